This is an optimization exercise on Yosys and OpenROAD, whose aim is small area, not a production implementation.
RTL that was checked went through simulation tests only; none was proved equivalent to the original.
Runs are listed by start time; runs that overlapped did not see each other's results, and the first one shown may already differ from the original design.
Some runs may be left out. An edit can pass the tests and still lose a function that they never use.
No functional check of the RTL was part of runs 1, 2, 5, 7, 8, 12 and 13.
Power figures rest on the tool's default switching activity, not on a simulated workload.

<file path="flow/config.mk">
export PLATFORM = sky130hd
export DESIGN_NAME = VectorExec
export DESIGN_NICKNAME = VectorExec
export VERILOG_FILES = /design/flow/design.v
export SDC_FILE = /design/flow/constraint.sdc
export NUM_CORES = 8
export LEC_CHECK = 0
export CAP_MARGIN = 20
export CORE_MARGIN = 2
export CORE_UTILIZATION = 30
export PLACE_DENSITY = 0.45
export SLEW_MARGIN = 20
</file>
<file path="flow/constraint.sdc">
create_clock -name core_clock -period 45.0 [get_ports {clk}]
set_input_delay 9.0000 -clock core_clock [delete_from_list [all_inputs] [get_ports {clk}]]
set_output_delay 9.0000 -clock core_clock [all_outputs]
set_load 0.01 [all_outputs]
</file>
<file path="flow/design.v">
module extendZero(input[7:0] in, output[20:0] out);
	assign out[7:0] = in[7:0];
	assign out[20:8] = '0;
endmodule
module MUX_ALU (inp0, inp1, select, out);
	input logic [20:0] inp0, inp1;
	input logic select;
	output logic [20:0] out;
	assign out = select ? inp1 : inp0;
endmodule
module ALU_Control (exec, opALU, aluSrc, operALUe, operALUve, operSum);
	input logic [3:0] exec;
	output logic [2:0] opALU;
	output logic aluSrc;
	output logic operALUe;
	output logic operALUve;
	output logic operSum;
	logic func;
	logic [2:0] opcode;
	assign func = exec[3];
	assign opcode = exec[2:0];
	always @(*) begin
		opALU = opcode;
		aluSrc = 1'b0;
		operALUe = 1'b0;
		operALUve = 1'b0;
		operSum = 1'b0;
		case(func)
			1'b0: begin
				case(opcode)
					3'b000: begin												 
						aluSrc = 1'b1;
						operALUe = 1'b1;
					end
					3'b001: begin												 
						operALUve = 1'b1;
					end
					3'b010: begin												 
						aluSrc = 1'b1;
						operALUe = 1'b1;
					end
					3'b011: begin												 
						aluSrc = 1'b1;
						operALUe = 1'b1;
					end
					3'b100: begin												 
						operALUve = 1'b1;
					end
					3'b101: begin												 
						operSum = 1'b1;
					end
					3'b110: begin												 
						operALUve = 1'b1;
					end
					3'b111: begin												 
						operALUe = 1'b1;
					end
				endcase
			end
			1'b1: begin															 
				opALU = 3'b111;
			end
		endcase
	end
endmodule
module ALU (op1, op2, funct, result);
	input logic [20: 0] op1;
	input logic [20: 0] op2;
	input logic [2: 0] funct;
	output logic [20: 0] result;
	always @(*) begin
		case(funct)
			3'b000:  
				result = op2;
			3'b010:  
				result = op1 + op2;
			3'b011:  
				result = op1 - op2;
			3'b111:  
				result = op1 * op2;
			default:
				result = '0;
		endcase
	end 
endmodule
module ALU_VE (op1, op2, funct, result);
	input logic [191: 0] op1;
	input logic [20: 0] op2;
	input logic [2: 0] funct;
	output logic [191:0] result;
	integer i;
	always @(*) begin
		result = '0;
		case(funct)
			3'b001: begin											 
				for (i = 0; i < 24; i = i + 1)
					result[8*i +: 8] = op2;
			end
			3'b100: begin											 
				for (i = 0; i < 24; i = i + 1)
					result[8*i +: 8] = op1[8*i +: 8] * op2;
			end
			3'b110: begin											 
				for (i = 0; i < 24; i = i + 1)
					result[8*i +: 8] = (op2 == 21'd0) ? 8'hFF : op1[8*i +: 8] / op2;
			end
			default: ;
		endcase
	end
endmodule
module ADDER_VV (op1, op2, result);
	input logic [191: 0] op1;
	input logic [191: 0] op2;
	output logic [191:0] result;
	integer i;
	always @(*) begin
		for (i = 0; i < 24; i = i + 1)
			result[8*i +: 8] = op1[8*i +: 8] + op2[8*i +: 8];
	end
endmodule
module MUX_MEM (inp0, inp1, opcode, out);
	input logic [191:0] inp0, inp1;
	input logic [2:0] opcode;
	output logic [191:0] out;
	always @(*) begin
		case(opcode)
			3'b101: begin
				out = inp0;
			end
			default: begin
				out = inp1;
			end
		endcase
	end
endmodule
module ID_EX(clk, rst, exc, r1e, r2e, r1v, r2v, imm,
						exc_out, r1e_out, r2e_out, r1v_out, r2v_out, imm_out);
	input logic clk;
	input logic rst;
	input logic [3:0] exc;
	input logic [20:0] r1e;
	input logic [20:0] r2e;
	input logic [191:0] r1v;
	input logic [191:0] r2v;
	input logic [20:0] imm;
	output logic [3:0] exc_out;
	output logic [20:0] r1e_out;
	output logic [20:0] r2e_out;
	output logic [191:0] r1v_out;
	output logic [191:0] r2v_out;
	output logic [20:0] imm_out;
	always @(posedge clk) begin
		if (rst)
			exc_out <= 4'b1000;					 
		else
			exc_out <= exc;
		r1e_out <= r1e;
		r2e_out <= r2e;
		r1v_out <= r1v;
		r2v_out <= r2v;
		imm_out <= imm;
	end
endmodule
module EX_MEM (clk, rst, weE, weV, resALUe, resV, resALUe_out, resV_out);
	input logic clk;
	input logic rst;
	input logic weE;
	input logic weV;
	input logic [20:0] resALUe;
	input logic [191:0] resV;
	output logic [20:0] resALUe_out;
	output logic [191:0] resV_out;
	always @(posedge clk) begin
		if (rst) begin
			resALUe_out <= '0;
			resV_out <= '0;
		end else begin
			if (weE)
				resALUe_out <= resALUe;
			if (weV)
				resV_out <= resV;
		end
	end
endmodule
module EXEC_Stage (exc, r1e, r2e, r1v, r2v, imm, resALUe, resV, weE, weV);
	input logic [3:0] exc; 
	input logic [20:0] r1e;
	input logic [20:0] r2e;
	input logic [191:0] r1v;
	input logic [191:0] r2v;
	input logic [20:0] imm;
	output logic [20:0] resALUe;
	output logic [191:0] resV;
	output logic weE;
	output logic weV;
	logic [20:0] muxAlu;
	logic [2:0] operAlu;
	logic aluSrc;
	logic [191:0] resALUve;
	logic [191:0] resSum;
	logic flagALUe;
	logic flagALUve;
	logic flagSum;
	ALU_Control controlALU (exc, operAlu, aluSrc, flagALUe, flagALUve, flagSum);
	MUX_ALU exMux (r2e, imm, aluSrc, muxAlu);
	ALU aluE(r1e, muxAlu, operAlu, resALUe);
	ALU_VE aluve(r2v, muxAlu, operAlu, resALUve);
	ADDER_VV addVV(r1v, r2v, resSum);
	MUX_MEM muxXmem(resSum, resALUve, operAlu, resV);
	assign weE = flagALUe;
	assign weV = flagALUve | flagSum;
endmodule
module VectorExec(clk, rst, op, imm, r1e, r2e, r1v, r2v, res_e, res_v);
	input logic clk;
	input logic rst;
	input logic [3:0] op;
	input logic [7:0] imm;
	input logic [20:0] r1e;
	input logic [20:0] r2e;
	input logic [191:0] r1v;
	input logic [191:0] r2v;
	output logic [20:0] res_e;
	output logic [191:0] res_v;
	logic [20:0] imm21;
	logic [3:0] exc_out;
	logic [20:0] r1e_out;
	logic [20:0] r2e_out;
	logic [191:0] r1v_out;
	logic [191:0] r2v_out;
	logic [20:0] imm_out;
	logic [20:0] resALUe;
	logic [191:0] resV;
	logic weE, weV;
	extendZero zeroExt (imm, imm21);
	ID_EX pipeIdex(clk, rst, op, r1e, r2e, r1v, r2v, imm21,
			exc_out, r1e_out, r2e_out, r1v_out, r2v_out, imm_out);
	EXEC_Stage execS(exc_out, r1e_out, r2e_out, r1v_out, r2v_out, imm_out, resALUe, resV, weE, weV);
	EX_MEM pipeExecMem(clk, rst, weE, weV, resALUe, resV, res_e, res_v);
endmodule
</file>
<file path="flow/run.sh">
#!/bin/bash
# synth_recipe.tcl (not shown) runs the flow's synth.tcl, then flattens the netlist and writes it again
# the make line also repeats each setting of config.mk as NAME=value (left out here)
make -C /OpenROAD-flow-scripts/flow DESIGN_CONFIG=/design/flow/config.mk WORK_HOME=/design/flow/orfs CLKGATE_MAP_FILE= SYNTH_SCRIPT=/design/flow/synth_recipe.tcl finish
</file>
==> summary.txt, run 1 <==
Run status
  • Result of the run: no timing/DRC/antenna violations

Floorplan
  • Initial core utilization: 0.301
  • Cell row count: approximately 380
  • IO Pins: 653
  • Area of the die: between 1000000 and 1500000 um2
  • Vertical die dimension: about 1000 um
  • Die width: 1040 um
  • Area of the core region: 1060000 um2

STA
  • Number of pins exceeding their max-slew limit in the final report: 0
  • Aggregate negative setup slack: 0 ns
  • Tmin final: 42.93 ns
  • Post-route clock period utilization: 0.954
  • Final-report setup violation count: 0
  • Relative slew slack: 0.135
  • Hold Fails Final Rpt: 0
  • Transition time of the tightest slew-check pin: 1.28 ns
  • Highest achievable clock rate: 23.3 MHz
  • Final worst hold slack: 0.490 ns
  • Worst Skew: between 0.1 and 0.15 ns

Clocking
  • Master cell of the clock root buffer: sky130_fd_sc_hd__clkbuf_16
  • Hold bufs inserted after CTS: 0
  • Number of buffers inserted during clock tree synthesis: 105
  • Clock transition at the registers of the reported paths: 0.07 ns
  • Later-pin clock latency in the skew report: 1.01 ns
  • Count of H-tree levels built during CTS: 3
  • Buffer depth of the longest clock path: 4
  • Number of sinks handled by clock tree synthesis: 655
  • CTS tree: yes

Synthesis
  • Main synth FF type: sky130_fd_sc_hd__dfxtp_1
  • Fraction of the yosys area taken by sequential cells: 0.0411
  • Post-synthesis instance total: between 40000 and 50000
  • Number of synthesized register bits: approximately 660
  • Netlist area before placement: around 320000 um2
  • Ys async rst share: 0
  • Count of different cell masters after synthesis: 117
  • Post-synth EDFFs: 0
  • Mean Syn Cell Area: 7.25 um2
  • Yosys warning total: 7

Routing
  • Number of remaining DRC errors: 0
  • Overall routed net length: 1620000 um
  • Via density: 5.81
  • First drt pass iteration count: 6
  • Average wire per standard cell: 26.8 um
  • Via Count: 351000
  • Antenna-violating nets left: 0
  • Initial drt markers: about 29000

Power and ir drop
  • Worst vdd rail ir drop: just over 0.08 mV
  • Clock network fraction of design power: 0.147
  • Reported leakage power: 179 nW
  • Total internal power: roughly 3.0 mW
  • Net switching power: 3.23 mW
  • Fraction of power spent switching nets: 0.521
  • Sequential share of power: 0.108
  • Power per standard cell area: about 17 nW/um2
  • Share of power burned in combinational logic: 0.745

Setup path
  • Master of the slowest instance on the critical path: sky130_fd_sc_hd__or4_4
  • CP dominant cell by count: sky130_fd_sc_hd__ha_1
  • Critical path data arrival time: 43.66 ns
  • Worst stage delay on the critical path: slightly below 0.7 ns
  • Type of origin of the critical path: flip-flop
  • Crit path required time: 45.73 ns
  • Type of the worst setup path: reg -> reg
  • Type of destination of the critical path: flip-flop
  • Maximum fanout encountered on the critical timing path: 14

Placed design
  • Number of instances in the placed design: about 60000
  • Final HPWL from detailed placement: 1300000 um
  • Buffers on Ports: 652
  • Area of placed instances: 357000 um2
  • Placer congestion estimate: 0.963

Layout
  • Fin util: 0.348
  • Non-filler instance count after layout: 60500
  • Combined area of the multi-input logic cells: around 300000 um2
  • Fraction of layout instances using a drive strength above 1: 0.118
  • Final Instance Area: 369000 um2
  • P&R area growth vs syn: 15.6%
  • Filler cell count in the final layout: 113000
  • Final nets: 53200
  • Sequential cell area in the final layout: 13100 um2

Global routing
  • Aggregate global routing overflow: 0
  • Largest net degree at the start of global routing: 78
  • First-pass GRT wire length: around 2300000 um
  • Antenna violations before repair: between 200 and 300
  • Vias in the first global route: 334000
  • Total GRT Usage: 0.286

Job
  • Count of max-cap constraint violations: 0

Min path
  • Hold Path Class: reg -> reg
-- cell families after synthesis --
| family | after synthesis | share of synthesized area |
|---|---|---|
| compound gates | 13600 | 0.285 |
| xor+xnor | 3425 | 0.0940 |
| fa+ha+maj | 6752 | 0.276 |
| buf+inv | 3523 | 0.0419 |
| flops | 655 | 0.0411 |
| mux | 1233 | 0.0423 |
| other cells | 1 | 0.0000118 |
| simple gates | 14800 | 0.220 |
-- stage by stage --
step	power, mW	setup WS [ns]
finish	6.19	2.07
CTS	6.11	0.000757
detailed placement	5.14	-2.25
global placement	5.11	-2.71
floorplan	3.78	-0.331
global route	6.68	-0.225
-- path summary, 6_finish.rpt --
kind | slack (ns) | endpoint | start | cells past startpoint
worst min register to register | 0.49 | pipeExecMem.resALUe_out[0] | pipeExecMem.resALUe_out[0] | 2
worst min-delay path | 0.49 | pipeExecMem.resALUe_out[0] | pipeExecMem.resALUe_out[0] | 2
worst max register to register | 2.07 | pipeExecMem.resV_out[48] | pipeIdex.exc_out[3] | 180
worst max-delay path | 2.07 | pipeExecMem.resV_out[48] | pipeIdex.exc_out[3] | 180
-- power by group through the flow --
stage / clock (mW) / sequential (mW) / combinational (mW)
global route: 0.943 / 0.668 / 5.07
detailed placement: 0 / 0.677 / 4.46
floorplan: 0 / 0.652 / 3.12
CTS: 0.935 / 0.665 / 4.51
global placement: 0 / 0.678 / 4.43
finish: 0.909 / 0.667 / 4.61
-- layout by cell type (no fill, tap or decap), drive strengths merged, types with 335 or more instances in the layout --
| master | count |
|---|---|
| nand4 | 428 |
| a21o | 1574 |
| or2 | 448 |
| o21a | 1517 |
| dfxtp | 655 |
| xor2 | 1312 |
| nor3 | 1610 |
| a211oi | 543 |
| fa | 468 |
| o211ai | 482 |
| clkdlybuf4s50 | 650 |
| a31oi | 610 |
| buf | 2335 |
| and2 | 604 |
| o21ai | 2442 |
| ha | 6284 |
| inv | 2152 |
| nand3 | 904 |
| nand2 | 3673 |
| nor2 | 4486 |
| o31ai | 376 |
| a21oi | 3238 |
| xnor2 | 2113 |
| mux2 | 914 |
| nand2b | 435 |
| or3 | 618 |
| and3 | 335 |
| nor2b | 602 |
-- sequential cells by signal, indices dropped and copies added (netlist names), named ones only --
| register | cells |
|---|---|
| pipeExecMem.resALUe_out | 21 |
| pipeExecMem.resV_out | 192 |
| pipeIdex.exc_out | 4 |
| pipeIdex.imm_out | 8 |
| pipeIdex.r1e_out | 21 |
| pipeIdex.r1v_out | 192 |
| pipeIdex.r2e_out | 21 |
| pipeIdex.r2v_out | 192 |
-- cells in the mapped netlist (all sizes together), types with 115 or more instances --
| cell | count | area [um2] |
|---|---|---|
| xor2 | 1312 | 11500 |
| nor3 | 1610 | 8080 |
| nor4 | 204 | 1310 |
| nand2b | 435 | 2720 |
| ha | 6284 | 78600 |
| o2111ai | 121 | 1060 |
| dfxtp | 655 | 13100 |
| a211o | 159 | 1390 |
| o211ai | 482 | 3620 |
| a31oi | 610 | 3820 |
| and2 | 604 | 3780 |
| o311ai | 115 | 1010 |
| xnor2 | 2113 | 18500 |
| o221ai | 122 | 1070 |
| nor2b | 602 | 3770 |
| nand3 | 904 | 4520 |
| buf | 204 | 910 |
| o21bai | 218 | 1640 |
| or2 | 448 | 2800 |
| o21ai | 2442 | 12200 |
| inv | 2135 | 8010 |
| o21a | 1517 | 11400 |
| mux2i | 319 | 3190 |
| nor2 | 4485 | 16800 |
| nand2 | 3673 | 13800 |
| a311oi | 129 | 1130 |
| and3 | 335 | 2100 |
| mux2 | 914 | 10300 |
| clkbuf | 1163 | 4370 |
| a31o | 144 | 1260 |
| a211oi | 543 | 4090 |
| a21oi | 3235 | 16200 |
| o31ai | 376 | 2850 |
| nand4 | 428 | 2680 |
| a221oi | 259 | 2320 |
| a21boi | 200 | 1500 |
| a2111oi | 117 | 1030 |
| or3 | 618 | 3870 |
| o22ai | 121 | 763 |
| a21o | 1574 | 11800 |
| fa | 468 | 9370 |
-- per-layer routing --
layer / part of all wire / vias to the layer above / track usage / routed length [um]
li1: - / 167000 / - / -
met1: 0.46 / 171000 / 0.397 / 747000
met4: 0.038 / 30 / 0.0949 / 62000
met2: 0.44 / 11000 / 0.456 / 708000
met3: 0.065 / 1712 / 0.0347 / 105000
met5: 0.00014 / - / 0 / 221
-- worst max-delay path, delay by kind of cell, from the launching register on --
kind	cells	cell delay (ns)
simple gates	42	10.07
flops	1	0.36
fa+ha+maj	20	5.91
buf+inv	16	2.45
mux	6	2.03
compound gates	96	21.82
-- cell type report --
| cell class | count | share of cell area |
|---|---|---|
| Tap cell | 14100 | 0.0477 |
| Inverter | 2156 | 0.0223 |
| Sequential cell | 655 | 0.0356 |
| Clock buffer | 129 | 0.00764 |
| Multi-Input combinational cell | 40100 | 0.816 |
| Antenna cell | 278 | 0.00189 |
| Timing Repair Buffer | 2989 | 0.0674 |
| Clock inverter | 55 | 0.00185 |
-- timing repair --
action                     CTS  global route
gates resized for setup    194          1327
pin swaps                    9           175
setup endpoints to repair   26            48
cloned                       0             8
setup buffers               17           200
==> run 2: changes to the inputs <==
==> flow/design.v (replaced) <==
module VE_BPP (x1, x2, one, two, pp);
	input  logic x1, x2, one, two;
	output logic pp;
	assign pp = (one & x1) | (two & x2);
endmodule
module VE_Scalar (a, b, imm, sMul, sAdd, sSub, sMov, y);
	input  logic [20:0] a;     
	input  logic [20:0] b;     
	input  logic [7:0] imm;
	input  logic sMul, sAdd, sSub, sMov;
	output logic [20:0] y;
	logic [22:0] bb;
	assign bb = {2'b00, b[20:1] & {20{sMul}}, (b[0] & sMul) | sAdd | sSub};
	logic one0, two0, neg0;
	logic [20:0] xa0;
	assign one0 = bb[0] ^ 1'b0;
	assign two0 = (bb[1] & ~bb[0] & ~1'b0) | (~bb[1] & bb[0] & 1'b0);
	assign neg0 = bb[1] & ~(bb[0] & 1'b0);
	assign xa0 = a[20:0] ^ {21{neg0}};
	logic p0_0; VE_BPP up0_0 (xa0[0], neg0, one0, two0, p0_0);
	logic p0_1; VE_BPP up0_1 (xa0[1], xa0[0], one0, two0, p0_1);
	logic p0_2; VE_BPP up0_2 (xa0[2], xa0[1], one0, two0, p0_2);
	logic p0_3; VE_BPP up0_3 (xa0[3], xa0[2], one0, two0, p0_3);
	logic p0_4; VE_BPP up0_4 (xa0[4], xa0[3], one0, two0, p0_4);
	logic p0_5; VE_BPP up0_5 (xa0[5], xa0[4], one0, two0, p0_5);
	logic p0_6; VE_BPP up0_6 (xa0[6], xa0[5], one0, two0, p0_6);
	logic p0_7; VE_BPP up0_7 (xa0[7], xa0[6], one0, two0, p0_7);
	logic p0_8; VE_BPP up0_8 (xa0[8], xa0[7], one0, two0, p0_8);
	logic p0_9; VE_BPP up0_9 (xa0[9], xa0[8], one0, two0, p0_9);
	logic p0_10; VE_BPP up0_10 (xa0[10], xa0[9], one0, two0, p0_10);
	logic p0_11; VE_BPP up0_11 (xa0[11], xa0[10], one0, two0, p0_11);
	logic p0_12; VE_BPP up0_12 (xa0[12], xa0[11], one0, two0, p0_12);
	logic p0_13; VE_BPP up0_13 (xa0[13], xa0[12], one0, two0, p0_13);
	logic p0_14; VE_BPP up0_14 (xa0[14], xa0[13], one0, two0, p0_14);
	logic p0_15; VE_BPP up0_15 (xa0[15], xa0[14], one0, two0, p0_15);
	logic p0_16; VE_BPP up0_16 (xa0[16], xa0[15], one0, two0, p0_16);
	logic p0_17; VE_BPP up0_17 (xa0[17], xa0[16], one0, two0, p0_17);
	logic p0_18; VE_BPP up0_18 (xa0[18], xa0[17], one0, two0, p0_18);
	logic p0_19; VE_BPP up0_19 (xa0[19], xa0[18], one0, two0, p0_19);
	logic p0_20; VE_BPP up0_20 (xa0[20], xa0[19], one0, two0, p0_20);
	logic one1, two1, neg1;
	logic [18:0] xa1;
	assign one1 = bb[2] ^ bb[1];
	assign two1 = (bb[3] & ~bb[2] & ~bb[1]) | (~bb[3] & bb[2] & bb[1]);
	assign neg1 = bb[3] & ~(bb[2] & bb[1]);
	assign xa1 = a[18:0] ^ {19{neg1}};
	logic p1_0; VE_BPP up1_0 (xa1[0], neg1, one1, two1, p1_0);
	logic p1_1; VE_BPP up1_1 (xa1[1], xa1[0], one1, two1, p1_1);
	logic p1_2; VE_BPP up1_2 (xa1[2], xa1[1], one1, two1, p1_2);
	logic p1_3; VE_BPP up1_3 (xa1[3], xa1[2], one1, two1, p1_3);
	logic p1_4; VE_BPP up1_4 (xa1[4], xa1[3], one1, two1, p1_4);
	logic p1_5; VE_BPP up1_5 (xa1[5], xa1[4], one1, two1, p1_5);
	logic p1_6; VE_BPP up1_6 (xa1[6], xa1[5], one1, two1, p1_6);
	logic p1_7; VE_BPP up1_7 (xa1[7], xa1[6], one1, two1, p1_7);
	logic p1_8; VE_BPP up1_8 (xa1[8], xa1[7], one1, two1, p1_8);
	logic p1_9; VE_BPP up1_9 (xa1[9], xa1[8], one1, two1, p1_9);
	logic p1_10; VE_BPP up1_10 (xa1[10], xa1[9], one1, two1, p1_10);
	logic p1_11; VE_BPP up1_11 (xa1[11], xa1[10], one1, two1, p1_11);
	logic p1_12; VE_BPP up1_12 (xa1[12], xa1[11], one1, two1, p1_12);
	logic p1_13; VE_BPP up1_13 (xa1[13], xa1[12], one1, two1, p1_13);
	logic p1_14; VE_BPP up1_14 (xa1[14], xa1[13], one1, two1, p1_14);
	logic p1_15; VE_BPP up1_15 (xa1[15], xa1[14], one1, two1, p1_15);
	logic p1_16; VE_BPP up1_16 (xa1[16], xa1[15], one1, two1, p1_16);
	logic p1_17; VE_BPP up1_17 (xa1[17], xa1[16], one1, two1, p1_17);
	logic p1_18; VE_BPP up1_18 (xa1[18], xa1[17], one1, two1, p1_18);
	logic one2, two2, neg2;
	logic [16:0] xa2;
	assign one2 = bb[4] ^ bb[3];
	assign two2 = (bb[5] & ~bb[4] & ~bb[3]) | (~bb[5] & bb[4] & bb[3]);
	assign neg2 = bb[5] & ~(bb[4] & bb[3]);
	assign xa2 = a[16:0] ^ {17{neg2}};
	logic p2_0; VE_BPP up2_0 (xa2[0], neg2, one2, two2, p2_0);
	logic p2_1; VE_BPP up2_1 (xa2[1], xa2[0], one2, two2, p2_1);
	logic p2_2; VE_BPP up2_2 (xa2[2], xa2[1], one2, two2, p2_2);
	logic p2_3; VE_BPP up2_3 (xa2[3], xa2[2], one2, two2, p2_3);
	logic p2_4; VE_BPP up2_4 (xa2[4], xa2[3], one2, two2, p2_4);
	logic p2_5; VE_BPP up2_5 (xa2[5], xa2[4], one2, two2, p2_5);
	logic p2_6; VE_BPP up2_6 (xa2[6], xa2[5], one2, two2, p2_6);
	logic p2_7; VE_BPP up2_7 (xa2[7], xa2[6], one2, two2, p2_7);
	logic p2_8; VE_BPP up2_8 (xa2[8], xa2[7], one2, two2, p2_8);
	logic p2_9; VE_BPP up2_9 (xa2[9], xa2[8], one2, two2, p2_9);
	logic p2_10; VE_BPP up2_10 (xa2[10], xa2[9], one2, two2, p2_10);
	logic p2_11; VE_BPP up2_11 (xa2[11], xa2[10], one2, two2, p2_11);
	logic p2_12; VE_BPP up2_12 (xa2[12], xa2[11], one2, two2, p2_12);
	logic p2_13; VE_BPP up2_13 (xa2[13], xa2[12], one2, two2, p2_13);
	logic p2_14; VE_BPP up2_14 (xa2[14], xa2[13], one2, two2, p2_14);
	logic p2_15; VE_BPP up2_15 (xa2[15], xa2[14], one2, two2, p2_15);
	logic p2_16; VE_BPP up2_16 (xa2[16], xa2[15], one2, two2, p2_16);
	logic one3, two3, neg3;
	logic [14:0] xa3;
	assign one3 = bb[6] ^ bb[5];
	assign two3 = (bb[7] & ~bb[6] & ~bb[5]) | (~bb[7] & bb[6] & bb[5]);
	assign neg3 = bb[7] & ~(bb[6] & bb[5]);
	assign xa3 = a[14:0] ^ {15{neg3}};
	logic p3_0; VE_BPP up3_0 (xa3[0], neg3, one3, two3, p3_0);
	logic p3_1; VE_BPP up3_1 (xa3[1], xa3[0], one3, two3, p3_1);
	logic p3_2; VE_BPP up3_2 (xa3[2], xa3[1], one3, two3, p3_2);
	logic p3_3; VE_BPP up3_3 (xa3[3], xa3[2], one3, two3, p3_3);
	logic p3_4; VE_BPP up3_4 (xa3[4], xa3[3], one3, two3, p3_4);
	logic p3_5; VE_BPP up3_5 (xa3[5], xa3[4], one3, two3, p3_5);
	logic p3_6; VE_BPP up3_6 (xa3[6], xa3[5], one3, two3, p3_6);
	logic p3_7; VE_BPP up3_7 (xa3[7], xa3[6], one3, two3, p3_7);
	logic p3_8; VE_BPP up3_8 (xa3[8], xa3[7], one3, two3, p3_8);
	logic p3_9; VE_BPP up3_9 (xa3[9], xa3[8], one3, two3, p3_9);
	logic p3_10; VE_BPP up3_10 (xa3[10], xa3[9], one3, two3, p3_10);
	logic p3_11; VE_BPP up3_11 (xa3[11], xa3[10], one3, two3, p3_11);
	logic p3_12; VE_BPP up3_12 (xa3[12], xa3[11], one3, two3, p3_12);
	logic p3_13; VE_BPP up3_13 (xa3[13], xa3[12], one3, two3, p3_13);
	logic p3_14; VE_BPP up3_14 (xa3[14], xa3[13], one3, two3, p3_14);
	logic one4, two4, neg4;
	logic [12:0] xa4;
	assign one4 = bb[8] ^ bb[7];
	assign two4 = (bb[9] & ~bb[8] & ~bb[7]) | (~bb[9] & bb[8] & bb[7]);
	assign neg4 = bb[9] & ~(bb[8] & bb[7]);
	assign xa4 = a[12:0] ^ {13{neg4}};
	logic p4_0; VE_BPP up4_0 (xa4[0], neg4, one4, two4, p4_0);
	logic p4_1; VE_BPP up4_1 (xa4[1], xa4[0], one4, two4, p4_1);
	logic p4_2; VE_BPP up4_2 (xa4[2], xa4[1], one4, two4, p4_2);
	logic p4_3; VE_BPP up4_3 (xa4[3], xa4[2], one4, two4, p4_3);
	logic p4_4; VE_BPP up4_4 (xa4[4], xa4[3], one4, two4, p4_4);
	logic p4_5; VE_BPP up4_5 (xa4[5], xa4[4], one4, two4, p4_5);
	logic p4_6; VE_BPP up4_6 (xa4[6], xa4[5], one4, two4, p4_6);
	logic p4_7; VE_BPP up4_7 (xa4[7], xa4[6], one4, two4, p4_7);
	logic p4_8; VE_BPP up4_8 (xa4[8], xa4[7], one4, two4, p4_8);
	logic p4_9; VE_BPP up4_9 (xa4[9], xa4[8], one4, two4, p4_9);
	logic p4_10; VE_BPP up4_10 (xa4[10], xa4[9], one4, two4, p4_10);
	logic p4_11; VE_BPP up4_11 (xa4[11], xa4[10], one4, two4, p4_11);
	logic p4_12; VE_BPP up4_12 (xa4[12], xa4[11], one4, two4, p4_12);
	logic one5, two5, neg5;
	logic [10:0] xa5;
	assign one5 = bb[10] ^ bb[9];
	assign two5 = (bb[11] & ~bb[10] & ~bb[9]) | (~bb[11] & bb[10] & bb[9]);
	assign neg5 = bb[11] & ~(bb[10] & bb[9]);
	assign xa5 = a[10:0] ^ {11{neg5}};
	logic p5_0; VE_BPP up5_0 (xa5[0], neg5, one5, two5, p5_0);
	logic p5_1; VE_BPP up5_1 (xa5[1], xa5[0], one5, two5, p5_1);
	logic p5_2; VE_BPP up5_2 (xa5[2], xa5[1], one5, two5, p5_2);
	logic p5_3; VE_BPP up5_3 (xa5[3], xa5[2], one5, two5, p5_3);
	logic p5_4; VE_BPP up5_4 (xa5[4], xa5[3], one5, two5, p5_4);
	logic p5_5; VE_BPP up5_5 (xa5[5], xa5[4], one5, two5, p5_5);
	logic p5_6; VE_BPP up5_6 (xa5[6], xa5[5], one5, two5, p5_6);
	logic p5_7; VE_BPP up5_7 (xa5[7], xa5[6], one5, two5, p5_7);
	logic p5_8; VE_BPP up5_8 (xa5[8], xa5[7], one5, two5, p5_8);
	logic p5_9; VE_BPP up5_9 (xa5[9], xa5[8], one5, two5, p5_9);
	logic p5_10; VE_BPP up5_10 (xa5[10], xa5[9], one5, two5, p5_10);
	logic one6, two6, neg6;
	logic [8:0] xa6;
	assign one6 = bb[12] ^ bb[11];
	assign two6 = (bb[13] & ~bb[12] & ~bb[11]) | (~bb[13] & bb[12] & bb[11]);
	assign neg6 = bb[13] & ~(bb[12] & bb[11]);
	assign xa6 = a[8:0] ^ {9{neg6}};
	logic p6_0; VE_BPP up6_0 (xa6[0], neg6, one6, two6, p6_0);
	logic p6_1; VE_BPP up6_1 (xa6[1], xa6[0], one6, two6, p6_1);
	logic p6_2; VE_BPP up6_2 (xa6[2], xa6[1], one6, two6, p6_2);
	logic p6_3; VE_BPP up6_3 (xa6[3], xa6[2], one6, two6, p6_3);
	logic p6_4; VE_BPP up6_4 (xa6[4], xa6[3], one6, two6, p6_4);
	logic p6_5; VE_BPP up6_5 (xa6[5], xa6[4], one6, two6, p6_5);
	logic p6_6; VE_BPP up6_6 (xa6[6], xa6[5], one6, two6, p6_6);
	logic p6_7; VE_BPP up6_7 (xa6[7], xa6[6], one6, two6, p6_7);
	logic p6_8; VE_BPP up6_8 (xa6[8], xa6[7], one6, two6, p6_8);
	logic one7, two7, neg7;
	logic [6:0] xa7;
	assign one7 = bb[14] ^ bb[13];
	assign two7 = (bb[15] & ~bb[14] & ~bb[13]) | (~bb[15] & bb[14] & bb[13]);
	assign neg7 = bb[15] & ~(bb[14] & bb[13]);
	assign xa7 = a[6:0] ^ {7{neg7}};
	logic p7_0; VE_BPP up7_0 (xa7[0], neg7, one7, two7, p7_0);
	logic p7_1; VE_BPP up7_1 (xa7[1], xa7[0], one7, two7, p7_1);
	logic p7_2; VE_BPP up7_2 (xa7[2], xa7[1], one7, two7, p7_2);
	logic p7_3; VE_BPP up7_3 (xa7[3], xa7[2], one7, two7, p7_3);
	logic p7_4; VE_BPP up7_4 (xa7[4], xa7[3], one7, two7, p7_4);
	logic p7_5; VE_BPP up7_5 (xa7[5], xa7[4], one7, two7, p7_5);
	logic p7_6; VE_BPP up7_6 (xa7[6], xa7[5], one7, two7, p7_6);
	logic one8, two8, neg8;
	logic [4:0] xa8;
	assign one8 = bb[16] ^ bb[15];
	assign two8 = (bb[17] & ~bb[16] & ~bb[15]) | (~bb[17] & bb[16] & bb[15]);
	assign neg8 = bb[17] & ~(bb[16] & bb[15]);
	assign xa8 = a[4:0] ^ {5{neg8}};
	logic p8_0; VE_BPP up8_0 (xa8[0], neg8, one8, two8, p8_0);
	logic p8_1; VE_BPP up8_1 (xa8[1], xa8[0], one8, two8, p8_1);
	logic p8_2; VE_BPP up8_2 (xa8[2], xa8[1], one8, two8, p8_2);
	logic p8_3; VE_BPP up8_3 (xa8[3], xa8[2], one8, two8, p8_3);
	logic p8_4; VE_BPP up8_4 (xa8[4], xa8[3], one8, two8, p8_4);
	logic one9, two9, neg9;
	logic [2:0] xa9;
	assign one9 = bb[18] ^ bb[17];
	assign two9 = (bb[19] & ~bb[18] & ~bb[17]) | (~bb[19] & bb[18] & bb[17]);
	assign neg9 = bb[19] & ~(bb[18] & bb[17]);
	assign xa9 = a[2:0] ^ {3{neg9}};
	logic p9_0; VE_BPP up9_0 (xa9[0], neg9, one9, two9, p9_0);
	logic p9_1; VE_BPP up9_1 (xa9[1], xa9[0], one9, two9, p9_1);
	logic p9_2; VE_BPP up9_2 (xa9[2], xa9[1], one9, two9, p9_2);
	logic one10, two10, neg10;
	logic [0:0] xa10;
	assign one10 = bb[20] ^ bb[19];
	assign two10 = (bb[21] & ~bb[20] & ~bb[19]) | (~bb[21] & bb[20] & bb[19]);
	assign neg10 = bb[21] & ~(bb[20] & bb[19]);
	assign xa10 = a[0:0] ^ {1{neg10}};
	logic p10_0; VE_BPP up10_0 (xa10[0], neg10, one10, two10, p10_0);
	logic n0; assign n0 = (imm[0] & (sAdd | sMov)) | (~imm[0] & sSub);
	logic n1; assign n1 = (imm[1] & (sAdd | sMov)) | (~imm[1] & sSub);
	logic n2; assign n2 = (imm[2] & (sAdd | sMov)) | (~imm[2] & sSub);
	logic n3; assign n3 = (imm[3] & (sAdd | sMov)) | (~imm[3] & sSub);
	logic n4; assign n4 = (imm[4] & (sAdd | sMov)) | (~imm[4] & sSub);
	logic n5; assign n5 = (imm[5] & (sAdd | sMov)) | (~imm[5] & sSub);
	logic n6; assign n6 = (imm[6] & (sAdd | sMov)) | (~imm[6] & sSub);
	logic n7; assign n7 = (imm[7] & (sAdd | sMov)) | (~imm[7] & sSub);
	logic s8, c8; VE_FA us8 (p0_0, neg0, n0, s8, c8);
	logic s9, c10; assign s9 = sSub ^ s8; assign c10 = sSub & s8;
	assign y[0] = s9;
	logic s11, c11; VE_FA us11 (p0_1, n1, c8, s11, c11);
	logic s12, c13; assign s12 = c10 ^ s11; assign c13 = c10 & s11;
	assign y[1] = s12;
	logic s14, c14; VE_FA us14 (p0_2, p1_0, neg1, s14, c14);
	logic s15, c15; VE_FA us15 (n2, c11, c13, s15, c15);
	logic s16, c17; assign s16 = s14 ^ s15; assign c17 = s14 & s15;
	assign y[2] = s16;
	logic s18, c18; VE_FA us18 (p0_3, p1_1, n3, s18, c18);
	logic s19, c19; VE_FA us19 (c14, c15, c17, s19, c19);
	logic s20, c21; assign s20 = s18 ^ s19; assign c21 = s18 & s19;
	assign y[3] = s20;
	logic s22, c22; VE_FA us22 (p0_4, p1_2, p2_0, s22, c22);
	logic s23, c23; VE_FA us23 (neg2, n4, c18, s23, c23);
	logic s24, c24; VE_FA us24 (c19, c21, s22, s24, c24);
	logic s25, c26; assign s25 = s23 ^ s24; assign c26 = s23 & s24;
	assign y[4] = s25;
	logic s27, c27; VE_FA us27 (p0_5, p1_3, p2_1, s27, c27);
	logic s28, c28; VE_FA us28 (n5, c22, c23, s28, c28);
	logic s29, c29; VE_FA us29 (c24, c26, s27, s29, c29);
	logic s30, c31; assign s30 = s28 ^ s29; assign c31 = s28 & s29;
	assign y[5] = s30;
	logic s32, c32; VE_FA us32 (p0_6, p1_4, p2_2, s32, c32);
	logic s33, c33; VE_FA us33 (p3_0, neg3, n6, s33, c33);
	logic s34, c34; VE_FA us34 (c27, c28, c29, s34, c34);
	logic s35, c35; VE_FA us35 (c31, s32, s33, s35, c35);
	logic s36, c37; assign s36 = s34 ^ s35; assign c37 = s34 & s35;
	assign y[6] = s36;
	logic s38, c38; VE_FA us38 (p0_7, p1_5, p2_3, s38, c38);
	logic s39, c39; VE_FA us39 (p3_1, n7, c32, s39, c39);
	logic s40, c40; VE_FA us40 (c33, c34, c35, s40, c40);
	logic s41, c41; VE_FA us41 (c37, s38, s39, s41, c41);
	logic s42, c43; assign s42 = s40 ^ s41; assign c43 = s40 & s41;
	assign y[7] = s42;
	logic s44, c44; VE_FA us44 (p0_8, p1_6, p2_4, s44, c44);
	logic s45, c45; VE_FA us45 (p3_2, p4_0, neg4, s45, c45);
	logic s46, c46; VE_FA us46 (sSub, c38, c39, s46, c46);
	logic s47, c47; VE_FA us47 (c40, c41, c43, s47, c47);
	logic s48, c48; VE_FA us48 (s44, s45, s46, s48, c48);
	logic s49, c50; assign s49 = s47 ^ s48; assign c50 = s47 & s48;
	assign y[8] = s49;
	logic s51, c51; VE_FA us51 (p0_9, p1_7, p2_5, s51, c51);
	logic s52, c52; VE_FA us52 (p3_3, p4_1, sSub, s52, c52);
	logic s53, c53; VE_FA us53 (c44, c45, c46, s53, c53);
	logic s54, c54; VE_FA us54 (c47, c48, c50, s54, c54);
	logic s55, c55; VE_FA us55 (s51, s52, s53, s55, c55);
	logic s56, c57; assign s56 = s54 ^ s55; assign c57 = s54 & s55;
	assign y[9] = s56;
	logic s58, c58; VE_FA us58 (p0_10, p1_8, p2_6, s58, c58);
	logic s59, c59; VE_FA us59 (p3_4, p4_2, p5_0, s59, c59);
	logic s60, c60; VE_FA us60 (neg5, sSub, c51, s60, c60);
	logic s61, c61; VE_FA us61 (c52, c53, c54, s61, c61);
	logic s62, c62; VE_FA us62 (c55, c57, s58, s62, c62);
	logic s63, c63; VE_FA us63 (s59, s60, s61, s63, c63);
	logic s64, c65; assign s64 = s62 ^ s63; assign c65 = s62 & s63;
	assign y[10] = s64;
	logic s66, c66; VE_FA us66 (p0_11, p1_9, p2_7, s66, c66);
	logic s67, c67; VE_FA us67 (p3_5, p4_3, p5_1, s67, c67);
	logic s68, c68; VE_FA us68 (sSub, c58, c59, s68, c68);
	logic s69, c69; VE_FA us69 (c60, c61, c62, s69, c69);
	logic s70, c70; VE_FA us70 (c63, c65, s66, s70, c70);
	logic s71, c71; VE_FA us71 (s67, s68, s69, s71, c71);
	logic s72, c73; assign s72 = s70 ^ s71; assign c73 = s70 & s71;
	assign y[11] = s72;
	logic s74, c74; VE_FA us74 (p0_12, p1_10, p2_8, s74, c74);
	logic s75, c75; VE_FA us75 (p3_6, p4_4, p5_2, s75, c75);
	logic s76, c76; VE_FA us76 (p6_0, neg6, sSub, s76, c76);
	logic s77, c77; VE_FA us77 (c66, c67, c68, s77, c77);
	logic s78, c78; VE_FA us78 (c69, c70, c71, s78, c78);
	logic s79, c79; VE_FA us79 (c73, s74, s75, s79, c79);
	logic s80, c80; VE_FA us80 (s76, s77, s78, s80, c80);
	logic s81, c82; assign s81 = s79 ^ s80; assign c82 = s79 & s80;
	assign y[12] = s81;
	logic s83, c83; VE_FA us83 (p0_13, p1_11, p2_9, s83, c83);
	logic s84, c84; VE_FA us84 (p3_7, p4_5, p5_3, s84, c84);
	logic s85, c85; VE_FA us85 (p6_1, sSub, c74, s85, c85);
	logic s86, c86; VE_FA us86 (c75, c76, c77, s86, c86);
	logic s87, c87; VE_FA us87 (c78, c79, c80, s87, c87);
	logic s88, c88; VE_FA us88 (c82, s83, s84, s88, c88);
	logic s89, c89; VE_FA us89 (s85, s86, s87, s89, c89);
	logic s90, c91; assign s90 = s88 ^ s89; assign c91 = s88 & s89;
	assign y[13] = s90;
	logic s92, c92; VE_FA us92 (p0_14, p1_12, p2_10, s92, c92);
	logic s93, c93; VE_FA us93 (p3_8, p4_6, p5_4, s93, c93);
	logic s94, c94; VE_FA us94 (p6_2, p7_0, neg7, s94, c94);
	logic s95, c95; VE_FA us95 (sSub, c83, c84, s95, c95);
	logic s96, c96; VE_FA us96 (c85, c86, c87, s96, c96);
	logic s97, c97; VE_FA us97 (c88, c89, c91, s97, c97);
	logic s98, c98; VE_FA us98 (s92, s93, s94, s98, c98);
	logic s99, c99; VE_FA us99 (s95, s96, s97, s99, c99);
	logic s100, c101; assign s100 = s98 ^ s99; assign c101 = s98 & s99;
	assign y[14] = s100;
	logic s102, c102; VE_FA us102 (p0_15, p1_13, p2_11, s102, c102);
	logic s103, c103; VE_FA us103 (p3_9, p4_7, p5_5, s103, c103);
	logic s104, c104; VE_FA us104 (p6_3, p7_1, sSub, s104, c104);
	logic s105, c105; VE_FA us105 (c92, c93, c94, s105, c105);
	logic s106, c106; VE_FA us106 (c95, c96, c97, s106, c106);
	logic s107, c107; VE_FA us107 (c98, c99, c101, s107, c107);
	logic s108, c108; VE_FA us108 (s102, s103, s104, s108, c108);
	logic s109, c109; VE_FA us109 (s105, s106, s107, s109, c109);
	logic s110, c111; assign s110 = s108 ^ s109; assign c111 = s108 & s109;
	assign y[15] = s110;
	logic s112, c112; VE_FA us112 (p0_16, p1_14, p2_12, s112, c112);
	logic s113, c113; VE_FA us113 (p3_10, p4_8, p5_6, s113, c113);
	logic s114, c114; VE_FA us114 (p6_4, p7_2, p8_0, s114, c114);
	logic s115, c115; VE_FA us115 (neg8, sSub, c102, s115, c115);
	logic s116, c116; VE_FA us116 (c103, c104, c105, s116, c116);
	logic s117, c117; VE_FA us117 (c106, c107, c108, s117, c117);
	logic s118, c118; VE_FA us118 (c109, c111, s112, s118, c118);
	logic s119, c119; VE_FA us119 (s113, s114, s115, s119, c119);
	logic s120, c120; VE_FA us120 (s116, s117, s118, s120, c120);
	logic s121, c122; assign s121 = s119 ^ s120; assign c122 = s119 & s120;
	assign y[16] = s121;
	logic s123, c123; VE_FA us123 (p0_17, p1_15, p2_13, s123, c123);
	logic s124, c124; VE_FA us124 (p3_11, p4_9, p5_7, s124, c124);
	logic s125, c125; VE_FA us125 (p6_5, p7_3, p8_1, s125, c125);
	logic s126, c126; VE_FA us126 (sSub, c112, c113, s126, c126);
	logic s127, c127; VE_FA us127 (c114, c115, c116, s127, c127);
	logic s128, c128; VE_FA us128 (c117, c118, c119, s128, c128);
	logic s129, c129; VE_FA us129 (c120, c122, s123, s129, c129);
	logic s130, c130; VE_FA us130 (s124, s125, s126, s130, c130);
	logic s131, c131; VE_FA us131 (s127, s128, s129, s131, c131);
	logic s132, c133; assign s132 = s130 ^ s131; assign c133 = s130 & s131;
	assign y[17] = s132;
	logic s134, c134; VE_FA us134 (p0_18, p1_16, p2_14, s134, c134);
	logic s135, c135; VE_FA us135 (p3_12, p4_10, p5_8, s135, c135);
	logic s136, c136; VE_FA us136 (p6_6, p7_4, p8_2, s136, c136);
	logic s137, c137; VE_FA us137 (p9_0, neg9, sSub, s137, c137);
	logic s138, c138; VE_FA us138 (c123, c124, c125, s138, c138);
	logic s139, c139; VE_FA us139 (c126, c127, c128, s139, c139);
	logic s140, c140; VE_FA us140 (c129, c130, c131, s140, c140);
	logic s141, c141; VE_FA us141 (c133, s134, s135, s141, c141);
	logic s142, c142; VE_FA us142 (s136, s137, s138, s142, c142);
	logic s143, c143; VE_FA us143 (s139, s140, s141, s143, c143);
	logic s144, c145; assign s144 = s142 ^ s143; assign c145 = s142 & s143;
	assign y[18] = s144;
	logic s146, c146; VE_FA us146 (p0_19, p1_17, p2_15, s146, c146);
	logic s147, c147; VE_FA us147 (p3_13, p4_11, p5_9, s147, c147);
	logic s148, c148; VE_FA us148 (p6_7, p7_5, p8_3, s148, c148);
	logic s149, c149; VE_FA us149 (p9_1, sSub, c134, s149, c149);
	logic s150, c150; VE_FA us150 (c135, c136, c137, s150, c150);
	logic s151, c151; VE_FA us151 (c138, c139, c140, s151, c151);
	logic s152, c152; VE_FA us152 (c141, c142, c143, s152, c152);
	logic s153, c153; VE_FA us153 (c145, s146, s147, s153, c153);
	logic s154, c154; VE_FA us154 (s148, s149, s150, s154, c154);
	logic s155, c155; VE_FA us155 (s151, s152, s153, s155, c155);
	logic s156, c157; assign s156 = s154 ^ s155; assign c157 = s154 & s155;
	assign y[19] = s156;
	logic s158, c158; VE_FA us158 (p0_20, p1_18, p2_16, s158, c158);
	logic s159, c159; VE_FA us159 (p3_14, p4_12, p5_10, s159, c159);
	logic s160, c160; VE_FA us160 (p6_8, p7_6, p8_4, s160, c160);
	logic s161, c161; VE_FA us161 (p9_2, p10_0, sSub, s161, c161);
	logic s162, c162; VE_FA us162 (c146, c147, c148, s162, c162);
	logic s163, c163; VE_FA us163 (c149, c150, c151, s163, c163);
	logic s164, c164; VE_FA us164 (c152, c153, c154, s164, c164);
	logic s165, c165; VE_FA us165 (c155, c157, s158, s165, c165);
	logic s166, c166; VE_FA us166 (s159, s160, s161, s166, c166);
	logic s167, c167; VE_FA us167 (s162, s163, s164, s167, c167);
	logic s168, c168; VE_FA us168 (s165, s166, s167, s168, c168);
	assign y[20] = s168;
endmodule
module VE_FA (a, b, c, s, co);
	input  logic a, b, c;
	output logic s, co;
	assign s = a ^ b ^ c;
	assign co = (a & b) | (a & c) | (b & c);
endmodule
module VE_MXI (a, b, s, y);
	input  logic a, b, s;
	output logic y;
	assign y = ~(s ? b : a);
endmodule
module VE_Lane (a, b, D, Dn, Mm, D0, hzd, mDiv, mMul, mAdd, y);
	input  logic [7:0] a;       
	input  logic [7:0] b;       
	input  logic [7:0] D;       
	input  logic [7:0] Dn;      
	input  logic [7:0] Mm;      
	input  logic [7:0] D0;      
	input  logic [7:0] hzd;     
	input  logic mDiv, mMul, mAdd;
	output logic [7:0] y;
	logic [7:0] q;
	logic [7:0] t0n;
	logic [7:0] x, y0n;
	logic [7:0] r [8:1];
	assign x = (a & {8{mDiv}}) | (b & {8{mAdd}});
	assign y0n = ~((a & {8{mAdd}}) | (Mm & {8{a[0]}}) | D0);
	genvar i, j;
	for (i = 7; i >= 0; i = i - 1) begin : row
		localparam int W = 8 - i;
		localparam bit NEG = (i % 2) == 0;
		logic [W-1:0] s, yy, t;
		logic [W:0] c;
		logic xi;
		assign xi = NEG ? ~x[i] : x[i];
		if (i == 7) begin : s7
			assign s = xi;
		end else begin : sn
			assign s = {r[i+1][W-2:0], xi};
		end
		assign c[0] = NEG ? ~mDiv : mDiv;
		for (j = 0; j < W; j = j + 1) begin : bitc
			if (i == 0) assign yy[j] = y0n[j];
			else if (NEG) assign yy[j] = Dn[j];
			else assign yy[j] = D[j];
			VE_FA fa (s[j], yy[j], c[j], t[j], c[j+1]);
		end
		assign q[i] = (NEG ? ~c[W] : c[W]) & hzd[i];
		if (i > 0) begin : rn
			logic sel;
			assign sel = (a[i] & mMul) | q[i];
			for (j = 0; j < W; j = j + 1) begin : mx
				VE_MXI m (s[j], t[j], sel, r[i][j]);
			end
			if (W < 8) assign r[i][7:W] = '0;
		end else begin : r0
			assign t0n = t;
		end
	end
	assign y = q | ~(t0n | {8{mDiv}});
endmodule
module VE_HOLD (p, q, ld, hd, d);
	input  logic p, q, ld, hd;
	output logic d;
	assign d = (p & ld) | (q & hd);
endmodule
module VectorExec(clk, rst, op, imm, r1e, r2e, r1v, r2v, res_e, res_v);
	input logic clk;
	input logic rst;
	input logic [3:0] op;
	input logic [7:0] imm;
	input logic [20:0] r1e;
	input logic [20:0] r2e;
	input logic [191:0] r1v;
	input logic [191:0] r2v;
	output logic [20:0] res_e;
	output logic [191:0] res_v;
	logic en, isS, isV, mBc, mMul, mAdd, mDiv, sMov, sAdd, sSub, sMul;
	assign en   = ~op[3];
	assign sMov = en & (op[2:0] == 3'b000);
	assign mBc  = en & (op[2:0] == 3'b001);
	assign sAdd = en & (op[2:0] == 3'b010);
	assign sSub = en & (op[2:0] == 3'b011);
	assign mMul = en & (op[2:0] == 3'b100);
	assign mAdd = en & (op[2:0] == 3'b101);
	assign mDiv = en & (op[2:0] == 3'b110);
	assign sMul = en & (op[2:0] == 3'b111);
	assign isS = sMov | sAdd | sSub | sMul;
	assign isV = mBc | mMul | mAdd | mDiv;
	logic [7:0] D, Mm, D0, hzd;
	genvar k;
	for (k = 0; k < 8; k = k + 1) begin : shc
		assign Mm[k] = mMul & r2e[k];
		assign D0[k] = (mDiv & ~r2e[k]) | (mBc & r2e[k]);
		assign D[k] = Mm[k] | D0[k];
		assign hzd[k] = mDiv & (r2e[20:8-k] == '0);
	end
	logic [191:0] vres;
	genvar l;
	for (l = 0; l < 24; l = l + 1) begin : lane
		VE_Lane u (.a(r2v[8*l +: 8]), .b(r1v[8*l +: 8]), .D(D), .Dn(~D), .Mm(Mm), .D0(D0), .hzd(hzd),
			.mDiv(mDiv), .mMul(mMul), .mAdd(mAdd), .y(vres[8*l +: 8]));
	end
	logic [20:0] sres;
	VE_Scalar scal (.a(r1e), .b(r2e), .imm(imm), .sMul(sMul), .sAdd(sAdd), .sSub(sSub),
		.sMov(sMov), .y(sres));
	logic [191:0] P;
	logic tE, tV;
	logic [20:0] Re;
	logic [191:0] Rv;
	logic ldE, hdE, ldV, hdV;
	assign ldE = ~rst & tE;
	assign hdE = ~rst & ~tE;
	assign ldV = ~rst & tV;
	assign hdV = ~rst & ~tV;
	logic [20:0] ReD;
	logic [191:0] RvD;
	genvar h;
	for (h = 0; h < 21; h = h + 1) begin : hE
		VE_HOLD u (P[h], Re[h], ldE, hdE, ReD[h]);
	end
	for (h = 0; h < 192; h = h + 1) begin : hV
		VE_HOLD u (P[h], Rv[h], ldV, hdV, RvD[h]);
	end
	always @(posedge clk) begin
		P <= {vres[191:21], (sres & {21{isS}}) | (vres[20:0] & {21{~isS}})};
		tE <= ~rst & isS;
		tV <= ~rst & isV;
		Re <= ReD;
		Rv <= RvD;
	end
	assign res_e = Re;
	assign res_v = Rv;
endmodule
--- a/flow/config.mk
+++ b/flow/config.mk
@@ -8,5 +8,7 @@
 export CAP_MARGIN = 20
 export CORE_MARGIN = 2
-export CORE_UTILIZATION = 30
-export PLACE_DENSITY = 0.45
+export CORE_UTILIZATION = 55
+export PLACE_DENSITY = 0.65
 export SLEW_MARGIN = 20
+export SYNTH_HIERARCHICAL = 1
+export SYNTH_MINIMUM_KEEP_SIZE = 0
==> summary.txt, run 2 <==
STA
  • Number of pins exceeding their max-slew limit in the final report: 0 (unchanged)
  • Post-route clock period utilization: 0.645 (was 0.954)
  • Unrepaired setup endpoints after global routing: no
  • Relative slew slack: 0.307 (was 0.135)
  • Aggregate negative setup slack: 0 ns (unchanged)
  • Hold Fails Final Rpt: 0 (unchanged)
  • Highest achievable clock rate: 34.4 MHz (was 23.3 MHz)
  • Transition time of the tightest slew-check pin: 1.04 ns (was 1.28 ns)
  • Tmin final: 29.05 ns (was 42.93 ns)
  • Final-report setup violation count: 0 (unchanged)
  • Final worst-path setup slack: 15.95 ns (was 2.07 ns)
  • Worst Skew: 0.0181 ns (was 0.141 ns)

Placed design
  • Placer congestion estimate: 0.952 (was 0.963)
  • Pre-CTS setup slack: 15.30 ns (was -2.25 ns)
  • Buffers on Ports: 652 (unchanged)
  • Number of instances in the placed design: 5796 (was 59800)
  • Final HPWL from detailed placement: 128000 um (was 1300000 um)

Clocking
  • Count of H-tree levels built during CTS: 2 (was 3)
  • Buffer depth of the longest clock path: 3 (was 4)
  • CTS tree: yes (unchanged)
  • Master cell of the clock root buffer: sky130_fd_sc_hd__clkbuf_16 (unchanged)
  • Later-pin clock latency in the skew report: 0.67 ns (was 1.01 ns)
  • # resized after CTS: 0 (was 194)
  • Hold bufs inserted after CTS: 0 (unchanged)
  • Number of sinks handled by clock tree synthesis: 407 (was 655)
  • Number of buffers inserted during clock tree synthesis: 50 (was 105)
  • Clock transition at the registers of the reported paths: 0.06 ns (was 0.07 ns)
  • Buffers inserted by post-CTS timing repair: 0 (was 17)

Setup path
  • Bufs and invs on worst path: 2 (was 16)
  • Crit path required time: 45.56 ns (was 45.73 ns)
  • Type of the worst setup path: in -> reg (was reg -> reg)
  • Terminus of the critical flop-to-flop path: Rv[44] (was pipeExecMem.resV_out[48])
  • Worst path top cell family by delay: adder cells (was compound AO/OA/AOI/OAI gates)
  • CP dominant cell by count: sky130_fd_sc_hd__fa_1 (was sky130_fd_sc_hd__ha_1)
  • Worst stage delay on the critical path: 1.10 ns (was 0.68 ns)
  • Type of destination of the critical path: flip-flop (unchanged)
  • Type of origin of the critical path: input port (was flip-flop)
  • Reg2Reg Setup Slack: 42.66 ns (was 2.07 ns)
  • Worst Reg-to-Reg Cells: 4 (was 180)
  • Maximum fanout encountered on the critical timing path: 24 (was 14)
  • Reg-to-reg critical path startpoint: tV (was pipeIdex.exc_out[3])
  • Master of the slowest instance on the critical path: sky130_fd_sc_hd__clkdlybuf4s50_1 (was sky130_fd_sc_hd__or4_4)
  • Critical path data arrival time: 29.61 ns (was 43.66 ns)

Layout
  • Final nets: 6130 (was 53200)
  • P&R area growth vs syn: 18.9% (was 15.6%)
  • Fraction of layout instances using a drive strength above 1: 0.0637 (was 0.118)
  • Most common library cell in the layout ignoring fill and taps: sky130_fd_sc_hd__fa_1 (was sky130_fd_sc_hd__ha_1)
  • Filler cell count in the final layout: 7110 (was 113000)
  • Largest registers ranked by flip-flop count: P (192), Rv (192), Re (21) (was pipeExecMem.resV_out (192), pipeIdex.r1v_out (192), pipeIdex.r2v_out (192))
  • Commonest cells after routing, fill and taps aside: 985 x sky130_fd_sc_hd__fa_1, 672 x sky130_fd_sc_hd__mux2i_1, 652 x sky130_fd_sc_hd__clkdlybuf4s50_1 (was 6283 x sky130_fd_sc_hd__ha_1, 4417 x sky130_fd_sc_hd__nor2_1, 3629 x sky130_fd_sc_hd__nand2_1)
  • Sequential cell area in the final layout: 8150 um2 (was 13100 um2)
  • Combined area of the multi-input logic cells: 38900 um2 (was 301000 um2)
  • Non-filler instance count after layout: 5909 (was 60500)

Power and ir drop
  • Power per standard cell area: 19.7 nW/um2 (was 16.8 nW/um2)
  • Sequential share of power: 0.351 (was 0.108)
  • Reported leakage power: 20.2 nW (was 179 nW)
  • Fraction of power spent switching nets: 0.330 (was 0.521)
  • Share of power burned in combinational logic: 0.266 (was 0.745)
  • Total internal power: 0.763 mW (was 2.96 mW)
  • Worst vdd rail ir drop: 0.0303 mV (was 0.0819 mV)
  • Net switching power: 0.376 mW (was 3.23 mW)
  • Clock network fraction of design power: 0.383 (was 0.147)

Run status
  • Result of the run: no timing/DRC/antenna violations (unchanged)

Floorplan
  • Cell row count: 109 (was 378)
  • Die width: 301 um (was 1040 um)
  • IO Pins: 653 (unchanged)
  • Vertical die dimension: 301 um (was 1040 um)
  • Area of the core region: 88000 um2 (was 1060000 um2)
  • Area of the die: 90700 um2 (was 1070000 um2)
  • Initial core utilization: 0.552 (was 0.301)

Routing
  • Antenna-violating nets left: 0 (unchanged)
  • Overall routed net length: 180000 um (was 1620000 um)
  • Initial drt markers: 3632 (was 28600)
  • Average wire per standard cell: 30.5 um (was 26.8 um)
  • Via Count: 38200 (was 351000)
  • Number of remaining DRC errors: 0 (unchanged)
  • First drt pass iteration count: 5 (was 6)
  • Via density: 6.47 (was 5.81)

Min path
  • Number of stages on the worst hold path: 1 (was 2)
  • Hold Path Class: reg -> reg (unchanged)
  • Endpoint of the worst hold path: Rv[108] (was pipeExecMem.resALUe_out[0])
  • Hold Startpoint: P[108] (was pipeExecMem.resALUe_out[0])

Synthesis
  • Netlist area before placement: 48600 um2 (was 319000 um2)
  • Post-synthesis instance total: 4068 (was 44000)
  • Yosys warning total: 10 (was 7)
  • Mean Syn Cell Area: 11.9 um2 (was 7.25 um2)

Global routing
  • Met3 Track Usage GR: 0.112 (was 0.0347)
  • First-pass GRT wire length: 267000 um (was 2310000 um)
  • Met2 global-route usage: 0.617 (was 0.456)
  • Vias in the first global route: 39800 (was 334000)
  • Aggregate global routing overflow: 0 (unchanged)
  • Global routing's busiest layer: met2 (unchanged)
  • Global-route track usage on met1: 0.527 (was 0.397)
  • Antenna violations before repair: 30 (was 272)
  • Total GRT Usage: 0.403 (was 0.286)
  • Largest net degree at the start of global routing: 132 (was 78)

Job
  • Count of max-cap constraint violations: 0 (unchanged)
## run 2: worst max-delay path by stage
stage / start / to / slack, ns / depth (start not counted)
after floorplan: op[0] / P[15] / 11.77 / 56
after global placement: op[3] / P[20] / 15.56 / 54
after detailed placement: op[3] / P[20] / 15.30 / 54
after CTS: op[3] / P[20] / 15.98 / 54
after global routing: op[3] / P[20] / 15.25 / 55
final: op[3] / P[20] / 15.95 / 54
## run 2: final cells by class
| cell class | instances | share of cell area |
|---|---|---|
| Inverter | 55 | 0.00357 |
| Multi-Input combinational cell | 3424 | 0.673 |
| Sequential cell | 407 | 0.141 |
| Tap cell | 1165 | 0.0252 |
| Timing Repair Buffer | 745 | 0.126 |
| Clock inverter | 31 | 0.00609 |
| Antenna cell | 20 | 0.000866 |
| Clock buffer | 62 | 0.0242 |
## run 2: layer usage
layer | vias up | share of wire
li1 | 16000 | -
met1 | 19600 | 0.38
met2 | 2134 | 0.45
met3 | 551 | 0.11
met4 | 20 | 0.059
met5 | - | 0.00064
## run 2: worst register-to-register path, stage by stage (launching register included)
cell and delay [ns]:
sky130_fd_sc_hd__dfxtp_1 0.38, sky130_fd_sc_hd__nor2b_4 0.17, sky130_fd_sc_hd__buf_4 0.71, sky130_fd_sc_hd__buf_4 0.71, sky130_fd_sc_hd__a22o_1 0.30
## run 2: through the flow
| stage | utilization | power [mW] | hold slack [ns] | instance area [um2] |
|---|---|---|---|---|
| 6_report | 0.657 | 1.14 | 0.451 | 57800 |
| 5_1_grt | 0.656 | 1.19 | 0.460 | 57700 |
| 4_1_cts | 0.656 | 1.14 | 0.453 | 57700 |
| 3_5_place_dp | 0.636 | 0.707 | 0.439 | 56000 |
| 3_3_place_gp | 0.636 | 0.701 | 0.434 | 56000 |
| 2_1_floorplan | - | 0.582 | 0.433 | 48600 |
## run 2: power by group through the flow
stage / clock, mW / sequential, mW / combinational, mW
2_1_floorplan: 0 / 0.404 / 0.179
3_3_place_gp: 0 / 0.407 / 0.293
3_5_place_dp: 0 / 0.407 / 0.299
4_1_cts: 0.442 / 0.400 / 0.301
5_1_grt: 0.453 / 0.402 / 0.332
6_report: 0.437 / 0.400 / 0.303
==> run 3: changes to the inputs <==
--- a/flow/design.v
+++ b/flow/design.v
@@ -381,28 +381,35 @@
 	assign y = ~(s ? b : a);
 endmodule
-module VE_Lane (a, b, D, Dn, Mm, D0, hzd, mDiv, mMul, mAdd, y);
+module VE_OUT (q, t, en, bc, y);
+	input  logic q, t, en, bc;
+	output logic y;
+	assign y = q | (t & en) | bc;
+endmodule
+module VE_Lane (a, b, D, Dn, Mm1, D0, hzd, mDiv, mMul, mAdd, bc, y);
 	input  logic [7:0] a;       
 	input  logic [7:0] b;       
 	input  logic [7:0] D;       
 	input  logic [7:0] Dn;      
-	input  logic [7:0] Mm;      
+	input  logic [7:0] Mm1;     
 	input  logic [7:0] D0;      
 	input  logic [7:0] hzd;     
 	input  logic mDiv, mMul, mAdd;
+	input  logic [7:0] bc;      
 	output logic [7:0] y;
 	logic [7:0] q;
-	logic [7:0] t0n;
-	logic [7:0] x, y0n;
+	logic [7:0] t0;
+	logic [7:0] y0;
+	logic ten;
 	logic [7:0] r [8:1];
-	assign x = (a & {8{mDiv}}) | (b & {8{mAdd}});
-	assign y0n = ~((a & {8{mAdd}}) | (Mm & {8{a[0]}}) | D0);
+	assign y0 = (b & {8{mAdd}}) | (Mm1 & {8{a[0]}}) | D0;
+	assign ten = mMul | mAdd;
 	genvar i, j;
 	for (i = 7; i >= 0; i = i - 1) begin : row
 		localparam int W = 8 - i;
-		localparam bit NEG = (i % 2) == 0;
+		localparam bit NEG = (i % 2) == 1;
 		logic [W-1:0] s, yy, t;
 		logic [W:0] c;
 		logic xi;
-		assign xi = NEG ? ~x[i] : x[i];
+		assign xi = NEG ? ~a[i] : a[i];
 		if (i == 7) begin : s7
 			assign s = xi;
@@ -412,5 +419,5 @@
 		assign c[0] = NEG ? ~mDiv : mDiv;
 		for (j = 0; j < W; j = j + 1) begin : bitc
-			if (i == 0) assign yy[j] = y0n[j];
+			if (i == 0) assign yy[j] = y0[j];
 			else if (NEG) assign yy[j] = Dn[j];
 			else assign yy[j] = D[j];
@@ -426,8 +433,10 @@
 			if (W < 8) assign r[i][7:W] = '0;
 		end else begin : r0
-			assign t0n = t;
+			assign t0 = t;
 		end
 	end
-	assign y = q | ~(t0n | {8{mDiv}});
+	for (j = 0; j < 8; j = j + 1) begin : yo
+		VE_OUT o (q[j], t0[j], ten, bc[j], y[j]);
+	end
 endmodule
 module VE_HOLD (p, q, ld, hd, d);
@@ -459,10 +468,12 @@
 	assign isS = sMov | sAdd | sSub | sMul;
 	assign isV = mBc | mMul | mAdd | mDiv;
-	logic [7:0] D, Mm, D0, hzd;
+	logic [7:0] D, Mm1, D0, hzd, bc, m1;
+	assign m1 = r2e[7:0] - 8'd1;
+	assign Mm1 = m1 & {8{mMul}};
+	assign D0 = ~r2e[7:0] & {8{mDiv}};
+	assign D = Mm1 | D0;
+	assign bc = r2e[7:0] & {8{mBc}};
 	genvar k;
 	for (k = 0; k < 8; k = k + 1) begin : shc
-		assign Mm[k] = mMul & r2e[k];
-		assign D0[k] = (mDiv & ~r2e[k]) | (mBc & r2e[k]);
-		assign D[k] = Mm[k] | D0[k];
 		assign hzd[k] = mDiv & (r2e[20:8-k] == '0);
 	end
@@ -470,5 +481,5 @@
 	genvar l;
 	for (l = 0; l < 24; l = l + 1) begin : lane
-		VE_Lane u (.a(r2v[8*l +: 8]), .b(r1v[8*l +: 8]), .D(D), .Dn(~D), .Mm(Mm), .D0(D0), .hzd(hzd),
+		VE_Lane u (.a(r2v[8*l +: 8]), .b(r1v[8*l +: 8]), .D(D), .Dn(~D), .Mm1(Mm1), .D0(D0), .hzd(hzd), .bc(bc),
 			.mDiv(mDiv), .mMul(mMul), .mAdd(mAdd), .y(vres[8*l +: 8]));
 	end
==> flow/flow/run.sh (new file) <==
#!/bin/bash
# Own layout flow: the standard flow (standard.sh) step by step, with
# the port buffers made from the smallest buffer cell instead of the one
# buffer_ports picks by default.  Each step's full output goes to its own
# log file in the work folder.
set -euo pipefail
export BUFFER_PORTS_ARGS="-buffer_cell sky130_fd_sc_hd__buf_1"
bash standard.sh synth > synth.log 2>&1
bash standard.sh floorplan > floorplan.log 2>&1
bash standard.sh place > place.log 2>&1
bash standard.sh cts > cts.log 2>&1
bash standard.sh route > route.log 2>&1
bash standard.sh finish > finish.log 2>&1
==> flow/standard.sh (new file) <==
#!/bin/bash
# synth_recipe.tcl (not shown) runs the flow's synth.tcl, then flattens the netlist and writes it again
# the make line also repeats each setting of config.mk as NAME=value (left out here)
make -C /OpenROAD-flow-scripts/flow DESIGN_CONFIG=/design/flow/config.mk WORK_HOME=/design/flow/orfs CLKGATE_MAP_FILE= SYNTH_SCRIPT=/design/flow/synth_recipe.tcl "${@:-finish}"
removed: flow/run.sh
==> summary.txt, run 3 <==
Layout
  • Fraction of layout instances using a drive strength above 1: 0.0632 (was 0.0637)
  • Most common library cell in the layout ignoring fill and taps: sky130_fd_sc_hd__fa_1 (unchanged)
  • Largest registers ranked by flip-flop count: P (192), Rv (192), Re (21) (unchanged)
  • Final nets: 5890 (was 6130)
  • Commonest cells after routing, fill and taps aside: 985 x sky130_fd_sc_hd__fa_1, 672 x sky130_fd_sc_hd__mux2i_1, 652 x sky130_fd_sc_hd__buf_1 (was 985 x sky130_fd_sc_hd__fa_1, 672 x sky130_fd_sc_hd__mux2i_1, 652 x sky130_fd_sc_hd__clkdlybuf4s50_1)
  • P&R area growth vs syn: 11.8% (was 18.9%)

STA
  • Worst Skew: 0.0312 ns (was 0.0181 ns)
  • Aggregate negative setup slack: 0 ns (unchanged)
  • Final-report setup violation count: 0 (unchanged)
  • Post-route clock period utilization: 0.633 (was 0.645)
  • Transition time of the tightest slew-check pin: 1.13 ns (was 1.04 ns)
  • Tmin final: 28.49 ns (was 29.05 ns)
  • Unrepaired setup endpoints after global routing: no (unchanged)
  • Highest achievable clock rate: 35.1 MHz (was 34.4 MHz)
  • Final worst-path setup slack: 16.51 ns (was 15.95 ns)
  • Hold Fails Final Rpt: 0 (unchanged)
  • Number of pins exceeding their max-slew limit in the final report: 0 (unchanged)
  • Relative slew slack: 0.249 (was 0.307)

Power and ir drop
  • Overall power: 1.14 mW (about the same)
  • Reported leakage power: 22.3 nW (was 20.2 nW)
  • Worst vdd rail ir drop: 0.0415 mV (was 0.0303 mV)
  • Power per standard cell area: 21.1 nW/um2 (was 19.7 nW/um2)

Synthesis
  • Mean Syn Cell Area: 12.7 um2 (was 11.9 um2)
  • Netlist area before placement: 48000 um2 (was 48600 um2)
  • Post-synthesis instance total: 3786 (was 4068)
  • Yosys warning total: 10 (unchanged)

Clocking
  • Number of buffers inserted during clock tree synthesis: 50 (unchanged)
  • # resized after CTS: 0 (unchanged)
  • Number of sinks handled by clock tree synthesis: 407 (unchanged)
  • Later-pin clock latency in the skew report: 0.67 ns (about the same)
  • Clock transition at the registers of the reported paths: 0.06 ns (about the same)
  • Hold bufs inserted after CTS: 0 (unchanged)
  • Buffer depth of the longest clock path: 3 (unchanged)
  • Master cell of the clock root buffer: sky130_fd_sc_hd__clkbuf_16 (unchanged)
  • CTS tree: yes (unchanged)
  • Buffers inserted by post-CTS timing repair: 0 (unchanged)
  • Count of H-tree levels built during CTS: 2 (unchanged)

Routing
  • Antenna-violating nets left: 0 (unchanged)
  • Via density: 6.52 (was 6.47)
  • Initial drt markers: 3675 (was 3632)
  • Average wire per standard cell: 31.7 um (was 30.5 um)
  • Number of remaining DRC errors: 0 (unchanged)
  • Via Count: 37000 (was 38200)
  • Overall routed net length: 179000 um (was 180000 um)
  • First drt pass iteration count: 6 (was 5)

Placed design
  • Placer congestion estimate: 0.969 (was 0.952)
  • Pre-CTS setup slack: 15.80 ns (was 15.30 ns)
  • Buffers on Ports: 652 (unchanged)
  • Final HPWL from detailed placement: 125000 um (was 128000 um)

Min path
  • Endpoint of the worst hold path: Rv[189] (was Rv[108])
  • Number of stages on the worst hold path: 1 (unchanged)
  • Hold Path Class: reg -> reg (unchanged)
  • Hold Startpoint: P[189] (was P[108])

Floorplan
  • Cell row count: 108 (was 109)
  • Area of the die: 89700 um2 (was 90700 um2)
  • IO Pins: 653 (unchanged)
  • Initial core utilization: 0.554 (was 0.552)
  • Area of the core region: 86600 um2 (was 88000 um2)
  • Die width: 299 um (was 301 um)
  • Vertical die dimension: 299 um (was 301 um)

Run status
  • Result of the run: no timing/DRC/antenna violations (unchanged)

Setup path
  • Worst stage delay on the critical path: 0.56 ns (was 1.10 ns)
  • Terminus of the critical flop-to-flop path: Rv[14] (was Rv[44])
  • Master of the slowest instance on the critical path: sky130_fd_sc_hd__fa_1 (was sky130_fd_sc_hd__clkdlybuf4s50_1)
  • Crit path required time: 45.53 ns (was 45.56 ns)
  • Type of destination of the critical path: flip-flop (unchanged)
  • Reg2Reg Setup Slack: 43.20 ns (was 42.66 ns)
  • Critical path data arrival time: 29.02 ns (was 29.61 ns)
  • Maximum fanout encountered on the critical timing path: 30 (was 24)
  • Worst Reg-to-Reg Cells: 3 (was 4)
  • Type of origin of the critical path: input port (unchanged)
  • Type of the worst setup path: in -> reg (unchanged)
  • CP dominant cell by count: sky130_fd_sc_hd__fa_1 (unchanged)
  • Reg-to-reg critical path startpoint: tV (unchanged)

Job
  • Count of max-cap constraint violations: 0 (unchanged)

Global routing
  • Antenna violations before repair: 34 (was 30)
  • Vias in the first global route: 38500 (was 39800)
  • Largest net degree at the start of global routing: 193 (was 132)
  • First-pass GRT wire length: 262000 um (was 267000 um)
  • Aggregate global routing overflow: 0 (unchanged)
  • Total GRT Usage: 0.405 (was 0.403)
[run 3: cell count changes in the layout (fill, tap and decap cells not counted), moves of 168 or more]
| cell | delta |
|---|---|
| sky130_fd_sc_hd__a211o_1 | +192 |
| sky130_fd_sc_hd__buf_1 | +652 |
| sky130_fd_sc_hd__a21o_1 | +168 |
| sky130_fd_sc_hd__a221o_1 | +192 |
| sky130_fd_sc_hd__clkdlybuf4s50_1 | -652 |
| sky130_fd_sc_hd__nand2_1 | -427 |
[run 3: metrics by stage]
step                      instance area, um2  cells  hold WS (ns)  utilization
final                                  53700   5668         0.425        0.620
after CTS                              53600   5636         0.419        0.619
after detailed placement               51900   5545         0.440        0.599
after floorplan                        48000   3786         0.433            -
after global routing                   53600   5654         0.460        0.619
after global placement                 51900   5545         0.435        0.599
[run 3: final cells by class]
class	instances	area, um2
clock inverters	26	317
diodes	32	80.1
inverters	133	522
clock buffers	65	1380
well taps	1155	1450
flip-flops and latches	407	8150
multi-input cells	3109	38600
fillers	7148	33000
repair buffers	741	3170
[run 3: worst max-delay path, delay by kind of cell]
family | cells | cell delay [ns]
simple gates | 3 | 0.78
compound gates | 1 | 0.26
buf+inv | 2 | 0.78
fa+ha+maj | 47 | 17.61
mux | 1 | 0.27
xor+xnor | 1 | 0.28
[run 3: routing by layer]
metal / wire [um] / track usage / share of wire / up-vias
met5: 98 / 0 / 0.00055 / -
met2: 79200 / 0.599 / 0.44 / 2176
met1: 69000 / 0.538 / 0.38 / 19000
met3: 21600 / 0.141 / 0.12 / 510
met4: 9580 / 0.186 / 0.053 / 16
li1: - / - / - / 15200
[run 3: worst max-delay path by stage]
stage	end	startpoint	slack, ns
final	P[20]	op[1]	16.51
after detailed placement	P[20]	op[1]	15.80
after global routing	P[20]	op[1]	15.68
after floorplan	P[15]	op[3]	6.05
after global placement	P[20]	op[1]	16.03
after CTS	P[20]	op[1]	16.51
[run 3: power by group]
part	total [mW]	switching (mW)	leakage (nW)	internal [mW]
Combinational	0.326	0.200	18.2	0.125
Sequential	0.383	0.00794	3.31	0.375
Clock	0.426	0.184	0.824	0.242
==> run 4: changes to the inputs <==
==> flow/run.sh (new file) <==
#!/bin/bash
# synth_recipe.tcl (not shown) runs the flow's synth.tcl, then flattens the netlist and writes it again
# the make line also repeats each setting of config.mk as NAME=value (left out here)
make -C /OpenROAD-flow-scripts/flow DESIGN_CONFIG=/design/flow/config.mk WORK_HOME=/design/flow/orfs CLKGATE_MAP_FILE= SYNTH_SCRIPT=/design/flow/synth_recipe.tcl finish
removed: flow/flow/run.sh
removed: flow/standard.sh
==> summary.txt, run 4 <==
Clocking
  • Buffer depth of the longest clock path: 3 (unchanged)
  • # resized after CTS: 0 (unchanged)
  • Count of H-tree levels built during CTS: 2 (unchanged)
  • CTS tree: yes (unchanged)
  • Buffers inserted by post-CTS timing repair: 0 (unchanged)
  • Hold bufs inserted after CTS: 0 (unchanged)
  • Number of buffers inserted during clock tree synthesis: 49 (was 50)
  • Later-pin clock latency in the skew report: 0.68 ns (was 0.67 ns)
  • Clock transition at the registers of the reported paths: 0.07 ns (was 0.06 ns)
  • Master cell of the clock root buffer: sky130_fd_sc_hd__clkbuf_16 (unchanged)
  • Number of sinks handled by clock tree synthesis: 407 (unchanged)

Power and ir drop
  • Clock network fraction of design power: 0.375 (about the same)
  • Net switching power: 0.398 mW (was 0.392 mW)
  • Power per standard cell area: 20.5 nW/um2 (was 21.1 nW/um2)
  • Sequential share of power: 0.323 (was 0.338)
  • Overall power: 1.19 mW (was 1.14 mW)
  • Share of power burned in combinational logic: 0.301 (was 0.287)
  • Fraction of power spent switching nets: 0.336 (was 0.346)
  • Total internal power: 0.788 mW (was 0.743 mW)
  • Reported leakage power: 24.0 nW (was 22.3 nW)
  • Worst vdd rail ir drop: 0.0352 mV (was 0.0415 mV)

Routing
  • Overall routed net length: 184000 um (was 179000 um)
  • Via Count: 37100 (was 37000)
  • Initial drt markers: 3525 (was 3675)
  • Antenna-violating nets left: 0 (unchanged)
  • Via density: 6.54 (was 6.52)
  • Number of remaining DRC errors: 0 (unchanged)
  • Average wire per standard cell: 32.5 um (was 31.7 um)
  • First drt pass iteration count: 5 (was 6)

Setup path
  • Critical path data arrival time: 29.32 ns (was 29.02 ns)
  • Type of the worst setup path: in -> reg (unchanged)
  • Terminus of the critical flop-to-flop path: Rv[55] (was Rv[14])
  • Worst Reg-to-Reg Cells: 4 (was 3)
  • Type of origin of the critical path: input port (unchanged)
  • Reg-to-reg critical path startpoint: tV (unchanged)
  • Worst stage delay on the critical path: 0.79 ns (was 0.56 ns)
  • Master of the slowest instance on the critical path: sky130_fd_sc_hd__clkdlybuf4s50_1 (was sky130_fd_sc_hd__fa_1)
  • Crit path required time: 45.56 ns (was 45.53 ns)
  • Type of destination of the critical path: flip-flop (unchanged)
  • Maximum fanout encountered on the critical timing path: 30 (unchanged)
  • CP dominant cell by count: sky130_fd_sc_hd__fa_1 (unchanged)
  • Reg2Reg Setup Slack: 41.94 ns (was 43.20 ns)

Floorplan
  • Area of the die: 89700 um2 (unchanged)
  • Vertical die dimension: 299 um (unchanged)
  • Initial core utilization: 0.554 (unchanged)
  • Area of the core region: 86600 um2 (unchanged)
  • Cell row count: 108 (unchanged)
  • Die width: 299 um (unchanged)
  • IO Pins: 653 (unchanged)

Global routing
  • Total GRT Usage: 0.414 (was 0.405)
  • Vias in the first global route: 39200 (was 38500)
  • Met2 global-route usage: 0.628 (was 0.599)
  • First-pass GRT wire length: 268000 um (was 262000 um)
  • Global routing's busiest layer: met2 (unchanged)
  • Largest net degree at the start of global routing: 146 (was 193)
  • Global-route track usage on met1: 0.544 (was 0.538)
  • Met3 Track Usage GR: 0.124 (was 0.141)
  • Antenna violations before repair: 46 (was 34)
  • Aggregate global routing overflow: 0 (unchanged)

Layout
  • Fin util: 0.667 (was 0.620)
  • Commonest cells after routing, fill and taps aside: 985 x sky130_fd_sc_hd__fa_1, 672 x sky130_fd_sc_hd__mux2i_1, 652 x sky130_fd_sc_hd__clkdlybuf4s50_1 (was 985 x sky130_fd_sc_hd__fa_1, 672 x sky130_fd_sc_hd__mux2i_1, 652 x sky130_fd_sc_hd__buf_1)
  • Filler cell count in the final layout: 6788 (was 7148)
  • Non-filler instance count after layout: 5671 (was 5668)
  • Most common library cell in the layout ignoring fill and taps: sky130_fd_sc_hd__fa_1 (unchanged)
  • Fraction of layout instances using a drive strength above 1: 0.0626 (was 0.0632)
  • Final nets: 5884 (was 5890)
  • P&R area growth vs syn: 20.3% (was 11.8%)
  • Largest registers ranked by flip-flop count: P (192), Rv (192), Re (21) (unchanged)
  • Final Instance Area: 57800 um2 (was 53700 um2)

STA
  • Unrepaired setup endpoints after global routing: no (unchanged)
  • Highest achievable clock rate: 34.8 MHz (was 35.1 MHz)
  • Aggregate negative setup slack: 0 ns (unchanged)
  • Relative slew slack: 0.249 (about the same)
  • Tmin final: 28.76 ns (was 28.49 ns)
  • Post-route clock period utilization: 0.639 (was 0.633)
  • Hold Fails Final Rpt: 0 (unchanged)
  • Transition time of the tightest slew-check pin: 1.12 ns (was 1.13 ns)
  • Final worst-path setup slack: 16.24 ns (was 16.51 ns)
  • Final worst hold slack: 0.418 ns (was 0.425 ns)
  • Final-report setup violation count: 0 (unchanged)
  • Number of pins exceeding their max-slew limit in the final report: 0 (unchanged)
  • Worst Skew: 0.0394 ns (was 0.0312 ns)

Placed design
  • Number of instances in the placed design: 5540 (was 5545)
  • Placer congestion estimate: 0.960 (was 0.969)
  • Buffers on Ports: 652 (unchanged)
  • Final HPWL from detailed placement: 129000 um (was 125000 um)
  • Area of placed instances: 55900 um2 (was 51900 um2)
  • Pre-CTS setup slack: 15.58 ns (was 15.80 ns)

Synthesis
  • Yosys warning total: 10 (unchanged)
  • Netlist area before placement: 48000 um2 (unchanged)
  • Mean Syn Cell Area: 12.7 um2 (unchanged)
  • Post-synthesis instance total: 3786 (unchanged)

Job
  • Count of max-cap constraint violations: 0 (unchanged)

Run status
  • Result of the run: no timing/DRC/antenna violations (unchanged)

Min path
  • Hold Path Class: reg -> reg (unchanged)
  • Endpoint of the worst hold path: Rv[189] (unchanged)
  • Hold Startpoint: P[189] (unchanged)
  • Number of stages on the worst hold path: 1 (unchanged)
==> run 4: worst max-delay path by stage <==
stage | slack, ns | start | endpoint | depth (start not counted)
finish | 16.24 | op[1] | P[20] | 55
CTS | 16.27 | op[1] | P[20] | 55
global placement | 15.76 | op[1] | P[20] | 55
floorplan | 6.05 | op[3] | P[15] | 56
detailed placement | 15.58 | op[1] | P[20] | 55
global route | 15.50 | op[1] | P[20] | 55
==> run 4: area by class of cell <==
cell class | instances | area (um2) | share of cell area
inverters | 133 | 522 | 0.00903
well taps | 1155 | 1450 | 0.0250
flip-flops and latches | 407 | 8150 | 0.141
repair buffers | 736 | 7210 | 0.125
clock inverters | 27 | 384 | 0.00665
multi-input cells | 3109 | 38600 | 0.668
clock buffers | 63 | 1370 | 0.0237
diodes | 41 | 103 | 0.00178
==> run 4: critical path: cells and delay by family <==
kind,cells,cell delay (ns)
compound gates,1,0.26
xor+xnor,1,0.28
fa+ha+maj,47,17.65
buf+inv,2,1.10
mux,1,0.27
simple gates,3,0.75
==> run 4: layer usage <==
layer	vias up	wire (um)
met5	-	178
met4	24	10300
met3	500	21200
met2	2249	82800
met1	19100	69700
li1	15200	-
==> run 4: power by group through the flow <==
stage / combinational, mW / clock (mW) / sequential (mW)
floorplan: 0.224 / 0 / 0.389
global placement: 0.339 / 0 / 0.391
detailed placement: 0.351 / 0 / 0.391
CTS: 0.353 / 0.448 / 0.383
global route: 0.396 / 0.461 / 0.384
finish: 0.357 / 0.445 / 0.383
==> run 5: changes to the inputs <==
==> flow/design.v (replaced) <==
module VE_Scalar (p, a, bb, imm, sAdd, sSub, sMov, y);
	input  logic [119:0] p;    
	input  logic [20:0] a;     
	input  logic [20:0] bb;    
	input  logic [7:0] imm;
	input  logic sAdd, sSub, sMov;
	output logic [20:0] y;
	logic h0; assign h0 = a[0] & bb[20];
	logic h1; assign h1 = a[4] & bb[16];
	logic h2; assign h2 = a[8] & bb[12];
	logic h3; assign h3 = a[12] & bb[8];
	logic h4; assign h4 = a[16] & bb[4];
	logic h5; assign h5 = a[20] & bb[0];
	logic cb0; assign cb0 = (imm[0] & (sAdd | sMov)) | (~imm[0] & sSub);
	logic cb1; assign cb1 = (imm[1] & (sAdd | sMov)) | (~imm[1] & sSub);
	logic cb2; assign cb2 = (imm[2] & (sAdd | sMov)) | (~imm[2] & sSub);
	logic cb3; assign cb3 = (imm[3] & (sAdd | sMov)) | (~imm[3] & sSub);
	logic cb4; assign cb4 = (imm[4] & (sAdd | sMov)) | (~imm[4] & sSub);
	logic cb5; assign cb5 = (imm[5] & (sAdd | sMov)) | (~imm[5] & sSub);
	logic cb6; assign cb6 = (imm[6] & (sAdd | sMov)) | (~imm[6] & sSub);
	logic cb7; assign cb7 = (imm[7] & (sAdd | sMov)) | (~imm[7] & sSub);
	logic s0, c0; VE_FA us0 (sSub, cb0, p[0], s0, c0);
	assign y[0] = s0;
	logic s1, c1; VE_FA us1 (cb1, p[1], c0, s1, c1);
	assign y[1] = s1;
	logic s2, c2; VE_FA us2 (cb2, p[2], c1, s2, c2);
	assign y[2] = s2;
	logic s3, c3; VE_FA us3 (cb3, p[3], c2, s3, c3);
	assign y[3] = s3;
	logic s4, c4; VE_FA us4 (cb4, p[40], p[4], s4, c4);
	logic s5, c5; VE_FA us5 (p[8], s4, c3, s5, c5);
	assign y[4] = s5;
	logic s6, c6; VE_FA us6 (cb5, p[41], p[5], s6, c6);
	logic s7, c7; VE_FA us7 (p[9], c4, s6, s7, c7);
	logic s8, c9; assign s8 = c5 ^ s7; assign c9 = c5 & s7;
	assign y[5] = s8;
	logic s10, c10; VE_FA us10 (cb6, p[10], p[42], s10, c10);
	logic s11, c11; VE_FA us11 (p[6], c6, s10, s11, c11);
	logic s12, c12; VE_FA us12 (c7, s11, c9, s12, c12);
	assign y[6] = s12;
	logic s13, c13; VE_FA us13 (cb7, p[11], p[43], s13, c13);
	logic s14, c14; VE_FA us14 (p[7], c10, s13, s14, c14);
	logic s15, c15; VE_FA us15 (c11, s14, c12, s15, c15);
	assign y[7] = s15;
	logic s16, c16; VE_FA us16 (sSub, p[12], p[16], s16, c16);
	logic s17, c17; VE_FA us17 (p[44], p[48], p[72], s17, c17);
	logic s18, c18; VE_FA us18 (c13, s16, s17, s18, c18);
	logic s19, c19; VE_FA us19 (c14, s18, c15, s19, c19);
	assign y[8] = s19;
	logic s20, c20; VE_FA us20 (sSub, p[13], p[17], s20, c20);
	logic s21, c21; VE_FA us21 (p[45], p[49], p[73], s21, c21);
	logic s22, c22; VE_FA us22 (c16, c17, s20, s22, c22);
	logic s23, c23; VE_FA us23 (s21, c18, s22, s23, c23);
	logic s24, c25; assign s24 = c19 ^ s23; assign c25 = c19 & s23;
	assign y[9] = s24;
	logic s26, c26; VE_FA us26 (sSub, p[14], p[18], s26, c26);
	logic s27, c27; VE_FA us27 (p[46], p[50], p[74], s27, c27);
	logic s28, c28; VE_FA us28 (c20, c21, s26, s28, c28);
	logic s29, c29; VE_FA us29 (s27, c22, s28, s29, c29);
	logic s30, c30; VE_FA us30 (c23, s29, c25, s30, c30);
	assign y[10] = s30;
	logic s31, c31; VE_FA us31 (sSub, p[15], p[19], s31, c31);
	logic s32, c32; VE_FA us32 (p[47], p[51], p[75], s32, c32);
	logic s33, c33; VE_FA us33 (c26, c27, s31, s33, c33);
	logic s34, c34; VE_FA us34 (s32, c28, s33, s34, c34);
	logic s35, c35; VE_FA us35 (c29, s34, c30, s35, c35);
	assign y[11] = s35;
	logic s36, c36; VE_FA us36 (sSub, p[20], p[24], s36, c36);
	logic s37, c37; VE_FA us37 (p[52], p[56], p[76], s37, c37);
	logic s38, c38; VE_FA us38 (p[80], p[96], c31, s38, c38);
	logic s39, c39; VE_FA us39 (c32, s36, s37, s39, c39);
	logic s40, c40; VE_FA us40 (c33, s38, s39, s40, c40);
	logic s41, c41; VE_FA us41 (c34, s40, c35, s41, c41);
	assign y[12] = s41;
	logic s42, c42; VE_FA us42 (sSub, p[21], p[25], s42, c42);
	logic s43, c43; VE_FA us43 (p[53], p[57], p[77], s43, c43);
	logic s44, c44; VE_FA us44 (p[81], p[97], c36, s44, c44);
	logic s45, c45; VE_FA us45 (c37, s42, s43, s45, c45);
	logic s46, c46; VE_FA us46 (c38, c39, s44, s46, c46);
	logic s47, c47; VE_FA us47 (s45, c40, s46, s47, c47);
	logic s48, c49; assign s48 = c41 ^ s47; assign c49 = c41 & s47;
	assign y[13] = s48;
	logic s50, c50; VE_FA us50 (sSub, p[22], p[26], s50, c50);
	logic s51, c51; VE_FA us51 (p[54], p[58], p[78], s51, c51);
	logic s52, c52; VE_FA us52 (p[82], p[98], c42, s52, c52);
	logic s53, c53; VE_FA us53 (c43, s50, s51, s53, c53);
	logic s54, c54; VE_FA us54 (c44, c45, s52, s54, c54);
	logic s55, c55; VE_FA us55 (s53, c46, s54, s55, c55);
	logic s56, c56; VE_FA us56 (c47, s55, c49, s56, c56);
	assign y[14] = s56;
	logic s57, c57; VE_FA us57 (sSub, p[23], p[27], s57, c57);
	logic s58, c58; VE_FA us58 (p[55], p[59], p[79], s58, c58);
	logic s59, c59; VE_FA us59 (p[83], p[99], c50, s59, c59);
	logic s60, c60; VE_FA us60 (c51, s57, s58, s60, c60);
	logic s61, c61; VE_FA us61 (c52, c53, s59, s61, c61);
	logic s62, c62; VE_FA us62 (s60, c54, s61, s62, c62);
	logic s63, c63; VE_FA us63 (c55, s62, c56, s63, c63);
	assign y[15] = s63;
	logic s64, c64; VE_FA us64 (sSub, p[100], p[104], s64, c64);
	logic s65, c65; VE_FA us65 (p[112], p[28], p[32], s65, c65);
	logic s66, c66; VE_FA us66 (p[60], p[64], p[84], s66, c66);
	logic s67, c67; VE_FA us67 (p[88], c57, c58, s67, c67);
	logic s68, c68; VE_FA us68 (s64, s65, s66, s68, c68);
	logic s69, c69; VE_FA us69 (c59, c60, s67, s69, c69);
	logic s70, c70; VE_FA us70 (s68, c61, s69, s70, c70);
	logic s71, c71; VE_FA us71 (c62, s70, c63, s71, c71);
	assign y[16] = s71;
	logic s72, c72; VE_FA us72 (sSub, p[101], p[105], s72, c72);
	logic s73, c73; VE_FA us73 (p[113], p[29], p[33], s73, c73);
	logic s74, c74; VE_FA us74 (p[61], p[65], p[85], s74, c74);
	logic s75, c75; VE_FA us75 (p[89], c64, c65, s75, c75);
	logic s76, c76; VE_FA us76 (c66, s72, s73, s76, c76);
	logic s77, c77; VE_FA us77 (s74, c67, c68, s77, c77);
	logic s78, c78; VE_FA us78 (s75, s76, c69, s78, c78);
	logic s79, c79; VE_FA us79 (s77, c70, s78, s79, c79);
	logic s80, c81; assign s80 = c71 ^ s79; assign c81 = c71 & s79;
	assign y[17] = s80;
	logic s82, c82; VE_FA us82 (sSub, p[102], p[106], s82, c82);
	logic s83, c83; VE_FA us83 (p[114], p[30], p[34], s83, c83);
	logic s84, c84; VE_FA us84 (p[62], p[66], p[86], s84, c84);
	logic s85, c85; VE_FA us85 (p[90], c72, c73, s85, c85);
	logic s86, c86; VE_FA us86 (c74, s82, s83, s86, c86);
	logic s87, c87; VE_FA us87 (s84, c75, c76, s87, c87);
	logic s88, c88; VE_FA us88 (s85, s86, c77, s88, c88);
	logic s89, c89; VE_FA us89 (s87, c78, s88, s89, c89);
	logic s90, c90; VE_FA us90 (c79, s89, c81, s90, c90);
	assign y[18] = s90;
	logic s91, c91; VE_FA us91 (sSub, p[103], p[107], s91, c91);
	logic s92, c92; VE_FA us92 (p[115], p[31], p[35], s92, c92);
	logic s93, c93; VE_FA us93 (p[63], p[67], p[87], s93, c93);
	logic s94, c94; VE_FA us94 (p[91], c82, c83, s94, c94);
	logic s95, c95; VE_FA us95 (c84, s91, s92, s95, c95);
	logic s96, c96; VE_FA us96 (s93, c85, c86, s96, c96);
	logic s97, c97; VE_FA us97 (s94, s95, c87, s97, c97);
	logic s98, c98; VE_FA us98 (s96, c88, s97, s98, c98);
	logic s99, c99; VE_FA us99 (c89, s98, c90, s99, c99);
	assign y[19] = s99;
	logic s100, c100; VE_FA us100 (sSub, h0, h1, s100, c100);
	logic s101, c101; VE_FA us101 (h2, h3, h4, s101, c101);
	logic s102, c102; VE_FA us102 (h5, s100, s101, s102, c102);
	logic s103, c103; VE_FA us103 (s102, p[108], p[116], s103, c103);
	logic s104, c104; VE_FA us104 (p[36], p[68], p[92], s104, c104);
	logic s105, c105; VE_FA us105 (c91, c92, c93, s105, c105);
	logic s106, c106; VE_FA us106 (s103, s104, c94, s106, c106);
	logic s107, c107; VE_FA us107 (c95, s105, c96, s107, c107);
	logic s108, c108; VE_FA us108 (s106, c97, s107, s108, c108);
	logic s109, c109; VE_FA us109 (c98, s108, c99, s109, c109);
	assign y[20] = s109;
endmodule
module VE_FA (a, b, c, s, co);
	input  logic a, b, c;
	output logic s, co;
	assign s = a ^ b ^ c;
	assign co = (a & b) | (a & c) | (b & c);
endmodule
module VE_MXI (a, b, s, y);
	input  logic a, b, s;
	output logic y;
	assign y = ~(s ? b : a);
endmodule
module VE_OUT (q, t, en, bc, y);
	input  logic q, t, en, bc;
	output logic y;
	assign y = q | (t & en) | bc;
endmodule
module VE_Lane (a, b, D, Dn, Mm1, D0, hzd, mDiv, mMul, mAdd, bc, y);
	input  logic [7:0] a;       
	input  logic [7:0] b;       
	input  logic [7:0] D;       
	input  logic [7:0] Dn;      
	input  logic [7:0] Mm1;     
	input  logic [7:0] D0;      
	input  logic [7:0] hzd;     
	input  logic mDiv, mMul, mAdd;
	input  logic [7:0] bc;      
	output logic [7:0] y;
	logic [7:0] q;
	logic [7:0] t0;
	logic [7:0] y0;
	logic ten;
	logic [7:0] r [8:1];
	assign y0 = (b & {8{mAdd}}) | (Mm1 & {8{a[0]}}) | D0;
	assign ten = mMul | mAdd;
	genvar i, j;
	for (i = 7; i >= 0; i = i - 1) begin : row
		localparam int W = 8 - i;
		localparam bit NEG = (i % 2) == 1;
		logic [W-1:0] s, yy, t;
		logic [W:0] c;
		logic xi;
		assign xi = NEG ? ~a[i] : a[i];
		if (i == 7) begin : s7
			assign s = xi;
		end else begin : sn
			assign s = {r[i+1][W-2:0], xi};
		end
		assign c[0] = NEG ? ~mDiv : mDiv;
		for (j = 0; j < W; j = j + 1) begin : bitc
			if (i == 0) assign yy[j] = y0[j];
			else if (NEG) assign yy[j] = Dn[j];
			else assign yy[j] = D[j];
			VE_FA fa (s[j], yy[j], c[j], t[j], c[j+1]);
		end
		assign q[i] = (NEG ? ~c[W] : c[W]) & hzd[i];
		if (i > 0) begin : rn
			logic sel;
			assign sel = (a[i] & mMul) | q[i];
			for (j = 0; j < W; j = j + 1) begin : mx
				VE_MXI m (s[j], t[j], sel, r[i][j]);
			end
			if (W < 8) assign r[i][7:W] = '0;
		end else begin : r0
			assign t0 = t;
		end
	end
	for (j = 0; j < 8; j = j + 1) begin : yo
		VE_OUT o (q[j], t0[j], ten, bc[j], y[j]);
	end
endmodule
module VE_HOLD (p, q, ld, hd, d);
	input  logic p, q, ld, hd;
	output logic d;
	assign d = (p & ld) | (q & hd);
endmodule
module VectorExec(clk, rst, op, imm, r1e, r2e, r1v, r2v, res_e, res_v);
	input logic clk;
	input logic rst;
	input logic [3:0] op;
	input logic [7:0] imm;
	input logic [20:0] r1e;
	input logic [20:0] r2e;
	input logic [191:0] r1v;
	input logic [191:0] r2v;
	output logic [20:0] res_e;
	output logic [191:0] res_v;
	logic en, isS, isV, mBc, mMul, mAdd, mDiv, sMov, sAdd, sSub, sMul;
	assign en   = ~op[3];
	assign sMov = en & (op[2:0] == 3'b000);
	assign mBc  = en & (op[2:0] == 3'b001);
	assign sAdd = en & (op[2:0] == 3'b010);
	assign sSub = en & (op[2:0] == 3'b011);
	assign mMul = en & (op[2:0] == 3'b100);
	assign mAdd = en & (op[2:0] == 3'b101);
	assign mDiv = en & (op[2:0] == 3'b110);
	assign sMul = en & (op[2:0] == 3'b111);
	assign isS = sMov | sAdd | sSub | sMul;
	assign isV = mBc | mMul | mAdd | mDiv;
	logic [7:0] D, Mm1, D0, hzd, bc, m1;
	assign m1 = r2e[7:0] - 8'd1;
	assign Mm1 = m1 & {8{mMul}};
	assign D0 = ~r2e[7:0] & {8{mDiv}};
	assign D = Mm1 | D0;
	assign bc = r2e[7:0] & {8{mBc}};
	genvar k;
	for (k = 0; k < 8; k = k + 1) begin : shc
		assign hzd[k] = mDiv & (r2e[20:8-k] == '0);
	end
	logic [20:0] bb;
	assign bb = {r2e[20:1] & {20{sMul}}, (r2e[0] & sMul) | sAdd | sSub};
	logic [7:0] Mm1g [0:4];
	genvar g;
	for (g = 0; g < 5; g = g + 1) begin : grp
		logic [3:0] bj;
		assign bj = bb[4*g +: 4];
		assign Mm1g[g] = isS ? {{4{bj == 4'd0}}, bj - 4'd1} : Mm1;
	end
	logic [191:0] vres;
	logic [119:0] prod;
	genvar l;
	for (l = 0; l < 24; l = l + 1) begin : lane
		if (l < 15) begin : sc
			localparam int J = (l < 5) ? 0 : (l < 9) ? 1 : (l < 12) ? 2 : (l < 14) ? 3 : 4;
			localparam int I = l - ((l < 5) ? 0 : (l < 9) ? 5 : (l < 12) ? 9 : (l < 14) ? 12 : 14);
			logic [7:0] la, lD;
			assign la = isS ? {4'd0, r1e[4*I +: 4]} : r2v[8*l +: 8];
			assign lD = Mm1g[J] | D0;
			VE_Lane u (.a(la), .b(r1v[8*l +: 8]), .D(lD), .Dn(~lD), .Mm1(Mm1g[J]), .D0(D0),
				.hzd(hzd), .bc(bc), .mDiv(mDiv), .mMul(mMul | isS), .mAdd(mAdd),
				.y(vres[8*l +: 8]));
			assign prod[8*l +: 8] = vres[8*l +: 8];
		end else begin : vc
			VE_Lane u (.a(r2v[8*l +: 8]), .b(r1v[8*l +: 8]), .D(D), .Dn(~D), .Mm1(Mm1), .D0(D0),
				.hzd(hzd), .bc(bc), .mDiv(mDiv), .mMul(mMul), .mAdd(mAdd),
				.y(vres[8*l +: 8]));
		end
	end
	logic [20:0] sres;
	VE_Scalar scal (.p(prod), .a(r1e), .bb(bb), .imm(imm), .sAdd(sAdd), .sSub(sSub),
		.sMov(sMov), .y(sres));
	logic [191:0] P;
	logic tE, tV;
	logic [20:0] Re;
	logic [191:0] Rv;
	logic ldE, hdE, ldV, hdV;
	assign ldE = ~rst & tE;
	assign hdE = ~rst & ~tE;
	assign ldV = ~rst & tV;
	assign hdV = ~rst & ~tV;
	logic [20:0] ReD;
	logic [191:0] RvD;
	genvar h;
	for (h = 0; h < 21; h = h + 1) begin : hE
		VE_HOLD u (P[h], Re[h], ldE, hdE, ReD[h]);
	end
	for (h = 0; h < 192; h = h + 1) begin : hV
		VE_HOLD u (P[h], Rv[h], ldV, hdV, RvD[h]);
	end
	always @(posedge clk) begin
		P <= {vres[191:21], (sres & {21{isS}}) | (vres[20:0] & {21{~isS}})};
		tE <= ~rst & isS;
		tV <= ~rst & isV;
		Re <= ReD;
		Rv <= RvD;
	end
	assign res_e = Re;
	assign res_v = Rv;
endmodule
==> flow/flow/run.sh (new file) <==
#!/bin/bash
# Own layout flow: the standard flow (standard.sh) step by step, with
# the port buffers made from the smallest buffer cell instead of the one
# buffer_ports picks by default.  Each step's full output goes to its own
# log file in the work folder.
set -euo pipefail
export BUFFER_PORTS_ARGS="-buffer_cell sky130_fd_sc_hd__buf_1"
bash standard.sh synth > synth.log 2>&1
bash standard.sh floorplan > floorplan.log 2>&1
bash standard.sh place > place.log 2>&1
bash standard.sh cts > cts.log 2>&1
bash standard.sh route > route.log 2>&1
bash standard.sh finish > finish.log 2>&1
==> flow/standard.sh (new file) <==
#!/bin/bash
# synth_recipe.tcl (not shown) runs the flow's synth.tcl, then flattens the netlist and writes it again
# the make line also repeats each setting of config.mk as NAME=value (left out here)
make -C /OpenROAD-flow-scripts/flow DESIGN_CONFIG=/design/flow/config.mk WORK_HOME=/design/flow/orfs CLKGATE_MAP_FILE= SYNTH_SCRIPT=/design/flow/synth_recipe.tcl "${@:-finish}"
removed: flow/run.sh
==> summary.txt, run 5 <==
Min path
  • Hold Path Class: reg -> reg (unchanged)
  • Hold Startpoint: P[189] (unchanged)
  • Endpoint of the worst hold path: Rv[189] (unchanged)
  • Number of stages on the worst hold path: 1 (unchanged)

Floorplan
  • IO Pins: 653 (unchanged)
  • Initial core utilization: 0.557 (was 0.554)
  • Area of the die: 87300 um2 (was 89700 um2)
  • Die width: 295 um (was 299 um)
  • Area of the core region: 84000 um2 (was 86600 um2)
  • Vertical die dimension: 295 um (was 299 um)
  • Cell row count: 106 (was 108)

STA
  • Hold Fails Final Rpt: 0 (unchanged)
  • Relative slew slack: 0.221 (was 0.249)
  • Highest achievable clock rate: 29.2 MHz (was 34.8 MHz)
  • Transition time of the tightest slew-check pin: 1.17 ns (was 1.12 ns)
  • Unrepaired setup endpoints after global routing: no (unchanged)
  • Aggregate negative setup slack: 0 ns (unchanged)
  • Number of pins exceeding their max-slew limit in the final report: 0 (unchanged)
  • Post-route clock period utilization: 0.760 (was 0.639)
  • Worst Skew: 0.0172 ns (was 0.0394 ns)
  • Final worst hold slack: 0.449 ns (was 0.418 ns)
  • Final-report setup violation count: 0 (unchanged)
  • Tmin final: 34.21 ns (was 28.76 ns)

Clocking
  • Number of buffers inserted during clock tree synthesis: 48 (was 49)
  • Clock transition at the registers of the reported paths: 0.07 ns (about the same)
  • Master cell of the clock root buffer: sky130_fd_sc_hd__clkbuf_16 (unchanged)
  • Buffers inserted by post-CTS timing repair: 0 (unchanged)
  • # resized after CTS: 0 (unchanged)
  • Count of H-tree levels built during CTS: 2 (unchanged)
  • Later-pin clock latency in the skew report: 0.66 ns (was 0.68 ns)
  • Number of sinks handled by clock tree synthesis: 407 (unchanged)
  • CTS tree: yes (unchanged)
  • Hold bufs inserted after CTS: 0 (unchanged)
  • Buffer depth of the longest clock path: 3 (unchanged)

Routing
  • Overall routed net length: 198000 um (was 184000 um)
  • Via Count: 38000 (was 37100)
  • Average wire per standard cell: 34.6 um (was 32.5 um)
  • Antenna-violating nets left: 0 (unchanged)
  • Initial drt markers: 3993 (was 3525)
  • Via density: 6.63 (was 6.54)
  • Number of remaining DRC errors: 0 (unchanged)
  • First drt pass iteration count: 6 (was 5)

Setup path
  • Reg2Reg Setup Slack: 42.64 ns (was 41.94 ns)
  • Type of destination of the critical path: flip-flop (unchanged)
  • Master of the slowest instance on the critical path: sky130_fd_sc_hd__or4b_4 (was sky130_fd_sc_hd__clkdlybuf4s50_1)
  • CP dominant cell by count: sky130_fd_sc_hd__fa_1 (unchanged)
  • Worst stage delay on the critical path: 0.61 ns (was 0.79 ns)
  • Type of origin of the critical path: input port (unchanged)
  • Terminus of the critical flop-to-flop path: Rv[174] (was Rv[55])
  • Crit path required time: 45.60 ns (was 45.56 ns)
  • Worst Reg-to-Reg Cells: 4 (unchanged)
  • Critical path data arrival time: 34.81 ns (was 29.32 ns)
  • Type of the worst setup path: in -> reg (unchanged)
  • Maximum fanout encountered on the critical timing path: 32 (was 30)
  • Reg-to-reg critical path startpoint: tV (unchanged)
  • Worst path top cell family by delay: adder cells (unchanged)
  • Bufs and invs on worst path: 3 (was 2)

Layout
  • Filler cell count in the final layout: 7008 (was 6788)
  • Most common library cell in the layout ignoring fill and taps: sky130_fd_sc_hd__fa_1 (unchanged)
  • Fin util: 0.625 (was 0.667)
  • P&R area growth vs syn: 12.3% (was 20.3%)
  • Final nets: 5940 (was 5884)
  • Final Instance Area: 52500 um2 (was 57800 um2)
  • Largest registers ranked by flip-flop count: P (192), Rv (192), Re (21) (unchanged)
  • Commonest cells after routing, fill and taps aside: 966 x sky130_fd_sc_hd__fa_1, 672 x sky130_fd_sc_hd__mux2i_1, 652 x sky130_fd_sc_hd__buf_1 (was 985 x sky130_fd_sc_hd__fa_1, 672 x sky130_fd_sc_hd__mux2i_1, 652 x sky130_fd_sc_hd__clkdlybuf4s50_1)
  • Fraction of layout instances using a drive strength above 1: 0.0638 (was 0.0626)

Global routing
  • Total GRT Usage: 0.461 (was 0.414)
  • First-pass GRT wire length: 280000 um (was 268000 um)
  • Aggregate global routing overflow: 0 (unchanged)
  • Largest net degree at the start of global routing: 193 (was 146)
  • Vias in the first global route: 38800 (was 39200)
  • Antenna violations before repair: 30 (was 46)

Placed design
  • Final HPWL from detailed placement: 150000 um (was 129000 um)
  • Buffers on Ports: 652 (unchanged)
  • Area of placed instances: 50700 um2 (was 55900 um2)
  • Placer congestion estimate: 1.05 (was 0.960)

Synthesis
  • Yosys warning total: 12 (was 10)
  • Mean Syn Cell Area: 12.2 um2 (was 12.7 um2)
  • Netlist area before placement: 46700 um2 (was 48000 um2)
  • Post-synthesis instance total: 3839 (was 3786)

Power and ir drop
  • Overall power: 1.67 mW (was 1.19 mW)
  • Reported leakage power: 22.4 nW (was 24.0 nW)
  • Worst vdd rail ir drop: 0.0322 mV (was 0.0352 mV)
  • Power per standard cell area: 31.7 nW/um2 (was 20.5 nW/um2)

Job
  • Count of max-cap constraint violations: 0 (unchanged)

Run status
  • Result of the run: no timing/DRC/antenna violations (unchanged)
## run 5: changes by cell type in the layout (fill, tap and decap cells not counted), moves of 26 or more
cell,delta
sky130_fd_sc_hd__xor2_1,-26
sky130_fd_sc_hd__and2_1,+75
sky130_fd_sc_hd__clkdlybuf4s50_1,-652
sky130_fd_sc_hd__a21o_1,+37
sky130_fd_sc_hd__a22o_1,-121
sky130_fd_sc_hd__nand2_1,+169
sky130_fd_sc_hd__buf_4,+40
sky130_fd_sc_hd__xnor2_1,-95
sky130_fd_sc_hd__buf_1,+652
## run 5: report_power, final
part | internal [mW] | switching, mW | leakage (nW)
combinational | 0.323 | 0.504 | 18.3
clock | 0.239 | 0.181 | 0.823
sequential | 0.397 | 0.0223 | 3.32
total | 0.959 | 0.706 | 22.4
## run 5: metrics by stage
step / std cells / setup WS [ns]
2_1_floorplan: 3839 / 9.17
3_3_place_gp: 5608 / 10.65
3_5_place_dp: 5608 / 10.30
4_1_cts: 5698 / 10.91
5_1_grt: 5710 / 9.78
6_report: 5728 / 10.79
## run 5: cell type report
cell class | count | area (um2) | area share
Sequential cell | 407 | 8150 | 0.155
Tap cell | 1134 | 1420 | 0.0270
Inverter | 150 | 578 | 0.0110
Clock buffer | 64 | 1400 | 0.0268
Timing Repair Buffer | 774 | 3390 | 0.0646
Antenna cell | 30 | 75.1 | 0.00143
Multi-Input combinational cell | 3143 | 37200 | 0.709
Clock inverter | 26 | 264 | 0.00503
## run 5: worst max-delay path by stage
| stage | start | end | slack [ns] | cells after the start |
|---|---|---|---|---|
| 6_report | op[2] | P[20] | 10.79 | 82 |
| 5_1_grt | op[2] | P[20] | 9.78 | 82 |
| 4_1_cts | op[2] | P[20] | 10.91 | 82 |
| 3_5_place_dp | op[2] | P[20] | 10.30 | 82 |
| 3_3_place_gp | op[2] | P[20] | 10.65 | 82 |
| 2_1_floorplan | op[0] | P[20] | 9.17 | 80 |
## run 5: routing by layer
layer / track usage / wire length [um] / up-vias
li1: - / - / 15300
met3: 0.183 / 27000 / 643
met4: 0.271 / 13800 / 20
met5: 0 / 148 / -
met1: 0.586 / 72500 / 19400
met2: 0.665 / 84900 / 2613
==> run 6: changes to the inputs <==
--- a/flow/design.v
+++ b/flow/design.v
@@ -164,5 +164,5 @@
 	assign y = q | (t & en) | bc;
 endmodule
-module VE_Lane (a, b, D, Dn, Mm1, D0, hzd, mDiv, mMul, mAdd, bc, y);
+module VE_Lane (a, b, D, Dn, Mm1, D0, hzd, k7, h7, mDiv, mMul, mAdd, bc, y);
 	input  logic [7:0] a;       
 	input  logic [7:0] b;       
@@ -172,4 +172,6 @@
 	input  logic [7:0] D0;      
 	input  logic [7:0] hzd;     
+	input  logic k7;            
+	input  logic h7;            
 	input  logic mDiv, mMul, mAdd;
 	input  logic [7:0] bc;      
@@ -182,6 +184,8 @@
 	assign y0 = (b & {8{mAdd}}) | (Mm1 & {8{a[0]}}) | D0;
 	assign ten = mMul | mAdd;
+	assign q[7] = (a[7] & hzd[7]) | h7;
+	assign r[7] = {7'd0, a[7] & ~k7};
 	genvar i, j;
-	for (i = 7; i >= 0; i = i - 1) begin : row
+	for (i = 6; i >= 0; i = i - 1) begin : row
 		localparam int W = 8 - i;
 		localparam bit NEG = (i % 2) == 1;
@@ -190,9 +194,5 @@
 		logic xi;
 		assign xi = NEG ? ~a[i] : a[i];
-		if (i == 7) begin : s7
-			assign s = xi;
-		end else begin : sn
-			assign s = {r[i+1][W-2:0], xi};
-		end
+		assign s = {r[i+1][W-2:0], xi};
 		assign c[0] = NEG ? ~mDiv : mDiv;
 		for (j = 0; j < W; j = j + 1) begin : bitc
@@ -252,4 +252,6 @@
 	assign D = Mm1 | D0;
 	assign bc = r2e[7:0] & {8{mBc}};
+	logic h7;
+	assign h7 = hzd[7] & ~r2e[0];
 	genvar k;
 	for (k = 0; k < 8; k = k + 1) begin : shc
@@ -276,10 +278,12 @@
 			assign lD = Mm1g[J] | D0;
 			VE_Lane u (.a(la), .b(r1v[8*l +: 8]), .D(lD), .Dn(~lD), .Mm1(Mm1g[J]), .D0(D0),
-				.hzd(hzd), .bc(bc), .mDiv(mDiv), .mMul(mMul | isS), .mAdd(mAdd),
+				.hzd(hzd), .k7((hzd[7] & r2e[0]) | Mm1g[J][0]), .h7(h7), .bc(bc),
+				.mDiv(mDiv), .mMul(mMul | isS), .mAdd(mAdd),
 				.y(vres[8*l +: 8]));
 			assign prod[8*l +: 8] = vres[8*l +: 8];
 		end else begin : vc
 			VE_Lane u (.a(r2v[8*l +: 8]), .b(r1v[8*l +: 8]), .D(D), .Dn(~D), .Mm1(Mm1), .D0(D0),
-				.hzd(hzd), .bc(bc), .mDiv(mDiv), .mMul(mMul), .mAdd(mAdd),
+				.hzd(hzd), .k7((hzd[7] & r2e[0]) | Mm1[0]), .h7(h7), .bc(bc),
+				.mDiv(mDiv), .mMul(mMul), .mAdd(mAdd),
 				.y(vres[8*l +: 8]));
 		end
--- a/flow/config.mk
+++ b/flow/config.mk
@@ -8,6 +8,9 @@
 export CAP_MARGIN = 20
 export CORE_MARGIN = 2
-export CORE_UTILIZATION = 55
-export PLACE_DENSITY = 0.65
+export CORE_UTILIZATION = 50
+export CTS_BUF_LIST = sky130_fd_sc_hd__clkbuf_8
+export CTS_CLUSTER_DIAMETER = 60
+export CTS_CLUSTER_SIZE = 16
+export PLACE_DENSITY = 0.6
 export SLEW_MARGIN = 20
 export SYNTH_HIERARCHICAL = 1
==> summary.txt, run 6 <==
Run status
  • Result of the run: no timing/DRC/antenna violations (unchanged)

STA
  • Unrepaired setup endpoints after global routing: no (unchanged)
  • Hold Fails Final Rpt: 0 (unchanged)
  • Worst Skew: 0.0367 ns (was 0.0172 ns)
  • Highest achievable clock rate: 29.4 MHz (was 29.2 MHz)
  • Transition time of the tightest slew-check pin: 1.04 ns (was 1.17 ns)
  • Post-route clock period utilization: 0.756 (was 0.760)
  • Tmin final: 34.02 ns (was 34.21 ns)
  • Aggregate negative setup slack: 0 ns (unchanged)
  • Final worst hold slack: 0.436 ns (was 0.449 ns)
  • Relative slew slack: 0.304 (was 0.221)
  • Final-report setup violation count: 0 (unchanged)
  • Number of pins exceeding their max-slew limit in the final report: 0 (unchanged)

Routing
  • Via Count: 37400 (was 38000)
  • Initial drt markers: 4269 (was 3993)
  • Average wire per standard cell: 35.0 um (was 34.6 um)
  • Overall routed net length: 202000 um (was 198000 um)
  • Antenna-violating nets left: 0 (unchanged)
  • First drt pass iteration count: 6 (unchanged)
  • Number of remaining DRC errors: 0 (unchanged)
  • Via density: 6.50 (was 6.63)

Floorplan
  • IO Pins: 653 (unchanged)
  • Area of the core region: 91200 um2 (was 84000 um2)
  • Die width: 307 um (was 295 um)
  • Cell row count: 111 (was 106)
  • Vertical die dimension: 307 um (was 295 um)
  • Area of the die: 94200 um2 (was 87300 um2)
  • Initial core utilization: 0.503 (was 0.557)

Clocking
  • Buffers inserted by post-CTS timing repair: 0 (unchanged)
  • Master cell of the clock root buffer: sky130_fd_sc_hd__clkbuf_8 (was sky130_fd_sc_hd__clkbuf_16)
  • Later-pin clock latency in the skew report: 0.78 ns (was 0.66 ns)
  • Hold bufs inserted after CTS: 0 (unchanged)
  • Number of sinks handled by clock tree synthesis: 407 (unchanged)
  • Count of H-tree levels built during CTS: 2 (unchanged)
  • # resized after CTS: 0 (unchanged)
  • Buffer depth of the longest clock path: 3 (unchanged)
  • Clock transition at the registers of the reported paths: 0.09 ns (was 0.07 ns)
  • CTS tree: yes (unchanged)
  • Number of buffers inserted during clock tree synthesis: 49 (was 48)

Global routing
  • Total GRT Usage: 0.430 (was 0.461)
  • Vias in the first global route: 38000 (was 38800)
  • Largest net degree at the start of global routing: 113 (was 193)
  • First-pass GRT wire length: 283000 um (was 280000 um)
  • Antenna violations before repair: 32 (was 30)
  • Aggregate global routing overflow: 0 (unchanged)

Min path
  • Number of stages on the worst hold path: 1 (unchanged)
  • Hold Path Class: reg -> reg (unchanged)

Layout
  • Largest registers ranked by flip-flop count: P (192), Rv (192), Re (21) (unchanged)
  • P&R area growth vs syn: 11.6% (was 12.3%)
  • Final nets: 5900 (was 5940)
  • Fin util: 0.561 (was 0.625)
  • Non-filler instance count after layout: 5755 (was 5728)
  • Commonest cells after routing, fill and taps aside: 942 x sky130_fd_sc_hd__fa_1, 652 x sky130_fd_sc_hd__buf_1, 648 x sky130_fd_sc_hd__mux2i_1 (was 966 x sky130_fd_sc_hd__fa_1, 672 x sky130_fd_sc_hd__mux2i_1, 652 x sky130_fd_sc_hd__buf_1)
  • Most common library cell in the layout ignoring fill and taps: sky130_fd_sc_hd__fa_1 (unchanged)
  • Filler cell count in the final layout: 8144 (was 7008)
  • Fraction of layout instances using a drive strength above 1: 0.0649 (was 0.0638)

Synthesis
  • Mean Syn Cell Area: 12.1 um2 (was 12.2 um2)
  • Yosys warning total: 12 (unchanged)
  • Netlist area before placement: 45900 um2 (was 46700 um2)
  • Post-synthesis instance total: 3800 (was 3839)

Setup path
  • Critical path data arrival time: 34.73 ns (was 34.81 ns)
  • Worst Reg-to-Reg Cells: 4 (unchanged)
  • Bufs and invs on worst path: 5 (was 3)
  • Master of the slowest instance on the critical path: sky130_fd_sc_hd__inv_2 (was sky130_fd_sc_hd__or4b_4)
  • Worst path top cell family by delay: adder cells (unchanged)
  • CP dominant cell by count: sky130_fd_sc_hd__fa_1 (unchanged)
  • Type of origin of the critical path: input port (unchanged)
  • Worst stage delay on the critical path: 0.59 ns (was 0.61 ns)
  • Type of the worst setup path: in -> reg (unchanged)
  • Number of cells on the critical path: 80 (was 82)
  • Crit path required time: 45.71 ns (was 45.60 ns)
  • Maximum fanout encountered on the critical timing path: 28 (was 32)
  • Type of destination of the critical path: flip-flop (unchanged)

Placed design
  • Number of instances in the placed design: 5643 (was 5608)
  • Buffers on Ports: 652 (unchanged)
  • Placer congestion estimate: 1.01 (was 1.05)
  • Final HPWL from detailed placement: 152000 um (was 150000 um)

Power and ir drop
  • Reported leakage power: 22.0 nW (was 22.4 nW)
  • Worst vdd rail ir drop: 0.0473 mV (was 0.0322 mV)
  • Power per standard cell area: 30.3 nW/um2 (was 31.7 nW/um2)

Job
  • Count of max-cap constraint violations: 0 (unchanged)
## run 6: where the power goes
group	switching (mW)	internal [mW]	total, mW
combinational	0.511	0.318	0.830
clock	0.180	0.129	0.309
sequential	0.0179	0.396	0.414
## run 6: layer usage
metal	share of wire	GRT usage	vias up
met5	0.00050	0	-
met4	0.060	0.226	14
met3	0.12	0.140	564
met2	0.43	0.615	2481
met1	0.39	0.583	19200
li1	-	-	15100
## run 6: layout make-up
cell class / count / area, um2 / area share
diodes: 25 / 62.6 / 0.00122
clock buffers: 50 / 688 / 0.0134
clock inverters: 37 / 435 / 0.00850
inverters: 129 / 490 / 0.00958
multi-input cells: 3149 / 36500 / 0.714
flip-flops and latches: 407 / 8150 / 0.159
well taps: 1186 / 1480 / 0.0290
repair buffers: 772 / 3360 / 0.0656
## run 6: path summary, 6_finish.rpt
path	startpoint	endpoint	slack [ns]
worst min register to register	P[43]	Rv[43]	0.44
worst max register to register	tV	Rv[175]	42.55
worst max-delay path	op[1]	P[20]	10.98
worst min-delay path	P[43]	Rv[43]	0.44
## run 6: per-stage QoR
stage | setup slack (ns) | power (mW) | instance area, um2
after floorplan | 9.36 | 1.02 | 45900
after global placement | 10.68 | 1.22 | 50000
after detailed placement | 10.48 | 1.23 | 50000
after CTS | 11.22 | 1.54 | 51100
after global routing | 9.96 | 1.66 | 51200
final | 10.98 | 1.55 | 51200
==> run 7: changes to the inputs <==
==> flow/design.v (replaced) <==
module VE_Scalar (p, a, bb, imm, sAdd, sSub, sMov, y);
	input  logic [87:0] p;    
	input  logic [20:0] a;     
	input  logic [20:0] bb;    
	input  logic [7:0] imm;
	input  logic sAdd, sSub, sMov;
	output logic [20:0] y;
	logic h12_0; assign h12_0 = a[12] & bb[0];
	logic h12_1; assign h12_1 = a[12] & bb[1];
	logic h12_2; assign h12_2 = a[12] & bb[2];
	logic h12_3; assign h12_3 = a[12] & bb[3];
	logic h8_0; assign h8_0 = a[8] & bb[4];
	logic h8_1; assign h8_1 = a[8] & bb[5];
	logic h8_2; assign h8_2 = a[8] & bb[6];
	logic h8_3; assign h8_3 = a[8] & bb[7];
	logic h4_0; assign h4_0 = a[4] & bb[8];
	logic h4_1; assign h4_1 = a[4] & bb[9];
	logic h4_2; assign h4_2 = a[4] & bb[10];
	logic h4_3; assign h4_3 = a[4] & bb[11];
	logic h0_0; assign h0_0 = a[0] & bb[12];
	logic h0_1; assign h0_1 = a[0] & bb[13];
	logic h0_2; assign h0_2 = a[0] & bb[14];
	logic h0_3; assign h0_3 = a[0] & bb[15];
	logic h20; assign h20 = a[0] & bb[20];
	logic cb0; assign cb0 = (imm[0] & (sAdd | sMov)) | (~imm[0] & sSub);
	logic cb1; assign cb1 = (imm[1] & (sAdd | sMov)) | (~imm[1] & sSub);
	logic cb2; assign cb2 = (imm[2] & (sAdd | sMov)) | (~imm[2] & sSub);
	logic cb3; assign cb3 = (imm[3] & (sAdd | sMov)) | (~imm[3] & sSub);
	logic cb4; assign cb4 = (imm[4] & (sAdd | sMov)) | (~imm[4] & sSub);
	logic cb5; assign cb5 = (imm[5] & (sAdd | sMov)) | (~imm[5] & sSub);
	logic cb6; assign cb6 = (imm[6] & (sAdd | sMov)) | (~imm[6] & sSub);
	logic cb7; assign cb7 = (imm[7] & (sAdd | sMov)) | (~imm[7] & sSub);
	logic s0, c0; VE_FA us0 (sSub, cb0, p[0], s0, c0);
	assign y[0] = s0;
	logic s1, c1; VE_FA us1 (cb1, p[1], c0, s1, c1);
	assign y[1] = s1;
	logic s2, c2; VE_FA us2 (cb2, p[2], c1, s2, c2);
	assign y[2] = s2;
	logic s3, c3; VE_FA us3 (cb3, p[3], c2, s3, c3);
	assign y[3] = s3;
	logic s4, c4; VE_FA us4 (cb4, p[32], p[4], s4, c4);
	logic s5, c5; VE_FA us5 (p[8], s4, c3, s5, c5);
	assign y[4] = s5;
	logic s6, c6; VE_FA us6 (cb5, p[33], p[5], s6, c6);
	logic s7, c7; VE_FA us7 (p[9], c4, s6, s7, c7);
	logic s8, c9; assign s8 = c5 ^ s7; assign c9 = c5 & s7;
	assign y[5] = s8;
	logic s10, c10; VE_FA us10 (cb6, p[10], p[34], s10, c10);
	logic s11, c11; VE_FA us11 (p[6], c6, s10, s11, c11);
	logic s12, c12; VE_FA us12 (c7, s11, c9, s12, c12);
	assign y[6] = s12;
	logic s13, c13; VE_FA us13 (cb7, p[11], p[35], s13, c13);
	logic s14, c14; VE_FA us14 (p[7], c10, s13, s14, c14);
	logic s15, c15; VE_FA us15 (c11, s14, c12, s15, c15);
	assign y[7] = s15;
	logic s16, c16; VE_FA us16 (sSub, p[12], p[16], s16, c16);
	logic s17, c17; VE_FA us17 (p[36], p[40], p[56], s17, c17);
	logic s18, c18; VE_FA us18 (c13, s16, s17, s18, c18);
	logic s19, c19; VE_FA us19 (c14, s18, c15, s19, c19);
	assign y[8] = s19;
	logic s20, c20; VE_FA us20 (sSub, p[13], p[17], s20, c20);
	logic s21, c21; VE_FA us21 (p[37], p[41], p[57], s21, c21);
	logic s22, c22; VE_FA us22 (c16, c17, s20, s22, c22);
	logic s23, c23; VE_FA us23 (s21, c18, s22, s23, c23);
	logic s24, c25; assign s24 = c19 ^ s23; assign c25 = c19 & s23;
	assign y[9] = s24;
	logic s26, c26; VE_FA us26 (sSub, p[14], p[18], s26, c26);
	logic s27, c27; VE_FA us27 (p[38], p[42], p[58], s27, c27);
	logic s28, c28; VE_FA us28 (c20, c21, s26, s28, c28);
	logic s29, c29; VE_FA us29 (s27, c22, s28, s29, c29);
	logic s30, c30; VE_FA us30 (c23, s29, c25, s30, c30);
	assign y[10] = s30;
	logic s31, c31; VE_FA us31 (sSub, p[15], p[19], s31, c31);
	logic s32, c32; VE_FA us32 (p[39], p[43], p[59], s32, c32);
	logic s33, c33; VE_FA us33 (c26, c27, s31, s33, c33);
	logic s34, c34; VE_FA us34 (s32, c28, s33, s34, c34);
	logic s35, c35; VE_FA us35 (c29, s34, c30, s35, c35);
	assign y[11] = s35;
	logic s36, c36; VE_FA us36 (sSub, h0_0, h12_0, s36, c36);
	logic s37, c37; VE_FA us37 (h4_0, h8_0, s36, s37, c37);
	logic s38, c38; VE_FA us38 (s37, p[20], p[44], s38, c38);
	logic s39, c39; VE_FA us39 (p[60], c31, c32, s39, c39);
	logic s40, c40; VE_FA us40 (s38, c33, s39, s40, c40);
	logic s41, c41; VE_FA us41 (c34, s40, c35, s41, c41);
	assign y[12] = s41;
	logic s42, c42; VE_FA us42 (sSub, h0_1, h12_1, s42, c42);
	logic s43, c43; VE_FA us43 (h4_1, h8_1, c36, s43, c43);
	logic s44, c44; VE_FA us44 (s42, c37, s43, s44, c44);
	logic s45, c45; VE_FA us45 (s44, p[21], p[24], s45, c45);
	logic s46, c46; VE_FA us46 (p[45], p[48], p[61], s46, c46);
	logic s47, c47; VE_FA us47 (p[64], p[72], c38, s47, c47);
	logic s48, c48; VE_FA us48 (s45, s46, c39, s48, c48);
	logic s49, c49; VE_FA us49 (s47, c40, s48, s49, c49);
	logic s50, c51; assign s50 = c41 ^ s49; assign c51 = c41 & s49;
	assign y[13] = s50;
	logic s52, c52; VE_FA us52 (sSub, h0_2, h12_2, s52, c52);
	logic s53, c53; VE_FA us53 (h4_2, h8_2, c42, s53, c53);
	logic s54, c54; VE_FA us54 (s52, c43, s53, s54, c54);
	logic s55, c55; VE_FA us55 (c44, s54, p[22], s55, c55);
	logic s56, c56; VE_FA us56 (p[25], p[46], p[49], s56, c56);
	logic s57, c57; VE_FA us57 (p[62], p[65], p[73], s57, c57);
	logic s58, c58; VE_FA us58 (c45, c46, s55, s58, c58);
	logic s59, c59; VE_FA us59 (s56, s57, c47, s59, c59);
	logic s60, c60; VE_FA us60 (s58, c48, s59, s60, c60);
	logic s61, c61; VE_FA us61 (c49, s60, c51, s61, c61);
	assign y[14] = s61;
	logic s62, c62; VE_FA us62 (sSub, h0_3, h12_3, s62, c62);
	logic s63, c63; VE_FA us63 (h4_3, h8_3, c52, s63, c63);
	logic s64, c64; VE_FA us64 (s62, c53, s63, s64, c64);
	logic s65, c65; VE_FA us65 (c54, s64, p[23], s65, c65);
	logic s66, c66; VE_FA us66 (p[26], p[47], p[50], s66, c66);
	logic s67, c67; VE_FA us67 (p[63], p[66], p[74], s67, c67);
	logic s68, c68; VE_FA us68 (c55, c56, c57, s68, c68);
	logic s69, c69; VE_FA us69 (s65, s66, s67, s69, c69);
	logic s70, c70; VE_FA us70 (c58, s68, s69, s70, c70);
	logic s71, c71; VE_FA us71 (c59, s70, c60, s71, c71);
	logic s72, c73; assign s72 = c61 ^ s71; assign c73 = c61 & s71;
	assign y[15] = s72;
	logic s74, c74; VE_FA us74 (sSub, c62, c63, s74, c74);
	logic s75, c75; VE_FA us75 (c64, s74, p[27], s75, c75);
	logic s76, c76; VE_FA us76 (p[51], p[67], p[75], s76, c76);
	logic s77, c77; VE_FA us77 (p[80], c65, c66, s77, c77);
	logic s78, c78; VE_FA us78 (c67, s75, s76, s78, c78);
	logic s79, c79; VE_FA us79 (c68, c69, s77, s79, c79);
	logic s80, c80; VE_FA us80 (s78, c70, s79, s80, c80);
	logic s81, c81; VE_FA us81 (s80, c71, c73, s81, c81);
	assign y[16] = s81;
	logic s82, c82; VE_FA us82 (sSub, c74, p[28], s82, c82);
	logic s83, c83; VE_FA us83 (p[52], p[68], p[76], s83, c83);
	logic s84, c84; VE_FA us84 (p[81], c75, c76, s84, c84);
	logic s85, c85; VE_FA us85 (s82, s83, c77, s85, c85);
	logic s86, c86; VE_FA us86 (c78, s84, c79, s86, c86);
	logic s87, c87; VE_FA us87 (s85, c80, s86, s87, c87);
	logic s88, c89; assign s88 = c81 ^ s87; assign c89 = c81 & s87;
	assign y[17] = s88;
	logic s90, c90; VE_FA us90 (sSub, p[29], p[53], s90, c90);
	logic s91, c91; VE_FA us91 (p[69], p[77], p[82], s91, c91);
	logic s92, c92; VE_FA us92 (c82, c83, s90, s92, c92);
	logic s93, c93; VE_FA us93 (s91, c84, s92, s93, c93);
	logic s94, c94; VE_FA us94 (c85, s93, c86, s94, c94);
	logic s95, c95; VE_FA us95 (c87, s94, c89, s95, c95);
	assign y[18] = s95;
	logic s96, c96; VE_FA us96 (sSub, p[30], p[54], s96, c96);
	logic s97, c97; VE_FA us97 (p[70], p[78], p[83], s97, c97);
	logic s98, c98; VE_FA us98 (c90, c91, s96, s98, c98);
	logic s99, c99; VE_FA us99 (s97, c92, s98, s99, c99);
	logic s100, c100; VE_FA us100 (c93, s99, c94, s100, c100);
	logic s101, c102; assign s101 = c95 ^ s100; assign c102 = c95 & s100;
	assign y[19] = s101;
	logic s103, c103; VE_FA us103 (sSub, h20, p[31], s103, c103);
	logic s104, c104; VE_FA us104 (p[55], p[71], p[79], s104, c104);
	logic s105, c105; VE_FA us105 (p[84], c96, c97, s105, c105);
	logic s106, c106; VE_FA us106 (s103, s104, c98, s106, c106);
	logic s107, c107; VE_FA us107 (s105, c99, s106, s107, c107);
	logic s108, c108; VE_FA us108 (s107, c100, c102, s108, c108);
	assign y[20] = s108;
endmodule
module VE_FA (a, b, c, s, co);
	input  logic a, b, c;
	output logic s, co;
	assign s = a ^ b ^ c;
	assign co = (a & b) | (a & c) | (b & c);
endmodule
module VE_MXI (a, b, s, y);
	input  logic a, b, s;
	output logic y;
	assign y = ~(s ? b : a);
endmodule
module VE_OUT (q, t, en, bc, y);
	input  logic q, t, en, bc;
	output logic y;
	assign y = q | (t & en) | bc;
endmodule
module VE_Lane (a, b, D, Dn, Mm1, D0, hzd, k7, h7, mDiv, mMul, mAdd, bc, y);
	input  logic [7:0] a;       
	input  logic [7:0] b;       
	input  logic [7:0] D;       
	input  logic [7:0] Dn;      
	input  logic [7:0] Mm1;     
	input  logic [7:0] D0;      
	input  logic [7:0] hzd;     
	input  logic k7;            
	input  logic h7;            
	input  logic mDiv, mMul, mAdd;
	input  logic [7:0] bc;      
	output logic [7:0] y;
	logic [7:0] q;
	logic [7:0] t0;
	logic [7:0] y0;
	logic ten;
	logic [7:0] r [8:1];
	assign y0 = (b & {8{mAdd}}) | (Mm1 & {8{a[0]}}) | D0;
	assign ten = mMul | mAdd;
	assign q[7] = (a[7] & hzd[7]) | h7;
	assign r[7] = {7'd0, a[7] & ~k7};
	genvar i, j;
	for (i = 6; i >= 0; i = i - 1) begin : row
		localparam int W = 8 - i;
		localparam bit NEG = (i % 2) == 1;
		logic [W-1:0] s, yy, t;
		logic [W:0] c;
		logic xi;
		assign xi = NEG ? ~a[i] : a[i];
		assign s = {r[i+1][W-2:0], xi};
		assign c[0] = NEG ? ~mDiv : mDiv;
		for (j = 0; j < W; j = j + 1) begin : bitc
			if (i == 0) assign yy[j] = y0[j];
			else if (NEG) assign yy[j] = Dn[j];
			else assign yy[j] = D[j];
			VE_FA fa (s[j], yy[j], c[j], t[j], c[j+1]);
		end
		assign q[i] = (NEG ? ~c[W] : c[W]) & hzd[i];
		if (i > 0) begin : rn
			logic sel;
			assign sel = (a[i] & mMul) | q[i];
			for (j = 0; j < W; j = j + 1) begin : mx
				VE_MXI m (s[j], t[j], sel, r[i][j]);
			end
			if (W < 8) assign r[i][7:W] = '0;
		end else begin : r0
			assign t0 = t;
		end
	end
	for (j = 0; j < 8; j = j + 1) begin : yo
		VE_OUT o (q[j], t0[j], ten, bc[j], y[j]);
	end
endmodule
module VE_HOLD (p, q, ld, hd, d);
	input  logic p, q, ld, hd;
	output logic d;
	assign d = (p & ld) | (q & hd);
endmodule
module VectorExec(clk, rst, op, imm, r1e, r2e, r1v, r2v, res_e, res_v);
	input logic clk;
	input logic rst;
	input logic [3:0] op;
	input logic [7:0] imm;
	input logic [20:0] r1e;
	input logic [20:0] r2e;
	input logic [191:0] r1v;
	input logic [191:0] r2v;
	output logic [20:0] res_e;
	output logic [191:0] res_v;
	logic en, isS, isV, mBc, mMul, mAdd, mDiv, sMov, sAdd, sSub, sMul;
	assign en   = ~op[3];
	assign sMov = en & (op[2:0] == 3'b000);
	assign mBc  = en & (op[2:0] == 3'b001);
	assign sAdd = en & (op[2:0] == 3'b010);
	assign sSub = en & (op[2:0] == 3'b011);
	assign mMul = en & (op[2:0] == 3'b100);
	assign mAdd = en & (op[2:0] == 3'b101);
	assign mDiv = en & (op[2:0] == 3'b110);
	assign sMul = en & (op[2:0] == 3'b111);
	assign isS = sMov | sAdd | sSub | sMul;
	assign isV = mBc | mMul | mAdd | mDiv;
	logic [7:0] D, Mm1, D0, hzd, bc, m1;
	assign m1 = r2e[7:0] - 8'd1;
	assign Mm1 = m1 & {8{mMul}};
	assign D0 = ~r2e[7:0] & {8{mDiv}};
	assign D = Mm1 | D0;
	assign bc = r2e[7:0] & {8{mBc}};
	logic h7;
	assign h7 = hzd[7] & ~r2e[0];
	genvar k;
	for (k = 0; k < 8; k = k + 1) begin : shc
		assign hzd[k] = mDiv & (r2e[20:8-k] == '0);
	end
	logic [20:0] bb;
	assign bb = {r2e[20:1] & {20{sMul}}, (r2e[0] & sMul) | sAdd | sSub};
	logic [7:0] Mm1g [0:4];
	genvar g;
	for (g = 0; g < 5; g = g + 1) begin : grp
		logic [3:0] bj;
		assign bj = bb[4*g +: 4];
		assign Mm1g[g] = isS ? {{4{bj == 4'd0}}, bj - 4'd1} : Mm1;
	end
	logic [191:0] vres;
	logic [87:0] prod;
	genvar l;
	for (l = 0; l < 24; l = l + 1) begin : lane
		if (l < 11) begin : sc
			localparam int J = (l < 4) ? 0 : (l < 7) ? 1 : (l < 9) ? 2 : (l < 10) ? 3 : 4;
			localparam int AO = (l == 1 || l == 5) ? 4 : (l == 2) ? 8 : (l == 3) ? 13 :
				(l == 6) ? 9 : (l == 8) ? 5 : (l == 9) ? 1 : 0;
			localparam int AW = (l == 3 || l == 6 || l == 8 || l == 9 || l == 10) ? 8 : 4;
			logic [7:0] la, lD;
			if (AW == 4) begin : a4
				assign la = isS ? {4'd0, r1e[AO +: 4]} : r2v[8*l +: 8];
			end else begin : a8
				assign la = isS ? r1e[AO +: 8] : r2v[8*l +: 8];
			end
			assign lD = Mm1g[J] | D0;
			VE_Lane u (.a(la), .b(r1v[8*l +: 8]), .D(lD), .Dn(~lD), .Mm1(Mm1g[J]), .D0(D0),
				.hzd(hzd), .k7((hzd[7] & r2e[0]) | Mm1g[J][0]), .h7(h7), .bc(bc),
				.mDiv(mDiv), .mMul(mMul | isS), .mAdd(mAdd),
				.y(vres[8*l +: 8]));
			assign prod[8*l +: 8] = vres[8*l +: 8];
		end else begin : vc
			VE_Lane u (.a(r2v[8*l +: 8]), .b(r1v[8*l +: 8]), .D(D), .Dn(~D), .Mm1(Mm1), .D0(D0),
				.hzd(hzd), .k7((hzd[7] & r2e[0]) | Mm1[0]), .h7(h7), .bc(bc),
				.mDiv(mDiv), .mMul(mMul), .mAdd(mAdd),
				.y(vres[8*l +: 8]));
		end
	end
	logic [20:0] sres;
	VE_Scalar scal (.p(prod), .a(r1e), .bb(bb), .imm(imm), .sAdd(sAdd), .sSub(sSub),
		.sMov(sMov), .y(sres));
	logic [191:0] P;
	logic tE, tV;
	logic [20:0] Re;
	logic [191:0] Rv;
	logic ldE, hdE, ldV, hdV;
	assign ldE = ~rst & tE;
	assign hdE = ~rst & ~tE;
	assign ldV = ~rst & tV;
	assign hdV = ~rst & ~tV;
	logic [20:0] ReD;
	logic [191:0] RvD;
	genvar h;
	for (h = 0; h < 21; h = h + 1) begin : hE
		VE_HOLD u (P[h], Re[h], ldE, hdE, ReD[h]);
	end
	for (h = 0; h < 192; h = h + 1) begin : hV
		VE_HOLD u (P[h], Rv[h], ldV, hdV, RvD[h]);
	end
	always @(posedge clk) begin
		P <= {vres[191:21], (sres & {21{isS}}) | (vres[20:0] & {21{~isS}})};
		tE <= ~rst & isS;
		tV <= ~rst & isV;
		Re <= ReD;
		Rv <= RvD;
	end
	assign res_e = Re;
	assign res_v = Rv;
endmodule
--- a/flow/config.mk
+++ b/flow/config.mk
@@ -6,5 +6,5 @@
 export NUM_CORES = 8
 export LEC_CHECK = 0
-export CAP_MARGIN = 20
+export CAP_MARGIN = 0
 export CORE_MARGIN = 2
 export CORE_UTILIZATION = 50
@@ -13,5 +13,5 @@
 export CTS_CLUSTER_SIZE = 16
 export PLACE_DENSITY = 0.6
-export SLEW_MARGIN = 20
+export SLEW_MARGIN = 0
 export SYNTH_HIERARCHICAL = 1
 export SYNTH_MINIMUM_KEEP_SIZE = 0
==> summary.txt, run 7 <==
Power and ir drop
  • Net switching power: 0.633 mW (was 0.709 mW)
  • Power per standard cell area: 28.0 nW/um2 (was 30.3 nW/um2)
  • Total internal power: 0.785 mW (was 0.844 mW)
  • Share of power burned in combinational logic: 0.503 (was 0.534)
  • Fraction of power spent switching nets: 0.446 (was 0.457)
  • Reported leakage power: 21.9 nW (was 22.0 nW)
  • Worst vdd rail ir drop: 0.0235 mV (was 0.0473 mV)
  • Sequential share of power: 0.287 (was 0.267)
  • Clock network fraction of design power: 0.210 (was 0.199)

Synthesis
  • Netlist area before placement: 45600 um2 (was 45900 um2)
  • Post-synthesis instance total: 3773 (was 3800)
  • Mean Syn Cell Area: 12.1 um2 (about the same)
  • Yosys warning total: 12 (unchanged)

Routing
  • Initial drt markers: 4240 (was 4269)
  • Number of remaining DRC errors: 0 (unchanged)
  • Via Count: 36700 (was 37400)
  • Via density: 6.46 (was 6.50)
  • Average wire per standard cell: 33.7 um (was 35.0 um)
  • Overall routed net length: 191000 um (was 202000 um)
  • Antenna-violating nets left: 0 (unchanged)
  • First drt pass iteration count: 6 (unchanged)

Setup path
  • Type of destination of the critical path: flip-flop (unchanged)
  • Bufs and invs on worst path: 3 (was 5)
  • Number of cells on the critical path: 78 (was 80)
  • Type of origin of the critical path: input port (unchanged)
  • CP dominant cell by count: sky130_fd_sc_hd__fa_1 (unchanged)
  • Worst stage delay on the critical path: 0.64 ns (was 0.59 ns)
  • Maximum fanout encountered on the critical timing path: 16 (was 28)
  • Terminus of the critical flop-to-flop path: Rv[64] (was Rv[175])
  • Crit path capture: P[20] (unchanged)
  • Critical path data arrival time: 34.39 ns (was 34.73 ns)
  • Worst path top cell family by delay: adder cells (unchanged)
  • Worst Reg-to-Reg Cells: 4 (unchanged)
  • Reg-to-reg critical path startpoint: tV (unchanged)
  • Reg2Reg Setup Slack: 42.31 ns (was 42.55 ns)
  • Master of the slowest instance on the critical path: sky130_fd_sc_hd__buf_1 (was sky130_fd_sc_hd__inv_2)
  • Crit path required time: 45.69 ns (was 45.71 ns)
  • Crit. Startpoint: op[1] (unchanged)
  • Type of the worst setup path: in -> reg (unchanged)

Floorplan
  • Vertical die dimension: 306 um (was 307 um)
  • Die width: 306 um (was 307 um)
  • Area of the die: 93700 um2 (was 94200 um2)
  • Initial core utilization: 0.506 (was 0.503)
  • IO Pins: 653 (unchanged)
  • Cell row count: 110 (was 111)
  • Area of the core region: 90100 um2 (was 91200 um2)

Clocking
  • CTS tree: yes (unchanged)
  • Master cell of the clock root buffer: sky130_fd_sc_hd__clkbuf_8 (unchanged)
  • Count of H-tree levels built during CTS: 2 (unchanged)
  • Hold bufs inserted after CTS: 0 (unchanged)
  • Later-pin clock latency in the skew report: 0.80 ns (was 0.78 ns)
  • Number of buffers inserted during clock tree synthesis: 46 (was 49)
  • Buffer depth of the longest clock path: 3 (unchanged)
  • Buffers inserted by post-CTS timing repair: 0 (unchanged)
  • # resized after CTS: 0 (unchanged)
  • Clock transition at the registers of the reported paths: 0.10 ns (was 0.09 ns)
  • Number of sinks handled by clock tree synthesis: 407 (unchanged)

Layout
  • Final nets: 5849 (was 5900)
  • P&R area growth vs syn: 11.1% (was 11.6%)
  • Commonest cells after routing, fill and taps aside: 937 x sky130_fd_sc_hd__fa_1, 652 x sky130_fd_sc_hd__buf_1, 648 x sky130_fd_sc_hd__mux2i_1 (was 942 x sky130_fd_sc_hd__fa_1, 652 x sky130_fd_sc_hd__buf_1, 648 x sky130_fd_sc_hd__mux2i_1)
  • Fraction of layout instances using a drive strength above 1: 0.0568 (was 0.0649)
  • Sequential cell area in the final layout: 8150 um2 (unchanged)
  • Combined area of the multi-input logic cells: 36300 um2 (was 36500 um2)
  • Filler cell count in the final layout: 8046 (was 8144)
  • Most common library cell in the layout ignoring fill and taps: sky130_fd_sc_hd__fa_1 (unchanged)
  • Largest registers ranked by flip-flop count: P (192), Rv (192), Re (21) (unchanged)

Placed design
  • Pre-CTS setup slack: 10.68 ns (was 10.48 ns)
  • Buffers on Ports: 652 (unchanged)
  • Final HPWL from detailed placement: 144000 um (was 152000 um)
  • Placer congestion estimate: 1.02 (was 1.01)

Global routing
  • First-pass GRT wire length: 273000 um (was 283000 um)
  • Antenna violations before repair: 23 (was 32)
  • Aggregate global routing overflow: 0 (unchanged)
  • Total GRT Usage: 0.411 (was 0.430)
  • Vias in the first global route: 38000 (about the same)
  • Largest net degree at the start of global routing: 69 (was 113)

Run status
  • Result of the run: no timing/DRC/antenna violations (unchanged)

STA
  • Unrepaired setup endpoints after global routing: no (unchanged)
  • Aggregate negative setup slack: 0 ns (unchanged)
  • Number of pins exceeding their max-slew limit in the final report: 0 (unchanged)
  • Relative slew slack: 0.168 (was 0.304)
  • Worst Skew: 0.0737 ns (was 0.0367 ns)
  • Post-route clock period utilization: 0.749 (was 0.756)
  • Final worst-path setup slack: 11.30 ns (was 10.98 ns)
  • Hold Fails Final Rpt: 0 (unchanged)
  • Transition time of the tightest slew-check pin: 1.25 ns (was 1.04 ns)
  • Highest achievable clock rate: 29.7 MHz (was 29.4 MHz)
  • Final-report setup violation count: 0 (unchanged)
  • Tmin final: 33.70 ns (was 34.02 ns)

Min path
  • Hold Path Class: reg -> reg (unchanged)

Job
  • Count of max-cap constraint violations: 0 (unchanged)
[run 7: power groups by stage]
| stage | logic [mW] | clock network, mW | registers, mW |
|---|---|---|---|
| 2_1_floorplan | 0.508 | 0 | 0.411 |
| 3_3_place_gp | 0.680 | 0 | 0.416 |
| 3_5_place_dp | 0.690 | 0 | 0.415 |
| 4_1_cts | 0.693 | 0.305 | 0.407 |
| 5_1_grt | 0.781 | 0.316 | 0.410 |
| 6_report | 0.713 | 0.298 | 0.407 |
[run 7: area by class of cell]
class                           instances  share of cell area
Sequential cell                       407               0.161
Timing Repair Buffer                  752              0.0633
Tap cell                             1176              0.0290
Antenna cell                           15            0.000740
Clock buffer                           47              0.0128
Multi-Input combinational cell       3120               0.715
Inverter                              133              0.0101
Clock inverter                         31             0.00807
[run 7: per-layer routing]
metal	vias to the layer above	part of all wire	GRT usage
li1	15000	-	-
met1	18800	0.38	0.547
met2	2354	0.43	0.604
met3	512	0.13	0.138
met4	20	0.056	0.194
met5	-	0.00076	0
[run 7: through the flow]
step	area (um2)	utilization	cells	power, mW	hold slack (ns)
6_report	50700	0.562	5681	1.42	0.449
5_1_grt	50700	0.562	5672	1.51	0.459
4_1_cts	50700	0.562	5666	1.40	0.422
3_5_place_dp	49600	0.550	5588	1.11	0.439
3_3_place_gp	49600	0.550	5588	1.10	0.435
2_1_floorplan	45600	-	3773	0.919	0.433
[run 7: worst min-delay path by stage]
stage	depth (start not counted)	endpoint	slack [ns]	start
6_report	1	Rv[53]	0.45	P[53]
5_1_grt	1	Rv[35]	0.46	P[35]
4_1_cts	1	Rv[42]	0.42	P[42]
3_5_place_dp	1	Rv[163]	0.44	P[163]
3_3_place_gp	1	Rv[173]	0.44	P[173]
2_1_floorplan	1	Rv[100]	0.43	P[100]
==> run 8: changes to the inputs <==
--- a/flow/design.v
+++ b/flow/design.v
@@ -167,4 +167,14 @@
 	assign y = ~(s ? b : a);
 endmodule
+module VE_LXP (a, e, sel, y);
+	input  logic a, e, sel;
+	output logic y;
+	assign y = ~(a ^ (sel & e));
+endmodule
+module VE_LXN (a, e, sel, y);
+	input  logic a, e, sel;
+	output logic y;
+	assign y = a ^ (sel & e);
+endmodule
 module VE_OUT (q, t, en, bc, y);
 	input  logic q, t, en, bc;
@@ -172,12 +182,24 @@
 	assign y = q | (t & en) | bc;
 endmodule
-module VE_Lane (a, b, D, Dn, Mm1, D0, hzd, k7, h7, mDiv, mMul, mAdd, bc, y);
+module VE_OUT2 (c, h, t, en, bc, y);
+	input  logic c, h, t, en, bc;
+	output logic y;
+	assign y = (c & h) | (t & en) | bc;
+endmodule
+module VE_SEL (a, m, c, h, y);
+	input  logic a, m, c, h;
+	output logic y;
+	assign y = (a & m) | (c & h);
+endmodule
+module VE_Lane (a, b, D, Dn, E, G1, G0, Mm1, D0, hzd, hzdn, k7, h7, mDiv, mMul, mAdd, bc, y);
 	input  logic [7:0] a;       
 	input  logic [7:0] b;       
 	input  logic [7:0] D;       
 	input  logic [7:0] Dn;      
+	input  logic E, G1, G0;     
 	input  logic [7:0] Mm1;     
 	input  logic [7:0] D0;      
 	input  logic [7:0] hzd;     
+	input  logic [7:0] hzdn;    
 	input  logic k7;            
 	input  logic h7;            
@@ -208,12 +230,30 @@
 			else if (NEG) assign yy[j] = Dn[j];
 			else assign yy[j] = D[j];
-			VE_FA fa (s[j], yy[j], c[j], t[j], c[j+1]);
+			if (j == 0 && i > 0) begin : lo
+				if (NEG) assign c[1] = ~((a[i] & G1) | G0);
+				else assign c[1] = (a[i] & G1) | G0;
+			end else begin : fb
+				VE_FA fa (s[j], yy[j], c[j], t[j], c[j+1]);
+			end
 		end
-		assign q[i] = (NEG ? ~c[W] : c[W]) & hzd[i];
-		if (i > 0) begin : rn
-			logic sel;
+		logic sel;
+		if (NEG) begin : qn
+			assign q[i] = ~(c[W] | hzdn[i]);
 			assign sel = (a[i] & mMul) | q[i];
+		end else begin : qp
+			assign q[i] = c[W] & hzd[i];
+			if (i > 0) begin : sp
+				VE_SEL us (a[i], mMul, c[W], hzd[i], sel);
+			end
+		end
+		if (i > 0) begin : rn
 			for (j = 0; j < W; j = j + 1) begin : mx
-				VE_MXI m (s[j], t[j], sel, r[i][j]);
+				if (j == 0 && NEG) begin : ln
+					VE_LXN m (a[i], E, sel, r[i][j]);
+				end else if (j == 0) begin : lp
+					VE_LXP m (a[i], E, sel, r[i][j]);
+				end else begin : mm
+					VE_MXI m (s[j], t[j], sel, r[i][j]);
+				end
 			end
 			if (W < 8) assign r[i][7:W] = '0;
@@ -223,5 +263,9 @@
 	end
 	for (j = 0; j < 8; j = j + 1) begin : yo
-		VE_OUT o (q[j], t0[j], ten, bc[j], y[j]);
+		if (j % 2 == 1 || j == 7) begin : on
+			VE_OUT o (q[j], t0[j], ten, bc[j], y[j]);
+		end else begin : op
+			VE_OUT2 o (row[j].c[8-j], hzd[j], t0[j], ten, bc[j], y[j]);
+		end
 	end
 endmodule
@@ -291,12 +335,14 @@
 			end
 			assign lD = Mm1g[J] | D0;
-			VE_Lane u (.a(la), .b(r1v[8*l +: 8]), .D(lD), .Dn(~lD), .Mm1(Mm1g[J]), .D0(D0),
-				.hzd(hzd), .k7((hzd[7] & r2e[0]) | Mm1g[J][0]), .h7(h7), .bc(bc),
+			VE_Lane u (.a(la), .b(r1v[8*l +: 8]), .D(lD), .Dn(~lD),
+				.E(lD[0] ^ mDiv), .G1(lD[0] | mDiv), .G0(lD[0] & mDiv), .Mm1(Mm1g[J]), .D0(D0),
+				.hzd(hzd), .hzdn(~hzd), .k7((hzd[7] & r2e[0]) | Mm1g[J][0]), .h7(h7), .bc(bc),
 				.mDiv(mDiv), .mMul(mMul | isS), .mAdd(mAdd),
 				.y(vres[8*l +: 8]));
 			assign prod[8*l +: 8] = vres[8*l +: 8];
 		end else begin : vc
-			VE_Lane u (.a(r2v[8*l +: 8]), .b(r1v[8*l +: 8]), .D(D), .Dn(~D), .Mm1(Mm1), .D0(D0),
-				.hzd(hzd), .k7((hzd[7] & r2e[0]) | Mm1[0]), .h7(h7), .bc(bc),
+			VE_Lane u (.a(r2v[8*l +: 8]), .b(r1v[8*l +: 8]), .D(D), .Dn(~D),
+				.E(D[0] ^ mDiv), .G1(D[0] | mDiv), .G0(D[0] & mDiv), .Mm1(Mm1), .D0(D0),
+				.hzd(hzd), .hzdn(~hzd), .k7((hzd[7] & r2e[0]) | Mm1[0]), .h7(h7), .bc(bc),
 				.mDiv(mDiv), .mMul(mMul), .mAdd(mAdd),
 				.y(vres[8*l +: 8]));
--- a/flow/config.mk
+++ b/flow/config.mk
@@ -6,5 +6,5 @@
 export NUM_CORES = 8
 export LEC_CHECK = 0
-export CAP_MARGIN = 0
+export CAP_MARGIN = 20
 export CORE_MARGIN = 2
 export CORE_UTILIZATION = 50
@@ -13,5 +13,5 @@
 export CTS_CLUSTER_SIZE = 16
 export PLACE_DENSITY = 0.6
-export SLEW_MARGIN = 0
+export SLEW_MARGIN = 20
 export SYNTH_HIERARCHICAL = 1
 export SYNTH_MINIMUM_KEEP_SIZE = 0
==> summary.txt, run 8 <==
Floorplan
  • Vertical die dimension: 299 um (was 306 um)
  • Area of the die: 89300 um2 (was 93700 um2)
  • Die width: 299 um (was 306 um)
  • Initial core utilization: 0.503 (was 0.506)
  • Area of the core region: 86500 um2 (was 90100 um2)
  • IO Pins: 653 (unchanged)
  • Cell row count: 108 (was 110)

Setup path
  • Worst path top cell family by delay: adder cells (unchanged)
  • Bufs and invs on worst path: 3 (unchanged)
  • Critical path data arrival time: 35.09 ns (was 34.39 ns)
  • Type of origin of the critical path: input port (unchanged)
  • CP dominant cell by count: sky130_fd_sc_hd__fa_1 (unchanged)
  • Crit path required time: 45.68 ns (was 45.69 ns)
  • Master of the slowest instance on the critical path: sky130_fd_sc_hd__buf_1 (unchanged)
  • Maximum fanout encountered on the critical timing path: 24 (was 16)
  • Type of destination of the critical path: flip-flop (unchanged)
  • Worst stage delay on the critical path: 0.78 ns (was 0.64 ns)
  • Type of the worst setup path: in -> reg (unchanged)

STA
  • Highest achievable clock rate: 29.1 MHz (was 29.7 MHz)
  • Unrepaired setup endpoints after global routing: no (unchanged)
  • Number of pins exceeding their max-slew limit in the final report: 0 (unchanged)
  • Transition time of the tightest slew-check pin: 1.25 ns (about the same)
  • Final-report setup violation count: 0 (unchanged)
  • Worst Skew: 0.0406 ns (was 0.0737 ns)
  • Post-route clock period utilization: 0.765 (was 0.749)
  • Aggregate negative setup slack: 0 ns (unchanged)
  • Relative slew slack: 0.163 (was 0.168)
  • Final worst hold slack: 0.432 ns (was 0.449 ns)
  • Hold Fails Final Rpt: 0 (unchanged)
  • Tmin final: 34.41 ns (was 33.70 ns)

Routing
  • Overall routed net length: 192000 um (was 191000 um)
  • Average wire per standard cell: 34.0 um (was 33.7 um)
  • Antenna-violating nets left: 0 (unchanged)
  • Number of remaining DRC errors: 0 (unchanged)
  • Via density: 6.67 (was 6.46)
  • Via Count: 37600 (was 36700)
  • Initial drt markers: 4750 (was 4240)
  • First drt pass iteration count: 6 (unchanged)

Power and ir drop
  • Power per standard cell area: 28.8 nW/um2 (was 28.0 nW/um2)
  • Sequential share of power: 0.291 (was 0.287)
  • Reported leakage power: 19.4 nW (was 21.9 nW)
  • Worst vdd rail ir drop: 0.0256 mV (was 0.0235 mV)
  • Clock network fraction of design power: 0.211 (was 0.210)
  • Net switching power: 0.620 mW (was 0.633 mW)
  • Total internal power: 0.774 mW (was 0.785 mW)
  • Share of power burned in combinational logic: 0.498 (was 0.503)
  • Fraction of power spent switching nets: 0.445 (was 0.446)

Global routing
  • First-pass GRT wire length: 273000 um (about the same)
  • Largest net degree at the start of global routing: 105 (was 69)
  • Antenna violations before repair: 26 (was 23)
  • Aggregate global routing overflow: 0 (unchanged)
  • Total GRT Usage: 0.428 (was 0.411)
  • Vias in the first global route: 38000 (about the same)

Layout
  • Most common library cell in the layout ignoring fill and taps: sky130_fd_sc_hd__fa_1 (unchanged)
  • Commonest cells after routing, fill and taps aside: 793 x sky130_fd_sc_hd__fa_1, 652 x sky130_fd_sc_hd__buf_1, 504 x sky130_fd_sc_hd__mux2i_1 (was 937 x sky130_fd_sc_hd__fa_1, 652 x sky130_fd_sc_hd__buf_1, 648 x sky130_fd_sc_hd__mux2i_1)
  • Non-filler instance count after layout: 5647 (was 5681)
  • Filler cell count in the final layout: 7825 (was 8046)
  • Fraction of layout instances using a drive strength above 1: 0.0604 (was 0.0568)
  • Final nets: 5698 (was 5849)
  • Largest registers ranked by flip-flop count: P (192), Rv (192), Re (21) (unchanged)
  • P&R area growth vs syn: 11.6% (was 11.1%)

Clocking
  • Buffer depth of the longest clock path: 3 (unchanged)
  • CTS tree: yes (unchanged)
  • # resized after CTS: 0 (unchanged)
  • Clock transition at the registers of the reported paths: 0.10 ns (about the same)
  • Master cell of the clock root buffer: sky130_fd_sc_hd__clkbuf_8 (unchanged)
  • Number of buffers inserted during clock tree synthesis: 47 (was 46)
  • Count of H-tree levels built during CTS: 2 (unchanged)
  • Hold bufs inserted after CTS: 0 (unchanged)
  • Number of sinks handled by clock tree synthesis: 407 (unchanged)
  • Buffers inserted by post-CTS timing repair: 0 (unchanged)
  • Later-pin clock latency in the skew report: 0.76 ns (was 0.80 ns)

Synthesis
  • Netlist area before placement: 43500 um2 (was 45600 um2)
  • Mean Syn Cell Area: 11.6 um2 (was 12.1 um2)
  • Yosys warning total: 12 (unchanged)
  • Post-synthesis instance total: 3755 (was 3773)

Run status
  • Result of the run: no timing/DRC/antenna violations (unchanged)

Job
  • Count of max-cap constraint violations: 0 (unchanged)

Placed design
  • Final HPWL from detailed placement: 142000 um (was 144000 um)
  • Placer congestion estimate: 0.978 (was 1.02)
  • Buffers on Ports: 652 (unchanged)
  • Number of instances in the placed design: 5546 (was 5588)

Min path
  • Hold Path Class: reg -> reg (unchanged)
## run 8: area by class of cell
| cell class | count | area [um2] | area share |
|---|---|---|---|
| Inverter | 42 | 164 | 0.00338 |
| Sequential cell | 407 | 8150 | 0.168 |
| Clock inverter | 29 | 354 | 0.00730 |
| Clock buffer | 49 | 674 | 0.0139 |
| Antenna cell | 22 | 55.1 | 0.00114 |
| Tap cell | 1155 | 1450 | 0.0298 |
| Multi-Input combinational cell | 3192 | 34400 | 0.710 |
| Timing Repair Buffer | 751 | 3220 | 0.0665 |
## run 8: power groups by stage
stage | Clock, mW | Combinational [mW] | Sequential (mW)
finish | 0.294 | 0.694 | 0.406
global route | 0.310 | 0.759 | 0.408
CTS | 0.300 | 0.674 | 0.406
detailed placement | 0 | 0.671 | 0.414
global placement | 0 | 0.662 | 0.414
floorplan | 0 | 0.494 | 0.411
## run 8: metal layers
metal  wire length, um  vias up  part of all wire  global-route usage
li1                  -    15300                 -                   -
met1             74000    19300              0.39               0.580
met2             82800     2524              0.43               0.625
met3             23700      538              0.12               0.125
met4             11300       18             0.059               0.215
met5               123        -           0.00064              0.0127
## run 8: through the flow
step / utilization / worst slack [ns] / instance area, um2 / power [mW]
after global routing: 0.560 / 9.70 / 48500 / 1.48
after detailed placement: 0.548 / 10.07 / 47400 / 1.08
after global placement: 0.548 / 10.41 / 47400 / 1.08
after CTS: 0.560 / 10.79 / 48400 / 1.38
final: 0.561 / 10.59 / 48500 / 1.39
after floorplan: - / 9.91 / 43500 / 0.905
## run 8: worst paths after layout
kind | end | start | cells past startpoint | slack (ns)
worst max-delay path | P[20] | op[1] | 78 | 10.59
worst min register to register | Rv[178] | P[178] | 1 | 0.43
worst min-delay path | Rv[178] | P[178] | 1 | 0.43
worst max register to register | Rv[1] | tV | 4 | 42.27
==> run 9: changes to the inputs <==
--- a/flow/design.v
+++ b/flow/design.v
@@ -321,11 +321,13 @@
 	logic [191:0] vres;
 	logic [87:0] prod;
+	logic [20:0] sres;
 	genvar l;
 	for (l = 0; l < 24; l = l + 1) begin : lane
-		if (l < 11) begin : sc
-			localparam int J = (l < 4) ? 0 : (l < 7) ? 1 : (l < 9) ? 2 : (l < 10) ? 3 : 4;
-			localparam int AO = (l == 1 || l == 5) ? 4 : (l == 2) ? 8 : (l == 3) ? 13 :
-				(l == 6) ? 9 : (l == 8) ? 5 : (l == 9) ? 1 : 0;
-			localparam int AW = (l == 3 || l == 6 || l == 8 || l == 9 || l == 10) ? 8 : 4;
+		if (l >= 3 && l < 14) begin : sc
+			localparam int n = l - 3;
+			localparam int J = (n < 4) ? 0 : (n < 7) ? 1 : (n < 9) ? 2 : (n < 10) ? 3 : 4;
+			localparam int AO = (n == 1 || n == 5) ? 4 : (n == 2) ? 8 : (n == 3) ? 13 :
+				(n == 6) ? 9 : (n == 8) ? 5 : (n == 9) ? 1 : 0;
+			localparam int AW = (n == 3 || n == 6 || n == 8 || n == 9 || n == 10) ? 8 : 4;
 			logic [7:0] la, lD;
 			if (AW == 4) begin : a4
@@ -340,14 +342,22 @@
 				.mDiv(mDiv), .mMul(mMul | isS), .mAdd(mAdd),
 				.y(vres[8*l +: 8]));
-			assign prod[8*l +: 8] = vres[8*l +: 8];
+			assign prod[8*n +: 8] = vres[8*l +: 8];
 		end else begin : vc
+			logic [7:0] lbc;
+			if (l < 3) begin : se
+				for (k = 0; k < 8; k = k + 1) begin : b
+					if (8*l + k < 21) assign lbc[k] = bc[k] | (sres[8*l + k] & isS);
+					else assign lbc[k] = bc[k];
+				end
+			end else begin : nse
+				assign lbc = bc;
+			end
 			VE_Lane u (.a(r2v[8*l +: 8]), .b(r1v[8*l +: 8]), .D(D), .Dn(~D),
 				.E(D[0] ^ mDiv), .G1(D[0] | mDiv), .G0(D[0] & mDiv), .Mm1(Mm1), .D0(D0),
-				.hzd(hzd), .hzdn(~hzd), .k7((hzd[7] & r2e[0]) | Mm1[0]), .h7(h7), .bc(bc),
+				.hzd(hzd), .hzdn(~hzd), .k7((hzd[7] & r2e[0]) | Mm1[0]), .h7(h7), .bc(lbc),
 				.mDiv(mDiv), .mMul(mMul), .mAdd(mAdd),
 				.y(vres[8*l +: 8]));
 		end
 	end
-	logic [20:0] sres;
 	VE_Scalar scal (.p(prod), .a(r1e), .bb(bb), .imm(imm), .sAdd(sAdd), .sSub(sSub),
 		.sMov(sMov), .y(sres));
@@ -371,5 +381,5 @@
 	end
 	always @(posedge clk) begin
-		P <= {vres[191:21], (sres & {21{isS}}) | (vres[20:0] & {21{~isS}})};
+		P <= vres;
 		tE <= ~rst & isS;
 		tV <= ~rst & isV;
==> summary.txt, run 9 <==
Run status
  • Result of the run: no timing/DRC/antenna violations (unchanged)

STA
  • Unrepaired setup endpoints after global routing: no (unchanged)
  • Final-report setup violation count: 0 (unchanged)
  • Number of pins exceeding their max-slew limit in the final report: 0 (unchanged)
  • Final worst hold slack: 0.439 ns (was 0.432 ns)
  • Aggregate negative setup slack: 0 ns (unchanged)
  • Post-route clock period utilization: 0.777 (was 0.765)
  • Tmin final: 34.97 ns (was 34.41 ns)
  • Highest achievable clock rate: 28.6 MHz (was 29.1 MHz)
  • Relative slew slack: 0.151 (was 0.163)
  • Transition time of the tightest slew-check pin: 1.27 ns (was 1.25 ns)
  • Hold Fails Final Rpt: 0 (unchanged)
  • Worst Skew: 0.0421 ns (was 0.0406 ns)

Global routing
  • First-pass GRT wire length: 275000 um (was 273000 um)
  • Total GRT Usage: 0.433 (was 0.428)
  • Antenna violations before repair: 36 (was 26)
  • Largest net degree at the start of global routing: 132 (was 105)
  • Aggregate global routing overflow: 0 (unchanged)
  • Vias in the first global route: 38300 (was 38000)

Floorplan
  • Initial core utilization: 0.507 (was 0.503)
  • Vertical die dimension: 298 um (was 299 um)
  • Cell row count: 107 (was 108)
  • IO Pins: 653 (unchanged)
  • Die width: 298 um (was 299 um)
  • Area of the die: 88900 um2 (was 89300 um2)
  • Area of the core region: 85400 um2 (was 86500 um2)

Clocking
  • Number of buffers inserted during clock tree synthesis: 45 (was 47)
  • # resized after CTS: 0 (unchanged)
  • Later-pin clock latency in the skew report: 0.74 ns (was 0.76 ns)
  • CTS tree: yes (unchanged)
  • Buffers inserted by post-CTS timing repair: 0 (unchanged)
  • Clock transition at the registers of the reported paths: 0.09 ns (was 0.10 ns)
  • Master cell of the clock root buffer: sky130_fd_sc_hd__clkbuf_8 (unchanged)
  • Buffer depth of the longest clock path: 3 (unchanged)
  • Count of H-tree levels built during CTS: 2 (unchanged)
  • Hold bufs inserted after CTS: 0 (unchanged)
  • Number of sinks handled by clock tree synthesis: 407 (unchanged)

Placed design
  • Buffers on Ports: 652 (unchanged)
  • Placer congestion estimate: 1.01 (was 0.978)
  • Area of placed instances: 47300 um2 (was 47400 um2)
  • Final HPWL from detailed placement: 143000 um (was 142000 um)

Power and ir drop
  • Reported leakage power: 19.4 nW (about the same)
  • Worst vdd rail ir drop: 0.0220 mV (was 0.0256 mV)
  • Overall power: 1.40 mW (was 1.39 mW)
  • Power per standard cell area: 28.8 nW/um2 (about the same)

Setup path
  • Crit path required time: 45.59 ns (was 45.68 ns)
  • Worst stage delay on the critical path: 0.69 ns (was 0.78 ns)
  • Maximum fanout encountered on the critical timing path: 29 (was 24)
  • Reg-to-reg critical path startpoint: tV (unchanged)
  • Type of destination of the critical path: flip-flop (unchanged)
  • Master of the slowest instance on the critical path: sky130_fd_sc_hd__o2bb2ai_1 (was sky130_fd_sc_hd__buf_1)
  • Type of the worst setup path: in -> reg (unchanged)
  • Critical path data arrival time: 35.57 ns (was 35.09 ns)
  • CP dominant cell by count: sky130_fd_sc_hd__fa_1 (unchanged)
  • Crit. Startpoint: op[2] (was op[1])
  • Type of origin of the critical path: input port (unchanged)

Layout
  • Fin util: 0.567 (was 0.561)
  • Fraction of layout instances using a drive strength above 1: 0.0614 (was 0.0604)
  • P&R area growth vs syn: 11.9% (was 11.6%)
  • Commonest cells after routing, fill and taps aside: 793 x sky130_fd_sc_hd__fa_1, 652 x sky130_fd_sc_hd__buf_1, 505 x sky130_fd_sc_hd__mux2i_1 (was 793 x sky130_fd_sc_hd__fa_1, 652 x sky130_fd_sc_hd__buf_1, 504 x sky130_fd_sc_hd__mux2i_1)
  • Most common library cell in the layout ignoring fill and taps: sky130_fd_sc_hd__fa_1 (unchanged)
  • Final Instance Area: 48400 um2 (was 48500 um2)
  • Final nets: 5658 (was 5698)
  • Largest registers ranked by flip-flop count: P (192), Rv (192), Re (21) (unchanged)
  • Filler cell count in the final layout: 7789 (was 7825)

Min path
  • Hold Path Class: reg -> reg (unchanged)
  • Hold Startpoint: P[24] (was P[178])

Synthesis
  • Yosys warning total: 12 (unchanged)
  • Post-synthesis instance total: 3705 (was 3755)
  • Netlist area before placement: 43300 um2 (was 43500 um2)
  • Mean Syn Cell Area: 11.7 um2 (was 11.6 um2)

Routing
  • Via density: 6.64 (was 6.67)
  • Met3 wire length: 21000 um (was 23700 um)
  • Routed wire length on met2: 85200 um (was 82800 um)
  • Initial drt markers: 4039 (was 4750)
  • Average wire per standard cell: 34.6 um (was 34.0 um)
  • Number of remaining DRC errors: 0 (unchanged)
  • Metal1 wirelength: 71700 um (was 74000 um)
  • Highest metal layer used by the detailed router: met5 (unchanged)
  • Via Count: 37200 (was 37600)
  • Antenna-violating nets left: 0 (unchanged)
  • First drt pass iteration count: 6 (unchanged)
  • Overall routed net length: 194000 um (was 192000 um)

Job
  • Count of max-cap constraint violations: 0 (unchanged)
[run 9: metrics by stage]
stage                     setup WS, ns  std cells
after floorplan                   8.40       3705
after global placement            9.94       5498
after detailed placement          9.69       5498
after CTS                        10.34       5573
after global routing              9.23       5586
final                            10.03       5598
[run 9: path summary, 6_finish.rpt]
path,slack (ns),cells after the start,endpoint
hold / removal,0.44,1,Rv[24]
hold reg to reg,0.44,1,Rv[24]
setup reg to reg,42.31,4,Rv[139]
setup / recovery,10.03,79,P[20]
[run 9: critical path: cells and delay by family]
kind	cells	cell delay, ns
adders and majority gates	49	18.61
AOI/OAI and AO/OA	11	3.27
buffers and inverters	5	2.05
and+or+nand+nor	8	1.65
xor gates and xnor gates	6	0.94
[run 9: cell type report]
class	count	area, um2	share of cell area
flip-flops and latches	407	8150	0.168
well taps	1144	1430	0.0296
inverters	43	173	0.00357
diodes	25	62.6	0.00129
clock buffers	49	674	0.0139
clock inverters	26	340	0.00703
multi-input cells	3145	34300	0.709
repair buffers	759	3260	0.0674
[run 9: routing by layer]
metal / GRT usage / vias to the layer above
li1: - / 15200
met1: 0.548 / 18900
met2: 0.646 / 2420
met3: 0.119 / 674
met4: 0.293 / 22
met5: 0 / -
[run 9: report_power, final]
part           total (mW)  switching, mW  internal, mW
logic               0.691          0.419         0.272
registers           0.414         0.0211         0.393
clock network       0.291          0.169         0.122
==> run 10: changes to the inputs <==
--- a/flow/config.mk
+++ b/flow/config.mk
@@ -8,9 +8,9 @@
 export CAP_MARGIN = 20
 export CORE_MARGIN = 2
-export CORE_UTILIZATION = 50
+export CORE_UTILIZATION = 62
 export CTS_BUF_LIST = sky130_fd_sc_hd__clkbuf_8
 export CTS_CLUSTER_DIAMETER = 60
 export CTS_CLUSTER_SIZE = 16
-export PLACE_DENSITY = 0.6
+export PLACE_DENSITY = 0.72
 export SLEW_MARGIN = 20
 export SYNTH_HIERARCHICAL = 1
==> summary.txt, run 10 <==
Setup path
  • Crit. Startpoint: op[2] (unchanged)
  • Critical path data arrival time: 35.35 ns (was 35.57 ns)
  • Worst Reg-to-Reg Cells: 4 (unchanged)
  • Worst stage delay on the critical path: 0.69 ns (about the same)
  • Master of the slowest instance on the critical path: sky130_fd_sc_hd__o2bb2ai_1 (unchanged)
  • Terminus of the critical flop-to-flop path: Rv[93] (was Rv[139])
  • Type of origin of the critical path: input port (unchanged)
  • Bufs and invs on worst path: 2 (was 5)
  • Type of the worst setup path: in -> reg (unchanged)
  • CP dominant cell by count: sky130_fd_sc_hd__fa_1 (unchanged)
  • Type of destination of the critical path: flip-flop (unchanged)
  • Reg2Reg Setup Slack: 42.89 ns (was 42.31 ns)
  • Crit path required time: 45.60 ns (was 45.59 ns)
  • Maximum fanout encountered on the critical timing path: 15 (was 29)
  • Worst path top cell family by delay: adder cells (unchanged)
  • Reg-to-reg critical path startpoint: tV (unchanged)

Clocking
  • # resized after CTS: 0 (unchanged)
  • CTS tree: yes (unchanged)
  • Number of sinks handled by clock tree synthesis: 407 (unchanged)
  • Number of buffers inserted during clock tree synthesis: 41 (was 45)
  • Count of H-tree levels built during CTS: 2 (unchanged)
  • Buffers inserted by post-CTS timing repair: 0 (unchanged)
  • Hold bufs inserted after CTS: 0 (unchanged)
  • Later-pin clock latency in the skew report: 0.71 ns (was 0.74 ns)
  • Clock transition at the registers of the reported paths: 0.10 ns (was 0.09 ns)
  • Master cell of the clock root buffer: sky130_fd_sc_hd__clkbuf_8 (unchanged)
  • Buffer depth of the longest clock path: 3 (unchanged)

Routing
  • First drt pass iteration count: 7 (was 6)
  • Via Count: 38400 (was 37200)
  • Overall routed net length: 184000 um (was 194000 um)
  • Antenna-violating nets left: 0 (unchanged)
  • Number of remaining DRC errors: 0 (unchanged)
  • Via density: 7.14 (was 6.64)
  • Initial drt markers: 4438 (was 4039)
  • Average wire per standard cell: 34.3 um (was 34.6 um)

Min path
  • Number of stages on the worst hold path: 1 (unchanged)
  • Hold Path Class: reg -> reg (unchanged)
  • Endpoint of the worst hold path: Rv[123] (was Rv[24])
  • Hold Startpoint: P[123] (was P[24])

Synthesis
  • Post-synthesis instance total: 3705 (unchanged)
  • Netlist area before placement: 43300 um2 (unchanged)
  • Yosys warning total: 12 (unchanged)
  • Mean Syn Cell Area: 11.7 um2 (unchanged)

Floorplan
  • Cell row count: 96 (was 107)
  • Area of the core region: 68800 um2 (was 85400 um2)
  • Vertical die dimension: 268 um (was 298 um)
  • Die width: 268 um (was 298 um)
  • Initial core utilization: 0.629 (was 0.507)
  • IO Pins: 653 (unchanged)
  • Area of the die: 71900 um2 (was 88900 um2)

Placed design
  • Buffers on Ports: 652 (unchanged)
  • Placer congestion estimate: 1.05 (was 1.01)
  • Final HPWL from detailed placement: 134000 um (was 143000 um)
  • Number of instances in the placed design: 5281 (was 5498)
  • Pre-CTS setup slack: 9.90 ns (was 9.69 ns)

Layout
  • Non-filler instance count after layout: 5384 (was 5598)
  • Final nets: 5650 (was 5658)
  • Commonest cells after routing, fill and taps aside: 793 x sky130_fd_sc_hd__fa_1, 652 x sky130_fd_sc_hd__buf_1, 505 x sky130_fd_sc_hd__mux2i_1 (unchanged)
  • Fin util: 0.696 (was 0.567)
  • Most common library cell in the layout ignoring fill and taps: sky130_fd_sc_hd__fa_1 (unchanged)
  • P&R area growth vs syn: 10.7% (was 11.9%)
  • Largest registers ranked by flip-flop count: P (192), Rv (192), Re (21) (unchanged)
  • Fraction of layout instances using a drive strength above 1: 0.0582 (was 0.0614)

Power and ir drop
  • Sequential share of power: 0.302 (was 0.296)
  • Share of power burned in combinational logic: 0.511 (was 0.495)
  • Clock network fraction of design power: 0.187 (was 0.208)
  • Total internal power: 0.762 mW (was 0.787 mW)
  • Worst vdd rail ir drop: 0.0280 mV (was 0.0220 mV)
  • Reported leakage power: 19.3 nW (was 19.4 nW)
  • Net switching power: 0.603 mW (was 0.609 mW)
  • Fraction of power spent switching nets: 0.442 (was 0.436)
  • Power per standard cell area: 28.5 nW/um2 (was 28.8 nW/um2)

STA
  • Final worst-path setup slack: 10.25 ns (was 10.03 ns)
  • Worst Skew: 0.0270 ns (was 0.0421 ns)
  • Post-route clock period utilization: 0.772 (was 0.777)
  • Highest achievable clock rate: 28.8 MHz (was 28.6 MHz)
  • Hold Fails Final Rpt: 0 (unchanged)
  • Final worst hold slack: 0.447 ns (was 0.439 ns)
  • Transition time of the tightest slew-check pin: 1.17 ns (was 1.27 ns)
  • Final-report setup violation count: 0 (unchanged)
  • Unrepaired setup endpoints after global routing: no (unchanged)
  • Number of pins exceeding their max-slew limit in the final report: 0 (unchanged)
  • Tmin final: 34.75 ns (was 34.97 ns)
  • Relative slew slack: 0.218 (was 0.151)
  • Aggregate negative setup slack: 0 ns (unchanged)

Global routing
  • Total GRT Usage: 0.514 (was 0.433)
  • Aggregate global routing overflow: 0 (unchanged)
  • First-pass GRT wire length: 263000 um (was 275000 um)
  • Largest net degree at the start of global routing: 138 (was 132)
  • Antenna violations before repair: 44 (was 36)
  • Vias in the first global route: 38500 (was 38300)

Run status
  • Result of the run: no timing/DRC/antenna violations (unchanged)

Job
  • Count of max-cap constraint violations: 0 (unchanged)
-- run 10: metal layers --
layer,track usage,vias up,part of all wire
li1,-,15200,-
met1,0.629,19100,0.34
met2,0.724,3199,0.42
met3,0.193,943,0.14
met4,0.425,28,0.10
met5,0,-,0.00088
-- run 10: through the flow --
| stage | cell area (um2) | power, mW |
|---|---|---|
| floorplan | 43300 | 0.917 |
| global placement | 47000 | 1.07 |
| detailed placement | 47000 | 1.09 |
| CTS | 47800 | 1.34 |
| global route | 47900 | 1.44 |
| finish | 47900 | 1.37 |
-- run 10: worst max path at each step --
stage | to | slack, ns | cells after the start
after floorplan | P[20] | 8.40 | 79
after global placement | P[20] | 10.25 | 77
after detailed placement | P[20] | 9.90 | 77
after CTS | P[20] | 10.56 | 77
after global routing | P[20] | 9.42 | 77
final | P[20] | 10.25 | 77
-- run 10: cell type report --
cell class	instances	area, um2
multi-input cells	3145	34300
fillers	5359	20900
flip-flops and latches	407	8150
repair buffers	755	3230
well taps	931	1160
clock buffers	42	578
clock inverters	22	239
inverters	43	170
diodes	39	97.6
-- run 10: power groups by stage --
stage	clock, mW	sequential [mW]	combinational [mW]
floorplan	0	0.412	0.505
finish	0.255	0.413	0.697
global placement	0	0.419	0.651
CTS	0.256	0.411	0.672
global route	0.268	0.414	0.757
detailed placement	0	0.419	0.669
-- run 10: worst reg2reg max path, delay by kind of cell, from the launching register on --
family | cells | cell delay (ns)
buf+inv | 2 | 1.18
flops | 1 | 0.39
compound gates | 1 | 0.31
simple gates | 1 | 0.18
==> run 11: changes to the inputs <==
--- a/flow/config.mk
+++ b/flow/config.mk
@@ -6,5 +6,5 @@
 export NUM_CORES = 8
 export LEC_CHECK = 0
-export CAP_MARGIN = 20
+export CAP_MARGIN = 10
 export CORE_MARGIN = 2
 export CORE_UTILIZATION = 62
@@ -13,5 +13,5 @@
 export CTS_CLUSTER_SIZE = 16
 export PLACE_DENSITY = 0.72
-export SLEW_MARGIN = 20
+export SLEW_MARGIN = 10
 export SYNTH_HIERARCHICAL = 1
 export SYNTH_MINIMUM_KEEP_SIZE = 0
==> summary.txt, run 11 <==
Layout
  • Non-filler instance count after layout: 5384 (unchanged)
  • Commonest cells after routing, fill and taps aside: 793 x sky130_fd_sc_hd__fa_1, 652 x sky130_fd_sc_hd__buf_1, 505 x sky130_fd_sc_hd__mux2i_1 (unchanged)
  • Combined area of the multi-input logic cells: 34300 um2 (unchanged)
  • Fraction of layout instances using a drive strength above 1: 0.0582 (unchanged)
  • Filler cell count in the final layout: 5359 (unchanged)
  • Most common library cell in the layout ignoring fill and taps: sky130_fd_sc_hd__fa_1 (unchanged)
  • P&R area growth vs syn: 10.7% (unchanged)
  • Final nets: 5650 (unchanged)
  • Sequential cell area in the final layout: 8150 um2 (unchanged)
  • Largest registers ranked by flip-flop count: P (192), Rv (192), Re (21) (unchanged)

Global routing
  • Aggregate global routing overflow: 0 (unchanged)
  • Largest net degree at the start of global routing: 138 (unchanged)
  • Vias in the first global route: 38500 (unchanged)
  • First-pass GRT wire length: 263000 um (unchanged)
  • Total GRT Usage: 0.514 (unchanged)
  • Antenna violations before repair: 44 (unchanged)

Setup path
  • Maximum fanout encountered on the critical timing path: 15 (unchanged)
  • CP dominant cell by count: sky130_fd_sc_hd__fa_1 (unchanged)
  • Type of destination of the critical path: flip-flop (unchanged)
  • Master of the slowest instance on the critical path: sky130_fd_sc_hd__o2bb2ai_1 (unchanged)
  • Type of origin of the critical path: input port (unchanged)
  • Critical path data arrival time: 35.35 ns (about the same)
  • Crit path required time: 45.60 ns (about the same)
  • Type of the worst setup path: in -> reg (unchanged)
  • Worst stage delay on the critical path: 0.69 ns (about the same)

Power and ir drop
  • Power per standard cell area: 28.5 nW/um2 (unchanged)
  • Reported leakage power: 19.3 nW (unchanged)
  • Worst vdd rail ir drop: 0.0280 mV (unchanged)

STA
  • Post-route clock period utilization: 0.772 (unchanged)
  • Unrepaired setup endpoints after global routing: no (unchanged)
  • Relative slew slack: 0.218 (unchanged)
  • Transition time of the tightest slew-check pin: 1.17 ns (unchanged)
  • Aggregate negative setup slack: 0 ns (unchanged)
  • Hold Fails Final Rpt: 0 (unchanged)
  • Highest achievable clock rate: 28.8 MHz (unchanged)
  • Tmin final: 34.75 ns (unchanged)
  • Number of pins exceeding their max-slew limit in the final report: 0 (unchanged)
  • Final-report setup violation count: 0 (unchanged)
  • Worst Skew: 0.0270 ns (unchanged)

Clocking
  • Later-pin clock latency in the skew report: 0.71 ns (about the same)
  • Number of buffers inserted during clock tree synthesis: 41 (unchanged)
  • Count of H-tree levels built during CTS: 2 (unchanged)
  • Number of sinks handled by clock tree synthesis: 407 (unchanged)
  • Master cell of the clock root buffer: sky130_fd_sc_hd__clkbuf_8 (unchanged)
  • Buffer depth of the longest clock path: 3 (unchanged)
  • # resized after CTS: 0 (unchanged)
  • CTS tree: yes (unchanged)
  • Buffers inserted by post-CTS timing repair: 0 (unchanged)
  • Hold bufs inserted after CTS: 0 (unchanged)
  • Clock transition at the registers of the reported paths: 0.10 ns (about the same)

Synthesis
  • Yosys warning total: 12 (unchanged)
  • Mean Syn Cell Area: 11.7 um2 (unchanged)
  • Netlist area before placement: 43300 um2 (unchanged)
  • Post-synthesis instance total: 3705 (unchanged)

Floorplan
  • Area of the core region: 68800 um2 (unchanged)
  • Die width: 268 um (unchanged)
  • IO Pins: 653 (unchanged)
  • Cell row count: 96 (unchanged)
  • Initial core utilization: 0.629 (unchanged)
  • Vertical die dimension: 268 um (unchanged)
  • Area of the die: 71900 um2 (unchanged)

Routing
  • Average wire per standard cell: 34.3 um (unchanged)
  • First drt pass iteration count: 7 (unchanged)
  • Number of remaining DRC errors: 0 (unchanged)
  • Via Count: 38400 (unchanged)
  • Initial drt markers: 4438 (unchanged)
  • Overall routed net length: 184000 um (unchanged)
  • Via density: 7.14 (unchanged)
  • Antenna-violating nets left: 0 (unchanged)

Placed design
  • Final HPWL from detailed placement: 134000 um (unchanged)
  • Buffers on Ports: 652 (unchanged)
  • Placer congestion estimate: 1.05 (unchanged)
  • Number of instances in the placed design: 5281 (unchanged)

Job
  • Count of max-cap constraint violations: 0 (unchanged)

Min path
  • Hold Path Class: reg -> reg (unchanged)

Run status
  • Result of the run: no timing/DRC/antenna violations (unchanged)
[run 11: cell type report]
cell class,instances,share of cell area
Multi-Input combinational cell,3145,0.716
Clock buffer,42,0.0121
Tap cell,931,0.0243
Timing Repair Buffer,755,0.0675
Clock inverter,22,0.00499
Antenna cell,39,0.00204
Sequential cell,407,0.170
Inverter,43,0.00355
[run 11: worst paths after layout]
path                                end  depth (start not counted)  slack (ns)  startpoint
worst max-delay path              P[20]                         77       10.25       op[2]
worst min-delay path            Rv[123]                          1        0.45      P[123]
worst max register to register   Rv[93]                          4       42.89          tV
worst min register to register  Rv[123]                          1        0.45      P[123]
[run 11: worst max-delay path, delay by kind of cell]
| family | cells | cell delay [ns] |
|---|---|---|
| AND/OR/NAND/NOR | 11 | 2.70 |
| AO/OA/AOI/OAI | 9 | 3.17 |
| adder cells (fa/ha/maj) | 49 | 18.67 |
| buffers and inverters | 2 | 0.89 |
| XOR/XNOR | 6 | 0.86 |
[run 11: per-stage QoR]
step | hold WS [ns] | area, um2 | power [mW] | setup slack (ns) | util
floorplan | 0.433 | 43300 | 0.917 | 8.40 | -
global placement | 0.434 | 47000 | 1.07 | 10.25 | 0.683
detailed placement | 0.439 | 47000 | 1.09 | 9.90 | 0.683
CTS | 0.450 | 47800 | 1.34 | 10.56 | 0.695
global route | 0.459 | 47900 | 1.44 | 9.42 | 0.695
finish | 0.447 | 47900 | 1.37 | 10.25 | 0.696
[run 11: layer usage]
layer	GRT usage	vias to the layer above	part of all wire
met2	0.724	3199	0.42
li1	-	15200	-
met4	0.425	28	0.10
met3	0.193	943	0.14
met1	0.629	19100	0.34
met5	0	-	0.00088
[run 11: where the power goes]
part	internal (mW)	leakage (nW)	switching (mW)	total, mW
Combinational	0.274	15.5	0.423	0.697
Sequential	0.393	3.32	0.0200	0.413
Clock	0.0954	0.415	0.160	0.255
Total	0.762	19.3	0.603	1.37
==> run 12: changes to the inputs <==
--- a/flow/design.v
+++ b/flow/design.v
@@ -192,5 +192,5 @@
 	assign y = (a & m) | (c & h);
 endmodule
-module VE_Lane (a, b, D, Dn, E, G1, G0, Mm1, D0, hzd, hzdn, k7, h7, mDiv, mMul, mAdd, bc, y);
+module VE_Lane (a, b, D, Dn, E, G1, G0, Mm1, D0, hzd, hzdn, k7, h7, mDiv, mMul, mAdd, ten, bc, y);
 	input  logic [7:0] a;       
 	input  logic [7:0] b;       
@@ -205,4 +205,5 @@
 	input  logic h7;            
 	input  logic mDiv, mMul, mAdd;
+	input  logic ten;           
 	input  logic [7:0] bc;      
 	output logic [7:0] y;
@@ -210,8 +211,6 @@
 	logic [7:0] t0;
 	logic [7:0] y0;
-	logic ten;
 	logic [7:0] r [8:1];
 	assign y0 = (b & {8{mAdd}}) | (Mm1 & {8{a[0]}}) | D0;
-	assign ten = mMul | mAdd;
 	assign q[7] = (a[7] & hzd[7]) | h7;
 	assign r[7] = {7'd0, a[7] & ~k7};
@@ -298,4 +297,6 @@
 	assign isS = sMov | sAdd | sSub | sMul;
 	assign isV = mBc | mMul | mAdd | mDiv;
+	logic nisS;
+	assign nisS = ~isS;
 	logic [7:0] D, Mm1, D0, hzd, bc, m1;
 	assign m1 = r2e[7:0] - 8'd1;
@@ -331,8 +332,10 @@
 			localparam int AW = (n == 3 || n == 6 || n == 8 || n == 9 || n == 10) ? 8 : 4;
 			logic [7:0] la, lD;
-			if (AW == 4) begin : a4
-				assign la = isS ? {4'd0, r1e[AO +: 4]} : r2v[8*l +: 8];
-			end else begin : a8
-				assign la = isS ? r1e[AO +: 8] : r2v[8*l +: 8];
+			for (k = 0; k < 8; k = k + 1) begin : am
+				if (k < AW) begin : ch
+					VE_HOLD ux (r1e[AO + k], r2v[8*l + k], isS, nisS, la[k]);
+				end else begin : z
+					assign la[k] = r2v[8*l + k] & nisS;
+				end
 			end
 			assign lD = Mm1g[J] | D0;
@@ -340,5 +343,5 @@
 				.E(lD[0] ^ mDiv), .G1(lD[0] | mDiv), .G0(lD[0] & mDiv), .Mm1(Mm1g[J]), .D0(D0),
 				.hzd(hzd), .hzdn(~hzd), .k7((hzd[7] & r2e[0]) | Mm1g[J][0]), .h7(h7), .bc(bc),
-				.mDiv(mDiv), .mMul(mMul | isS), .mAdd(mAdd),
+				.mDiv(mDiv), .mMul(mMul | isS), .mAdd(mAdd), .ten(mMul | mAdd | isS),
 				.y(vres[8*l +: 8]));
 			assign prod[8*n +: 8] = vres[8*l +: 8];
@@ -356,5 +359,5 @@
 				.E(D[0] ^ mDiv), .G1(D[0] | mDiv), .G0(D[0] & mDiv), .Mm1(Mm1), .D0(D0),
 				.hzd(hzd), .hzdn(~hzd), .k7((hzd[7] & r2e[0]) | Mm1[0]), .h7(h7), .bc(lbc),
-				.mDiv(mDiv), .mMul(mMul), .mAdd(mAdd),
+				.mDiv(mDiv), .mMul(mMul), .mAdd(mAdd), .ten(mMul | mAdd),
 				.y(vres[8*l +: 8]));
 		end
--- a/flow/config.mk
+++ b/flow/config.mk
@@ -6,5 +6,5 @@
 export NUM_CORES = 8
 export LEC_CHECK = 0
-export CAP_MARGIN = 10
+export CAP_MARGIN = 20
 export CORE_MARGIN = 2
 export CORE_UTILIZATION = 62
@@ -13,5 +13,5 @@
 export CTS_CLUSTER_SIZE = 16
 export PLACE_DENSITY = 0.72
-export SLEW_MARGIN = 10
+export SLEW_MARGIN = 20
 export SYNTH_HIERARCHICAL = 1
 export SYNTH_MINIMUM_KEEP_SIZE = 0
==> summary.txt, run 12 <==
STA
  • Final-report setup violation count: 0 (unchanged)
  • Aggregate negative setup slack: 0 ns (unchanged)
  • Relative slew slack: 0.210 (was 0.218)
  • Tmin final: 35.36 ns (was 34.75 ns)
  • Unrepaired setup endpoints after global routing: no (unchanged)
  • Transition time of the tightest slew-check pin: 1.18 ns (was 1.17 ns)
  • Worst Skew: 0.0406 ns (was 0.0270 ns)
  • Number of pins exceeding their max-slew limit in the final report: 0 (unchanged)
  • Highest achievable clock rate: 28.3 MHz (was 28.8 MHz)
  • Post-route clock period utilization: 0.786 (was 0.772)
  • Hold Fails Final Rpt: 0 (unchanged)

Floorplan
  • Die width: 268 um (about the same)
  • Area of the die: 71600 um2 (was 71900 um2)
  • Area of the core region: 68700 um2 (was 68800 um2)
  • IO Pins: 653 (unchanged)
  • Cell row count: 96 (unchanged)
  • Vertical die dimension: 268 um (about the same)
  • Initial core utilization: 0.627 (was 0.629)

Clocking
  • Number of buffers inserted during clock tree synthesis: 44 (was 41)
  • Buffer depth of the longest clock path: 3 (unchanged)
  • Later-pin clock latency in the skew report: 0.72 ns (was 0.71 ns)
  • Clock transition at the registers of the reported paths: 0.11 ns (was 0.10 ns)
  • # resized after CTS: 0 (unchanged)
  • Number of sinks handled by clock tree synthesis: 407 (unchanged)
  • Hold bufs inserted after CTS: 0 (unchanged)
  • Master cell of the clock root buffer: sky130_fd_sc_hd__clkbuf_8 (unchanged)
  • CTS tree: yes (unchanged)
  • Buffers inserted by post-CTS timing repair: 0 (unchanged)
  • Count of H-tree levels built during CTS: 2 (unchanged)

Setup path
  • Maximum fanout encountered on the critical timing path: 26 (was 15)
  • Critical path data arrival time: 35.94 ns (was 35.35 ns)
  • Worst stage delay on the critical path: 0.66 ns (was 0.69 ns)
  • Bufs and invs on worst path: 4 (was 2)
  • Crit path required time: 45.59 ns (was 45.60 ns)
  • Type of destination of the critical path: flip-flop (unchanged)
  • Type of the worst setup path: in -> reg (unchanged)
  • Type of origin of the critical path: input port (unchanged)
  • Worst path top cell family by delay: adder cells (unchanged)
  • CP dominant cell by count: sky130_fd_sc_hd__fa_1 (unchanged)
  • Master of the slowest instance on the critical path: sky130_fd_sc_hd__o2bb2ai_1 (unchanged)

Layout
  • Combined area of the multi-input logic cells: 34100 um2 (was 34300 um2)
  • Sequential cell area in the final layout: 8150 um2 (unchanged)
  • Largest registers ranked by flip-flop count: P (192), Rv (192), Re (21) (unchanged)
  • P&R area growth vs syn: 11.4% (was 10.7%)
  • Filler cell count in the final layout: 5541 (was 5359)
  • Fraction of layout instances using a drive strength above 1: 0.0574 (was 0.0582)
  • Final nets: 5550 (was 5650)
  • Most common library cell in the layout ignoring fill and taps: sky130_fd_sc_hd__fa_1 (unchanged)
  • Non-filler instance count after layout: 5293 (was 5384)
  • Commonest cells after routing, fill and taps aside: 793 x sky130_fd_sc_hd__fa_1, 652 x sky130_fd_sc_hd__buf_1, 504 x sky130_fd_sc_hd__mux2i_1 (was 793 x sky130_fd_sc_hd__fa_1, 652 x sky130_fd_sc_hd__buf_1, 505 x sky130_fd_sc_hd__mux2i_1)

Synthesis
  • Yosys warning total: 12 (unchanged)
  • Netlist area before placement: 43100 um2 (was 43300 um2)
  • Post-synthesis instance total: 3585 (was 3705)
  • Mean Syn Cell Area: 12.0 um2 (was 11.7 um2)

Power and ir drop
  • Worst vdd rail ir drop: 0.0291 mV (was 0.0280 mV)
  • Overall power: 1.39 mW (was 1.37 mW)
  • Power per standard cell area: 29.0 nW/um2 (was 28.5 nW/um2)
  • Reported leakage power: 19.1 nW (was 19.3 nW)

Run status
  • Result of the run: no timing/DRC/antenna violations (unchanged)

Routing
  • First drt pass iteration count: 6 (was 7)
  • Overall routed net length: 185000 um (was 184000 um)
  • Initial drt markers: 4957 (was 4438)
  • Number of remaining DRC errors: 0 (unchanged)
  • Via density: 7.24 (was 7.14)
  • Via Count: 38300 (was 38400)
  • Average wire per standard cell: 35.0 um (was 34.3 um)
  • Antenna-violating nets left: 0 (unchanged)

Placed design
  • Final HPWL from detailed placement: 132000 um (was 134000 um)
  • Number of instances in the placed design: 5178 (was 5281)
  • Buffers on Ports: 652 (unchanged)
  • Placer congestion estimate: 1.04 (was 1.05)

Global routing
  • Largest net degree at the start of global routing: 100 (was 138)
  • Antenna violations before repair: 50 (was 44)
  • Vias in the first global route: 38300 (was 38500)
  • Aggregate global routing overflow: 0 (unchanged)
  • Total GRT Usage: 0.516 (was 0.514)
  • First-pass GRT wire length: 262000 um (was 263000 um)

Job
  • Count of max-cap constraint violations: 0 (unchanged)

Min path
  • Hold Path Class: reg -> reg (unchanged)
==> run 12: worst register-to-register path, stage by stage (launching register included) <==
cell and delay [ns]:
sky130_fd_sc_hd__dfxtp_1 0.39, sky130_fd_sc_hd__nor2b_4 0.17, sky130_fd_sc_hd__buf_4 0.50, sky130_fd_sc_hd__buf_4 0.88, sky130_fd_sc_hd__a22o_1 0.45
==> run 12: where the power goes <==
| group | switching [mW] | total (mW) | internal (mW) |
|---|---|---|---|
| logic | 0.422 | 0.697 | 0.274 |
| clock network | 0.169 | 0.280 | 0.111 |
| registers | 0.0205 | 0.412 | 0.392 |
| total | 0.612 | 1.39 | 0.777 |
==> run 12: area by class of cell <==
type,instances,area share
well taps,931,0.0243
multi-input cells,3027,0.711
inverters,46,0.00373
flip-flops and latches,407,0.170
clock buffers,46,0.0132
clock inverters,28,0.00673
repair buffers,767,0.0693
diodes,41,0.00214
==> run 12: final timing paths <==
check                            from     end  slack, ns  depth (start not counted)
worst max-delay path            op[1]   P[20]       9.64                         77
worst min-delay path            P[99]  Rv[99]       0.42                          1
worst max register to register     tV  Rv[96]      42.51                          4
worst min register to register  P[99]  Rv[99]       0.42                          1
==> run 12: routing by layer <==
metal	vias to the layer above	part of all wire	track usage
met5	-	0.0012	0
met4	36	0.095	0.401
met3	942	0.15	0.212
met2	3237	0.41	0.729
met1	19100	0.34	0.627
li1	15000	-	-
==> run 12: per-stage QoR <==
stage                     area [um2]  hold slack [ns]  utilization  setup slack (ns)
after global placement         46900            0.435        0.683              9.76
final                          48000            0.416        0.698              9.64
after floorplan                43100            0.433            -              6.96
after detailed placement       46900            0.439        0.683              9.44
after CTS                      47900            0.416        0.697             10.09
after global routing           47900            0.443        0.697              8.96
==> run 13: changes to the inputs <==
--- a/flow/config.mk
+++ b/flow/config.mk
@@ -10,6 +10,6 @@
 export CORE_UTILIZATION = 62
 export CTS_BUF_LIST = sky130_fd_sc_hd__clkbuf_8
-export CTS_CLUSTER_DIAMETER = 60
-export CTS_CLUSTER_SIZE = 16
+export CTS_CLUSTER_DIAMETER = 50
+export CTS_CLUSTER_SIZE = 12
 export PLACE_DENSITY = 0.72
 export SLEW_MARGIN = 20
==> summary.txt, run 13 <==
Layout
  • Commonest cells after routing, fill and taps aside: 793 x sky130_fd_sc_hd__fa_1, 652 x sky130_fd_sc_hd__buf_1, 504 x sky130_fd_sc_hd__mux2i_1 (unchanged)
  • Filler cell count in the final layout: 5505 (was 5541)
  • P&R area growth vs syn: 11.9% (was 11.4%)
  • Final Instance Area: 48200 um2 (was 48000 um2)
  • Final nets: 5563 (was 5550)
  • Largest registers ranked by flip-flop count: P (192), Rv (192), Re (21) (unchanged)
  • Fin util: 0.701 (was 0.698)
  • Fraction of layout instances using a drive strength above 1: 0.0617 (was 0.0574)
  • Most common library cell in the layout ignoring fill and taps: sky130_fd_sc_hd__fa_1 (unchanged)

Placed design
  • Buffers on Ports: 652 (unchanged)
  • Pre-CTS setup slack: 9.44 ns (unchanged)
  • Placer congestion estimate: 1.04 (unchanged)
  • Final HPWL from detailed placement: 132000 um (unchanged)
  • Area of placed instances: 46900 um2 (unchanged)

STA
  • Aggregate negative setup slack: 0 ns (unchanged)
  • Unrepaired setup endpoints after global routing: no (unchanged)
  • Relative slew slack: 0.195 (was 0.210)
  • Final-report setup violation count: 0 (unchanged)
  • Final worst-path setup slack: 9.72 ns (was 9.64 ns)
  • Post-route clock period utilization: 0.784 (was 0.786)
  • Worst Skew: 0.0479 ns (was 0.0406 ns)
  • Transition time of the tightest slew-check pin: 1.21 ns (was 1.18 ns)
  • Hold Fails Final Rpt: 0 (unchanged)
  • Number of pins exceeding their max-slew limit in the final report: 0 (unchanged)
  • Highest achievable clock rate: 28.3 MHz (about the same)
  • Tmin final: 35.28 ns (was 35.36 ns)

Clocking
  • Number of buffers inserted during clock tree synthesis: 57 (was 44)
  • # resized after CTS: 0 (unchanged)
  • Count of H-tree levels built during CTS: 2 (unchanged)
  • CTS tree: yes (unchanged)
  • Hold bufs inserted after CTS: 0 (unchanged)
  • Master cell of the clock root buffer: sky130_fd_sc_hd__clkbuf_8 (unchanged)
  • Buffer depth of the longest clock path: 3 (unchanged)
  • Number of sinks handled by clock tree synthesis: 407 (unchanged)
  • Clock transition at the registers of the reported paths: 0.08 ns (was 0.11 ns)
  • Later-pin clock latency in the skew report: 0.75 ns (was 0.72 ns)
  • Buffers inserted by post-CTS timing repair: 0 (unchanged)

Synthesis
  • Yosys warning total: 12 (unchanged)
  • Mean Syn Cell Area: 12.0 um2 (unchanged)
  • Post-synthesis instance total: 3585 (unchanged)
  • Netlist area before placement: 43100 um2 (unchanged)

Routing
  • Via Count: 38300 (about the same)
  • Overall routed net length: 185000 um (about the same)
  • Antenna-violating nets left: 0 (unchanged)
  • Average wire per standard cell: 34.7 um (was 35.0 um)
  • Via density: 7.21 (was 7.24)
  • Number of remaining DRC errors: 0 (unchanged)
  • Initial drt markers: 4972 (was 4957)
  • First drt pass iteration count: 8 (was 6)

Floorplan
  • Die width: 268 um (unchanged)
  • Area of the core region: 68700 um2 (unchanged)
  • Initial core utilization: 0.627 (unchanged)
  • Vertical die dimension: 268 um (unchanged)
  • Area of the die: 71600 um2 (unchanged)
  • IO Pins: 653 (unchanged)
  • Cell row count: 96 (unchanged)

Setup path
  • Worst stage delay on the critical path: 0.64 ns (was 0.66 ns)
  • Critical path data arrival time: 35.90 ns (was 35.94 ns)
  • CP dominant cell by count: sky130_fd_sc_hd__fa_1 (unchanged)
  • Type of destination of the critical path: flip-flop (unchanged)
  • Crit path required time: 45.62 ns (was 45.59 ns)
  • Maximum fanout encountered on the critical timing path: 26 (unchanged)
  • Type of the worst setup path: in -> reg (unchanged)
  • Master of the slowest instance on the critical path: sky130_fd_sc_hd__buf_1 (was sky130_fd_sc_hd__o2bb2ai_1)
  • Type of origin of the critical path: input port (unchanged)

Global routing
  • Antenna violations before repair: 49 (was 50)
  • Total GRT Usage: 0.516 (about the same)
  • First-pass GRT wire length: 262000 um (about the same)
  • Largest net degree at the start of global routing: 100 (unchanged)
  • Vias in the first global route: 38300 (about the same)
  • Aggregate global routing overflow: 0 (unchanged)

Power and ir drop
  • Worst vdd rail ir drop: 0.0305 mV (was 0.0291 mV)
  • Reported leakage power: 19.2 nW (was 19.1 nW)
  • Power per standard cell area: 29.5 nW/um2 (was 29.0 nW/um2)

Run status
  • Result of the run: no timing/DRC/antenna violations (unchanged)

Job
  • Count of max-cap constraint violations: 0 (unchanged)

Min path
  • Hold Path Class: reg -> reg (unchanged)
[run 13: metrics by stage]
| stage | instances | total power [mW] | hold WS, ns |
|---|---|---|---|
| floorplan | 3585 | 0.909 | 0.433 |
| global placement | 5178 | 1.07 | 0.435 |
| detailed placement | 5178 | 1.08 | 0.439 |
| CTS | 5272 | 1.40 | 0.423 |
| global route | 5288 | 1.49 | 0.445 |
| finish | 5316 | 1.42 | 0.423 |
[run 13: worst max-delay path, delay by kind of cell]
kind / cells / cell delay [ns]
and+or+nand+nor: 10 / 2.69
buffers and inverters: 4 / 1.92
xor gates and xnor gates: 6 / 0.92
AOI/OAI and AO/OA: 9 / 3.12
adders and majority gates: 48 / 18.21
[run 13: power by group]
group,total [mW],switching (mW),internal [mW]
logic,0.695,0.421,0.274
registers,0.411,0.0195,0.392
clock network,0.316,0.177,0.139
total,1.42,0.617,0.805
[run 13: routing by layer]
layer  GRT usage  wire, um  vias to the layer above
met5           0       133                        -
met3       0.204     29000                     1008
met2       0.733     76600                     3309
met4       0.398     18000                       20
met1       0.628     60800                    19000
li1            -         -                    15000
[run 13: worst paths after layout]
path	start	end	slack, ns	depth (start not counted)
max	op[1]	P[20]	9.72	77
min	P[136]	Rv[136]	0.42	1
max reg2reg	tV	Rv[68]	42.51	4
min reg2reg	P[136]	Rv[136]	0.42	1
[run 13: area by class of cell]
| cell class | instances | area (um2) | area share |
|---|---|---|---|
| diodes | 44 | 110 | 0.00229 |
| repair buffers | 767 | 3320 | 0.0690 |
| well taps | 931 | 1160 | 0.0242 |
| flip-flops and latches | 407 | 8150 | 0.169 |
| multi-input cells | 3027 | 34100 | 0.708 |
| clock buffers | 61 | 840 | 0.0174 |
| clock inverters | 33 | 318 | 0.00660 |
| inverters | 46 | 179 | 0.00371 |
==> run 14: changes to the inputs <==
--- a/flow/design.v
+++ b/flow/design.v
@@ -1,4 +1,4 @@
 module VE_Scalar (p, a, bb, imm, sAdd, sSub, sMov, y);
-	input  logic [87:0] p;    
+	input  logic [79:0] p;    
 	input  logic [20:0] a;     
 	input  logic [20:0] bb;    
@@ -10,16 +10,20 @@
 	logic h12_2; assign h12_2 = a[12] & bb[2];
 	logic h12_3; assign h12_3 = a[12] & bb[3];
-	logic h8_0; assign h8_0 = a[8] & bb[4];
-	logic h8_1; assign h8_1 = a[8] & bb[5];
-	logic h8_2; assign h8_2 = a[8] & bb[6];
-	logic h8_3; assign h8_3 = a[8] & bb[7];
-	logic h4_0; assign h4_0 = a[4] & bb[8];
-	logic h4_1; assign h4_1 = a[4] & bb[9];
-	logic h4_2; assign h4_2 = a[4] & bb[10];
-	logic h4_3; assign h4_3 = a[4] & bb[11];
-	logic h0_0; assign h0_0 = a[0] & bb[12];
-	logic h0_1; assign h0_1 = a[0] & bb[13];
-	logic h0_2; assign h0_2 = a[0] & bb[14];
-	logic h0_3; assign h0_3 = a[0] & bb[15];
+	logic h8_4; assign h8_4 = a[8] & bb[4];
+	logic h8_5; assign h8_5 = a[8] & bb[5];
+	logic h8_6; assign h8_6 = a[8] & bb[6];
+	logic h8_7; assign h8_7 = a[8] & bb[7];
+	logic h4_8; assign h4_8 = a[4] & bb[8];
+	logic h4_9; assign h4_9 = a[4] & bb[9];
+	logic h4_10; assign h4_10 = a[4] & bb[10];
+	logic h4_11; assign h4_11 = a[4] & bb[11];
+	logic h0_12; assign h0_12 = a[0] & bb[12];
+	logic h0_13; assign h0_13 = a[0] & bb[13];
+	logic h0_14; assign h0_14 = a[0] & bb[14];
+	logic h0_15; assign h0_15 = a[0] & bb[15];
+	logic h0_16; assign h0_16 = a[0] & bb[16];
+	logic h0_17; assign h0_17 = a[0] & bb[17];
+	logic h0_18; assign h0_18 = a[0] & bb[18];
+	logic h0_19; assign h0_19 = a[0] & bb[19];
 	logic h20; assign h20 = a[0] & bb[20];
 	logic cb0; assign cb0 = (imm[0] & (sAdd | sMov)) | (~imm[0] & sSub);
@@ -77,6 +81,6 @@
 	logic s35, c35; VE_FA us35 (c29, s34, c30, s35, c35);
 	assign y[11] = s35;
-	logic s36, c36; VE_FA us36 (sSub, h0_0, h12_0, s36, c36);
-	logic s37, c37; VE_FA us37 (h4_0, h8_0, s36, s37, c37);
+	logic s36, c36; VE_FA us36 (sSub, h0_12, h12_0, s36, c36);
+	logic s37, c37; VE_FA us37 (h4_8, h8_4, s36, s37, c37);
 	logic s38, c38; VE_FA us38 (s37, p[20], p[44], s38, c38);
 	logic s39, c39; VE_FA us39 (p[60], c31, c32, s39, c39);
@@ -84,6 +88,6 @@
 	logic s41, c41; VE_FA us41 (c34, s40, c35, s41, c41);
 	assign y[12] = s41;
-	logic s42, c42; VE_FA us42 (sSub, h0_1, h12_1, s42, c42);
-	logic s43, c43; VE_FA us43 (h4_1, h8_1, c36, s43, c43);
+	logic s42, c42; VE_FA us42 (sSub, h0_13, h12_1, s42, c42);
+	logic s43, c43; VE_FA us43 (h4_9, h8_5, c36, s43, c43);
 	logic s44, c44; VE_FA us44 (s42, c37, s43, s44, c44);
 	logic s45, c45; VE_FA us45 (s44, p[21], p[24], s45, c45);
@@ -94,6 +98,6 @@
 	logic s50, c51; assign s50 = c41 ^ s49; assign c51 = c41 & s49;
 	assign y[13] = s50;
-	logic s52, c52; VE_FA us52 (sSub, h0_2, h12_2, s52, c52);
-	logic s53, c53; VE_FA us53 (h4_2, h8_2, c42, s53, c53);
+	logic s52, c52; VE_FA us52 (sSub, h0_14, h12_2, s52, c52);
+	logic s53, c53; VE_FA us53 (h4_10, h8_6, c42, s53, c53);
 	logic s54, c54; VE_FA us54 (s52, c43, s53, s54, c54);
 	logic s55, c55; VE_FA us55 (c44, s54, p[22], s55, c55);
@@ -105,6 +109,6 @@
 	logic s61, c61; VE_FA us61 (c49, s60, c51, s61, c61);
 	assign y[14] = s61;
-	logic s62, c62; VE_FA us62 (sSub, h0_3, h12_3, s62, c62);
-	logic s63, c63; VE_FA us63 (h4_3, h8_3, c52, s63, c63);
+	logic s62, c62; VE_FA us62 (sSub, h0_15, h12_3, s62, c62);
+	logic s63, c63; VE_FA us63 (h4_11, h8_7, c52, s63, c63);
 	logic s64, c64; VE_FA us64 (s62, c53, s63, s64, c64);
 	logic s65, c65; VE_FA us65 (c54, s64, p[23], s65, c65);
@@ -117,41 +121,41 @@
 	logic s72, c73; assign s72 = c61 ^ s71; assign c73 = c61 & s71;
 	assign y[15] = s72;
-	logic s74, c74; VE_FA us74 (sSub, c62, c63, s74, c74);
-	logic s75, c75; VE_FA us75 (c64, s74, p[27], s75, c75);
-	logic s76, c76; VE_FA us76 (p[51], p[67], p[75], s76, c76);
-	logic s77, c77; VE_FA us77 (p[80], c65, c66, s77, c77);
-	logic s78, c78; VE_FA us78 (c67, s75, s76, s78, c78);
+	logic s74, c74; VE_FA us74 (sSub, h0_16, c62, s74, c74);
+	logic s75, c75; VE_FA us75 (c63, s74, c64, s75, c75);
+	logic s76, c76; VE_FA us76 (s75, p[27], p[51], s76, c76);
+	logic s77, c77; VE_FA us77 (p[67], p[75], c65, s77, c77);
+	logic s78, c78; VE_FA us78 (c66, c67, s76, s78, c78);
 	logic s79, c79; VE_FA us79 (c68, c69, s77, s79, c79);
 	logic s80, c80; VE_FA us80 (s78, c70, s79, s80, c80);
 	logic s81, c81; VE_FA us81 (s80, c71, c73, s81, c81);
 	assign y[16] = s81;
-	logic s82, c82; VE_FA us82 (sSub, c74, p[28], s82, c82);
-	logic s83, c83; VE_FA us83 (p[52], p[68], p[76], s83, c83);
-	logic s84, c84; VE_FA us84 (p[81], c75, c76, s84, c84);
-	logic s85, c85; VE_FA us85 (s82, s83, c77, s85, c85);
-	logic s86, c86; VE_FA us86 (c78, s84, c79, s86, c86);
-	logic s87, c87; VE_FA us87 (s85, c80, s86, s87, c87);
+	logic s82, c82; VE_FA us82 (sSub, h0_17, c74, s82, c82);
+	logic s83, c83; VE_FA us83 (s82, c75, p[28], s83, c83);
+	logic s84, c84; VE_FA us84 (p[52], p[68], p[76], s84, c84);
+	logic s85, c85; VE_FA us85 (c76, s83, s84, s85, c85);
+	logic s86, c86; VE_FA us86 (c77, c78, s85, s86, c86);
+	logic s87, c87; VE_FA us87 (c79, s86, c80, s87, c87);
 	logic s88, c89; assign s88 = c81 ^ s87; assign c89 = c81 & s87;
 	assign y[17] = s88;
-	logic s90, c90; VE_FA us90 (sSub, p[29], p[53], s90, c90);
-	logic s91, c91; VE_FA us91 (p[69], p[77], p[82], s91, c91);
-	logic s92, c92; VE_FA us92 (c82, c83, s90, s92, c92);
-	logic s93, c93; VE_FA us93 (s91, c84, s92, s93, c93);
-	logic s94, c94; VE_FA us94 (c85, s93, c86, s94, c94);
-	logic s95, c95; VE_FA us95 (c87, s94, c89, s95, c95);
+	logic s90, c90; VE_FA us90 (sSub, h0_18, c82, s90, c90);
+	logic s91, c91; VE_FA us91 (s90, p[29], p[53], s91, c91);
+	logic s92, c92; VE_FA us92 (p[69], p[77], c83, s92, c92);
+	logic s93, c93; VE_FA us93 (c84, s91, c85, s93, c93);
+	logic s94, c94; VE_FA us94 (s92, c86, s93, s94, c94);
+	logic s95, c95; VE_FA us95 (s94, c87, c89, s95, c95);
 	assign y[18] = s95;
-	logic s96, c96; VE_FA us96 (sSub, p[30], p[54], s96, c96);
-	logic s97, c97; VE_FA us97 (p[70], p[78], p[83], s97, c97);
-	logic s98, c98; VE_FA us98 (c90, c91, s96, s98, c98);
+	logic s96, c96; VE_FA us96 (sSub, h0_19, c90, s96, c96);
+	logic s97, c97; VE_FA us97 (s96, p[30], p[54], s97, c97);
+	logic s98, c98; VE_FA us98 (p[70], p[78], c91, s98, c98);
 	logic s99, c99; VE_FA us99 (s97, c92, s98, s99, c99);
 	logic s100, c100; VE_FA us100 (c93, s99, c94, s100, c100);
 	logic s101, c102; assign s101 = c95 ^ s100; assign c102 = c95 & s100;
 	assign y[19] = s101;
-	logic s103, c103; VE_FA us103 (sSub, h20, p[31], s103, c103);
-	logic s104, c104; VE_FA us104 (p[55], p[71], p[79], s104, c104);
-	logic s105, c105; VE_FA us105 (p[84], c96, c97, s105, c105);
-	logic s106, c106; VE_FA us106 (s103, s104, c98, s106, c106);
-	logic s107, c107; VE_FA us107 (s105, c99, s106, s107, c107);
-	logic s108, c108; VE_FA us108 (s107, c100, c102, s108, c108);
+	logic s103, c103; VE_FA us103 (sSub, h20, c96, s103, c103);
+	logic s104, c104; VE_FA us104 (s103, p[31], p[55], s104, c104);
+	logic s105, c105; VE_FA us105 (p[71], p[79], c97, s105, c105);
+	logic s106, c106; VE_FA us106 (s104, c98, s105, s106, c106);
+	logic s107, c107; VE_FA us107 (c99, s106, c100, s107, c107);
+	logic s108; assign s108 = c102 ^ s107;
 	assign y[20] = s108;
 endmodule
@@ -313,22 +317,23 @@
 	logic [20:0] bb;
 	assign bb = {r2e[20:1] & {20{sMul}}, (r2e[0] & sMul) | sAdd | sSub};
-	logic [7:0] Mm1g [0:4];
+	logic [7:0] Mm1g [0:3];
 	genvar g;
-	for (g = 0; g < 5; g = g + 1) begin : grp
+	for (g = 0; g < 3; g = g + 1) begin : grp
 		logic [3:0] bj;
 		assign bj = bb[4*g +: 4];
 		assign Mm1g[g] = isS ? {{4{bj == 4'd0}}, bj - 4'd1} : Mm1;
 	end
+	assign Mm1g[3] = isS ? bb[12 +: 8] - 8'd1 : Mm1;
 	logic [191:0] vres;
-	logic [87:0] prod;
+	logic [79:0] prod;
 	logic [20:0] sres;
 	genvar l;
 	for (l = 0; l < 24; l = l + 1) begin : lane
-		if (l >= 3 && l < 14) begin : sc
+		if (l >= 3 && l < 13) begin : sc
 			localparam int n = l - 3;
-			localparam int J = (n < 4) ? 0 : (n < 7) ? 1 : (n < 9) ? 2 : (n < 10) ? 3 : 4;
+			localparam int J = (n < 4) ? 0 : (n < 7) ? 1 : (n < 9) ? 2 : 3;
 			localparam int AO = (n == 1 || n == 5) ? 4 : (n == 2) ? 8 : (n == 3) ? 13 :
 				(n == 6) ? 9 : (n == 8) ? 5 : (n == 9) ? 1 : 0;
-			localparam int AW = (n == 3 || n == 6 || n == 8 || n == 9 || n == 10) ? 8 : 4;
+			localparam int AW = (n == 3 || n == 6 || n == 8 || n == 9) ? 8 : 4;
 			logic [7:0] la, lD;
 			for (k = 0; k < 8; k = k + 1) begin : am
--- a/flow/config.mk
+++ b/flow/config.mk
@@ -8,9 +8,9 @@
 export CAP_MARGIN = 20
 export CORE_MARGIN = 2
-export CORE_UTILIZATION = 62
+export CORE_UTILIZATION = 56
 export CTS_BUF_LIST = sky130_fd_sc_hd__clkbuf_8
-export CTS_CLUSTER_DIAMETER = 50
-export CTS_CLUSTER_SIZE = 12
-export PLACE_DENSITY = 0.72
+export CTS_CLUSTER_DIAMETER = 60
+export CTS_CLUSTER_SIZE = 16
+export PLACE_DENSITY = 0.66
 export SLEW_MARGIN = 20
 export SYNTH_HIERARCHICAL = 1
==> summary.txt, run 14 <==
Power and ir drop
  • Sequential share of power: 0.291 (was 0.289)
  • Worst vdd rail ir drop: 0.0307 mV (was 0.0305 mV)
  • Total internal power: 0.804 mW (was 0.805 mW)
  • Power per standard cell area: 29.8 nW/um2 (was 29.5 nW/um2)
  • Share of power burned in combinational logic: 0.506 (was 0.489)
  • Reported leakage power: 19.0 nW (was 19.2 nW)
  • Clock network fraction of design power: 0.203 (was 0.222)
  • Fraction of power spent switching nets: 0.439 (was 0.434)
  • Net switching power: 0.629 mW (was 0.617 mW)

Setup path
  • Type of the worst setup path: in -> reg (unchanged)
  • Crit path required time: 45.60 ns (was 45.62 ns)
  • Type of destination of the critical path: flip-flop (unchanged)
  • CP dominant cell by count: sky130_fd_sc_hd__fa_1 (unchanged)
  • Worst stage delay on the critical path: 0.84 ns (was 0.64 ns)
  • Bufs and invs on worst path: 4 (unchanged)
  • Worst path top cell family by delay: adder cells (unchanged)
  • Master of the slowest instance on the critical path: sky130_fd_sc_hd__clkinv_2 (was sky130_fd_sc_hd__buf_1)
  • Type of origin of the critical path: input port (unchanged)
  • Critical path data arrival time: 35.42 ns (was 35.90 ns)
  • Maximum fanout encountered on the critical timing path: 61 (was 26)

Placed design
  • Area of placed instances: 47000 um2 (was 46900 um2)
  • Number of instances in the placed design: 5263 (was 5178)
  • Placer congestion estimate: 1.02 (was 1.04)
  • Buffers on Ports: 652 (unchanged)
  • Final HPWL from detailed placement: 135000 um (was 132000 um)

STA
  • Highest achievable clock rate: 28.7 MHz (was 28.3 MHz)
  • Number of pins exceeding their max-slew limit in the final report: 0 (unchanged)
  • Aggregate negative setup slack: 0 ns (unchanged)
  • Relative slew slack: 0.223 (was 0.195)
  • Unrepaired setup endpoints after global routing: no (unchanged)
  • Transition time of the tightest slew-check pin: 1.16 ns (was 1.21 ns)
  • Post-route clock period utilization: 0.774 (was 0.784)
  • Tmin final: 34.82 ns (was 35.28 ns)
  • Final-report setup violation count: 0 (unchanged)
  • Worst Skew: 0.0309 ns (was 0.0479 ns)
  • Hold Fails Final Rpt: 0 (unchanged)

Layout
  • Final nets: 5535 (was 5563)
  • P&R area growth vs syn: 11.8% (was 11.9%)
  • Fraction of layout instances using a drive strength above 1: 0.0619 (was 0.0617)
  • Filler cell count in the final layout: 6475 (was 5505)
  • Most common library cell in the layout ignoring fill and taps: sky130_fd_sc_hd__fa_1 (unchanged)
  • Commonest cells after routing, fill and taps aside: 792 x sky130_fd_sc_hd__fa_1, 652 x sky130_fd_sc_hd__buf_1, 504 x sky130_fd_sc_hd__mux2i_1 (was 793 x sky130_fd_sc_hd__fa_1, 652 x sky130_fd_sc_hd__buf_1, 504 x sky130_fd_sc_hd__mux2i_1)
  • Final Instance Area: 48100 um2 (was 48200 um2)
  • Non-filler instance count after layout: 5379 (was 5316)
  • Fin util: 0.633 (was 0.701)
  • Largest registers ranked by flip-flop count: P (192), Rv (192), Re (21) (unchanged)

Floorplan
  • Die width: 281 um (was 268 um)
  • Area of the die: 79100 um2 (was 71600 um2)
  • IO Pins: 653 (unchanged)
  • Initial core utilization: 0.566 (was 0.627)
  • Vertical die dimension: 281 um (was 268 um)
  • Area of the core region: 76100 um2 (was 68700 um2)
  • Cell row count: 101 (was 96)

Routing
  • Via Count: 37500 (was 38300)
  • Initial drt markers: 4431 (was 4972)
  • Overall routed net length: 188000 um (was 185000 um)
  • Antenna-violating nets left: 0 (unchanged)
  • First drt pass iteration count: 6 (was 8)
  • Average wire per standard cell: 34.9 um (was 34.7 um)
  • Number of remaining DRC errors: 0 (unchanged)
  • Via density: 6.96 (was 7.21)

Min path
  • Hold Path Class: reg -> reg (unchanged)

Clocking
  • Buffers inserted by post-CTS timing repair: 0 (unchanged)
  • Clock transition at the registers of the reported paths: 0.09 ns (was 0.08 ns)
  • Number of sinks handled by clock tree synthesis: 407 (unchanged)
  • Master cell of the clock root buffer: sky130_fd_sc_hd__clkbuf_8 (unchanged)
  • Buffer depth of the longest clock path: 3 (unchanged)
  • # resized after CTS: 0 (unchanged)
  • Number of buffers inserted during clock tree synthesis: 46 (was 57)
  • Later-pin clock latency in the skew report: 0.72 ns (was 0.75 ns)
  • Count of H-tree levels built during CTS: 2 (unchanged)
  • Hold bufs inserted after CTS: 0 (unchanged)
  • CTS tree: yes (unchanged)

Synthesis
  • Netlist area before placement: 43000 um2 (was 43100 um2)
  • Mean Syn Cell Area: 12.1 um2 (was 12.0 um2)
  • Yosys warning total: 12 (unchanged)
  • Post-synthesis instance total: 3568 (was 3585)

Global routing
  • Total GRT Usage: 0.475 (was 0.516)
  • First-pass GRT wire length: 266000 um (was 262000 um)
  • Largest net degree at the start of global routing: 107 (was 100)
  • Antenna violations before repair: 40 (was 49)
  • Vias in the first global route: 38000 (was 38300)
  • Aggregate global routing overflow: 0 (unchanged)

Run status
  • Result of the run: no timing/DRC/antenna violations (unchanged)

Job
  • Count of max-cap constraint violations: 0 (unchanged)
run 14: worst register-to-register path, cell delays in order, from the launching register on:
cell and delay (ns):
sky130_fd_sc_hd__dfxtp_1 0.39, sky130_fd_sc_hd__nor2b_4 0.17, sky130_fd_sc_hd__buf_4 0.70, sky130_fd_sc_hd__buf_4 0.72, sky130_fd_sc_hd__a22o_1 0.32
run 14: stage by stage:
step / power [mW] / hold slack (ns) / worst slack [ns]
detailed placement: 1.13 / 0.439 / 9.90
floorplan: 0.963 / 0.433 / 9.94
global placement: 1.11 / 0.434 / 10.24
global route: 1.52 / 0.448 / 9.19
finish: 1.43 / 0.444 / 10.18
CTS: 1.42 / 0.446 / 10.59
run 14: area by class of cell:
class,instances,area (um2),area share
clock buffer,51,702,0.0146
tap,1030,1290,0.0268
multi-input combinational,3016,34100,0.708
inverter,46,179,0.00372
antenna,35,87.6,0.00182
timing repair buffer,765,3320,0.0689
sequential,407,8150,0.169
clock inverter,29,319,0.00663
run 14: power by group through the flow:
stage / sequential [mW] / combinational (mW) / clock (mW)
6_report: 0.417 / 0.725 / 0.291
5_1_grt: 0.418 / 0.794 / 0.306
4_1_cts: 0.415 / 0.708 / 0.294
3_5_place_dp: 0.423 / 0.702 / 0
3_3_place_gp: 0.423 / 0.687 / 0
2_1_floorplan: 0.415 / 0.548 / 0
run 14: worst paths after layout:
path	cells after the start	start	slack (ns)	end
hold reg to reg	1	P[153]	0.44	Rv[153]
hold / removal	1	P[153]	0.44	Rv[153]
setup reg to reg	4	tV	42.65	Rv[52]
setup / recovery	78	op[0]	10.18	P[20]
run 14: routing by layer:
metal  vias up  part of all wire  global-route usage
li1      14900                 -                   -
met1     18800              0.35               0.589
met2      2836              0.42               0.680
met3       860              0.13               0.152
met4        20             0.097               0.385
met5         -           0.00077             0.00313
==> run 15: changes to the inputs <==
==> flow/flow/run.sh (replaced) <==
#!/bin/bash
# Own layout flow: the standard flow (standard.sh) step by step, with
# two changes to how the layout is made:
#  - the port buffers are the smallest buffer cell (buffer_ports
#    -buffer_cell) instead of the one buffer_ports picks by default;
#  - after global routing, repair_timing -recover_power downsizes cells on
#    paths with timing slack to spare (ORFS's RECOVER_POWER).
# Each step's full output goes to its own log file in the work folder.
set -euo pipefail
export BUFFER_PORTS_ARGS="-buffer_cell sky130_fd_sc_hd__buf_1"
export RECOVER_POWER=100
bash standard.sh synth > synth.log 2>&1
bash standard.sh floorplan > floorplan.log 2>&1
bash standard.sh place > place.log 2>&1
bash standard.sh cts > cts.log 2>&1
bash standard.sh route > route.log 2>&1
bash standard.sh finish > finish.log 2>&1
--- a/flow/config.mk
+++ b/flow/config.mk
@@ -8,9 +8,9 @@
 export CAP_MARGIN = 20
 export CORE_MARGIN = 2
-export CORE_UTILIZATION = 56
+export CORE_UTILIZATION = 62
 export CTS_BUF_LIST = sky130_fd_sc_hd__clkbuf_8
 export CTS_CLUSTER_DIAMETER = 60
 export CTS_CLUSTER_SIZE = 16
-export PLACE_DENSITY = 0.66
+export PLACE_DENSITY = 0.72
 export SLEW_MARGIN = 20
 export SYNTH_HIERARCHICAL = 1
==> summary.txt, run 15 <==
Floorplan
  • Area of the core region: 68700 um2 (was 76100 um2)
  • Cell row count: 96 (was 101)
  • IO Pins: 653 (unchanged)
  • Vertical die dimension: 267 um (was 281 um)
  • Initial core utilization: 0.626 (was 0.566)
  • Area of the die: 71500 um2 (was 79100 um2)
  • Die width: 267 um (was 281 um)

Setup path
  • Worst path top cell family by delay: adder cells (unchanged)
  • Number of cells on the critical path: 72 (was 78)
  • Critical path data arrival time: 36.71 ns (was 35.42 ns)
  • Worst Reg-to-Reg Cells: 3 (was 4)
  • Master of the slowest instance on the critical path: sky130_fd_sc_hd__clkbuf_1 (was sky130_fd_sc_hd__clkinv_2)
  • Worst stage delay on the critical path: 2.41 ns (was 0.84 ns)
  • Type of destination of the critical path: flip-flop (unchanged)
  • CP dominant cell by count: sky130_fd_sc_hd__fa_1 (unchanged)
  • Type of origin of the critical path: input port (unchanged)
  • Maximum fanout encountered on the critical timing path: 51 (was 61)
  • Crit path required time: 45.61 ns (was 45.60 ns)
  • Type of the worst setup path: in -> reg (unchanged)
  • Bufs and invs on worst path: 4 (unchanged)

Layout
  • Fraction of layout instances using a drive strength above 1: 0.0551 (was 0.0619)
  • Non-filler instance count after layout: 5264 (was 5379)
  • Largest registers ranked by flip-flop count: P (192), Rv (192), Re (21) (unchanged)
  • Final nets: 5525 (was 5535)
  • Commonest cells after routing, fill and taps aside: 792 x sky130_fd_sc_hd__fa_1, 650 x sky130_fd_sc_hd__buf_1, 504 x sky130_fd_sc_hd__mux2i_1 (was 792 x sky130_fd_sc_hd__fa_1, 652 x sky130_fd_sc_hd__buf_1, 504 x sky130_fd_sc_hd__mux2i_1)
  • Most common library cell in the layout ignoring fill and taps: sky130_fd_sc_hd__fa_1 (unchanged)
  • P&R area growth vs syn: 11.1% (was 11.8%)

Global routing
  • Aggregate global routing overflow: 0 (unchanged)
  • First-pass GRT wire length: 262000 um (was 266000 um)
  • Antenna violations before repair: 37 (was 40)
  • Largest net degree at the start of global routing: 165 (was 107)
  • Total GRT Usage: 0.518 (was 0.475)
  • Vias in the first global route: 38200 (was 38000)

Synthesis
  • Mean Syn Cell Area: 12.1 um2 (unchanged)
  • Netlist area before placement: 43000 um2 (unchanged)
  • Post-synthesis instance total: 3568 (unchanged)
  • Yosys warning total: 12 (unchanged)

Clocking
  • Number of sinks handled by clock tree synthesis: 407 (unchanged)
  • Master cell of the clock root buffer: sky130_fd_sc_hd__clkbuf_8 (unchanged)
  • Later-pin clock latency in the skew report: 0.73 ns (was 0.72 ns)
  • Number of buffers inserted during clock tree synthesis: 44 (was 46)
  • Buffer depth of the longest clock path: 3 (unchanged)
  • Count of H-tree levels built during CTS: 2 (unchanged)
  • Buffers inserted by post-CTS timing repair: 0 (unchanged)
  • CTS tree: yes (unchanged)
  • # resized after CTS: 0 (unchanged)
  • Hold bufs inserted after CTS: 0 (unchanged)
  • Clock transition at the registers of the reported paths: 0.11 ns (was 0.09 ns)

Placed design
  • Buffers on Ports: 652 (unchanged)
  • Placer congestion estimate: 1.06 (was 1.02)
  • Final HPWL from detailed placement: 132000 um (was 135000 um)
  • Pre-CTS setup slack: 10.85 ns (was 9.90 ns)
  • Number of instances in the placed design: 5157 (was 5263)

STA
  • Transition time of the tightest slew-check pin: 8.21 ns (was 1.16 ns)
  • Highest achievable clock rate: 27.7 MHz (was 28.7 MHz)
  • Number of pins exceeding their max-slew limit in the final report: 469 (was 0)
  • Relative slew slack: -4.47 (was 0.223)
  • Hold Fails Final Rpt: 0 (unchanged)
  • Tmin final: 36.10 ns (was 34.82 ns)
  • Final worst-path setup slack: 8.90 ns (was 10.18 ns)
  • Worst Skew: 0.0465 ns (was 0.0309 ns)
  • Aggregate negative setup slack: 0 ns (unchanged)
  • Final worst hold slack: 0.453 ns (was 0.444 ns)
  • Unrepaired setup endpoints after global routing: no (unchanged)
  • Post-route clock period utilization: 0.802 (was 0.774)
  • Final-report setup violation count: 0 (unchanged)

Routing
  • Overall routed net length: 184000 um (was 188000 um)
  • Routed wire length on met2: 76700 um (was 79300 um)
  • Average wire per standard cell: 35.0 um (was 34.9 um)
  • Via Count: 37900 (was 37500)
  • Number of remaining DRC errors: 0 (unchanged)
  • Met3 wire length: 27200 um (was 25100 um)
  • Initial drt markers: 4605 (was 4431)
  • First drt pass iteration count: 7 (was 6)
  • Via density: 7.19 (was 6.96)
  • Highest metal layer used by the detailed router: met5 (unchanged)
  • Metal1 wirelength: 62100 um (was 64800 um)
  • Antenna-violating nets left: 0 (unchanged)

Power and ir drop
  • Power per standard cell area: 30.4 nW/um2 (was 29.8 nW/um2)
  • Worst vdd rail ir drop: 0.0311 mV (was 0.0307 mV)
  • Reported leakage power: 18.9 nW (was 19.0 nW)

Job
  • Count of max-cap constraint violations: 10 (was 0)

Min path
  • Hold Path Class: reg -> reg (unchanged)
  • Number of stages on the worst hold path: 1 (unchanged)

Run status
  • Result of the run: finished with violations (was no timing/DRC/antenna violations)
  • Failed Checks: max-capacitance violations, max-slew violations
## run 15: per-stage QoR
step / power [mW] / cell area [um2] / utilization
floorplan: 0.963 / 43000 / -
global placement: 1.13 / 46900 / 0.682
detailed placement: 1.15 / 46900 / 0.682
CTS: 1.42 / 47800 / 0.696
global route: 1.53 / 47800 / 0.695
finish: 1.45 / 47800 / 0.696
## run 15: cell type report
| class | instances | area [um2] |
|---|---|---|
| Multi-Input combinational cell | 3016 | 34100 |
| Clock buffer | 46 | 633 |
| Inverter | 46 | 179 |
| Sequential cell | 407 | 8150 |
| Clock inverter | 27 | 315 |
| Timing Repair Buffer | 757 | 3230 |
| Antenna cell | 34 | 85.1 |
| Tap cell | 931 | 1160 |
| Fill cell | 5457 | 20900 |
## run 15: final timing paths
kind	start	slack (ns)	to
worst max register to register	tV	35.62	Rv[19]
worst max-delay path	op[0]	8.90	P[20]
worst min-delay path	P[190]	0.45	Rv[190]
worst min register to register	P[190]	0.45	Rv[190]
## run 15: where the power goes
| group | leakage (nW) | total (mW) | switching (mW) | internal [mW] |
|---|---|---|---|---|
| sequential | 3.32 | 0.417 | 0.0219 | 0.395 |
| combinational | 15.1 | 0.754 | 0.451 | 0.302 |
| clock | 0.475 | 0.282 | 0.172 | 0.111 |
| total | 18.9 | 1.45 | 0.645 | 0.808 |
## run 15: per-layer routing
metal  global-route usage  up-vias
li1                     -    14900
met1                0.629    18800
met2                0.724     3173
met3                0.209      956
met4                0.421       26
met5              0.00624        -
## run 15: worst reg2reg max path, delay by kind of cell, from the launching register on
kind | cells | cell delay (ns)
AND/OR/NAND/NOR | 1 | 2.02
flip-flops | 1 | 0.39
AO/OA/AOI/OAI | 1 | 1.27
buffers and inverters | 1 | 5.60
==> run 16: changes to the inputs <==
==> flow/flow/run.sh (replaced) <==
#!/bin/bash
# Own layout flow: the standard flow (standard.sh) step by step, with
# the port buffers made from the smallest buffer cell instead of the one
# buffer_ports picks by default.  Each step's full output goes to its own
# log file in the work folder.
set -euo pipefail
export BUFFER_PORTS_ARGS="-buffer_cell sky130_fd_sc_hd__buf_1"
bash standard.sh synth > synth.log 2>&1
bash standard.sh floorplan > floorplan.log 2>&1
bash standard.sh place > place.log 2>&1
bash standard.sh cts > cts.log 2>&1
bash standard.sh route > route.log 2>&1
bash standard.sh finish > finish.log 2>&1
==> summary.txt, run 16 <==
Routing
  • Initial drt markers: 4768 (was 4605)
  • First drt pass iteration count: 10 (was 7)
  • Number of remaining DRC errors: 0 (unchanged)
  • Average wire per standard cell: 34.9 um (was 35.0 um)
  • Via density: 7.22 (was 7.19)
  • Antenna-violating nets left: 0 (unchanged)
  • Overall routed net length: 184000 um (about the same)
  • Via Count: 38000 (was 37900)

Layout
  • Fin util: 0.697 (was 0.696)
  • Largest registers ranked by flip-flop count: P (192), Rv (192), Re (21) (unchanged)
  • Most common library cell in the layout ignoring fill and taps: sky130_fd_sc_hd__fa_1 (unchanged)
  • Non-filler instance count after layout: 5268 (was 5264)
  • Commonest cells after routing, fill and taps aside: 792 x sky130_fd_sc_hd__fa_1, 652 x sky130_fd_sc_hd__buf_1, 504 x sky130_fd_sc_hd__mux2i_1 (was 792 x sky130_fd_sc_hd__fa_1, 650 x sky130_fd_sc_hd__buf_1, 504 x sky130_fd_sc_hd__mux2i_1)
  • Fraction of layout instances using a drive strength above 1: 0.0584 (was 0.0551)
  • Final nets: 5525 (unchanged)
  • P&R area growth vs syn: 11.3% (was 11.1%)

Global routing
  • Vias in the first global route: 38200 (unchanged)
  • Largest net degree at the start of global routing: 165 (unchanged)
  • First-pass GRT wire length: 262000 um (unchanged)
  • Total GRT Usage: 0.518 (unchanged)
  • Antenna violations before repair: 37 (unchanged)
  • Aggregate global routing overflow: 0 (unchanged)

Floorplan
  • Die width: 267 um (unchanged)
  • Vertical die dimension: 267 um (unchanged)
  • Initial core utilization: 0.626 (unchanged)
  • IO Pins: 653 (unchanged)
  • Area of the die: 71500 um2 (unchanged)
  • Area of the core region: 68700 um2 (unchanged)
  • Cell row count: 96 (unchanged)

Power and ir drop
  • Fraction of power spent switching nets: 0.444 (about the same)
  • Share of power burned in combinational logic: 0.518 (was 0.519)
  • Reported leakage power: 18.9 nW (about the same)
  • Clock network fraction of design power: 0.195 (was 0.194)
  • Power per standard cell area: 30.3 nW/um2 (was 30.4 nW/um2)
  • Sequential share of power: 0.287 (about the same)
  • Worst vdd rail ir drop: 0.0311 mV (about the same)
  • Total internal power: 0.807 mW (was 0.808 mW)
  • Net switching power: 0.644 mW (was 0.645 mW)

STA
  • Relative slew slack: 0.137 (was -4.47)
  • Post-route clock period utilization: 0.750 (was 0.802)
  • Unrepaired setup endpoints after global routing: no (unchanged)
  • Aggregate negative setup slack: 0 ns (unchanged)
  • Final-report setup violation count: 0 (unchanged)
  • Worst Skew: 0.0383 ns (was 0.0465 ns)
  • Highest achievable clock rate: 29.6 MHz (was 27.7 MHz)
  • Hold Fails Final Rpt: 0 (unchanged)
  • Transition time of the tightest slew-check pin: 1.29 ns (was 8.21 ns)
  • Number of pins exceeding their max-slew limit in the final report: 0 (was 469)
  • Final worst-path setup slack: 11.25 ns (was 8.90 ns)
  • Tmin final: 33.75 ns (was 36.10 ns)

Setup path
  • Reg2Reg Setup Slack: 42.51 ns (was 35.62 ns)
  • Worst Reg-to-Reg Cells: 3 (unchanged)
  • Reg-to-reg critical path startpoint: tV (unchanged)
  • Maximum fanout encountered on the critical timing path: 17 (was 51)
  • Master of the slowest instance on the critical path: sky130_fd_sc_hd__nand4bb_4 (was sky130_fd_sc_hd__clkbuf_1)
  • Worst stage delay on the critical path: 0.70 ns (was 2.41 ns)
  • CP dominant cell by count: sky130_fd_sc_hd__fa_1 (unchanged)
  • Critical path data arrival time: 34.36 ns (was 36.71 ns)
  • Type of origin of the critical path: input port (unchanged)
  • Type of destination of the critical path: flip-flop (unchanged)
  • Type of the worst setup path: in -> reg (unchanged)
  • Terminus of the critical flop-to-flop path: Rv[19] (unchanged)
  • Crit path required time: 45.62 ns (was 45.61 ns)

Synthesis
  • Mean Syn Cell Area: 12.1 um2 (unchanged)
  • Post-synthesis instance total: 3568 (unchanged)
  • Yosys warning total: 12 (unchanged)
  • Netlist area before placement: 43000 um2 (unchanged)

Clocking
  • Buffers inserted by post-CTS timing repair: 0 (unchanged)
  • Number of sinks handled by clock tree synthesis: 407 (unchanged)
  • Master cell of the clock root buffer: sky130_fd_sc_hd__clkbuf_8 (unchanged)
  • Count of H-tree levels built during CTS: 2 (unchanged)
  • Hold bufs inserted after CTS: 0 (unchanged)
  • Clock transition at the registers of the reported paths: 0.11 ns (about the same)
  • # resized after CTS: 0 (unchanged)
  • CTS tree: yes (unchanged)
  • Number of buffers inserted during clock tree synthesis: 44 (unchanged)
  • Buffer depth of the longest clock path: 3 (unchanged)
  • Later-pin clock latency in the skew report: 0.73 ns (about the same)

Min path
  • Number of stages on the worst hold path: 1 (unchanged)
  • Hold Startpoint: P[190] (unchanged)
  • Endpoint of the worst hold path: Rv[190] (unchanged)
  • Hold Path Class: reg -> reg (unchanged)

Job
  • Count of max-cap constraint violations: 0 (was 10)

Placed design
  • Number of instances in the placed design: 5157 (unchanged)
  • Final HPWL from detailed placement: 132000 um (unchanged)
  • Buffers on Ports: 652 (unchanged)
  • Pre-CTS setup slack: 10.85 ns (unchanged)
  • Placer congestion estimate: 1.06 (unchanged)

Run status
  • Result of the run: no timing/DRC/antenna violations (was finished with violations)
==> run 16: area by class of cell <==
| class | count | area [um2] |
|---|---|---|
| diodes | 38 | 95.1 |
| clock buffers | 46 | 633 |
| clock inverters | 27 | 315 |
| fillers | 5439 | 20800 |
| inverters | 46 | 179 |
| multi-input cells | 3016 | 34100 |
| flip-flops and latches | 407 | 8150 |
| well taps | 931 | 1160 |
| repair buffers | 757 | 3270 |
==> run 16: power by group through the flow <==
stage	sequential [mW]	combinational, mW	clock [mW]
2_1_floorplan	0.415	0.548	0
3_3_place_gp	0.423	0.703	0
3_5_place_dp	0.423	0.724	0
4_1_cts	0.415	0.728	0.281
5_1_grt	0.418	0.814	0.294
6_report	0.417	0.752	0.282
==> run 16: routing by layer <==
layer / vias up / track usage / part of all wire
li1: 14900 / - / -
met3: 950 / 0.209 / 0.15
met4: 20 / 0.421 / 0.096
met2: 3243 / 0.724 / 0.42
met5: - / 0.00624 / 0.00068
met1: 18900 / 0.629 / 0.34
==> run 16: how the worst max path moves through the flow <==
stage	start	to	slack, ns	depth (start not counted)
after floorplan	op[3]	P[20]	9.94	76
after global placement	op[3]	P[20]	11.32	77
after detailed placement	op[0]	P[20]	10.85	76
after CTS	op[0]	P[20]	11.58	76
after global routing	op[3]	P[20]	10.39	77
final	op[0]	P[20]	11.25	76
==> run 16: per-stage QoR <==
stage / hold slack [ns] / instance area [um2] / power, mW
after global routing: 0.460 / 47900 / 1.53
final: 0.456 / 47900 / 1.45
after CTS: 0.452 / 47800 / 1.42
after floorplan: 0.433 / 43000 / 0.963
after global placement: 0.434 / 46900 / 1.13
after detailed placement: 0.439 / 46900 / 1.15
==> run 16: critical path, delay by kind of cell <==
family,cells,cell delay (ns)
adders and majority gates,48,18.18
AOI/OAI and AO/OA,9,3.15
and+or+nand+nor,11,2.68
xor gates and xnor gates,7,1.01
buffers and inverters,1,0.26
==> run 17: changes to the inputs <==
--- a/flow/config.mk
+++ b/flow/config.mk
@@ -12,4 +12,5 @@
 export CTS_CLUSTER_DIAMETER = 60
 export CTS_CLUSTER_SIZE = 16
+export GPL_TIMING_DRIVEN = 0
 export PLACE_DENSITY = 0.72
 export SLEW_MARGIN = 20
==> summary.txt, run 17 <==
Run status
  • Result of the run: no timing/DRC/antenna violations (unchanged)

STA
  • Number of pins exceeding their max-slew limit in the final report: 0 (unchanged)
  • Relative slew slack: 0.0952 (was 0.137)
  • Highest achievable clock rate: 28.4 MHz (was 29.6 MHz)
  • Final worst-path setup slack: 9.74 ns (was 11.25 ns)
  • Hold Fails Final Rpt: 0 (unchanged)
  • Transition time of the tightest slew-check pin: 1.36 ns (was 1.29 ns)
  • Final-report setup violation count: 0 (unchanged)
  • Final worst hold slack: 0.446 ns (was 0.456 ns)
  • Post-route clock period utilization: 0.784 (was 0.750)
  • Aggregate negative setup slack: 0 ns (unchanged)
  • Tmin final: 35.26 ns (was 33.75 ns)
  • Worst Skew: 0.0498 ns (was 0.0383 ns)
  • Unrepaired setup endpoints after global routing: no (unchanged)

Clocking
  • Hold bufs inserted after CTS: 0 (unchanged)
  • Number of buffers inserted during clock tree synthesis: 43 (was 44)
  • # resized after CTS: 0 (unchanged)
  • Buffer depth of the longest clock path: 3 (unchanged)
  • Count of H-tree levels built during CTS: 2 (unchanged)
  • Buffers inserted by post-CTS timing repair: 0 (unchanged)
  • Number of sinks handled by clock tree synthesis: 407 (unchanged)
  • Master cell of the clock root buffer: sky130_fd_sc_hd__clkbuf_8 (unchanged)
  • Later-pin clock latency in the skew report: 0.71 ns (was 0.73 ns)
  • Clock transition at the registers of the reported paths: 0.10 ns (was 0.11 ns)
  • CTS tree: yes (unchanged)

Global routing
  • Aggregate global routing overflow: 0 (unchanged)
  • First-pass GRT wire length: 263000 um (was 262000 um)
  • Antenna violations before repair: 51 (was 37)
  • Largest net degree at the start of global routing: 66 (was 165)
  • Vias in the first global route: 38700 (was 38200)
  • Total GRT Usage: 0.518 (about the same)

Synthesis
  • Post-synthesis instance total: 3568 (unchanged)
  • Yosys warning total: 12 (unchanged)
  • Mean Syn Cell Area: 12.1 um2 (unchanged)
  • Netlist area before placement: 43000 um2 (unchanged)

Layout
  • Filler cell count in the final layout: 5065 (was 5439)
  • Final nets: 5629 (was 5525)
  • Sequential cell area in the final layout: 8150 um2 (unchanged)
  • Combined area of the multi-input logic cells: 34200 um2 (was 34100 um2)
  • P&R area growth vs syn: 15.9% (was 11.3%)
  • Largest registers ranked by flip-flop count: P (192), Rv (192), Re (21) (unchanged)
  • Fraction of layout instances using a drive strength above 1: 0.0813 (was 0.0584)
  • Commonest cells after routing, fill and taps aside: 792 x sky130_fd_sc_hd__fa_1, 648 x sky130_fd_sc_hd__buf_1, 504 x sky130_fd_sc_hd__mux2i_1 (was 792 x sky130_fd_sc_hd__fa_1, 652 x sky130_fd_sc_hd__buf_1, 504 x sky130_fd_sc_hd__mux2i_1)
  • Most common library cell in the layout ignoring fill and taps: sky130_fd_sc_hd__fa_1 (unchanged)

Placed design
  • Placer congestion estimate: 1.00 (was 1.06)
  • Buffers on Ports: 648 (was 652)
  • Pre-CTS setup slack: 9.49 ns (was 10.85 ns)
  • Final HPWL from detailed placement: 137000 um (was 132000 um)

Floorplan
  • Cell row count: 96 (unchanged)
  • Vertical die dimension: 267 um (unchanged)
  • Area of the core region: 68700 um2 (unchanged)
  • Initial core utilization: 0.626 (unchanged)
  • Area of the die: 71500 um2 (unchanged)
  • IO Pins: 653 (unchanged)
  • Die width: 267 um (unchanged)

Setup path
  • Type of the worst setup path: in -> reg (unchanged)
  • Reg-to-reg critical path startpoint: tV (unchanged)
  • Type of origin of the critical path: input port (unchanged)
  • Reg2Reg Setup Slack: 43.33 ns (was 42.51 ns)
  • Crit path required time: 45.55 ns (was 45.62 ns)
  • CP dominant cell by count: sky130_fd_sc_hd__fa_1 (unchanged)
  • Worst stage delay on the critical path: 0.79 ns (was 0.70 ns)
  • Crit path capture: P[19] (was P[20])
  • Terminus of the critical flop-to-flop path: Rv[169] (was Rv[19])
  • Master of the slowest instance on the critical path: sky130_fd_sc_hd__inv_1 (was sky130_fd_sc_hd__nand4bb_4)
  • Critical path data arrival time: 35.81 ns (was 34.36 ns)
  • Worst Reg-to-Reg Cells: 5 (was 3)
  • Type of destination of the critical path: flip-flop (unchanged)
  • Crit. Startpoint: op[3] (was op[0])
  • Maximum fanout encountered on the critical timing path: 24 (was 17)

Routing
  • Via Count: 38500 (was 38000)
  • Via density: 7.14 (was 7.22)
  • Initial drt markers: 4866 (was 4768)
  • Overall routed net length: 185000 um (was 184000 um)
  • First drt pass iteration count: 9 (was 10)
  • Antenna-violating nets left: 0 (unchanged)
  • Average wire per standard cell: 34.2 um (was 34.9 um)
  • Number of remaining DRC errors: 0 (unchanged)

Job
  • Count of max-cap constraint violations: 0 (unchanged)

Min path
  • Number of stages on the worst hold path: 1 (unchanged)
  • Hold Path Class: reg -> reg (unchanged)

Power and ir drop
  • Power per standard cell area: 31.2 nW/um2 (was 30.3 nW/um2)
  • Overall power: 1.56 mW (was 1.45 mW)
  • Worst vdd rail ir drop: 0.0388 mV (was 0.0311 mV)
  • Reported leakage power: 19.8 nW (was 18.9 nW)
run 17: changes by cell type in the layout (fill, tap and decap cells not counted), sizes merged:
cell      before  now
diode         38   56
clkinv        14   10
buf          757  854
clkbuf        46   55
inv           55   57
clkinvlp       3    1
bufinv         1    2
run 17: worst max-delay path: cells and delay by family:
kind	cells	cell delay, ns
xor+xnor	6	1.10
buf+inv	6	2.10
fa+ha+maj	49	18.41
compound gates	10	3.43
simple gates	9	1.74
run 17: worst min-delay path by stage:
stage | start | end | slack, ns
after floorplan | P[100] | Rv[100] | 0.43
after global placement | P[136] | Rv[136] | 0.43
after detailed placement | P[147] | Rv[147] | 0.44
after CTS | P[61] | Rv[61] | 0.44
after global routing | P[61] | Rv[61] | 0.45
final | P[61] | Rv[61] | 0.45
run 17: per-layer routing:
layer  global-route usage  share of wire
met5               0.0132         0.0015
met4                0.418          0.098
met3                0.228           0.15
met2                0.711           0.41
met1                0.628           0.34
run 17: layout make-up:
class / instances / share of cell area
clock buffer: 47 / 0.0130
buffer: 99 / 0.0174
sequential: 407 / 0.163
antenna: 56 / 0.00281
tap: 931 / 0.0233
clock inverter: 24 / 0.00642
inverter: 46 / 0.00396
timing repair buffer: 763 / 0.0853
multi-input combinational: 3016 / 0.685
run 17: power breakdown:
part           total [mW]  leakage (nW)  internal, mW  switching (mW)
combinational       0.861          16.0         0.376           0.485
clock               0.280         0.491         0.117           0.163
sequential          0.415          3.32         0.395          0.0201
total                1.56          19.8         0.888           0.668
run 17: per-stage QoR:
| step | util | instance area (um2) | cells |
|---|---|---|---|
| after floorplan | - | 43000 | 3568 |
| after global placement | 0.679 | 46600 | 5147 |
| after detailed placement | 0.710 | 48800 | 5262 |
| after CTS | 0.724 | 49800 | 5333 |
| after global routing | 0.725 | 49800 | 5363 |
| final | 0.726 | 49900 | 5389 |
==> run 18: changes to the inputs <==
--- a/flow/config.mk
+++ b/flow/config.mk
@@ -8,10 +8,9 @@
 export CAP_MARGIN = 20
 export CORE_MARGIN = 2
-export CORE_UTILIZATION = 62
+export CORE_UTILIZATION = 65
 export CTS_BUF_LIST = sky130_fd_sc_hd__clkbuf_8
 export CTS_CLUSTER_DIAMETER = 60
 export CTS_CLUSTER_SIZE = 16
-export GPL_TIMING_DRIVEN = 0
-export PLACE_DENSITY = 0.72
+export PLACE_DENSITY = 0.75
 export SLEW_MARGIN = 20
 export SYNTH_HIERARCHICAL = 1
==> summary.txt, run 18 <==
Run status
  • Result of the run: no timing/DRC/antenna violations (unchanged)

Placed design
  • Number of instances in the placed design: 5083 (was 5262)
  • Placer congestion estimate: 1.06 (was 1.00)
  • Final HPWL from detailed placement: 130000 um (was 137000 um)
  • Buffers on Ports: 652 (was 648)
  • Area of placed instances: 46700 um2 (was 48800 um2)

STA
  • Relative slew slack: 0.108 (was 0.0952)
  • Final-report setup violation count: 0 (unchanged)
  • Hold Fails Final Rpt: 0 (unchanged)
  • Number of pins exceeding their max-slew limit in the final report: 0 (unchanged)
  • Tmin final: 33.90 ns (was 35.26 ns)
  • Post-route clock period utilization: 0.753 (was 0.784)
  • Unrepaired setup endpoints after global routing: no (unchanged)
  • Transition time of the tightest slew-check pin: 1.32 ns (was 1.36 ns)
  • Highest achievable clock rate: 29.5 MHz (was 28.4 MHz)
  • Worst Skew: 0.0320 ns (was 0.0498 ns)
  • Final worst hold slack: 0.442 ns (was 0.446 ns)
  • Aggregate negative setup slack: 0 ns (unchanged)

Global routing
  • Largest net degree at the start of global routing: 193 (was 66)
  • First-pass GRT wire length: 259000 um (was 263000 um)
  • Vias in the first global route: 38100 (was 38700)
  • Antenna violations before repair: 37 (was 51)
  • Total GRT Usage: 0.536 (was 0.518)
  • Aggregate global routing overflow: 0 (unchanged)

Layout
  • Most common library cell in the layout ignoring fill and taps: sky130_fd_sc_hd__fa_1 (unchanged)
  • Final nets: 5518 (was 5629)
  • Sequential cell area in the final layout: 8150 um2 (unchanged)
  • P&R area growth vs syn: 10.9% (was 15.9%)
  • Combined area of the multi-input logic cells: 34100 um2 (was 34200 um2)
  • Largest registers ranked by flip-flop count: P (192), Rv (192), Re (21) (unchanged)
  • Fraction of layout instances using a drive strength above 1: 0.0567 (was 0.0813)
  • Final Instance Area: 47700 um2 (was 49900 um2)
  • Non-filler instance count after layout: 5183 (was 5389)
  • Commonest cells after routing, fill and taps aside: 792 x sky130_fd_sc_hd__fa_1, 652 x sky130_fd_sc_hd__buf_1, 504 x sky130_fd_sc_hd__mux2i_1 (was 792 x sky130_fd_sc_hd__fa_1, 648 x sky130_fd_sc_hd__buf_1, 504 x sky130_fd_sc_hd__mux2i_1)
  • Filler cell count in the final layout: 4822 (was 5065)

Floorplan
  • Initial core utilization: 0.656 (was 0.626)
  • Area of the die: 68300 um2 (was 71500 um2)
  • IO Pins: 653 (unchanged)
  • Area of the core region: 65600 um2 (was 68700 um2)
  • Die width: 261 um (was 267 um)
  • Vertical die dimension: 261 um (was 267 um)
  • Cell row count: 94 (was 96)

Routing
  • Via density: 7.35 (was 7.14)
  • Via Count: 38100 (was 38500)
  • Average wire per standard cell: 35.2 um (was 34.2 um)
  • First drt pass iteration count: 9 (unchanged)
  • Antenna-violating nets left: 0 (unchanged)
  • Number of remaining DRC errors: 0 (unchanged)
  • Initial drt markers: 4885 (was 4866)
  • Overall routed net length: 183000 um (was 185000 um)

Setup path
  • Critical path data arrival time: 34.52 ns (was 35.81 ns)
  • Worst Reg-to-Reg Cells: 3 (was 5)
  • Worst stage delay on the critical path: 0.73 ns (was 0.79 ns)
  • Maximum fanout encountered on the critical timing path: 17 (was 24)
  • Bufs and invs on worst path: 1 (was 6)
  • Reg2Reg Setup Slack: 43.20 ns (was 43.33 ns)
  • Worst path top cell family by delay: adder cells (unchanged)
  • Type of destination of the critical path: flip-flop (unchanged)
  • Type of the worst setup path: in -> reg (unchanged)
  • Crit path required time: 45.62 ns (was 45.55 ns)
  • Terminus of the critical flop-to-flop path: Rv[133] (was Rv[169])
  • Master of the slowest instance on the critical path: sky130_fd_sc_hd__o2bb2ai_1 (was sky130_fd_sc_hd__inv_1)
  • CP dominant cell by count: sky130_fd_sc_hd__fa_1 (unchanged)
  • Reg-to-reg critical path startpoint: tV (unchanged)
  • Type of origin of the critical path: input port (unchanged)

Clocking
  • CTS tree: yes (unchanged)
  • Buffer depth of the longest clock path: 3 (unchanged)
  • Buffers inserted by post-CTS timing repair: 0 (unchanged)
  • # resized after CTS: 0 (unchanged)
  • Master cell of the clock root buffer: sky130_fd_sc_hd__clkbuf_8 (unchanged)
  • Count of H-tree levels built during CTS: 2 (unchanged)
  • Later-pin clock latency in the skew report: 0.72 ns (was 0.71 ns)
  • Number of buffers inserted during clock tree synthesis: 43 (unchanged)
  • Clock transition at the registers of the reported paths: 0.10 ns (about the same)
  • Hold bufs inserted after CTS: 0 (unchanged)
  • Number of sinks handled by clock tree synthesis: 407 (unchanged)

Synthesis
  • Post-synthesis instance total: 3568 (unchanged)
  • Netlist area before placement: 43000 um2 (unchanged)
  • Yosys warning total: 12 (unchanged)
  • Mean Syn Cell Area: 12.1 um2 (unchanged)

Min path
  • Endpoint of the worst hold path: Rv[103] (was Rv[61])
  • Hold Startpoint: P[103] (was P[61])
  • Hold Path Class: reg -> reg (unchanged)
  • Number of stages on the worst hold path: 1 (unchanged)

Power and ir drop
  • Worst vdd rail ir drop: 0.0335 mV (was 0.0388 mV)
  • Reported leakage power: 18.9 nW (was 19.8 nW)
  • Power per standard cell area: 30.1 nW/um2 (was 31.2 nW/um2)

Job
  • Count of max-cap constraint violations: 0 (unchanged)
[run 18: layout make-up]
cell class | instances | share of cell area
well taps | 864 | 0.0226
clock inverters | 20 | 0.00574
multi-input cells | 3016 | 0.714
repair buffers | 751 | 0.0677
flip-flops and latches | 407 | 0.171
clock buffers | 48 | 0.0138
inverters | 46 | 0.00372
diodes | 31 | 0.00162
[run 18: how the worst max path moves through the flow]
stage,cells after the start,from,to
after floorplan,76,op[3],P[20]
after global placement,76,op[0],P[20]
after detailed placement,76,op[0],P[20]
after CTS,76,op[0],P[20]
after global routing,79,op[0],P[20]
final,76,op[0],P[20]
[run 18: worst register-to-register path, delay by kind of cell, from the launching register on]
kind / cells / cell delay, ns
compound gates: 1 / 0.48
flops: 1 / 0.43
simple gates: 1 / 0.20
buf+inv: 1 / 0.61
[run 18: report_power, final]
group	leakage [nW]	internal [mW]	switching, mW
Sequential	3.32	0.395	0.0229
Clock	0.475	0.113	0.164
Combinational	15.1	0.300	0.444
Total	18.9	0.808	0.631
[run 18: metrics by stage]
stage          power, mW  setup slack (ns)   util
2_1_floorplan      0.963              9.94      -
3_3_place_gp        1.11             11.18  0.712
3_5_place_dp        1.14             10.68  0.712
4_1_cts             1.41             11.41  0.726
5_1_grt             1.51             10.46  0.727
6_report            1.44             11.10  0.728
[run 18: per-layer routing]
layer / wire length [um] / track usage / share of wire / vias to the layer above
met3: 28500 / 0.231 / 0.16 / 1054
met5: 267 / 0.00486 / 0.0015 / -
li1: - / - / - / 14900
met1: 59300 / 0.639 / 0.32 / 18700
met2: 75500 / 0.752 / 0.41 / 3399
met4: 19100 / 0.439 / 0.10 / 28

re-timing with driven ports:
In the flow no input, the clock included, has a driving cell. The finished layouts below were timed again as built, in two steps. Step 1 assumes that a clkbuf_16 drives the clock port and a buf_2 every other input. Step 2 times the ports against the registers' clock, not the clock port: input delays grow and output delays shrink by t, the midpoint of the rising clock arrivals with the driver on. Slacks: no drivers / after step 1 / after step 2; pairs: no drivers / after step 1.
run	t, ns	setup slack, ns	clock arrival spread, ns
run 1	1.113	2.066 / 2.067 / 2.067	0.150 / 0.150
run 2	0.734	15.953 / 15.968 / 15.233	0.023 / 0.023
run 3	0.734	16.509 / 16.558 / 15.824	0.035 / 0.035
run 4	0.738	16.239 / 16.291 / 15.553	0.044 / 0.044
run 5	0.716	10.789 / 10.732 / 10.016	0.027 / 0.027
run 6	0.834	10.975 / 10.923 / 10.089	0.053 / 0.053
run 7	0.834	11.301 / 11.336 / 10.502	0.085 / 0.085
run 8	0.810	10.590 / 10.634 / 9.823	0.057 / 0.057
run 9	0.778	10.026 / 9.976 / 9.197	0.052 / 0.053
run 10	0.754	10.251 / 10.183 / 9.428	0.036 / 0.035
run 11	0.754	10.251 / 10.183 / 9.428	0.036 / 0.035
run 12	0.764	9.644 / 9.573 / 8.809	0.064 / 0.064
run 13	0.798	9.716 / 9.641 / 8.843	0.053 / 0.053
run 14	0.778	10.185 / 10.148 / 9.369	0.041 / 0.041
run 15	0.775	8.905 / 8.852 / 8.077	0.050 / 0.050
run 16	0.779	11.251 / 11.234 / 10.455	0.043 / 0.044
run 17	0.750	9.740 / 9.771 / 9.021	0.074 / 0.074
run 18	0.769	11.098 / 11.106 / 10.337	0.048 / 0.048
For run 6, which loses most, drivers alone change the setup slack by -0.052 ns; drivers and shift together by -0.886 ns.
